Source: an optimization exercise on an open RTL-to-GDS flow (aim: small area). Production flows keep margins and buffers that such runs may drop.
Only simulation tests tie the RTL to the original design; equivalence was not proved.
Order is by start time. A run may have started before the one above it ended, and the first run may already hold edits.
The series may have gaps, and a smaller design here may also do less where the tests do not look.

`design/flow/run.sh`:
```
#!/bin/bash
# synth_recipe.tcl (not shown) runs the flow's synth.tcl, then flattens the netlist and writes it again
# the make line also repeats each setting of config.mk as NAME=value (left out here)
make -C /OpenROAD-flow-scripts/flow DESIGN_CONFIG=/design/flow/config.mk WORK_HOME=/design/flow/orfs CLKGATE_MAP_FILE= SYNTH_SCRIPT=/design/flow/synth_recipe.tcl finish
```
`design/flow/config.mk`:
```
export PLATFORM = sky130hd
export DESIGN_NAME = core
export DESIGN_NICKNAME = core
export VERILOG_FILES = /design/flow/design.v
export SDC_FILE = /design/flow/constraint.sdc
export NUM_CORES = 4
export LEC_CHECK = 0
export CAP_MARGIN = 20
export CORE_MARGIN = 2
export CORE_UTILIZATION = 35
export PLACE_DENSITY = 0.55
export SLEW_MARGIN = 20
```
`design/flow/constraint.sdc`:
```
create_clock -name core_clock -period 25.0 [get_ports {clk}]
set_input_delay 5.0000 -clock core_clock [delete_from_list [all_inputs] [get_ports {clk}]]
set_output_delay 5.0000 -clock core_clock [all_outputs]
set_load 0.01 [all_outputs]
```
`design/flow/design.v`:
```
module mux2Data(
	input select,
	input [31:0] a,b,
	output [31:0] y);
	wire [31:0] a_internal, b_internal;
	assign y = (select) ? b : a;
endmodule
module mux2RegD(
	input select,
	input[4:0] a,b,
	output [4:0] y);
	assign y = (select) ? b : a;
endmodule
module mux2Logic(
	input select,
	input[3:0] a,b,
	output [3:0] y);
	assign y = (select) ? b : a;
endmodule
module mux4Logic(
	input [1:0] select,
	input [3:0] a,b,c,d,
	output [3:0] y);
	assign y = select[1] ? (select[0] ? d : c) : (select[0] ? b : a);
endmodule
module mux4Data(
	input [1:0] select,
	input [31:0] a,b,c,d,
	output [31:0] y);
	assign y = select[1] ? (select[0] ? d : c) : (select[0] ? b : a);
endmodule
module flipflop (
    input clk, reset, writeEn,
    input [31:0] regIn,
    output reg [31:0] regOut);
    always @ (posedge clk) begin
        if (reset == 1) regOut <= 0;
        else if (writeEn) regOut <= regIn;
    end
endmodule  
module ALU(
    input [31:0] regA,regB,
    input [3:0] aluoperation,
    output reg [31:0] regD,
    output reg zero,lt,gt,
    output reg is_comp);
    always@(*) begin 
        gt = 1'b0;
        lt = 1'b0;
        if(regA>regB) begin
            gt = 1'b1;
            lt = 1'b0; 
        end 
        else if(regA<regB) begin
            gt = 1'b0;
            lt = 1'b1;  
        end
        case (aluoperation)
            4'b0000 : regD = regA | regB;  
            4'b0001 : regD = regA & regB;  
            4'b0010 : regD = regA + regB;  
            4'b0100 : regD = regA ^ regB;  
            4'b0110 : regD = regA - regB;  
            4'b0111 : regD = {31'b0,lt};  
        default : regD = regA + regB;  
        endcase
        if (aluoperation == 4'b1000)
            is_comp = 1'b1;
        else
            is_comp = 1'b0;
        if (regD==32'd0) zero=1'b1;
        else zero=1'b0;
    end
endmodule
module alu_control (
    input [5:0] alu_function,
    input [1:0] alu_op,
    output reg [3:0] alu_control
    );
    always @(*) begin
        alu_control = 4'b0010;  
        if (alu_op == 2'b10) begin
            case (alu_function)
                6'b000000: alu_control = 4'b0000;  
                6'b000001: alu_control = 4'b0001;  
                6'b000010: alu_control = 4'b0010;  
                6'b000100: alu_control = 4'b0100;  
                6'b000110: alu_control = 4'b0110;  
                6'b000111: alu_control = 4'b0111;  
                6'b001000: alu_control = 4'b1000;  
                default: alu_control = 4'b0010;  
            endcase
        end
    end
endmodule  
module forwarding_unit(
    input RegW_en_mem, RegW_en_wb,
    input [4:0] mem_regD, wb_regD,
    input [4:0] reg_s, reg_t,
    output reg [1:0] selMuxRegA, selMuxRegB
);
always @(*) begin
        selMuxRegB = 2'b00;
        selMuxRegA = 2'b00;
        if (RegW_en_mem == 1 && mem_regD != 0) begin
            if ( mem_regD == reg_s ) begin
                selMuxRegA = 2'b10;
                selMuxRegB = 2'b00;
            end
            if ( mem_regD == reg_t ) begin
                selMuxRegB = 2'b10;
                selMuxRegA = 2'b00;
            end
        end
        else if (RegW_en_wb == 1 && wb_regD != 0) begin
            if (!(RegW_en_mem == 1 && mem_regD != 0)  && (mem_regD == reg_s )) begin
                if ( wb_regD == reg_s ) begin
                    selMuxRegA = 2'b01;
                    selMuxRegB = 2'b00;
                end
            end 
            if (!(RegW_en_mem == 1 && mem_regD != 0)  && (mem_regD == reg_t )) begin
                if ( wb_regD == reg_t ) begin
                    selMuxRegB = 2'b01;
                    selMuxRegA = 2'b00;
                end
            end
        end
    end
endmodule
module RegFile (
    input [4:0] regA, regB, regD,
    input [31:0] data_to_w,
    input clk, reset, RegWriteEn,
    output [31:0] regA_data, regB_data);
    reg [31:0] regfile [31:0];
    integer i;
    always @(posedge clk)begin
        if (reset) begin
            for (i=0; i<32; i=i+1)
                regfile[i] <= i*10;
        end
        else begin
	    if (RegWriteEn) 
	 	    regfile[regD] <= data_to_w;
            if (!(RegWriteEn && regD == 5'd0))
                regfile[0] <= 0;
        end
    end
    assign regA_data = regfile[regA];
    assign regB_data = regfile[regB];
endmodule
module control (
    input clk,reset,
    input [31:0] instruction,
    input block_pipe_data_cache,
    input block_pipe_instr_cache,
    output reg ALU_REG_DEST,
    output reg is_branch,
    output reg MEM_R_EN, MEM_W_EN,
    output reg MEM_TO_REG,
    output reg WB_EN,
    output reg [1:0] ALU_OP,
    output [4:0] regA,
    output reg [4:0] regB, regD,
    output reg EN_REG_FETCH, EN_REG_DECODE, EN_REG_ALU, EN_REG_MEM,
    output reg is_immediate,
    output [31:0] inject_nop,
    output reg injecting_nop
    );
    wire [5:0] FUNCTION_INT;
    assign FUNCTION_INT = instruction [31:26];
    assign regA = instruction [25:21];
    reg [1:0] ALU_OP_internal;
    always @ ( * ) begin 
        WB_EN = 0;
        ALU_REG_DEST = 0;
        is_branch = 0;
        MEM_R_EN = 0;
        MEM_W_EN = 0;
        MEM_TO_REG = 0;
        ALU_OP = 2'b00;
        regD = 5'b00000;
        regB = 5'b00000;
        is_immediate = 0;
        EN_REG_FETCH = 1;
        EN_REG_DECODE = 1;
        EN_REG_ALU = 1;
        EN_REG_MEM = 1;
        injecting_nop = 1'b0;
        case({FUNCTION_INT})
            6'b000000: begin
                WB_EN = 1;
                ALU_REG_DEST = 1;
                is_branch = 0;
                MEM_R_EN = 0;
                MEM_W_EN = 0;
                MEM_TO_REG = 0;
                ALU_OP = 2'b10;
                regD = instruction[15:11];
                regB = instruction[20:16];
                is_immediate  = 0;
            end
            6'b000001: begin
                WB_EN = 0;
                ALU_REG_DEST = 1;
                is_branch = 0;
                MEM_R_EN = 0;
                MEM_W_EN = 0;
                MEM_TO_REG = 0;
                ALU_OP = 2'b10;
                regD = instruction[15:11];
                regB = instruction[20:16];
                is_immediate  = 0;
            end
            6'b000010: begin
                WB_EN = 1;
                ALU_REG_DEST = 1;
                is_branch = 0;
                MEM_R_EN = 0;
                MEM_W_EN = 0;
                MEM_TO_REG = 0;
                ALU_OP = 2'b11;
                regD = instruction[20:16];
                regB = 6'b000000;
                is_immediate  = 1;
            end
            6'b000011: begin
                WB_EN = 1;
                ALU_REG_DEST = 0;
                is_branch = 0;
                MEM_R_EN = 1;
                MEM_W_EN = 0;
                MEM_TO_REG = 1;
                ALU_OP = 2'b00;
                regD = instruction[20:16];
                regB = 6'b000000;
                is_immediate  = 1;
            end
            6'b000100: begin
                WB_EN = 1;
                ALU_REG_DEST = 0;
                is_branch = 0;
                MEM_R_EN = 1;
                MEM_W_EN = 0;
                MEM_TO_REG = 1;
                ALU_OP = 2'b00;
                regD = instruction[20:16];
                regB = 6'b000000;
                is_immediate  = 1;
            end
            6'b000101: begin
                WB_EN = 0;
                ALU_REG_DEST = 1;
                is_branch = 0;
                MEM_R_EN = 0;
                MEM_W_EN = 1;
                MEM_TO_REG = 0;
                ALU_OP = 2'b00;
                regB = instruction[20:16];
                regD = 6'b000000;
                is_immediate  = 1;
            end
            6'b000110: begin
                WB_EN = 0;
                ALU_REG_DEST = 1;
                is_branch = 0;
                MEM_R_EN = 0;
                MEM_W_EN = 1;
                MEM_TO_REG = 0;
                ALU_OP = 2'b00;
                regB = instruction[20:16];
                regD = 6'b000000;
                is_immediate  = 1;
            end
            6'b000111: begin
                WB_EN = 1;
                ALU_REG_DEST = 0;
                is_branch = 0;
                MEM_R_EN = 0;
                MEM_W_EN = 0;
                MEM_TO_REG = 0;
                ALU_OP = 2'b00;
                regD = instruction[20:16];
                regB = 6'b000000;
                is_immediate  = 0;
            end
            6'b001000: begin
                WB_EN = 1;
                ALU_REG_DEST = 0;
                is_branch = 0;
                MEM_R_EN = 0;
                MEM_W_EN = 0;
                MEM_TO_REG = 0;
                ALU_OP = 2'b00;
                regD = instruction[20:16];
                regB = 6'b000000;
                is_immediate  = 0;
            end
            6'b001001: begin
                WB_EN = 1;
                ALU_REG_DEST = 1;
                is_branch = 1;
                MEM_R_EN = 0;
                MEM_W_EN = 0;
                MEM_TO_REG = 0;
                ALU_OP = 2'b01;
                regD = 6'b000000;
                regB = instruction[20:16];
                is_immediate  = 1;
            end
            6'b001010: begin
                WB_EN = 0;
                ALU_REG_DEST = 1;
                is_branch = 1;
                MEM_R_EN = 0;
                MEM_W_EN = 0;
                MEM_TO_REG = 0;
                ALU_OP = 2'b01;
                regD = 6'b000000;
                regB = instruction[20:16];
                is_immediate  = 0;
            end
            6'b001011: begin
                WB_EN = 0;
                ALU_REG_DEST = 1;
                is_branch = 1;
                MEM_R_EN = 0;
                MEM_W_EN = 0;
                MEM_TO_REG = 0;
                ALU_OP = 2'b01;
                regD = 6'b000000;
                regB = instruction[20:16];
                is_immediate  = 0;
            end
            6'b001100: begin
                WB_EN = 1;
                ALU_REG_DEST = 1;
                is_branch = 0;
                MEM_R_EN = 0;
                MEM_W_EN = 0;
                MEM_TO_REG = 0;
                ALU_OP = 2'b10;
                is_immediate  = 0;
            end
            6'b001101: begin
                WB_EN = 1;
                ALU_REG_DEST = 1;
                is_branch = 0;
                MEM_R_EN = 0;
                MEM_W_EN =0;
                MEM_TO_REG =0;
                ALU_OP = 2'b10;
                is_immediate  = 0;
            end
            6'b001110: begin
                WB_EN = 1;
                ALU_REG_DEST = 1;
                is_branch = 0;
                MEM_R_EN = 0;
                MEM_W_EN =0;
                MEM_TO_REG =0;
                ALU_OP = 2'b10;
                is_immediate  = 0;
            end
            default: begin
                WB_EN = 0;
                ALU_REG_DEST = 0;
                is_branch = 0;
                MEM_R_EN = 0;
                MEM_W_EN =0;
                MEM_TO_REG =0;
                ALU_OP = 2'b10;
                is_immediate  = 0;
            end
        endcase
        if (block_pipe_instr_cache == 1'b1) begin
            EN_REG_FETCH = 0;
            EN_REG_DECODE = 1;
            EN_REG_ALU = 1;
            EN_REG_MEM = 1;
            injecting_nop = 1'b1;
             WB_EN =0; 
        end
        else begin
            EN_REG_FETCH = 1;
            injecting_nop = 1'b0;
        end
        if (block_pipe_data_cache  == 1'b1) begin
            EN_REG_FETCH = 0;
            EN_REG_DECODE = 0;
            EN_REG_ALU = 0;
            EN_REG_MEM = 0;
            WB_EN =0; 
        end
        else if (block_pipe_data_cache  == 1'b0 && block_pipe_instr_cache == 1'b0) begin
            EN_REG_FETCH = 1;
            EN_REG_DECODE = 1;
            EN_REG_ALU = 1;
            EN_REG_MEM = 1;     
        end
    end 
    assign inject_nop = 32'b0;
endmodule  
module store_buffer (    
    input clk, reset,flush, 
    input mem_read,
    input mem_write, 
    input [31:0] address, 
    input [31:0] writedata,
    input cache_ready_to_catch,
    output reg [31:0] data_read,
    output reg hit_storeBuffer,
    output reg [63:0] data_to_cache,
    output reg sending_data_to_cache,
    output reg storeBuffer_full,
    output reg exists_address,
    input cache_hit);
    reg [63:0] storeBuffer [0:3];
    reg storeBuffer_valid [0:3];
    wire pos_0, pos_1,pos_2,pos_3;
    assign pos_0 = storeBuffer[0][63:32] & address & storeBuffer_valid[0];
    assign pos_1 = storeBuffer[1][63:32] & address & storeBuffer_valid[1];
    assign pos_2 = storeBuffer[2][63:32] & address & storeBuffer_valid[2];
    assign pos_3 = storeBuffer[3][63:32] & address & storeBuffer_valid[3];
    assign exists_address = pos_0 | pos_1 | pos_2 | pos_3;
    int valid;
    reg [31:0] t_data_read;
    reg t_hit_storeBuffer, t_sending_data_to_cache, t_storeBuffer_full;
    reg [63:0] t_data_to_cache;
    int t_valid;
    reg [63:0] t_storeBuffer [0:3];
    reg t_storeBuffer_valid [0:3];
    always @ (posedge clk) begin
        t_data_read = data_read;
        t_hit_storeBuffer = hit_storeBuffer;
        t_data_to_cache = data_to_cache;
        t_sending_data_to_cache = sending_data_to_cache;
        t_storeBuffer_full = storeBuffer_full;
        t_valid = valid;
        for (int q = 0; q < 4; q++) t_storeBuffer[q] = storeBuffer[q];
        for (int q = 0; q < 4; q++) t_storeBuffer_valid[q] = storeBuffer_valid[q];
        if (reset == 1'b1) begin
            for (int k = 0; k < 4; k++) begin         
                t_storeBuffer[k] = 64'b0;
                t_storeBuffer_valid[k] = 1'b0;
            end
            t_sending_data_to_cache = 0;
            t_hit_storeBuffer = 0;
            t_storeBuffer_full = 1'b0;
            t_data_read = 32'b0;
            t_data_to_cache = 64'b0;
            t_valid = 0;
        end
        else begin
        if (flush == 1'b1) begin
            for (int k = 0; k < 4; k++) begin         
                t_storeBuffer[k] = 64'b0;
                t_storeBuffer_valid[k] = 1'b0;
            end
            t_sending_data_to_cache = 0;
            t_hit_storeBuffer = 0;
            t_storeBuffer_full = 1'b0;
        end
        if (mem_read == 1'b1 && cache_ready_to_catch == 1'b0) begin
            t_hit_storeBuffer = 1'b0;
            t_valid = 1;
            for (int k = 0; k < 4; k++) if (t_valid == 1) begin
                if (t_storeBuffer_valid[k] == 1'b1 && t_storeBuffer[k][63:32] == address) begin
                    t_data_read = t_storeBuffer[k][31:0];
                    t_hit_storeBuffer = 1'b1;
                    t_valid = 0;
                end
            end
        end
        if (mem_write == 1'b1 && cache_ready_to_catch == 1'b0) begin
            t_hit_storeBuffer = 1'b0;
            t_valid = 1;
            for (int k = 0; k < 4; k++) if (t_valid == 1) begin
                if (t_storeBuffer_valid[k] == 1'b1 && t_storeBuffer[k][63:32] == address) begin
                    t_storeBuffer[k][31:0] = writedata;
                    t_hit_storeBuffer = 1'b1;
                    t_valid = 0;
                end
                if (t_storeBuffer_valid[k] == 1'b0 && cache_hit == 1'b1) begin
                    t_storeBuffer[k][31:0] = writedata;
                    t_storeBuffer[k][63:32] = address;
                    t_hit_storeBuffer = 1'b0;
                    t_storeBuffer_valid[k] = 1'b1;
                    t_valid = 0;
                end
            end
        end
        if (cache_ready_to_catch == 1'b1) begin
            if (t_storeBuffer_valid[0] == 1'b1) begin
                t_sending_data_to_cache= 1'b1;
                t_data_to_cache = t_storeBuffer[0];
                t_storeBuffer_valid[0] = 1'b0;
                t_valid = 1;
                for (int k = 1; k < 4; k++) if (t_valid == 1) begin
                    if (t_storeBuffer_valid[k] == 1'b1) begin
                        t_storeBuffer[k-1] = t_storeBuffer[k];
                        t_storeBuffer_valid[k-1] = 1'b1;
                        t_storeBuffer_valid[k] = 1'b0;
                    end
                    else begin
                        t_valid = 0;
                    end
                end
            end
            else begin
                t_sending_data_to_cache= 1'b0;
            end
        end
        if (t_storeBuffer_valid[3] == 1'b1) begin
            t_storeBuffer_full = 1'b1;
        end
        else begin
            t_storeBuffer_full = 1'b0;
        end
        end
        data_read <= t_data_read;
        hit_storeBuffer <= t_hit_storeBuffer;
        data_to_cache <= t_data_to_cache;
        sending_data_to_cache <= t_sending_data_to_cache;
        storeBuffer_full <= t_storeBuffer_full;
        valid <= t_valid;
        for (int q = 0; q < 4; q++) storeBuffer[q] <= t_storeBuffer[q];
        for (int q = 0; q < 4; q++) storeBuffer_valid[q] <= t_storeBuffer_valid[q];
    end
endmodule
module data_cache (    
    input clk, reset,flush, 
    input mem_read,
    input mem_write, 
    input [31:0] address, 
    input [31:0] writedata, 
    output reg [31:0] readdata,
    input [127:0] data_from_mem,
    input read_ready_from_mem,
    input written_data_ack,
    output reg reqD_mem,
    output reg reqD_stop,
    output reg [25:0] reqAddrD_mem,
    output reg reqD_cache_write,
    output reg [127:0] data_to_mem,
    output reg [25:0] reqAddrD_write_mem);
    reg [127:0] dataCache [0:3];
    reg [25:0] dataTag [0:3];
    reg dataValid [0:3];
    reg dataDirty [0:3];
    wire [3:0] addr_byte;
    wire [1:0] addr_index;
    wire [25:0] addr_tag;
    reg req_valid;
    reg pending_req;
    reg ready_next;
    wire [31:0] next_instruction;
    reg [31:0] readdata_intern;
    reg cache_hit;
    assign addr_byte = address[3:0];
    assign    addr_index = address[5:4];
    assign    addr_tag = address[31:6];
    int row;
    wire [31:0] data_read_store_buffer;
    wire [63:0] data_to_write_from_SB;
    wire hit_storeBuffer,storeBuffer_full,exists_address_in_SB;
    wire sending_data_to_cache,cache_ready_to_catch;
    int addr_byte_SB;
    int rowSB;
    assign addr_byte_SB = data_to_write_from_SB[35:32];
    assign rowSB = data_to_write_from_SB[37:36];
    reg cache_ready_to_catch_SB;
    assign cache_ready_to_catch = (!mem_read & !mem_write) | cache_ready_to_catch_SB;
    store_buffer store_buffer(
        .clk(clk),
        .reset(reset),
        .flush(flush),
        .mem_read(mem_read),
        .mem_write(mem_write),
        .address(address),
        .writedata(writedata),
        .cache_ready_to_catch(cache_ready_to_catch),
        .data_read(data_read_store_buffer),
        .hit_storeBuffer(hit_storeBuffer),
        .data_to_cache(data_to_write_from_SB),
        .sending_data_to_cache(sending_data_to_cache),
        .storeBuffer_full(storeBuffer_full),
        .exists_address(exists_address_in_SB),
        .cache_hit(cache_hit)
    );
    mux2Data dataread_StoreBuffer(
        .select(hit_storeBuffer),
        .a(readdata_intern),
        .b(data_read_store_buffer),
        .y(readdata)
    );
    int flushing_SB;
    reg [158:0] line_ext;
    always @ (negedge clk) begin
        if (reset == 1'b1) begin
            cache_hit = 1'b0;
            req_valid = 1'b1;
            pending_req = 1'b0;
            reqD_mem = 1'b0;
            reqD_cache_write = 1'b0;
            reqAddrD_write_mem =26'b0;
            reqD_stop = 1'b0;
            flushing_SB = 0;
            reqAddrD_mem = 26'b0;
            data_to_mem = 128'b0;
            readdata_intern = 32'b0;
            cache_ready_to_catch_SB = 1'b0;
            ready_next = 1'b0;
            for (int k = 0; k < 4; k++) begin         
                dataDirty[k] = 0;
                dataValid[k] = 0;
                dataCache[k] = 128'b0;
                dataTag[k] = 26'b0;
            end
        end
        else begin
        if (flush == 1'b1) begin
            cache_hit = 1'b0;
            req_valid = 1'b1;
            pending_req = 1'b0;
            reqD_mem = 1'b0;
            reqD_cache_write = 1'b0;
            reqAddrD_write_mem =26'b0;
            reqD_stop = 1'b0;
            flushing_SB = 0;
            for (int k = 0; k < 4; k++) begin         
                dataDirty[k] = 0;
                dataValid[k] = 0;
            end
        end
        row = addr_index;
        cache_hit=1'b0;
        if (sending_data_to_cache == 1'b1 && flushing_SB == 1) begin
            line_ext = {31'b0, dataCache [rowSB]};
            line_ext[addr_byte_SB*8 +: 31] = data_to_write_from_SB[30:0];
            dataCache [rowSB] = line_ext[127:0];
            cache_hit=1'b1;
            dataDirty[rowSB]=1;
        end
        if (storeBuffer_full == 1'b1 || sending_data_to_cache == 1'b1) begin
            cache_ready_to_catch_SB = 1'b1;
            ready_next = 1'b0;
            flushing_SB= 1;
            reqD_stop = 1'b1;
        end
        else begin
            cache_ready_to_catch_SB = 1'b0;
            ready_next = 1'b1;
            reqD_stop = 1'b0;
            flushing_SB= 0;
        end
        if (pending_req && flushing_SB == 0 && read_ready_from_mem == 1'b1) begin
            if (dataDirty[row] == 0) begin
                dataCache [row] = data_from_mem;
                dataTag [row] = addr_tag;
                pending_req = 1'b0;
                dataValid [row] = 1'b1;
                ready_next = 1'b1;
                reqD_mem = 1'b0;
            end
        end
        if (pending_req == 1'b1 && written_data_ack == 1'b1 && flushing_SB == 0) begin
            pending_req = 1'b0;
        end
        if (!pending_req && req_valid && mem_read && flushing_SB == 0) begin
            if (dataTag [row] == addr_tag) begin
                if (dataValid [row] == 1'b1) begin
                    line_ext = {31'b0, dataCache [row]};
                    readdata_intern = {1'b0, line_ext[addr_byte*8 +: 31]};
                    cache_hit=1'b1;
                end
            end
            else begin
                cache_hit = 1'b0;
            end
            if (cache_hit == 1'b0) begin
                if (dataDirty[row] == 1'b0) begin
                    pending_req = 1'b1;
                    reqAddrD_mem = address[31:2];
                    reqD_mem = 1'b1;
                    ready_next = 1'b0;
                end
                else begin
                    pending_req = 1'b1;
                    data_to_mem = dataCache [row];
                    reqAddrD_mem = address[31:2];
                    reqD_mem = 1'b1;
                    ready_next = 1'b0;
                    reqD_cache_write = 1'b1;
                    dataDirty[row] = 1'b0;
                end 
            end
        end
        else if (!pending_req && req_valid && mem_write && flushing_SB == 0) begin
            if (dataTag [row] == addr_tag) begin
                if (dataValid [row] == 1'b1) begin
                    cache_hit=1'b1;
                    dataDirty[row]=1;
                end
            end
            else begin
                cache_hit = 1'b0;
            end
            if (cache_hit == 1'b0) begin
                if (dataDirty[row] == 1'b0) begin
                    pending_req = 1'b1;
                    reqAddrD_mem = address[31:2];
                    reqD_mem = 1'b1;
                    ready_next = 1'b0;
                    reqD_cache_write = 1'b0;
                end
                else begin
                    pending_req = 1'b1;
                    data_to_mem = dataCache [row];
                    reqAddrD_write_mem = {dataTag[row],row,4'b0000};
                    reqAddrD_mem = address[31:2];
                    reqD_mem = 1'b1;
                    ready_next = 1'b0;
                    reqD_cache_write = 1'b1;
                    dataDirty[row] = 1'b0;
                end 
            end
        end
        end
    end
endmodule  
module instr_cache (    
    input clk, reset,flush, 
    input mem_read,
    input [31:0] address, 
    output reg [31:0] readdata,
    input [127:0] data_from_mem,
    input read_ready_from_mem,
    input written_data_ack,
    output reg reqI_mem,
    output reg [25:0] reqAddrI_mem,
    output reg cache_hit);
    reg [127:0] dataCache [0:3];
    reg [25:0] dataTag [0:3];
    reg dataValid [0:3];
    wire [3:0] addr_byte;
    wire [1:0] addr_index;
    wire [25:0] addr_tag;
    reg req_valid;
    reg pending_req;
    reg ready_next;
    wire [31:0] next_instruction;
    assign addr_byte = address[3:0];
    assign    addr_index = address[5:4];
    assign    addr_tag = address[31:6];
    integer row;
    reg [158:0] line_ext;
    always @ (negedge clk) begin
        if (reset == 1'b1) begin
            for (int k = 0; k < 4; k++) begin         
                cache_hit = 1'b0;
                req_valid = 1'b1;
                pending_req = 1'b0;
                dataValid[k] = 0;
                dataCache[k] = 128'b0;
                dataTag[k] = 26'b0;
                reqI_mem = 1'b0;
                reqAddrI_mem = 26'b0;
                ready_next = 1'b0;
                readdata = 32'b0;
            end
        end
        else begin
        if (flush == 1'b1) begin
            for (int k = 0; k < 4; k++) begin         
                cache_hit = 1'b0;
                req_valid = 1'b1;
                pending_req = 1'b0;
                dataValid[k] = 0;
                reqI_mem = 1'b0;
                readdata = 32'b0;
            end
        end
        row = addr_index;
        cache_hit=1'b0;
        if (pending_req && read_ready_from_mem == 1'b1) begin
            dataCache [row] = data_from_mem;
            dataTag [row] = addr_tag;
            pending_req = 1'b0;
            dataValid [row] = 1'b1;
            ready_next = 1'b1;
            reqI_mem = 1'b0;
        end
        if (pending_req == 1'b1 && written_data_ack == 1'b1) begin
            pending_req = 1'b0;
        end
        if (!pending_req && req_valid && mem_read) begin
            if (dataTag [row] == addr_tag) begin
                if (dataValid [row] == 1'b1) begin
                    line_ext = {31'b0, dataCache [row]};
                    readdata = {1'b0, line_ext[addr_byte*8 +: 31]};
                    cache_hit=1'b1;
                end
            end
            else begin
                cache_hit = 1'b0;
            end
            if (cache_hit == 1'b0) begin
                pending_req = 1'b1;
                reqAddrI_mem = address[31:4];
                reqI_mem = 1'b1;
                ready_next = 1'b0;
            end
        end
        end
    end
endmodule  
module memory_controller (    
    input clk, reset, 
    input reqI_cache,
    input reqD_cache,
    input reqD_cache_write,
    input [25:0] reqAddrD_mem,
    input [25:0] reqAddrD_write_mem,
    input [25:0] reqAddrI_mem,
    input [127:0] data_from_cache,
    output reg [127:0] data_to_cache,
    output reg read_ready_for_icache,
    output reg read_ready_for_dcache,
    output reg written_data_ack,
    output [25:0] mem_addr,
    input [127:0] mem_rdata,
    output [25:0] mem_waddr,
    output [127:0] mem_wdata,
    output mem_we);
    integer count_mem_received;
    integer count_mem_response;
    reg recived_mem_access;
    reg attending_mem_access;
    reg arbitror;
    reg [25:0] data_req_to_mem,where_to_write;
    reg [127:0] data_req_by_cache;
    reg write_to_mem;
    reg [127:0] data_to_write;
    assign mem_addr = data_req_to_mem;
    assign mem_waddr = where_to_write;
    assign mem_wdata = data_to_write;
    assign mem_we = write_to_mem;
    always @ (*) data_req_by_cache = mem_rdata;
    integer t_count_mem_received, t_count_mem_response;
    reg t_recived_mem_access, t_attending_mem_access, t_arbitror;
    reg [25:0] t_data_req_to_mem, t_where_to_write;
    reg [127:0] t_data_to_write, t_data_to_cache;
    reg t_write_to_mem, t_written_data_ack, t_read_ready_for_icache, t_read_ready_for_dcache;
    always @ (posedge clk) begin
        t_count_mem_received = count_mem_received;
        t_count_mem_response = count_mem_response;
        t_recived_mem_access = recived_mem_access;
        t_attending_mem_access = attending_mem_access;
        t_arbitror = arbitror;
        t_data_req_to_mem = data_req_to_mem;
        t_where_to_write = where_to_write;
        t_data_to_write = data_to_write;
        t_write_to_mem = write_to_mem;
        t_written_data_ack = written_data_ack;
        t_data_to_cache = data_to_cache;
        t_read_ready_for_icache = read_ready_for_icache;
        t_read_ready_for_dcache = read_ready_for_dcache;
        if (reset == 1'b1) begin
            t_recived_mem_access = 1'b0;
            t_attending_mem_access = 1'b0;
            t_count_mem_received = 0;
            t_count_mem_response = 0;
            t_arbitror = 1'b0;
            t_data_req_to_mem = 26'b0;
            t_where_to_write = 26'b0;
            t_data_to_write = 128'b0;
            t_data_to_cache = 128'b0;
            t_read_ready_for_icache = 1'b0;
            t_read_ready_for_dcache = 1'b0;
            t_write_to_mem = 1'b0;
            t_written_data_ack = 1'b0;
        end
        else begin
        t_write_to_mem=0;
        t_written_data_ack=0;
        if (( reqI_cache == 1'b1 || reqD_cache == 1'b1) && t_recived_mem_access != 1'b1 && t_attending_mem_access != 1'b1 && t_read_ready_for_icache == 1'b0 && t_read_ready_for_dcache == 1'b0 ) begin
            t_recived_mem_access = 1'b1;
            if (reqD_cache == 1'b1) begin
                t_arbitror = 1'b0;
            end
            else begin
                t_arbitror = 1'b1;
            end
        end
        if (t_count_mem_received == 4) begin
            t_attending_mem_access = 1'b1;
            t_count_mem_received = 0;
            if (t_arbitror == 1'b0) begin
                t_data_req_to_mem = reqAddrD_mem;
                if (reqD_cache_write == 1'b1) begin
                    t_data_to_write = data_from_cache;
                    t_where_to_write = reqAddrD_write_mem;
                    t_write_to_mem = 1'b1;
                    t_written_data_ack = 1'b1;
                end
            end
            else begin
                t_data_req_to_mem = reqAddrI_mem;
            end
            t_recived_mem_access = 1'b0;
        end
        if (t_count_mem_response == 4) begin
            t_data_to_cache = data_req_by_cache;
            t_count_mem_response = 0;
            if (t_arbitror == 1'b0) begin
                t_read_ready_for_dcache = 1'b1;
                t_read_ready_for_icache = 1'b0;
            end
            else begin
                t_read_ready_for_icache = 1'b1;
                t_read_ready_for_dcache = 1'b0;
            end
            t_attending_mem_access = 1'b0;
        end
        else begin
            t_read_ready_for_dcache = 1'b0;
            t_read_ready_for_icache = 1'b0;
        end
        if (t_recived_mem_access ==  1'b1) begin
            t_count_mem_received = t_count_mem_received + 1; 
        end
        if (t_attending_mem_access ==  1'b1) begin
            t_count_mem_response = t_count_mem_response + 1; 
        end
        end
        count_mem_received <= t_count_mem_received;
        count_mem_response <= t_count_mem_response;
        recived_mem_access <= t_recived_mem_access;
        attending_mem_access <= t_attending_mem_access;
        arbitror <= t_arbitror;
        data_req_to_mem <= t_data_req_to_mem;
        where_to_write <= t_where_to_write;
        data_to_write <= t_data_to_write;
        write_to_mem <= t_write_to_mem;
        written_data_ack <= t_written_data_ack;
        data_to_cache <= t_data_to_cache;
        read_ready_for_icache <= t_read_ready_for_icache;
        read_ready_for_dcache <= t_read_ready_for_dcache;
    end
endmodule  
module fetch_stage(
    input [31:0] PCbranch,
    input clk,reset,writePCEn,flush,
    input BRANCH, 
    input EN_REG,
    input [127:0] instr_from_mem,
    input read_ready_from_mem,
    input written_data_ack_from_mem,
    output reg [31:0] PCnext,
    output reg [31:0] instruction,
    output reg reqI_mem,
    output reg [25:0] reqAddrI_mem);
    wire [31:0] PC_internal_plus_4, PC_internal_plus_4_int,PC_address_to_PC,instruction_internal;
    wire [31:0] PC_INTERNAL;
    reg cache_hit;
    int count_ready_next_inst;
    mux2Data muxSelectPC(
        .select(BRANCH),
        .a(PC_internal_plus_4),
        .b(PCbranch),
        .y(PC_address_to_PC)
    );
    assign PC_internal_plus_4 = PC_INTERNAL +4;
    instr_cache instr_cache(
        .clk(clk),
        .reset(reset),
        .flush(flush), 
        .mem_read(EN_REG),
        .address(PC_INTERNAL), 
        .readdata(instruction_internal),
        .data_from_mem(instr_from_mem),
        .read_ready_from_mem(read_ready_from_mem),
        .written_data_ack(written_data_ack_from_mem),
        .reqI_mem(reqI_mem),
        .reqAddrI_mem(reqAddrI_mem),
        .cache_hit(cache_hit)
    );
    flipflop PC(
        .clk(clk),
        .reset(reset),
        .writeEn(EN_REG & !read_ready_from_mem & cache_hit ),
        .regIn(PC_address_to_PC),
        .regOut(PC_INTERNAL)
    );
    assign instruction = instruction_internal;
    always @ (posedge clk) begin
        if (flush || reset) begin
            PCnext <= 0;
        end
        else if (EN_REG && !read_ready_from_mem) begin
            PCnext <= PC_address_to_PC;
        end
    end
endmodule
module decode_stage(
    input clk,reset,flush,
    input [31:0] PCNEXT_init,
    input [31:0] instruction,
    input [4:0] registerD,
    input [31:0]registerD_data,
    input RegW_en,
    input EN_REG,
    input block_pipe_data_cache,
    input block_pipe_instr_cache,
    output reg [31:0] RegAdata,
    output reg [31:0] RegBdata,
    output reg [31:0] lower_half_instruction,
    output reg [31:0] PCNEXT,
    output reg WB_EN, MEM_R_EN, MEM_W_EN,
    output reg [4:0] regD_reg,
    output reg [4:0] regD_imme,
    output reg ALU_REG_DEST,
    output reg is_BRANCH,
    output reg [5:0] FUNCTION,
    output reg [4:0] regA, regB,
    output reg MEM_TO_REG,
    output reg [1:0] ALU_OP,
    output reg EN_REG_FETCH, EN_REG_DECODE, EN_REG_ALU, EN_REG_MEM,
    output reg is_immediate    );
    wire [31:0] instruction_internal,lower_half_instruction_internal;
    wire [31:0] PC_internal,PCnext_internal;
    wire [31:0] regAdata_internal,regBdata_internal;
    wire [4:0] regD_reg_internal, regD_imme_internal;
    wire ALU_REG_DEST_INT, IS_BRANCH_INT;
    wire MEM_R_EN_INT, MEM_W_EN_INT, MEM_TO_REG_INT, WB_EN_INT;
    wire [1:0] ALU_OP_INT;
    wire [5:0] FUNCTION_INT;
    wire [4:0] regA_int, regB_int, regD_init,regD_int;
    wire EN_REG_FETCH_INT, EN_REG_DECODE_INT, EN_REG_ALU_INT, EN_REG_MEM_INT;
    wire is_immediate_int;
    wire [31:0] inject_nop;
    wire injecting_nop;
    assign EN_REG_FETCH = EN_REG_FETCH_INT;
    assign EN_REG_DECODE = EN_REG_DECODE_INT;
    assign EN_REG_ALU = EN_REG_ALU_INT;
    assign EN_REG_MEM = EN_REG_MEM_INT;
    assign FUNCTION_INT = instruction [31:26];
    control control(
        .clk(clk),
        .reset(reset),
        .instruction(instruction),
        .ALU_REG_DEST(ALU_REG_DEST_INT),
        .is_branch(IS_BRANCH_INT),
        .MEM_R_EN(MEM_R_EN_INT),
        .MEM_W_EN(MEM_W_EN_INT),
        .MEM_TO_REG(MEM_TO_REG_INT),
        .WB_EN(WB_EN_INT),
        .regA(regA_int),
        .regB(regB_int),
        .regD(regD_int),
        .ALU_OP(ALU_OP_INT),
        .EN_REG_FETCH(EN_REG_FETCH_INT),
        .EN_REG_DECODE(EN_REG_DECODE_INT),
        .EN_REG_ALU(EN_REG_ALU_INT),
        .EN_REG_MEM(EN_REG_MEM_INT),
        .is_immediate(is_immediate_int),
        .block_pipe_instr_cache(block_pipe_instr_cache),
        .block_pipe_data_cache(block_pipe_data_cache),
        .inject_nop(inject_nop),
        .injecting_nop(injecting_nop)
    );
    RegFile registers(
        .clk(clk),
        .reset(reset),
        .regA(regA_int),
        .regB(regB_int),
        .regD(registerD),
        .data_to_w(registerD_data),
        .RegWriteEn(RegW_en),
        .regA_data(regAdata_internal),
        .regB_data(regBdata_internal)
    );
    mux2Data nop_injection(
        .a(instruction),
        .b(inject_nop),
        .y(instruction_internal),
        .select(injecting_nop)
    );
    assign lower_half_instruction_internal = { 16'b0, instruction_internal[15:0] };
    assign regD_reg_internal = instruction_internal[20:16];
    assign regD_imme_internal = instruction_internal[15:11];
    always @ (posedge clk) begin
        if (reset) begin
            RegAdata <= 0;
            RegBdata <= 0;
            lower_half_instruction  <= 0;
            PCNEXT <= 0;
            WB_EN <= 0;
            MEM_R_EN <= 0;
            MEM_W_EN <= 0;
            regD_reg  <= 0;
            regD_imme  <= 0;
            ALU_REG_DEST <= 0;
            is_BRANCH <= 0;
            MEM_R_EN <= 0;
            MEM_W_EN <= 0;
            MEM_TO_REG <= 0;
            WB_EN <= 0;
            FUNCTION <= 6'b000000;
            regA  <= 5'b00000;
            regB <= 5'b00000;
            ALU_OP <= 0;
            is_immediate <= 0;
        end
        else begin
            if (flush) begin
                RegAdata <= 0;
                RegBdata <= 0;
                lower_half_instruction  <= 0;
                PCNEXT <= 0;
                WB_EN <= 0;
                MEM_R_EN <= 0;
                MEM_W_EN <= 0;
                regD_reg  <= 0;
                regD_imme  <= 0;
                ALU_REG_DEST <= 0;
                is_BRANCH <= 0;
                MEM_R_EN <= 0;
                MEM_W_EN <= 0;
                MEM_TO_REG <= 0;
                WB_EN <= 0;
                FUNCTION <= 6'b000000;
                regA  <= 5'b00000;
                regB <= 5'b00000;
                ALU_OP <= 0;
                is_immediate <= 0;
            end
            else if (EN_REG) begin
                RegAdata <= regAdata_internal;
                RegBdata <= regBdata_internal;
                lower_half_instruction  <= lower_half_instruction_internal;
                PCNEXT<= PCNEXT_init;
                WB_EN <= WB_EN_INT;
                MEM_R_EN <= MEM_R_EN_INT;
                MEM_W_EN <= MEM_W_EN_INT;
                regD_reg <= regD_int;
                regD_imme <= regD_imme_internal;
                ALU_REG_DEST <= ALU_REG_DEST_INT;
                is_BRANCH <= IS_BRANCH_INT;
                MEM_R_EN <= MEM_R_EN_INT;
                MEM_TO_REG <= MEM_TO_REG_INT;
                FUNCTION <= FUNCTION_INT;
                regA  <= regA_int;
                regB <= regB_int;
                ALU_OP <= ALU_OP_INT;
                is_immediate <= is_immediate_int;
            end
        end
    end
endmodule
module alu_stage(
    input clk, reset, 
    input [4:0] mem_regD, wb_regD,
    input RegW_en_mem, RegW_en_wb,
    input [31:0] regAdata_init,regBdata_init,
    input [4:0] reg_s,reg_t,
    input [31:0] regFromWB, regFromMem,
    input [31:0] lower_half_instruction,
    input WB_EN_INIT, MEM_R_EN_INIT, MEM_W_EN_INIT,
    input [31:0] PCNEXT_init,
    input [1:0] ALU_OP,
    input REG_DEST,
    input [4:0] regD_reg,
    input [4:0] regD_imme,
    input is_BRANCH_init,
    input EN_REG,
    input MEM_TO_REG_INIT,
    input [5:0] FUNCTION,
    input is_immediate,
    output reg MEM_TO_REG,
    output reg [31:0] regDdata, regBdata,
    output reg zero,  
    output reg WB_EN, MEM_R_EN, MEM_W_EN,
    output reg [31:0] PCNEXT,
    output reg is_BRANCH,
    output reg [4:0] regD
    );
    wire [31:0] unused_data;
    wire [31:0] regDdata_internal;
    wire [31:0] regBdata_internal,regBdata_pre_internal;
    wire [31:0] regAdata_internal;
    wire [31:0] immediate;
    wire zero_internal;
    wire [4:0] regD_internal;
    wire [1:0] selMuxRegA, selMuxRegB;
    wire lt,gt;
    wire [3:0] alu_control_int;
    wire [31:0] PC_NEXT_INTERNAL;
    wire [5:0] FUNCTION_TO_ALU;
    assign immediate = lower_half_instruction;
    assign FUNCTION_TO_ALU = lower_half_instruction [5:0];
    assign PC_NEXT_INTERNAL = PCNEXT_init + (lower_half_instruction << 2);
    assign unused_data = 32'h0000;
    alu_control alu_controller(
        .alu_function(FUNCTION_TO_ALU),
        .alu_op(ALU_OP),
        .alu_control(alu_control_int)
    );
    forwarding_unit forward_logic(
        .RegW_en_mem(RegW_en_mem),
        .RegW_en_wb(RegW_en_wb),
        .mem_regD(mem_regD),
        .wb_regD(wb_regD),
        .reg_s(reg_s),
        .reg_t(reg_t),
        .selMuxRegA(selMuxRegA),
        .selMuxRegB(selMuxRegB)
    );
    mux2RegD muxRegD (
        .select(REG_DEST),
        .a(regD_imme),
        .b(regD_reg),
        .y(regD_internal)
    );
    mux4Data muxRegA (
        .select(selMuxRegA),
        .a(regAdata_init),
        .b(regFromWB),
        .c(regFromMem),
        .d(unused_data),
        .y(regAdata_internal)
    );
    mux2Data muxImmeRegB(
        .select(is_immediate),
        .a(regBdata_init),
        .b(immediate),
        .y(regBdata_pre_internal)
    );
    mux4Data muxRegB (
        .select(selMuxRegB),
        .a(regBdata_pre_internal),
        .b(regFromWB),
        .c(regFromMem),
        .d(unused_data),
        .y(regBdata_internal)
    );
    ALU alu(
        .regA(regAdata_internal),
        .regB(regBdata_internal),
        .aluoperation(alu_control_int),
        .regD(regDdata_internal),
        .zero(zero_internal),
        .lt(lt),
        .gt(gt)
    );
    always @ (posedge clk) begin
        if (reset) begin
            WB_EN <= 0;
            MEM_R_EN <= 0;
            MEM_W_EN <= 0;
            regDdata <= 0;
            zero <= 0;
            regBdata <= 0;
            PCNEXT <= 0;
            regD <= 0;
            is_BRANCH <= 0;
            MEM_TO_REG <= 0;
        end
        else if (EN_REG) begin
            WB_EN <= WB_EN_INIT;
            MEM_R_EN <= MEM_R_EN_INIT;
            MEM_W_EN <= MEM_W_EN_INIT;
            regDdata <= regDdata_internal;
            regBdata <= regBdata_internal;
            zero <= zero_internal;
            PCNEXT <= PC_NEXT_INTERNAL;
            regD <= regD_internal;
            is_BRANCH <= is_BRANCH_init;
            MEM_TO_REG <= MEM_TO_REG_INIT;
        end
    end
endmodule
module mem_stage(
    input clk, reset,zero, flush,
    input WB_EN_INIT, MEM_R_EN_INIT, MEM_W_EN_INIT,
    input [31:0] regBdata_write_data,regData_address,
    input [31:0] PCNEXT_INIT,
    input is_BRANCH,
    input EN_REG,
    input [4:0] regD_init,
    input MEM_TO_REG_INIT,
    output reg WB_EN,
    output reg MEM_TO_REG,
    output reg [31:0] read_data_mem,
    output reg [31:0] alu_result,
    output reg BRANCH,
    output reg [31:0] PCNEXT,
    output reg [4:0] regD,
    input [127:0] data_from_mem,
    input read_ready_from_mem,
    input written_data_ack_from_mem,
    output reg reqD_mem,
    output reg [25:0] reqAddrD_mem,
    output reg [127:0] data_to_mem,
    output reg reqD_cache_write,
    output reg [25:0] reqAddrD_write_mem,
    output reg reqD_stop    
);
    wire [31:0] read_data_mem_intern;
    assign BRANCH = is_BRANCH & zero;
    data_cache data_cache(
        .clk(clk), 
        .reset(reset),
        .flush(flush), 
        .mem_read(MEM_R_EN_INIT),
        .mem_write(MEM_W_EN_INIT), 
        .address(regData_address), 
        .writedata(regBdata_write_data), 
        .readdata(read_data_mem_intern),
        .data_from_mem ( data_from_mem),
        .read_ready_from_mem (read_ready_from_mem),
        .written_data_ack( written_data_ack_from_mem),
        .reqD_mem (reqD_mem),
        .reqD_stop(reqD_stop),
        .reqAddrD_mem ( reqAddrD_mem),
        .reqD_cache_write ( reqD_cache_write),
        .data_to_mem ( data_to_mem),
        .reqAddrD_write_mem(reqAddrD_write_mem)
    );
    always @ (posedge clk) begin
        if (reset) begin
            WB_EN <= 0;
            MEM_TO_REG <= 0;
            read_data_mem <= 0;
            alu_result <= 0;
            PCNEXT <= 32'b00000000000000000000000000000000;
            regD <= 0;
        end
        else if (EN_REG) begin
            WB_EN <= WB_EN_INIT;
            MEM_TO_REG <= MEM_R_EN_INIT;
            alu_result <= regData_address;
            read_data_mem <= read_data_mem_intern;
            PCNEXT <= PCNEXT_INIT;
            regD <= regD_init;
        end
    end
endmodule
module writeB_stage(
    input clk, reset, 
    input RegW_en_init,
    input [31:0] alu_result, memReadVal,
    input [4:0] RegD_init,
    input MemToReg,
    output [31:0] WriteData,
    output [4:0] RegD,
    output RegW_en);
    wire [31:0] WriteData_internal;
    mux2Data dataFromtoW(
        .select(MemToReg),
        .a(alu_result),
        .b(memReadVal),
        .y(WriteData_internal)
    );
    assign RegD = RegD_init;
    assign WriteData = WriteData_internal;
    assign RegW_en = RegW_en_init;
endmodule 
module core(
    input clk, reset, flush,
    output [25:0] mem_addr,
    input [127:0] mem_rdata,
    output [25:0] mem_waddr,
    output [127:0] mem_wdata,
    output mem_we
);
    wire [31:0] instruction_to_decode;
    wire [31:0] PCnext_to_decode;
    wire [31:0] RegAdata_to_alu, RegBdata_to_alu;
    wire [31:0] lower_half_instruction_to_alu;
    wire WB_EN_TO_ALU, MEM_R_EN_TO_ALU, MEM_W_EN_TO_ALU, ALU_REG_DEST_TO_ALU;
    wire [31:0] PC_TO_ALU;
    wire [4:0] regD_reg_ALU, regD_imme_ALU;
    wire is_BRANCH_TO_ALU;
    wire [1:0] ALU_OP_TO_ALU;
    wire [5:0] FUNCTION_TO_ALU;
    wire [4:0] reg_s, reg_t;
    wire MEM_TO_REG_TO_ALU;
    wire [31:0] regDdata_to_mem, regBdata_to_mem;
    wire zero_to_mem;
    wire WB_EN_TO_MEM, MEM_R_EN_TO_MEM, MEM_W_EN_TO_MEM;
    wire [31:0] PC_TO_MEM;
    wire is_BRANCH_TO_MEM;
    wire MEM_TO_REG_TO_MEM;
    wire WB_EN_TO_WB;
    wire MEM_TO_REG_TO_WB;
    wire [31:0] alu_result_to_wb;
    wire [31:0] read_data_mem_to_wb;
    wire [31:0] write_data_to_reg;
    wire [4:0] destination_reg;
    wire RegW_en_to_decode;
    wire BRANCH_TO_FETCH;
    wire [31:0] PCNEXT_TO_FETCH;
    wire [4:0] regD_to_wb;
    wire [4:0] regD_to_mem;
    wire is_immediate;
    wire EN_REG_FETCH, EN_REG_DECODE, EN_REG_ALU, EN_REG_MEM;
    wire reqI_cache, read_ready_for_icache, write,written_data_ack;
    wire [127:0] data_to_cache,data_to_mem;
    wire [25:0] reqAddrI_mem;
    wire reqD_cache, reqD_stop,reqD_cache_write;
    wire read_ready_for_dcache;
    wire [25:0] reqAddrD_mem,reqAddrD_write_mem;
    wire block_pipe_data_cache, block_pipe_instr_cache;
    assign block_pipe_data_cache = reqD_cache | reqD_stop;
    assign block_pipe_instr_cache = reqI_cache;
    fetch_stage fetch_state(
        .PCbranch(PCNEXT_TO_FETCH),
        .clk(clk),
        .reset(reset),
        .flush(flush),
        .writePCEn(EN_REG_FETCH),
        .BRANCH(BRANCH_TO_FETCH),
        .PCnext(PCnext_to_decode),
        .instruction(instruction_to_decode),
        .EN_REG ( EN_REG_FETCH),
        .read_ready_from_mem(read_ready_for_icache),
        .written_data_ack_from_mem(written_data_ack),
        .reqI_mem(reqI_cache),
        .reqAddrI_mem(reqAddrI_mem),
        .instr_from_mem(data_to_cache)
    );
    decode_stage decode_state(
        .clk(clk),
        .reset(reset),
        .flush(flush),
        .PCNEXT_init(PCnext_to_decode),
        .instruction(instruction_to_decode),
        .registerD(destination_reg),
        .registerD_data(write_data_to_reg),
        .RegW_en ( RegW_en_to_decode),
        .EN_REG ( EN_REG_DECODE),
        .RegAdata(RegAdata_to_alu),
        .RegBdata(RegBdata_to_alu),
        .lower_half_instruction(lower_half_instruction_to_alu),
        .PCNEXT(PC_TO_ALU),
        .WB_EN(WB_EN_TO_ALU), 
        .MEM_R_EN(MEM_R_EN_TO_ALU), 
        .MEM_W_EN(MEM_W_EN_TO_ALU),
        .regD_reg(regD_reg_ALU),
        .regD_imme(regD_imme_ALU),
        .ALU_OP(ALU_OP_TO_ALU),
        .ALU_REG_DEST(ALU_REG_DEST_TO_ALU),
        .is_BRANCH(is_BRANCH_TO_ALU),
        .FUNCTION(FUNCTION_TO_ALU),
        .regA(reg_s),
        .regB(reg_t),
        .MEM_TO_REG(MEM_TO_REG_TO_ALU),
        .EN_REG_FETCH(EN_REG_FETCH),
        .EN_REG_DECODE(EN_REG_DECODE),
        .EN_REG_ALU(EN_REG_ALU),
        .EN_REG_MEM(EN_REG_MEM),
        .is_immediate(is_immediate),
        .block_pipe_data_cache(block_pipe_data_cache),
        .block_pipe_instr_cache(block_pipe_instr_cache)
    );
    alu_stage alu_state(
        .clk(clk),
        .reset(reset),
        .mem_regD(regD_to_mem),
        .wb_regD(regD_to_wb),
        .RegW_en_mem(WB_EN_TO_MEM),
        .RegW_en_wb(RegW_en_to_decode),
        .regAdata_init(RegAdata_to_alu),
        .regBdata_init(RegBdata_to_alu),
        .reg_s(reg_s),
        .reg_t(reg_t),
        .regFromWB(write_data_to_reg),
        .regFromMem(alu_result_to_wb),
        .lower_half_instruction(lower_half_instruction_to_alu),
        .FUNCTION(FUNCTION_TO_ALU),
        .WB_EN_INIT(WB_EN_TO_ALU), 
        .MEM_R_EN_INIT(MEM_R_EN_TO_ALU),
        .MEM_W_EN_INIT(MEM_W_EN_TO_ALU),
        .MEM_TO_REG_INIT( MEM_TO_REG_TO_ALU),
        .is_immediate(is_immediate),
        .PCNEXT_init(PC_TO_ALU),
        .ALU_OP(ALU_OP_TO_ALU),
        .REG_DEST(ALU_REG_DEST_TO_ALU),
        .regD_reg(regD_reg_ALU),
        .regD_imme(regD_imme_ALU),
        .is_BRANCH_init(is_BRANCH_TO_ALU),
        .EN_REG ( EN_REG_ALU),
        .regDdata(regDdata_to_mem),
        .regBdata(regBdata_to_mem),
        .zero(zero_to_mem),
        .WB_EN(WB_EN_TO_MEM), 
        .MEM_R_EN(MEM_R_EN_TO_MEM),
        .MEM_W_EN(MEM_W_EN_TO_MEM),
        .MEM_TO_REG( MEM_TO_REG_TO_MEM),
        .PCNEXT(PC_TO_MEM),
        .regD ( regD_to_mem),
        .is_BRANCH(is_BRANCH_TO_MEM)
    );
    mem_stage mem_state(
        .clk(clk),
        .reset(reset),
        .flush(flush),
        .WB_EN_INIT(WB_EN_TO_MEM), 
        .MEM_R_EN_INIT(MEM_R_EN_TO_MEM),
        .MEM_W_EN_INIT(MEM_W_EN_TO_MEM),
        .regBdata_write_data(regBdata_to_mem),
        .regData_address(regDdata_to_mem),
        .PCNEXT_INIT(PC_TO_MEM),
        .zero(zero_to_mem),
        .is_BRANCH(is_BRANCH_TO_MEM),
        .WB_EN(WB_EN_TO_WB),
        .MEM_TO_REG_INIT( MEM_TO_REG_TO_MEM),
        .MEM_TO_REG( MEM_TO_REG_TO_WB),
        .read_data_mem( read_data_mem_to_wb),
        .alu_result (alu_result_to_wb),
        .regD_init (regD_to_mem),
        .regD (regD_to_wb),
        .BRANCH (BRANCH_TO_FETCH),
        .PCNEXT (PCNEXT_TO_FETCH),
        .EN_REG (EN_REG_MEM),
        .data_from_mem(data_to_cache),
        .read_ready_from_mem(read_ready_for_dcache),
        .written_data_ack_from_mem(written_data_ack),
        .reqD_mem(reqD_cache),
        .reqAddrD_mem(reqAddrD_mem),
        .data_to_mem(data_to_mem),
        .reqD_cache_write(reqD_cache_write),
        .reqAddrD_write_mem(reqAddrD_write_mem),
        .reqD_stop(reqD_stop)
    );
    writeB_stage writeB_state(
        .clk(clk),
        .reset(reset),
        .RegW_en_init(WB_EN_TO_WB),
        .alu_result(alu_result_to_wb),
        .memReadVal(read_data_mem_to_wb),
        .RegD_init(regD_to_wb),
        .MemToReg( MEM_TO_REG_TO_WB),
        .WriteData(write_data_to_reg),
        .RegD(destination_reg),
        .RegW_en(RegW_en_to_decode)
    );
    memory_controller memory_controller(
        .clk(clk), 
        .reset(reset), 
        .reqI_cache (reqI_cache),
        .reqD_cache (reqD_cache),
        .reqD_cache_write ( reqD_cache_write),
        .reqAddrD_mem ( reqAddrD_mem),
        .reqAddrI_mem ( reqAddrI_mem),
        .data_from_cache ( data_to_mem),
        .data_to_cache (data_to_cache),
        .read_ready_for_icache (read_ready_for_icache),
        .read_ready_for_dcache(read_ready_for_dcache),
        .written_data_ack (written_data_ack),
        .reqAddrD_write_mem(reqAddrD_write_mem),
        .mem_addr(mem_addr),
        .mem_rdata(mem_rdata),
        .mem_waddr(mem_waddr),
        .mem_wdata(mem_wdata),
        .mem_we(mem_we)
    );
endmodule
```
==> flow_summary_export.csv, run 1 <==
group,metric,value,unit
worst_setup_path,cp_max_fo,33,
grt,grt_pass1_wl,1250000,um
finish,layout-drive-gt1-share,0.112,
worst_setup_path,cp-endpoint,"mem_state.data_cache.readdata_intern[6]$_SDFFE_NP0P_",
worst_setup_path,r2r-start,"alu_state.regDdata[5]$_SDFFE_PP0N_",
grt,gr-total-overflow,0,
drt,drtIter0Drc,25610,
drt,drc,0,
floorplanning,start_util,0.351,
finish,finalNetCount,22782,
finish,top_register,"decode_state.registers.regfile",
clock_network,root_buffer,"clkbuf_16",
synthesis,yosys.cell_count.top_type,"nand2_1",
synthesis,ys_top_cells_by_area,"dfxtp_1 27%, edfxtp_1 16%, nand2_1 7.4%, mux4_2 7.1%, a21oi_1 5.8%",
clock_network,post-cts-setup-buffer-count,0,
placement,gp_congestion,1.01,
timing,drv_slew,0,
synthesis,ys_ff_latch,3664,
worst_setup_path,cp-start-kind,"input port",
synthesis,syn_inst,21917,
floorplanning,io_pins,312,
synthesis,synth-edff-count,1024,
finish,syn_to_final_growth,15.5,%
timing,max_slew_margin,0.151,
job,drv_cap,0,
drt,first_pass_iters,9,
floorplanning,dieArea,555000,um^2
placement,dp_cells,27844,
drt,routedWlPerCell,29.3,um
clock_network,cts_resized,0,
finish,instances_no_fill,30179,
finish,utilization,0.405,
placement,port_buffers,311,
synthesis,syn_area_per_cell,8.77,um^2
clock_network,numCtsBuffers,419,
worst_setup_path,worst_setup_path_end_kind,"register",
timing,setup-violations-final,0,
placement,post-dp-hpwl,559000,um
finish,largest_reg_flops,1024,
drt,wl_met2,372000,um
timing,worst_slew_pin_slew,1270,ps
worst_setup_path,worst_ep_arrival_time,10800,ps
worst_setup_path,rrSetupSlack,5600,ps
worst_setup_path,reg2reg_depth,14,
floorplanning,placementRows,272,
synthesis,ys_top_cells_by_count,"3805 x nand2_1, 2640 x dfxtp_1, 2606 x nor2_1, 2240 x a21oi_1, 1720 x clkbuf_1",
worst_setup_path,r2r_end,"mem_state.data_cache.readdata_intern[6]$_SDFFE_NP0P_",
drt,top_layer,"met5",
clock_network,clock_latency,1080,ps
grt,antenna_found_initial,55,
worst_setup_path,crit_start,"flush",
worst_setup_path,crit_required,13450,ps
drt,route.met3.wl,111000,um
synthesis,ys_seq_area_frac,0.435,
drt,drtAntennaViolNets,0,
clock_network,clock_sinks,3664,
synthesis,synth_cell_types,105,
finish,multi_input_area,100000,um^2
finish,fillers,54539,
timing,hold_viol,0,
timing,rsz0062_at_grt,"no",
timing,whs,390,ps
drt,wl_met1,346000,um
min_path,hold_path_class,"register to register",
clock_network,cts_htree_levels,5,
clock_network,clk_path_buf_depth,4,
clock_network,clkTransAtPathRegs,60,ps
synthesis,async_reset_ff_frac,0,
clock_network,cts_hold_buffers,0,
clock_network,cts_tree,"yes",
grt,grt_usage,0.301,
drt,vias,183470,
timing,fin_tns_setup,0,ps
drt,drt-total-wl,883000,um
worst_setup_path,timing.setup.critical_path_class,"input port to register",
floorplanning,core_area,548000,um^2
grt,grt_pass1_vias,172833,
timing,skew,129,ps
run_status,status,"timing/DRC/antenna clean",
synthesis,synth_top_area_cell,"dfxtp_1",
synthesis,ys.flop_type,"dfxtp_1",
grt,grt_max_degree,226,
floorplanning,die_x,745,um
finish,regArea,83700,um^2
synthesis,yosysTopAreaCellShare,0.275,
synthesis,ys_warn_count,32,
floorplanning,fp.dieH,745,um
synthesis,synth.cell_area,192000,um^2
drt,viasPerCell,6.08,
==> placed cells by master, fill, tap and decap left out, drive strengths merged, types with 309 or more instances in the layout <==
cell type      Yosys  layout
and2             362     362
mux4             605     605
edfxtp          1024    1024
a21oi           2240    2240
mux2             429     429
a211oi           504     504
nand2           3807    3807
o21ai            689     689
clkdlybuf4s50      0     309
mux2i            698     698
nor2            2608    2608
clkbuf          1721     535
dfxtp           2640    2640
buf              501     550
inv              218    1790
==> layout make-up <==
| cell class | count | area share |
|---|---|---|
| timing repair buffer | 862 | 0.0357 |
| inverter | 232 | 0.00398 |
| clock buffer | 532 | 0.0527 |
| multi-input combinational | 15829 | 0.452 |
| clock inverter | 1774 | 0.0378 |
| tap | 7261 | 0.0409 |
| sequential | 3664 | 0.377 |
| antenna | 25 | 0.000282 |
==> how the worst min path moves through the flow <==
stage	cells after the start	from	end	slack [ps]
CTS	2	alu_state.PCNEXT[9]$_SDFFE_PP0N_	mem_state.PCNEXT[9]$_SDFFE_PP0N_	390
finish	2	alu_state.PCNEXT[9]$_SDFFE_PP0N_	mem_state.PCNEXT[9]$_SDFFE_PP0N_	390
global route	2	alu_state.PCNEXT[9]$_SDFFE_PP0N_	mem_state.PCNEXT[9]$_SDFFE_PP0N_	410
global placement	1	mem_state.data_cache.req_valid$_SDFF_NP1_	mem_state.data_cache.req_valid$_SDFF_NP1_	420
floorplan	1	mem_state.data_cache.req_valid$_SDFF_NP1_	mem_state.data_cache.req_valid$_SDFF_NP1_	400
detailed placement	1	mem_state.data_cache.req_valid$_SDFF_NP1_	mem_state.data_cache.req_valid$_SDFF_NP1_	420
==> cell families after synthesis <==
group,count (synthesis),share of synthesized area
AND/OR/NAND/NOR,8289,0.186
flip-flops,3664,0.435
XOR/XNOR,205,0.00934
AO/OA/AOI/OAI,5450,0.180
buffers and inverters,2455,0.0500
other,1,0.0000195
multiplexers,1732,0.132
adder cells (fa/ha/maj),121,0.00798
==> per-stage QoR <==
| step | worst slack (ps) | cell area (um^2) |
|---|---|---|
| 2_1_floorplan | 3950 | 192000 |
| 3_3_place_gp | 1920 | 202000 |
| 3_5_place_dp | 1910 | 202000 |
| 4_1_cts | 2950 | 222000 |
| 5_1_grt | 2540 | 222000 |
| 6_report | 2660 | 222000 |
==> metal layers <==
layer	GRT usage	vias up
met3	0.0969	2328
met1	0.392	89745
met4	0.166	28
met2	0.442	11606
li1	-	79763
met5	0	-
==> worst max-delay path: stages <==
cell	delay, ps
buf_8	150
nand3b_4	530
nor4_4	990
nand2_4	540
a32oi_1	360
o32ai_1	140
a2111oi_2	470
nand4_1	290
nor2_2	390
and4_1	640
nand2_2	490
a2111oi_0	520
a22o_1	190
Power of run 1 is not shown: the default activity estimate is doubtful for this run.
==> inputs of run 2 (changes only) <==
--- a/design/flow/design.v
+++ b/design/flow/design.v
@@ -44,15 +44,10 @@
     output reg [31:0] regD,
-    output reg zero,lt,gt,
-    output reg is_comp);
-    always@(*) begin 
-        gt = 1'b0;
-        lt = 1'b0;
-        if(regA>regB) begin
-            gt = 1'b1;
-            lt = 1'b0; 
-        end 
-        else if(regA<regB) begin
-            gt = 1'b0;
-            lt = 1'b1;  
-        end
+    output zero,lt,gt,
+    output is_comp);
+    wire sub = aluoperation == 4'b0110 || aluoperation == 4'b0111;
+    wire [32:0] sum = {1'b0, regA} + {1'b0, regB ^ {32{sub}}} + {32'b0, sub};
+    assign lt = !sum[32];
+    assign gt = 1'b0;
+    assign is_comp = aluoperation == 4'b1000;
+    always @(*) begin
         case (aluoperation)
@@ -60,15 +55,8 @@
             4'b0001 : regD = regA & regB;  
-            4'b0010 : regD = regA + regB;  
             4'b0100 : regD = regA ^ regB;  
-            4'b0110 : regD = regA - regB;  
-            4'b0111 : regD = {31'b0,lt};  
-        default : regD = regA + regB;  
+            4'b0111 : regD = {31'b0, lt};  
+            default : regD = sum[31:0];    
         endcase
-        if (aluoperation == 4'b1000)
-            is_comp = 1'b1;
-        else
-            is_comp = 1'b0;
-        if (regD==32'd0) zero=1'b1;
-        else zero=1'b0;
     end
+    assign zero = regD == 32'd0;
 endmodule
@@ -135,18 +123,32 @@
     output [31:0] regA_data, regB_data);
-    reg [31:0] regfile [31:0];
+    reg [31:0] regfile [1:31];
+    reg [31:1] written;
+    reg [31:0] reg0;
     integer i;
-    always @(posedge clk)begin
-        if (reset) begin
-            for (i=0; i<32; i=i+1)
-                regfile[i] <= i*10;
-        end
-        else begin
-	    if (RegWriteEn) 
-	 	    regfile[regD] <= data_to_w;
-            if (!(RegWriteEn && regD == 5'd0))
-                regfile[0] <= 0;
+    always @(posedge clk) begin
+        if (reset)
+            written <= 31'b0;
+        else if (RegWriteEn && regD != 5'd0)
+            written[regD] <= 1'b1;
+    end
+    always @(posedge clk) begin
+        if (RegWriteEn && regD != 5'd0)
+            regfile[regD] <= data_to_w;
+    end
+    always @(posedge clk) begin
+        reg0 <= (!reset && RegWriteEn && regD == 5'd0) ? data_to_w : 32'b0;
+    end
+    reg [31:0] rawA, rawB;
+    always @(*) begin
+        rawA = (regA == 5'd0) ? reg0 : 32'b0;
+        rawB = (regB == 5'd0) ? reg0 : 32'b0;
+        for (i = 1; i < 32; i = i + 1) begin
+            rawA = rawA | ({32{regA == i}} & regfile[i]);
+            rawB = rawB | ({32{regB == i}} & regfile[i]);
         end
     end
-    assign regA_data = regfile[regA];
-    assign regB_data = regfile[regB];
+    wire wA = (regA == 5'd0) ? 1'b1 : written[regA];
+    wire wB = (regB == 5'd0) ? 1'b1 : written[regB];
+    assign regA_data = wA ? rawA : {23'b0, regA, 3'b0} + {25'b0, regA, 1'b0};
+    assign regB_data = wB ? rawB : {23'b0, regB, 3'b0} + {25'b0, regB, 1'b0};
 endmodule
@@ -413,119 +415,66 @@
     output reg hit_storeBuffer,
-    output reg [63:0] data_to_cache,
+    output [63:0] data_to_cache,
     output reg sending_data_to_cache,
     output reg storeBuffer_full,
-    output reg exists_address,
+    output exists_address,
     input cache_hit);
-    reg [63:0] storeBuffer [0:3];
-    reg storeBuffer_valid [0:3];
-    wire pos_0, pos_1,pos_2,pos_3;
-    assign pos_0 = storeBuffer[0][63:32] & address & storeBuffer_valid[0];
-    assign pos_1 = storeBuffer[1][63:32] & address & storeBuffer_valid[1];
-    assign pos_2 = storeBuffer[2][63:32] & address & storeBuffer_valid[2];
-    assign pos_3 = storeBuffer[3][63:32] & address & storeBuffer_valid[3];
-    assign exists_address = pos_0 | pos_1 | pos_2 | pos_3;
-    int valid;
-    reg [31:0] t_data_read;
-    reg t_hit_storeBuffer, t_sending_data_to_cache, t_storeBuffer_full;
-    reg [63:0] t_data_to_cache;
-    int t_valid;
-    reg [63:0] t_storeBuffer [0:3];
-    reg t_storeBuffer_valid [0:3];
-    always @ (posedge clk) begin
-        t_data_read = data_read;
-        t_hit_storeBuffer = hit_storeBuffer;
-        t_data_to_cache = data_to_cache;
-        t_sending_data_to_cache = sending_data_to_cache;
-        t_storeBuffer_full = storeBuffer_full;
-        t_valid = valid;
-        for (int q = 0; q < 4; q++) t_storeBuffer[q] = storeBuffer[q];
-        for (int q = 0; q < 4; q++) t_storeBuffer_valid[q] = storeBuffer_valid[q];
-        if (reset == 1'b1) begin
-            for (int k = 0; k < 4; k++) begin         
-                t_storeBuffer[k] = 64'b0;
-                t_storeBuffer_valid[k] = 1'b0;
-            end
-            t_sending_data_to_cache = 0;
-            t_hit_storeBuffer = 0;
-            t_storeBuffer_full = 1'b0;
-            t_data_read = 32'b0;
-            t_data_to_cache = 64'b0;
-            t_valid = 0;
-        end
-        else begin
-        if (flush == 1'b1) begin
-            for (int k = 0; k < 4; k++) begin         
-                t_storeBuffer[k] = 64'b0;
-                t_storeBuffer_valid[k] = 1'b0;
-            end
-            t_sending_data_to_cache = 0;
-            t_hit_storeBuffer = 0;
-            t_storeBuffer_full = 1'b0;
-        end
-        if (mem_read == 1'b1 && cache_ready_to_catch == 1'b0) begin
-            t_hit_storeBuffer = 1'b0;
-            t_valid = 1;
-            for (int k = 0; k < 4; k++) if (t_valid == 1) begin
-                if (t_storeBuffer_valid[k] == 1'b1 && t_storeBuffer[k][63:32] == address) begin
-                    t_data_read = t_storeBuffer[k][31:0];
-                    t_hit_storeBuffer = 1'b1;
-                    t_valid = 0;
-                end
-            end
-        end
-        if (mem_write == 1'b1 && cache_ready_to_catch == 1'b0) begin
-            t_hit_storeBuffer = 1'b0;
-            t_valid = 1;
-            for (int k = 0; k < 4; k++) if (t_valid == 1) begin
-                if (t_storeBuffer_valid[k] == 1'b1 && t_storeBuffer[k][63:32] == address) begin
-                    t_storeBuffer[k][31:0] = writedata;
-                    t_hit_storeBuffer = 1'b1;
-                    t_valid = 0;
-                end
-                if (t_storeBuffer_valid[k] == 1'b0 && cache_hit == 1'b1) begin
-                    t_storeBuffer[k][31:0] = writedata;
-                    t_storeBuffer[k][63:32] = address;
-                    t_hit_storeBuffer = 1'b0;
-                    t_storeBuffer_valid[k] = 1'b1;
-                    t_valid = 0;
-                end
-            end
+    reg [31:0] sbAddr [0:3];
+    reg [31:0] sbData [0:3];
+    reg [1:0] head;
+    reg [2:0] count;
+    assign exists_address = 1'b0;
+    wire [2:0] cnt = flush ? 3'd0 : count;
+    reg [3:0] vmask;
+    reg [3:0] match;
+    integer k;
+    always @(*) begin
+        for (k = 0; k < 4; k++) begin
+            vmask[k] = ((k - head) & 3) < cnt;
+            match[k] = vmask[k] && sbAddr[k] == address;
         end
-        if (cache_ready_to_catch == 1'b1) begin
-            if (t_storeBuffer_valid[0] == 1'b1) begin
-                t_sending_data_to_cache= 1'b1;
-                t_data_to_cache = t_storeBuffer[0];
-                t_storeBuffer_valid[0] = 1'b0;
-                t_valid = 1;
-                for (int k = 1; k < 4; k++) if (t_valid == 1) begin
-                    if (t_storeBuffer_valid[k] == 1'b1) begin
-                        t_storeBuffer[k-1] = t_storeBuffer[k];
-                        t_storeBuffer_valid[k-1] = 1'b1;
-                        t_storeBuffer_valid[k] = 1'b0;
-                    end
-                    else begin
-                        t_valid = 0;
-                    end
-                end
-            end
-            else begin
-                t_sending_data_to_cache= 1'b0;
-            end
+    end
+    wire any_match = |match;
+    wire [31:0] match_data = ({32{match[0]}} & sbData[0]) | ({32{match[1]}} & sbData[1])
+                           | ({32{match[2]}} & sbData[2]) | ({32{match[3]}} & sbData[3]);
+    wire do_read = mem_read && !cache_ready_to_catch;
+    wire do_write = mem_write && !cache_ready_to_catch;
+    wire insert = do_write && !any_match && cache_hit && cnt != 3'd4;
+    wire drain = cache_ready_to_catch && cnt != 3'd0;
+    wire [1:0] tail = head + cnt[1:0];
+    always @ (posedge clk) begin
+        for (k = 0; k < 4; k++) begin
+            if (!reset && do_write && (match[k] || (insert && tail == k)))
+                sbData[k] <= writedata;
+            if (!reset && insert && tail == k)
+                sbAddr[k] <= address;
         end
-        if (t_storeBuffer_valid[3] == 1'b1) begin
-            t_storeBuffer_full = 1'b1;
+    end
+    always @ (posedge clk) begin
+        if (reset == 1'b1) begin
+            head <= 2'd0;
+            count <= 3'd0;
+            sending_data_to_cache <= 1'b0;
+            hit_storeBuffer <= 1'b0;
+            storeBuffer_full <= 1'b0;
+            data_read <= 32'b0;
         end
         else begin
-            t_storeBuffer_full = 1'b0;
+            if (do_read && any_match)
+                data_read <= match_data;
+            if (do_read || do_write)
+                hit_storeBuffer <= any_match;
+            else if (flush)
+                hit_storeBuffer <= 1'b0;
+            if (cache_ready_to_catch)
+                sending_data_to_cache <= drain;
+            else if (flush)
+                sending_data_to_cache <= 1'b0;
+            if (drain)
+                head <= head + 2'd1;
+            count <= cnt + (insert ? 3'd1 : 3'd0) - (drain ? 3'd1 : 3'd0);
+            storeBuffer_full <= (cnt + (insert ? 3'd1 : 3'd0) - (drain ? 3'd1 : 3'd0)) == 3'd4;
         end
-        end
-        data_read <= t_data_read;
-        hit_storeBuffer <= t_hit_storeBuffer;
-        data_to_cache <= t_data_to_cache;
-        sending_data_to_cache <= t_sending_data_to_cache;
-        storeBuffer_full <= t_storeBuffer_full;
-        valid <= t_valid;
-        for (int q = 0; q < 4; q++) storeBuffer[q] <= t_storeBuffer[q];
-        for (int q = 0; q < 4; q++) storeBuffer_valid[q] <= t_storeBuffer_valid[q];
     end
+    wire [1:0] last = head - 2'd1;
+    assign data_to_cache = {sbAddr[last], sbData[last]};
 endmodule
@@ -537,3 +486,3 @@
     input [31:0] writedata, 
-    output reg [31:0] readdata,
+    output [31:0] readdata,
     input [127:0] data_from_mem,
@@ -541,35 +490,29 @@
     input written_data_ack,
-    output reg reqD_mem,
-    output reg reqD_stop,
-    output reg [25:0] reqAddrD_mem,
-    output reg reqD_cache_write,
+    output reqD_mem,
+    output reqD_stop,
+    output [25:0] reqAddrD_mem,
+    output reqD_cache_write,
     output reg [127:0] data_to_mem,
-    output reg [25:0] reqAddrD_write_mem);
+    output [25:0] reqAddrD_write_mem,
+    output reg reqD_q,
+    output reg reqD_stop_q);
     reg [127:0] dataCache [0:3];
     reg [25:0] dataTag [0:3];
-    reg dataValid [0:3];
-    reg dataDirty [0:3];
-    wire [3:0] addr_byte;
-    wire [1:0] addr_index;
-    wire [25:0] addr_tag;
-    reg req_valid;
+    reg [3:0] dataValid;
+    reg [3:0] dataDirty;
     reg pending_req;
-    reg ready_next;
-    wire [31:0] next_instruction;
-    reg [31:0] readdata_intern;
-    reg cache_hit;
-    assign addr_byte = address[3:0];
-    assign    addr_index = address[5:4];
-    assign    addr_tag = address[31:6];
-    int row;
+    reg reqD_cache_write_q;
+    reg [1:0] reqAddrD_write_row_q;
+    reg [25:0] reqAddrD_mem_q;
+    wire cache_hit;
+    wire [3:0] addr_byte = address[3:0];
+    wire [1:0] row = address[5:4];
+    wire [25:0] addr_tag = address[31:6];
     wire [31:0] data_read_store_buffer;
     wire [63:0] data_to_write_from_SB;
-    wire hit_storeBuffer,storeBuffer_full,exists_address_in_SB;
-    wire sending_data_to_cache,cache_ready_to_catch;
-    int addr_byte_SB;
-    int rowSB;
-    assign addr_byte_SB = data_to_write_from_SB[35:32];
-    assign rowSB = data_to_write_from_SB[37:36];
-    reg cache_ready_to_catch_SB;
-    assign cache_ready_to_catch = (!mem_read & !mem_write) | cache_ready_to_catch_SB;
+    wire hit_storeBuffer, storeBuffer_full, exists_address_in_SB;
+    wire sending_data_to_cache;
+    wire [3:0] addr_byte_SB = data_to_write_from_SB[35:32];
+    wire [1:0] rowSB = data_to_write_from_SB[37:36];
+    wire cache_ready_to_catch = (!mem_read & !mem_write) | reqD_stop;
     store_buffer store_buffer(
@@ -591,140 +534,93 @@
     );
-    mux2Data dataread_StoreBuffer(
-        .select(hit_storeBuffer),
-        .a(readdata_intern),
-        .b(data_read_store_buffer),
-        .y(readdata)
-    );
-    int flushing_SB;
-    reg [158:0] line_ext;
-    always @ (negedge clk) begin
-        if (reset == 1'b1) begin
-            cache_hit = 1'b0;
-            req_valid = 1'b1;
-            pending_req = 1'b0;
-            reqD_mem = 1'b0;
-            reqD_cache_write = 1'b0;
-            reqAddrD_write_mem =26'b0;
-            reqD_stop = 1'b0;
-            flushing_SB = 0;
-            reqAddrD_mem = 26'b0;
-            data_to_mem = 128'b0;
-            readdata_intern = 32'b0;
-            cache_ready_to_catch_SB = 1'b0;
-            ready_next = 1'b0;
-            for (int k = 0; k < 4; k++) begin         
-                dataDirty[k] = 0;
-                dataValid[k] = 0;
-                dataCache[k] = 128'b0;
-                dataTag[k] = 26'b0;
+    assign readdata = hit_storeBuffer ? data_read_store_buffer : readdata_intern;
+    wire [3:0] rowbit = 4'b1 << row;
+    wire [3:0] rowSBbit = 4'b1 << rowSB;
+    wire sbw = !reset && sending_data_to_cache && reqD_stop_q && !flush;
+    wire fs_new = storeBuffer_full || sending_data_to_cache;
+    wire p0 = pending_req && !flush;
+    wire [3:0] v0 = flush ? 4'b0 : dataValid;
+    wire [3:0] d0 = flush ? 4'b0 : dataDirty;
+    wire [3:0] d1 = sbw ? (d0 | rowSBbit) : d0;
+    wire fill = !reset && p0 && !fs_new && read_ready_from_mem && !d1[row];
+    wire p2 = p0 && !fill && !(written_data_ack && !fs_new);
+    wire look_r = !reset && !p2 && !fs_new && mem_read;
+    wire look_w = !reset && !p2 && !fs_new && !mem_read && mem_write;
+    wire [127:0] line_row = dataCache[row];
+    wire [25:0] tag_row = dataTag[row];
+    wire hit = fill || (v0[row] && tag_row == addr_tag);
+    wire miss = (look_r || look_w) && !hit;
+    wire dirty_miss = miss && d1[row];
+    wire [127:0] line_rd = fill ? data_from_mem : line_row;
+    wire [159:0] line_ext = {32'b0, line_rd};
+    reg [63:0] win;
+    always @(*) begin
+        case (addr_byte[3:2])
+            2'd0: win = line_ext[63:0];
+            2'd1: win = line_ext[95:32];
+            2'd2: win = line_ext[127:64];
+            default: win = line_ext[159:96];
+        endcase
+    end
+    reg [30:0] word_rd;
+    always @(*) begin
+        case (addr_byte[1:0])
+            2'd0: word_rd = win[30:0];
+            2'd1: word_rd = win[38:8];
+            2'd2: word_rd = win[46:16];
+            default: word_rd = win[54:24];
+        endcase
+    end
+    wire [31:0] readdata_intern = {1'b0, word_rd};
+    wire [158:0] sb_shift = {128'b0, data_to_write_from_SB[30:0]} << (addr_byte_SB*8);
+    reg [15:0] byte_en, bit7_en;
+    integer b;
+    always @(*) begin
+        for (b = 0; b < 16; b++) begin
+            byte_en[b] = (b >= addr_byte_SB) && (b <= addr_byte_SB + 3);
+            bit7_en[b] = (b >= addr_byte_SB) && (b < addr_byte_SB + 3);
+        end
+    end
+    wire [127:0] line_wr = fill ? data_from_mem : sb_shift[127:0];
+    integer r, j;
+    always @ (posedge clk) begin
+        for (r = 0; r < 4; r++) begin
+            for (j = 0; j < 128; j++) begin
+                if (!reset && ((fill && rowbit[r]) || (sbw && rowSBbit[r] && (j % 8 == 7 ? bit7_en[j/8] : byte_en[j/8]))))
+                    dataCache[r][j] <= line_wr[j];
             end
+            if (!reset && fill && rowbit[r])
+                dataTag[r] <= addr_tag;
         end
-        else begin
-        if (flush == 1'b1) begin
-            cache_hit = 1'b0;
-            req_valid = 1'b1;
-            pending_req = 1'b0;
-            reqD_mem = 1'b0;
-            reqD_cache_write = 1'b0;
-            reqAddrD_write_mem =26'b0;
-            reqD_stop = 1'b0;
-            flushing_SB = 0;
-            for (int k = 0; k < 4; k++) begin         
-                dataDirty[k] = 0;
-                dataValid[k] = 0;
-            end
-        end
-        row = addr_index;
-        cache_hit=1'b0;
-        if (sending_data_to_cache == 1'b1 && flushing_SB == 1) begin
-            line_ext = {31'b0, dataCache [rowSB]};
-            line_ext[addr_byte_SB*8 +: 31] = data_to_write_from_SB[30:0];
-            dataCache [rowSB] = line_ext[127:0];
-            cache_hit=1'b1;
-            dataDirty[rowSB]=1;
-        end
-        if (storeBuffer_full == 1'b1 || sending_data_to_cache == 1'b1) begin
-            cache_ready_to_catch_SB = 1'b1;
-            ready_next = 1'b0;
-            flushing_SB= 1;
-            reqD_stop = 1'b1;
+    end
+    assign cache_hit = sbw || ((look_r || look_w) && hit);
+    assign reqD_stop = !reset && fs_new;
+    assign reqD_mem = reset ? 1'b0 : miss ? 1'b1 : (flush || fill) ? 1'b0 : reqD_q;
+    assign reqAddrD_mem = reset ? 26'b0 : miss ? address[27:2] : reqAddrD_mem_q;
+    assign reqD_cache_write = reset ? 1'b0 : dirty_miss ? 1'b1 :
+                              (flush || (look_w && miss)) ? 1'b0 : reqD_cache_write_q;
+    wire [1:0] reqAddrD_write_row = reset ? 2'b0 : (look_w && dirty_miss) ? row :
+                                    flush ? 2'b0 : reqAddrD_write_row_q;
+    assign reqAddrD_write_mem = {20'b0, reqAddrD_write_row, 4'b0000};
+    always @ (posedge clk) begin
+        if (dirty_miss)
+            data_to_mem <= line_row;
+        reqD_q <= reqD_mem;
+        reqD_stop_q <= reqD_stop;
+        reqAddrD_mem_q <= reqAddrD_mem;
+        reqD_cache_write_q <= reqD_cache_write;
+        reqAddrD_write_row_q <= reqAddrD_write_row;
+        if (reset == 1'b1) begin
+            pending_req <= 1'b0;
+            dataDirty <= 4'b0;
+            dataValid <= 4'b0;
         end
         else begin
-            cache_ready_to_catch_SB = 1'b0;
-            ready_next = 1'b1;
-            reqD_stop = 1'b0;
-            flushing_SB= 0;
-        end
-        if (pending_req && flushing_SB == 0 && read_ready_from_mem == 1'b1) begin
-            if (dataDirty[row] == 0) begin
-                dataCache [row] = data_from_mem;
-                dataTag [row] = addr_tag;
-                pending_req = 1'b0;
-                dataValid [row] = 1'b1;
-                ready_next = 1'b1;
-                reqD_mem = 1'b0;
-            end
-        end
-        if (pending_req == 1'b1 && written_data_ack == 1'b1 && flushing_SB == 0) begin
-            pending_req = 1'b0;
-        end
-        if (!pending_req && req_valid && mem_read && flushing_SB == 0) begin
-            if (dataTag [row] == addr_tag) begin
-                if (dataValid [row] == 1'b1) begin
-                    line_ext = {31'b0, dataCache [row]};
-                    readdata_intern = {1'b0, line_ext[addr_byte*8 +: 31]};
-                    cache_hit=1'b1;
-                end
-            end
-            else begin
-                cache_hit = 1'b0;
-            end
-            if (cache_hit == 1'b0) begin
-                if (dataDirty[row] == 1'b0) begin
-                    pending_req = 1'b1;
-                    reqAddrD_mem = address[31:2];
-                    reqD_mem = 1'b1;
-                    ready_next = 1'b0;
-                end
-                else begin
-                    pending_req = 1'b1;
-                    data_to_mem = dataCache [row];
-                    reqAddrD_mem = address[31:2];
-                    reqD_mem = 1'b1;
-                    ready_next = 1'b0;
-                    reqD_cache_write = 1'b1;
-                    dataDirty[row] = 1'b0;
-                end 
-            end
-        end
-        else if (!pending_req && req_valid && mem_write && flushing_SB == 0) begin
-            if (dataTag [row] == addr_tag) begin
-                if (dataValid [row] == 1'b1) begin
-                    cache_hit=1'b1;
-                    dataDirty[row]=1;
-                end
-            end
-            else begin
-                cache_hit = 1'b0;
-            end
-            if (cache_hit == 1'b0) begin
-                if (dataDirty[row] == 1'b0) begin
-                    pending_req = 1'b1;
-                    reqAddrD_mem = address[31:2];
-                    reqD_mem = 1'b1;
-                    ready_next = 1'b0;
-                    reqD_cache_write = 1'b0;
-                end
-                else begin
-                    pending_req = 1'b1;
-                    data_to_mem = dataCache [row];
-                    reqAddrD_write_mem = {dataTag[row],row,4'b0000};
-                    reqAddrD_mem = address[31:2];
-                    reqD_mem = 1'b1;
-                    ready_next = 1'b0;
-                    reqD_cache_write = 1'b1;
-                    dataDirty[row] = 1'b0;
-                end 
-            end
-        end
+            pending_req <= p2 || miss;
+            dataValid <= fill ? (v0 | rowbit) : v0;
+            if (dirty_miss)
+                dataDirty <= d1 & ~rowbit;
+            else if (look_w && hit)
+                dataDirty <= d1 | rowbit;
+            else
+                dataDirty <= d1;
         end
@@ -736,3 +632,3 @@
     input [31:0] address, 
-    output reg [31:0] readdata,
+    output [31:0] readdata,
     input [127:0] data_from_mem,
@@ -740,80 +636,47 @@
     input written_data_ack,
-    output reg reqI_mem,
-    output reg [25:0] reqAddrI_mem,
-    output reg cache_hit);
-    reg [127:0] dataCache [0:3];
+    output reqI_mem,
+    output reg reqI_q,
+    output [25:0] reqAddrI_mem,
+    output cache_hit);
+    reg [123:0] dataCache [0:3];
     reg [25:0] dataTag [0:3];
-    reg dataValid [0:3];
-    wire [3:0] addr_byte;
-    wire [1:0] addr_index;
-    wire [25:0] addr_tag;
-    reg req_valid;
+    reg [3:0] dataValid;
     reg pending_req;
-    reg ready_next;
-    wire [31:0] next_instruction;
-    assign addr_byte = address[3:0];
-    assign    addr_index = address[5:4];
-    assign    addr_tag = address[31:6];
-    integer row;
-    reg [158:0] line_ext;
-    always @ (negedge clk) begin
+    reg [31:0] readdata_q;
+    wire [1:0] addr_word = address[3:2];
+    wire [1:0] row = address[5:4];
+    wire [25:0] addr_tag = address[31:6];
+    assign reqAddrI_mem = address[29:4];
+    wire [123:0] line_in = {data_from_mem[126:96], data_from_mem[94:64],
+                            data_from_mem[62:32], data_from_mem[30:0]};
+    wire fill = !reset && !flush && pending_req && read_ready_from_mem;
+    wire p1 = pending_req && !flush && !read_ready_from_mem && !written_data_ack;
+    wire [3:0] v1 = flush ? 4'b0 : dataValid;
+    wire look = !reset && !p1 && mem_read;
+    wire [123:0] line = dataCache[row];
+    wire [30:0] word = line[addr_word*31 +: 31];
+    wire hit = look && v1[row] && dataTag[row] == addr_tag;
+    wire miss = look && !hit;
+    assign cache_hit = hit;
+    assign readdata = reset ? 32'b0 : hit ? {1'b0, word} : flush ? 32'b0 : readdata_q;
+    assign reqI_mem = reset ? 1'b0 : miss ? 1'b1 : (flush || fill) ? 1'b0 : reqI_q;
+    always @ (posedge clk) begin
+        if (fill) begin
+            dataCache[row] <= line_in;
+            dataTag[row] <= addr_tag;
+        end
+    end
+    always @ (posedge clk) begin
+        readdata_q <= readdata;
+        reqI_q <= reqI_mem;
         if (reset == 1'b1) begin
-            for (int k = 0; k < 4; k++) begin         
-                cache_hit = 1'b0;
-                req_valid = 1'b1;
-                pending_req = 1'b0;
-                dataValid[k] = 0;
-                dataCache[k] = 128'b0;
-                dataTag[k] = 26'b0;
-                reqI_mem = 1'b0;
-                reqAddrI_mem = 26'b0;
-                ready_next = 1'b0;
-                readdata = 32'b0;
-            end
+            pending_req <= 1'b0;
+            dataValid <= 4'b0;
         end
         else begin
-        if (flush == 1'b1) begin
-            for (int k = 0; k < 4; k++) begin         
-                cache_hit = 1'b0;
-                req_valid = 1'b1;
-                pending_req = 1'b0;
-                dataValid[k] = 0;
-                reqI_mem = 1'b0;
-                readdata = 32'b0;
-            end
-        end
-        row = addr_index;
-        cache_hit=1'b0;
-        if (pending_req && read_ready_from_mem == 1'b1) begin
-            dataCache [row] = data_from_mem;
-            dataTag [row] = addr_tag;
-            pending_req = 1'b0;
-            dataValid [row] = 1'b1;
-            ready_next = 1'b1;
-            reqI_mem = 1'b0;
-        end
-        if (pending_req == 1'b1 && written_data_ack == 1'b1) begin
-            pending_req = 1'b0;
-        end
-        if (!pending_req && req_valid && mem_read) begin
-            if (dataTag [row] == addr_tag) begin
-                if (dataValid [row] == 1'b1) begin
-                    line_ext = {31'b0, dataCache [row]};
-                    readdata = {1'b0, line_ext[addr_byte*8 +: 31]};
-                    cache_hit=1'b1;
-                end
-            end
-            else begin
-                cache_hit = 1'b0;
-            end
-            if (cache_hit == 1'b0) begin
-                pending_req = 1'b1;
-                reqAddrI_mem = address[31:4];
-                reqI_mem = 1'b1;
-                ready_next = 1'b0;
-            end
-        end
+            dataValid <= fill ? (v1 | (4'b1 << row)) : v1;
+            pending_req <= miss || p1;
         end
     end
-endmodule  
+endmodule
 module memory_controller (    
@@ -836,117 +699,48 @@
     output mem_we);
-    integer count_mem_received;
-    integer count_mem_response;
-    reg recived_mem_access;
-    reg attending_mem_access;
+    reg [3:0] state;
     reg arbitror;
-    reg [25:0] data_req_to_mem,where_to_write;
-    reg [127:0] data_req_by_cache;
+    reg [25:0] data_req_to_mem;
+    reg [1:0] where_to_write;
     reg write_to_mem;
-    reg [127:0] data_to_write;
     assign mem_addr = data_req_to_mem;
-    assign mem_waddr = where_to_write;
-    assign mem_wdata = data_to_write;
+    assign mem_waddr = {20'b0, where_to_write, 4'b0000};
+    assign mem_wdata = data_from_cache;
     assign mem_we = write_to_mem;
-    always @ (*) data_req_by_cache = mem_rdata;
-    integer t_count_mem_received, t_count_mem_response;
-    reg t_recived_mem_access, t_attending_mem_access, t_arbitror;
-    reg [25:0] t_data_req_to_mem, t_where_to_write;
-    reg [127:0] t_data_to_write, t_data_to_cache;
-    reg t_write_to_mem, t_written_data_ack, t_read_ready_for_icache, t_read_ready_for_dcache;
+    wire accept = (reqI_cache || reqD_cache) && state == 4'd0 && !read_ready_for_icache && !read_ready_for_dcache;
+    wire issue = state == 4'd4;
+    wire respond = state == 4'd8;
+    wire do_write = issue && !arbitror && reqD_cache_write;
     always @ (posedge clk) begin
-        t_count_mem_received = count_mem_received;
-        t_count_mem_response = count_mem_response;
-        t_recived_mem_access = recived_mem_access;
-        t_attending_mem_access = attending_mem_access;
-        t_arbitror = arbitror;
-        t_data_req_to_mem = data_req_to_mem;
-        t_where_to_write = where_to_write;
-        t_data_to_write = data_to_write;
-        t_write_to_mem = write_to_mem;
-        t_written_data_ack = written_data_ack;
-        t_data_to_cache = data_to_cache;
-        t_read_ready_for_icache = read_ready_for_icache;
-        t_read_ready_for_dcache = read_ready_for_dcache;
         if (reset == 1'b1) begin
-            t_recived_mem_access = 1'b0;
-            t_attending_mem_access = 1'b0;
-            t_count_mem_received = 0;
-            t_count_mem_response = 0;
-            t_arbitror = 1'b0;
-            t_data_req_to_mem = 26'b0;
-            t_where_to_write = 26'b0;
-            t_data_to_write = 128'b0;
-            t_data_to_cache = 128'b0;
-            t_read_ready_for_icache = 1'b0;
-            t_read_ready_for_dcache = 1'b0;
-            t_write_to_mem = 1'b0;
-            t_written_data_ack = 1'b0;
+            state <= 4'd0;
+            arbitror <= 1'b0;
+            data_req_to_mem <= 26'b0;
+            write_to_mem <= 1'b0;
+            written_data_ack <= 1'b0;
+            read_ready_for_icache <= 1'b0;
+            read_ready_for_dcache <= 1'b0;
         end
         else begin
-        t_write_to_mem=0;
-        t_written_data_ack=0;
-        if (( reqI_cache == 1'b1 || reqD_cache == 1'b1) && t_recived_mem_access != 1'b1 && t_attending_mem_access != 1'b1 && t_read_ready_for_icache == 1'b0 && t_read_ready_for_dcache == 1'b0 ) begin
-            t_recived_mem_access = 1'b1;
-            if (reqD_cache == 1'b1) begin
-                t_arbitror = 1'b0;
-            end
-            else begin
-                t_arbitror = 1'b1;
-            end
-        end
-        if (t_count_mem_received == 4) begin
-            t_attending_mem_access = 1'b1;
-            t_count_mem_received = 0;
-            if (t_arbitror == 1'b0) begin
-                t_data_req_to_mem = reqAddrD_mem;
-                if (reqD_cache_write == 1'b1) begin
-                    t_data_to_write = data_from_cache;
-                    t_where_to_write = reqAddrD_write_mem;
-                    t_write_to_mem = 1'b1;
-                    t_written_data_ack = 1'b1;
-                end
-            end
-            else begin
-                t_data_req_to_mem = reqAddrI_mem;
-            end
-            t_recived_mem_access = 1'b0;
-        end
-        if (t_count_mem_response == 4) begin
-            t_data_to_cache = data_req_by_cache;
-            t_count_mem_response = 0;
-            if (t_arbitror == 1'b0) begin
-                t_read_ready_for_dcache = 1'b1;
-                t_read_ready_for_icache = 1'b0;
-            end
-            else begin
-                t_read_ready_for_icache = 1'b1;
-                t_read_ready_for_dcache = 1'b0;
-            end
-            t_attending_mem_access = 1'b0;
-        end
-        else begin
-            t_read_ready_for_dcache = 1'b0;
-            t_read_ready_for_icache = 1'b0;
-        end
-        if (t_recived_mem_access ==  1'b1) begin
-            t_count_mem_received = t_count_mem_received + 1; 
-        end
-        if (t_attending_mem_access ==  1'b1) begin
-            t_count_mem_response = t_count_mem_response + 1; 
+            if (accept) begin
+                state <= 4'd1;
+                arbitror <= !reqD_cache;
+            end
+            else if (respond)
+                state <= 4'd0;
+            else if (state != 4'd0)
+                state <= state + 4'd1;
+            if (issue)
+                data_req_to_mem <= arbitror ? reqAddrI_mem : reqAddrD_mem;
+            write_to_mem <= do_write;
+            written_data_ack <= do_write;
+            read_ready_for_icache <= respond && arbitror;
+            read_ready_for_dcache <= respond && !arbitror;
         end
+    end
+    always @ (posedge clk) begin
+        if (!reset && do_write) begin
+            where_to_write <= reqAddrD_write_mem[5:4];
         end
-        count_mem_received <= t_count_mem_received;
-        count_mem_response <= t_count_mem_response;
-        recived_mem_access <= t_recived_mem_access;
-        attending_mem_access <= t_attending_mem_access;
-        arbitror <= t_arbitror;
-        data_req_to_mem <= t_data_req_to_mem;
-        where_to_write <= t_where_to_write;
-        data_to_write <= t_data_to_write;
-        write_to_mem <= t_write_to_mem;
-        written_data_ack <= t_written_data_ack;
-        data_to_cache <= t_data_to_cache;
-        read_ready_for_icache <= t_read_ready_for_icache;
-        read_ready_for_dcache <= t_read_ready_for_dcache;
     end
+    always @ (*) data_to_cache = mem_rdata;
 endmodule  
@@ -957,2 +751,3 @@
     input EN_REG,
+    input mem_read_q,
     input [127:0] instr_from_mem,
@@ -962,7 +757,8 @@
     output reg [31:0] instruction,
-    output reg reqI_mem,
-    output reg [25:0] reqAddrI_mem);
+    output reqI_mem,
+    output reqI_q,
+    output [25:0] reqAddrI_mem);
     wire [31:0] PC_internal_plus_4, PC_internal_plus_4_int,PC_address_to_PC,instruction_internal;
     wire [31:0] PC_INTERNAL;
-    reg cache_hit;
+    wire cache_hit;
     int count_ready_next_inst;
@@ -979,3 +775,3 @@
         .flush(flush), 
-        .mem_read(EN_REG),
+        .mem_read(mem_read_q),
         .address(PC_INTERNAL), 
@@ -986,2 +782,3 @@
         .reqI_mem(reqI_mem),
+        .reqI_q(reqI_q),
         .reqAddrI_mem(reqAddrI_mem),
@@ -989,9 +786,8 @@
     );
-    flipflop PC(
-        .clk(clk),
-        .reset(reset),
-        .writeEn(EN_REG & !read_ready_from_mem & cache_hit ),
-        .regIn(PC_address_to_PC),
-        .regOut(PC_INTERNAL)
-    );
+    reg [31:2] PC_q;
+    always @ (posedge clk) begin
+        if (reset == 1) PC_q <= 0;
+        else if (EN_REG & !read_ready_from_mem & cache_hit) PC_q <= PC_address_to_PC[31:2];
+    end
+    assign PC_INTERNAL = {PC_q, 2'b00};
     assign instruction = instruction_internal;
@@ -1002,3 +798,3 @@
         else if (EN_REG && !read_ready_from_mem) begin
-            PCnext <= PC_address_to_PC;
+            PCnext <= {PC_address_to_PC[31:2], 2'b00};
         end
@@ -1203,3 +999,3 @@
     assign FUNCTION_TO_ALU = lower_half_instruction [5:0];
-    assign PC_NEXT_INTERNAL = PCNEXT_init + (lower_half_instruction << 2);
+    assign PC_NEXT_INTERNAL = {PCNEXT_init[31:2] + lower_half_instruction[29:0], 2'b00};
     assign unused_data = 32'h0000;
@@ -1303,8 +1099,10 @@
     input written_data_ack_from_mem,
-    output reg reqD_mem,
-    output reg [25:0] reqAddrD_mem,
-    output reg [127:0] data_to_mem,
-    output reg reqD_cache_write,
-    output reg [25:0] reqAddrD_write_mem,
-    output reg reqD_stop    
+    output reqD_mem,
+    output [25:0] reqAddrD_mem,
+    output [127:0] data_to_mem,
+    output reqD_cache_write,
+    output [25:0] reqAddrD_write_mem,
+    output reqD_stop,
+    output reqD_q,
+    output reqD_stop_q
 );
@@ -1326,2 +1124,4 @@
         .reqD_stop(reqD_stop),
+        .reqD_q(reqD_q),
+        .reqD_stop_q(reqD_stop_q),
         .reqAddrD_mem ( reqAddrD_mem),
@@ -1416,2 +1216,4 @@
     wire block_pipe_data_cache, block_pipe_instr_cache;
+    wire reqI_q, reqD_q, reqD_stop_q;
+    wire EN_FETCH_Q = !(reqI_q | reqD_q | reqD_stop_q);
     assign block_pipe_data_cache = reqD_cache | reqD_stop;
@@ -1428,2 +1230,4 @@
         .EN_REG ( EN_REG_FETCH),
+        .mem_read_q(EN_FETCH_Q),
+        .reqI_q(reqI_q),
         .read_ready_from_mem(read_ready_for_icache),
@@ -1536,3 +1340,5 @@
         .reqAddrD_write_mem(reqAddrD_write_mem),
-        .reqD_stop(reqD_stop)
+        .reqD_stop(reqD_stop),
+        .reqD_q(reqD_q),
+        .reqD_stop_q(reqD_stop_q)
     );
--- a/design/flow/config.mk
+++ b/design/flow/config.mk
@@ -9,4 +9,7 @@
 export CORE_MARGIN = 2
-export CORE_UTILIZATION = 35
-export PLACE_DENSITY = 0.55
+export CORE_UTILIZATION = 50
+export CTS_BUF_LIST = sky130_fd_sc_hd__clkbuf_16
+export CTS_CLUSTER_DIAMETER = 80
+export CTS_CLUSTER_SIZE = 20
+export PLACE_DENSITY = 0.6
 export SLEW_MARGIN = 20
==> run 2 against run 1 <==
  * Still clean
  * Final cell count is 52% lower
  * Critical path depth is 8 higher
  * Hold slack better by 45 ps
  * Synthesized area is 27% lower
==> flow_summary_export.csv, run 2 <==
group,metric,value,unit
run_status,status,"timing/DRC/antenna clean",
synthesis,ys.flop_type,"edfxtp_1",
drt,viasPerCell,7.10,
clock_network,clk_path_buf_depth,4,
finish,regArea,90200,um^2
worst_setup_path,timing.setup.critical_path_class,"input port to register",
synthesis,yosysTopAreaCellShare,0.557,
drt,routedWlPerCell,39.3,um
grt,grt_pass1_vias,96261,
min_path,whs_path_depth,2,
worst_setup_path,worst_ep_arrival_time,13090,ps
job,drv_cap,0,
synthesis,syn_area_per_cell,13.3,um^2
grt,antenna_found_initial,34,
grt,grt_pass1_wl,773000,um
finish,top_register,"decode_state.registers.regfile",
timing,hold_viol,0,
clock_network,root_buffer,"clkbuf_16",
clock_network,clock_sinks,3209,
finish,syn_to_final_growth,9.93,%
synthesis,synth.cell_area,140000,um^2
timing,fin_tns_setup,0,ps
synthesis,synth-edff-count,2594,
placement,post-dp-hpwl,357000,um
min_path,min_from,"decode_state.MEM_R_EN$_SDFFE_PP0N_",
worst_setup_path,reg2reg_depth,19,
synthesis,ys_ff_latch,3209,
timing,max_slew_margin,0.130,
worst_setup_path,worst_setup_path_end_kind,"register",
drt,first_pass_iters,10,
placement,gp_congestion,0.985,
min_path,hold_path_class,"register to register",
drt,drc,0,
finish,layout-drive-gt1-share,0.112,
timing,period_share,0.490,
floorplanning,placementRows,194,
synthesis,ys_top_cells_by_count,"2594 x edfxtp_1, 1043 x nand2_1, 663 x a22oi_1, 628 x nor2_1, 622 x clkbuf_1",
clock_network,clkTransAtPathRegs,90,ps
timing,drv_slew,0,
placement,port_buffers,287,
finish,largest_reg_flops,992,
clock_network,cts_hold_buffers,0,
drt,drt-total-wl,566000,um
grt,grt_usage,0.388,
floorplanning,core_area,279000,um^2
synthesis,synth_cell_types,93,
floorplanning,io_pins,312,
worst_setup_path,cp_max_fo,37,
clock_network,cts_resized,0,
finish,fillers,22730,
worst_setup_path,cp-start-kind,"input port",
worst_setup_path,rrSetupSlack,15970,ps
timing,setup-violations-final,0,
synthesis,syn_inst,10478,
worst_setup_path,r2r_end,"decode_state.RegBdata[6]$_SDFFE_PP0N_",
drt,drtIter0Drc,18583,
finish,finalNetCount,10834,
min_path,hold_end,"alu_state.MEM_R_EN$_SDFFE_PP0N_",
grt,grt_max_degree,140,
drt,drtAntennaViolNets,0,
synthesis,ys_seq_area_frac,0.645,
finish,multi_input_area,46700,um^2
floorplanning,die_x,533,um
worst_setup_path,crit_required,25850,ps
synthesis,yosys.cell_count.top_type,"edfxtp_1",
finish,final_cell_mix,"2594 x edfxtp_1, 1041 x nand2_1, 663 x a22oi_1, 601 x dfxtp_1, 572 x nor2_1",
floorplanning,fp.dieH,533,um
floorplanning,start_util,0.501,
synthesis,synth_top_area_cell,"edfxtp_1",
clock_network,cts_htree_levels,4,
synthesis,ys_warn_count,23,
clock_network,cts_tree,"yes",
timing,fmax,0.0817,GHz
timing,worst_slew_pin_slew,1300,ps
synthesis,async_reset_ff_frac,0,
finish,final_common_cell,"edfxtp_1",
drt,vias,102312,
timing,layout_min_cycle_time,12240,ps
floorplanning,dieArea,284000,um^2
clock_network,numCtsBuffers,195,
synthesis,ys_top_cells_by_area,"edfxtp_1 56%, dfxtp_1 8.8%, mux4_2 6.0%, a22oi_1 3.6%, nand2_1 2.8%",
timing,rsz0062_at_grt,"no",
grt,gr-total-overflow,0,
clock_network,post-cts-setup-buffer-count,0,
clock_network,clock_latency,970,ps
timing,skew,71.8,ps
==> run 2: changes by cell type in the layout (fill, tap and decap cells not counted), sizes merged, moves of 263 or more <==
cell    previous run  this run
dfxtp           2640       615
mux2             429        36
a211oi           504       108
edfxtp          1024      2594
a21oi           2240       548
and2             362        30
nor2            2608       628
nand2           3807      1044
clkbuf           535       204
mux2i            698       224
a22oi             92       663
o21ai            689       426
inv             1790       272
o221ai           271         4
==> run 2: worst max path at each step <==
| stage | start | to | depth (start not counted) |
|---|---|---|---|
| after floorplan | reset | fetch_state.instr_cache.dataValid[1]$_SDFF_PP0_ | 6 |
| after global placement | flush | decode_state.RegBdata[6]$_SDFFE_PP0N_ | 19 |
| after detailed placement | flush | decode_state.RegBdata[6]$_SDFFE_PP0N_ | 19 |
| after CTS | flush | decode_state.RegBdata[6]$_SDFFE_PP0N_ | 19 |
| after global routing | flush | decode_state.RegBdata[6]$_SDFFE_PP0N_ | 21 |
| final | flush | decode_state.RegBdata[6]$_SDFFE_PP0N_ | 21 |
==> run 2: per-stage QoR <==
| step | area [um^2] | instances | utilization | setup WS (ps) | hold WS [ps] |
|---|---|---|---|---|---|
| after floorplan | 140000 | 10501 | - | 7140 | 414 |
| after global placement | 148000 | 14054 | 0.530 | 12300 | 427 |
| after detailed placement | 148000 | 14063 | 0.530 | 12150 | 440 |
| after CTS | 154000 | 14392 | 0.551 | 13100 | 434 |
| after global routing | 154000 | 14397 | 0.551 | 12720 | 445 |
| final | 154000 | 14416 | 0.551 | 12760 | 436 |
==> run 2: final cells by class <==
type / instances / share of cell area
flip-flops and latches: 3209 / 0.587
multi-input cells: 6322 / 0.304
repair buffers: 635 / 0.0359
clock buffers: 203 / 0.0330
well taps: 3724 / 0.0303
clock inverters: 126 / 0.00501
inverters: 174 / 0.00428
diodes: 23 / 0.000374
==> run 2: per-layer routing <==
layer / GRT usage / up-vias / routed length [um] / part of all wire
met5: 0.00186 / - / 226 / 0.00040
met4: 0.174 / 24 / 32100 / 0.057
met3: 0.130 / 1743 / 79500 / 0.14
met2: 0.553 / 8168 / 237000 / 0.42
met1: 0.539 / 51530 / 217000 / 0.38
li1: - / 40847 / - / -
==> run 2: logic make-up after synthesis <==
family	Yosys count	synth area share
adders and majority gates	166	0.0151
AOI/OAI and AO/OA	2661	0.132
xor gates and xnor gates	317	0.0200
DFF	3209	0.645
muxes	633	0.0791
other	1	0.0000268
buffers and inverters	970	0.0275
and+or+nand+nor	2521	0.0815
==> run 2: critical path: stages <==
cell and delay, ps:
clkdlybuf4s50_1 460, buf_4 240, nor4b_1 100, nor3_1 380, o211ai_1 130, or4_1 490
or4b_1 520, or4_2 1060, mux2_2 460, inv_1 120, nand2_1 240, inv_1 210
ha_1 600, clkinv_1 680, nor3_2 810, buf_4 750, a22oi_1 220, nand3_1 130
or3_1 130, o21ai_2 60, a211oi_2 200
Power of run 2 is not shown: the default activity estimate is doubtful for this run.
==> inputs of run 3 (changes only) <==
==> design/flow/flow/run.sh (new file) <==
#!/bin/bash
# The standard layout (standard.sh, unchanged synthesis and steps),
# with two choices of how cells are picked:
#  - port buffers use the smallest buffer cell instead of a delay cell;
#  - clock tree synthesis inserts no dummy loads, with larger sink clusters
#    and 16x clock buffers.
# Every tool's output goes to the ORFS logs under orfs/logs; the make output
# as a whole is kept in flow_run.log.
set -o pipefail
export BUFFER_PORTS_ARGS="-buffer_cell sky130_fd_sc_hd__buf_1"
export CTS_ARGS="-sink_clustering_enable -repair_clock_nets -dont_use_dummy_load -buf_list sky130_fd_sc_hd__clkbuf_16 -sink_clustering_size 20 -sink_clustering_max_diameter 80"
bash standard.sh 2>&1 | tee flow_run.log
==> design/flow/standard.sh (new file) <==
#!/bin/bash
# synth_recipe.tcl (not shown) runs the flow's synth.tcl, then flattens the netlist and writes it again
# the make line also repeats each setting of config.mk as NAME=value (left out here)
make -C /OpenROAD-flow-scripts/flow DESIGN_CONFIG=/design/flow/config.mk WORK_HOME=/design/flow/orfs CLKGATE_MAP_FILE= SYNTH_SCRIPT=/design/flow/synth_recipe.tcl "${@:-finish}"
removed: design/flow/run.sh
==> run 3 against run 2 <==
  * Routed wire length shrank 2.1%
  * Critical path depth is 2 higher
  * Highest routed layer unchanged
  * Sequential share of layout area increased by 1.1 points
  * Final cell count shrank 1.1%
  * Global-route usage shrank 0.94 points
  * Die area unchanged
  * Critical endpoint unchanged
  * Register-to-register slack got worse by 700 ps
  * Maximum frequency is 0.41% lower
  * Critical path type unchanged
  * Clock skew up 2.7 ps
  * Still clean
  * Non-clock buffer count fell by 20
  * Sequential cell count unchanged
==> flow_summary_export.csv, run 3 <==
group,metric,value,unit
finish,syn_to_final_growth,7.90,%
synthesis,yosysTopAreaCellShare,0.557,
grt,antenna_found_initial,24,
placement,post-dp-hpwl,345000,um
min_path,min_from,"decode_state.MEM_W_EN$_SDFFE_PP0N_",
finish,layout-drive-gt1-share,0.108,
grt,grt_pass1_wl,757000,um
grt,met2_usage,0.531,
finish,finalNetCount,10815,
worst_setup_path,max_stage_delay,1180,ps
synthesis,ys.flop_type,"edfxtp_1",
timing,fin_tns_setup,0,ps
placement,gp_congestion,0.983,
synthesis,ys_ff_latch,3209,
synthesis,ys_warn_count,23,
grt,top_usage_layer,"met2",
timing,worst_slew_pin_slew,1210,ps
clock_network,clkTransAtPathRegs,80,ps
drt,drc,0,
min_path,hold_end,"alu_state.MEM_W_EN$_SDFFE_PP0N_",
clock_network,cts_tree,"yes",
min_path,hold_path_class,"register to register",
clock_network,post-cts-setup-buffer-count,0,
clock_network,numCtsBuffers,196,
worst_setup_path,cp_max_fo,37,
worst_setup_path,worst_ep_arrival_time,13160,ps
finish,largest_reg_flops,992,
synthesis,synth-edff-count,2594,
grt,grt_use_met3,0.131,
synthesis,syn_inst,10478,
floorplanning,placementRows,194,
min_path,whs_path_depth,2,
worst_setup_path,cp_common_cell,"buf_4",
grt,gr-total-overflow,0,
finish,final_cell_mix,"2594 x edfxtp_1, 1040 x nand2_1, 663 x a22oi_1, 601 x dfxtp_1, 572 x nor2_1",
drt,viasPerCell,7.17,
grt,grt_pass1_vias,94998,
job,drv_cap,0,
timing,drv_slew,0,
clock_network,cts_htree_levels,4,
synthesis,ys_seq_area_frac,0.645,
drt,routedWlPerCell,38.9,um
timing,rsz0062_at_grt,"no",
run_status,status,"timing/DRC/antenna clean",
worst_setup_path,cp-start-kind,"input port",
timing,period_share,0.492,
worst_setup_path,slowest_stage,"nor3_2",
worst_setup_path,timing.setup.critical_path_class,"input port to register",
worst_setup_path,crit_required,25870,ps
floorplanning,dieArea,284000,um^2
worst_setup_path,reg2reg_depth,21,
grt,met1_usage,0.529,
drt,drtIter0Drc,18539,
synthesis,ys_top_cells_by_count,"2594 x edfxtp_1, 1043 x nand2_1, 663 x a22oi_1, 628 x nor2_1, 622 x clkbuf_1",
synthesis,synth_top_area_cell,"edfxtp_1",
floorplanning,start_util,0.501,
drt,drt-total-wl,554000,um
timing,layout_min_cycle_time,12290,ps
clock_network,root_buffer,"clkbuf_16",
synthesis,syn_area_per_cell,13.3,um^2
worst_setup_path,crit_chain,"buf_1, buf_4, nor4b_1, nor3_1, o211ai_1, or4_1, or4b_1, or4_2, buf_4, mux2_2, inv_1, nand2_1, inv_1, ha_1, clkinv_1, nor3_2, buf_4, a22o_1, a221oi_1, nand3_1, or3_1, o21ai_2, a211oi_2",
clock_network,cts_resized,0,
clock_network,cts_hold_buffers,0,
worst_setup_path,r2r_end,"decode_state.RegBdata[6]$_SDFFE_PP0N_",
floorplanning,fp.dieH,533,um
timing,setup-violations-final,0,
grt,grt_usage,0.379,
grt,grt_max_degree,140,
clock_network,clock_sinks,3209,
worst_setup_path,rrSetupSlack,15270,ps
timing,fmax,0.0814,GHz
synthesis,ys_top_cells_by_area,"edfxtp_1 56%, dfxtp_1 8.8%, mux4_2 6.0%, a22oi_1 3.6%, nand2_1 2.8%",
drt,vias,102247,
placement,port_buffers,287,
finish,final_common_cell,"edfxtp_1",
worst_setup_path,worst_setup_path_end_kind,"register",
timing,max_slew_margin,0.169,
synthesis,synth_cell_types,93,
floorplanning,io_pins,312,
timing,skew,74.5,ps
synthesis,synth.cell_area,140000,um^2
synthesis,yosys.cell_count.top_type,"edfxtp_1",
floorplanning,die_x,533,um
synthesis,async_reset_ff_frac,0,
floorplanning,core_area,279000,um^2
finish,top_register,"decode_state.registers.regfile",
clock_network,clk_path_buf_depth,4,
clock_network,clock_latency,950,ps
timing,hold_viol,0,
drt,first_pass_iters,12,
drt,drtAntennaViolNets,0,
-- run 3: changes by cell type in the layout (fill, tap and decap cells not counted), moves of 7 or more --
cell             previous run  this run
o21ai_0                   368       359
clkinv_8                    8         0
clkdlybuf4s50_1           286         0
inv_6                       8         0
clkinv_2                    7         0
clkbuf_16                 203       196
buf_1                       0       286
buf_4                     338       317
inv_1                     248       166
-- run 3: cells by family (layout without fill, tap and decap cells) --
| group | after synthesis | count (layout) | synth area share |
|---|---|---|---|
| adders and majority gates | 166 | 166 | 0.0151 |
| other | 1 | 43 | 0.0000268 |
| muxes | 633 | 633 | 0.0791 |
| DFF | 3209 | 3209 | 0.645 |
| xor gates and xnor gates | 317 | 317 | 0.0200 |
| buffers and inverters | 970 | 985 | 0.0275 |
| AOI/OAI and AO/OA | 2661 | 2661 | 0.132 |
| and+or+nand+nor | 2521 | 2521 | 0.0815 |
-- run 3: metal layers --
metal / wire length [um] / share of wire / up-vias
met4: 32600 / 0.059 / 18
met3: 83300 / 0.15 / 1928
li1: - / - / 40662
met2: 229000 / 0.41 / 8451
met5: 158 / 0.00029 / -
met1: 209000 / 0.38 / 51188
-- run 3: worst max path at each step --
stage               cells after the start  startpoint                                               to  slack [ps]
floorplan                               6       reset  fetch_state.instr_cache.dataValid[1]$_SDFF_PP0_        7140
global placement                       23       flush            decode_state.RegBdata[6]$_SDFFE_PP0N_       12390
detailed placement                     23       flush            decode_state.RegBdata[6]$_SDFFE_PP0N_       12230
CTS                                    23       flush            decode_state.RegBdata[6]$_SDFFE_PP0N_       13160
global route                           23       flush            decode_state.RegBdata[6]$_SDFFE_PP0N_       12800
finish                                 23       flush            decode_state.RegBdata[6]$_SDFFE_PP0N_       12710
-- run 3: critical path: cells and delay by family --
kind | cells | cell delay, ps
AO/OA/AOI/OAI | 5 | 690
buffers and inverters | 7 | 2460
adder cells (fa/ha/maj) | 1 | 630
AND/OR/NAND/NOR | 9 | 3930
multiplexers | 1 | 370
-- run 3: area by class of cell --
class,instances,area (um^2)
clock buffer,196,4900
tap,3724,4660
inverter,174,658
antenna,19,47.5
sequential,3209,90200
timing repair buffer,615,3620
multi-input combinational,6322,46800
fill,23008,128000
-- run 3: metrics by stage --
step | hold WS [ps] | setup WS, ps | utilization | cells | cell area (um^2)
6_report | 427 | 12710 | 0.541 | 14259 | 151000
5_1_grt | 444 | 12800 | 0.541 | 14243 | 151000
4_1_cts | 422 | 13160 | 0.541 | 14237 | 151000
3_5_place_dp | 437 | 12230 | 0.523 | 14041 | 146000
3_3_place_gp | 430 | 12390 | 0.523 | 14037 | 146000
2_1_floorplan | 414 | 7140 | - | 10501 | 140000
Power of run 3 is not shown: the default activity estimate is doubtful for this run.
==> inputs of run 4 (changes only) <==
--- a/design/flow/design.v
+++ b/design/flow/design.v
@@ -40,2 +40,18 @@
 endmodule  
+module ripple_add #(parameter W = 32) (
+    input [W-1:0] a, b,
+    input cin,
+    output [W-1:0] s,
+    output cout);
+    wire [W-1:0] p = a ^ b;
+    wire [W-1:0] g = a & b;
+    wire [W:0] c;
+    assign c[0] = cin;
+    genvar i;
+    for (i = 0; i < W; i = i + 1) begin : rc
+        assign c[i+1] = g[i] | (p[i] & c[i]);
+    end
+    assign s = p ^ c[W-1:0];
+    assign cout = c[W];
+endmodule
 module ALU(
@@ -47,4 +63,6 @@
     wire sub = aluoperation == 4'b0110 || aluoperation == 4'b0111;
-    wire [32:0] sum = {1'b0, regA} + {1'b0, regB ^ {32{sub}}} + {32'b0, sub};
-    assign lt = !sum[32];
+    wire [31:0] sum;
+    wire carry;
+    ripple_add #(32) adder (.a(regA), .b(regB ^ {32{sub}}), .cin(sub), .s(sum), .cout(carry));
+    assign lt = !carry;
     assign gt = 1'b0;
@@ -57,3 +75,3 @@
             4'b0111 : regD = {31'b0, lt};  
-            default : regD = sum[31:0];    
+            default : regD = sum;          
         endcase
@@ -151,4 +169,16 @@
     wire wB = (regB == 5'd0) ? 1'b1 : written[regB];
-    assign regA_data = wA ? rawA : {23'b0, regA, 3'b0} + {25'b0, regA, 1'b0};
-    assign regB_data = wB ? rawB : {23'b0, regB, 3'b0} + {25'b0, regB, 1'b0};
+    function [8:0] times10 (input [4:0] r);
+        times10 = r * 9'd10;
+    endfunction
+    reg [8:0] initA, initB;
+    integer t;
+    always @(*) begin
+        initA = 9'd0; initB = 9'd0;
+        for (t = 0; t < 32; t = t + 1) begin
+            if (regA == t) initA = times10(t);
+            if (regB == t) initB = times10(t);
+        end
+    end
+    assign regA_data = wA ? rawA : {23'b0, initA};
+    assign regB_data = wB ? rawB : {23'b0, initB};
 endmodule
@@ -431,3 +461,8 @@
         for (k = 0; k < 4; k++) begin
-            vmask[k] = ((k - head) & 3) < cnt;
+            case (2'(k) - head)
+                2'd0: vmask[k] = cnt != 3'd0;
+                2'd1: vmask[k] = cnt[2] | cnt[1];
+                2'd2: vmask[k] = cnt[2] | (cnt[1] & cnt[0]);
+                default: vmask[k] = cnt[2];
+            endcase
             match[k] = vmask[k] && sbAddr[k] == address;
@@ -574,10 +609,5 @@
     wire [158:0] sb_shift = {128'b0, data_to_write_from_SB[30:0]} << (addr_byte_SB*8);
-    reg [15:0] byte_en, bit7_en;
-    integer b;
-    always @(*) begin
-        for (b = 0; b < 16; b++) begin
-            byte_en[b] = (b >= addr_byte_SB) && (b <= addr_byte_SB + 3);
-            bit7_en[b] = (b >= addr_byte_SB) && (b < addr_byte_SB + 3);
-        end
-    end
+    wire [18:0] off_hot = {3'b0, 16'b1 << addr_byte_SB};
+    wire [15:0] byte_en = off_hot[15:0] | (off_hot[15:0] << 1) | (off_hot[15:0] << 2) | (off_hot[15:0] << 3);
+    wire [15:0] bit7_en = off_hot[15:0] | (off_hot[15:0] << 1) | (off_hot[15:0] << 2);
     wire [127:0] line_wr = fill ? data_from_mem : sb_shift[127:0];
@@ -644,3 +674,3 @@
     reg pending_req;
-    reg [31:0] readdata_q;
+    reg [30:0] readdata_q;
     wire [1:0] addr_word = address[3:2];
@@ -660,3 +690,3 @@
     assign cache_hit = hit;
-    assign readdata = reset ? 32'b0 : hit ? {1'b0, word} : flush ? 32'b0 : readdata_q;
+    assign readdata = reset ? 32'b0 : hit ? {1'b0, word} : flush ? 32'b0 : {1'b0, readdata_q};
     assign reqI_mem = reset ? 1'b0 : miss ? 1'b1 : (flush || fill) ? 1'b0 : reqI_q;
@@ -669,3 +699,3 @@
     always @ (posedge clk) begin
-        readdata_q <= readdata;
+        readdata_q <= readdata[30:0];
         reqI_q <= reqI_mem;
@@ -740,5 +770,6 @@
     always @ (posedge clk) begin
-        if (!reset && do_write) begin
+        if (reset)
+            where_to_write <= 2'b0;
+        else if (do_write)
             where_to_write <= reqAddrD_write_mem[5:4];
-        end
     end
@@ -770,3 +801,6 @@
     );
-    assign PC_internal_plus_4 = PC_INTERNAL +4;
+    wire [31:2] PC_inc;
+    wire PC_inc_carry;
+    ripple_add #(30) pc_inc (.a(PC_INTERNAL[31:2]), .b(30'b0), .cin(1'b1), .s(PC_inc), .cout(PC_inc_carry));
+    assign PC_internal_plus_4 = {PC_inc, 2'b00};
     instr_cache instr_cache(
@@ -999,3 +1033,6 @@
     assign FUNCTION_TO_ALU = lower_half_instruction [5:0];
-    assign PC_NEXT_INTERNAL = {PCNEXT_init[31:2] + lower_half_instruction[29:0], 2'b00};
+    wire [31:2] PC_target;
+    wire PC_target_carry;
+    ripple_add #(30) pc_add (.a(PCNEXT_init[31:2]), .b(lower_half_instruction[29:0]), .cin(1'b0), .s(PC_target), .cout(PC_target_carry));
+    assign PC_NEXT_INTERNAL = {PC_target, 2'b00};
     assign unused_data = 32'h0000;
==> run 4 against run 3 <==
  * Setup slack worse by 4600 ps
  * Global-route usage is 0.23 points lower
  * Core utilization is 0.20 points higher
  * Routed wire length is 0.71% lower
  * Still clean
==> flow_summary_export.csv, run 4 <==
group,metric,value,unit
run_status,status,"timing/DRC/antenna clean",
clock_network,cts_htree_levels,4,
floorplanning,start_util,0.503,
drt,drtAntennaViolNets,0,
synthesis,ys_warn_count,23,
clock_network,post-cts-setup-buffer-count,0,
worst_setup_path,cp_common_cell,"fa_1",
synthesis,syn_area_per_cell,13.6,um^2
placement,preCtsSetupSlack,8350,ps
synthesis,ys_seq_area_frac,0.647,
worst_setup_path,crit_buf_inv,4,
synthesis,synth_fa_ha_area_frac,0.0197,
worst_setup_path,cp_max_fo,36,
finish,syn_to_final_growth,7.89,%
timing,rsz0062_at_grt,"no",
clock_network,clkTransAtPathRegs,80,ps
finish,final_cell_mix,"2592 x edfxtp_1, 1008 x nand2_1, 603 x dfxtp_1, 588 x a22oi_1, 542 x nor2_1",
clock_network,cts_resized,0,
finish,largest_reg_flops,992,
grt,grt_pass1_wl,750000,um
clock_network,clock_sinks,3208,
floorplanning,placementRows,193,
synthesis,synth_top_area_cell,"edfxtp_1",
drt,routedWlPerCell,39.2,um
worst_setup_path,slowest_stage,"or4_1",
timing,drv_slew,0,
timing,fmax,0.0593,GHz
worst_setup_path,timing.setup.critical_path_class,"register to register",
worst_setup_path,cp-start-kind,"register",
floorplanning,die_x,532,um
synthesis,synth_top_family_by_area,"compound AO/OA/AOI/OAI gates",
timing,period_share,0.674,
finish,layout-drive-gt1-share,0.106,
timing,max_slew_margin,0.102,
timing,fin_tns_setup,0,ps
worst_setup_path,worst_ep_arrival_time,17680,ps
synthesis,ys.flop_type,"edfxtp_1",
synthesis,ys_top_cells_by_count,"2592 x edfxtp_1, 1012 x nand2_1, 616 x dfxtp_1, 588 x a22oi_1, 573 x nor2_1",
placement,post-dp-hpwl,345000,um
drt,first_pass_iters,10,
grt,grt_usage,0.377,
clock_network,clk_path_buf_depth,4,
finish,top_register,"decode_state.registers.regfile",
drt,drc,0,
floorplanning,core_area,277000,um^2
synthesis,ys_top_cells_by_area,"edfxtp_1 56%, dfxtp_1 8.9%, mux4_2 5.3%, a22oi_1 3.2%, nand2_1 2.7%",
timing,setup_ws,8140,ps
synthesis,yosysTopAreaCellShare,0.559,
clock_network,cts_hold_buffers,0,
synthesis,synth_cell_types,110,
synthesis,synth.cell_area,139000,um^2
drt,drtIter0Drc,19943,
drt,viasPerCell,7.22,
floorplanning,fp.dieH,532,um
drt,drt-total-wl,550000,um
worst_setup_path,path_delay_family,"adder cells",
grt,grt_max_degree,125,
synthesis,synth-compound-area-share,0.130,
worst_setup_path,worst_setup_path_end_kind,"register",
min_path,hold_path_class,"register to register",
synthesis,synth_simple_gate_area_frac,0.0816,
synthesis,ys_ff_latch,3208,
clock_network,numCtsBuffers,194,
floorplanning,dieArea,283000,um^2
clock_network,root_buffer,"clkbuf_16",
synthesis,yosys.cell_count.top_type,"edfxtp_1",
timing,layout_min_cycle_time,16860,ps
grt,grt_pass1_vias,93814,
synthesis,synthXorXnorAreaFrac,0.0158,
floorplanning,io_pins,312,
synthesis,syn_inst,10244,
job,drv_cap,0,
finish,final_common_cell,"edfxtp_1",
worst_setup_path,crit_required,25830,ps
timing,worst_slew_pin_slew,1350,ps
grt,antenna_found_initial,54,
grt,gr-total-overflow,0,
placement,gp_congestion,0.991,
drt,vias,101373,
timing,hold_viol,0,
worst_setup_path,max_stage_delay,580,ps
finish,finalNetCount,10628,
synthesis,async_reset_ff_frac,0,
clock_network,cts_tree,"yes",
timing,skew,132,ps
timing,setup-violations-final,0,
synthesis,synth-edff-count,2592,
placement,port_buffers,287,
clock_network,clock_latency,1000,ps
synthesis,synthMuxAreaShare,0.0771,
-- run 4: tightest hold or removal path, cell delays in order (launching register included) --
cell and delay [ps]:
dfxtp_1 310, nand2_1 50, a21oi_1 50
-- run 4: final timing paths --
check | depth (start not counted) | slack, ps | end | from
min reg2reg | 2 | 410 | mem_state.PCNEXT[12]$_SDFFE_PP0N_ | alu_state.PCNEXT[12]$_SDFFE_PP0N_
max reg2reg | 51 | 8140 | alu_state.zero$_SDFFE_PP0N_ | alu_state.regD[0]$_SDFFE_PP0N_
min | 2 | 410 | mem_state.PCNEXT[12]$_SDFFE_PP0N_ | alu_state.PCNEXT[12]$_SDFFE_PP0N_
max | 51 | 8140 | alu_state.zero$_SDFFE_PP0N_ | alu_state.regD[0]$_SDFFE_PP0N_
-- run 4: cell families after synthesis --
kind of cell	after synthesis
other	1
DFF	3208
muxes	623
adders and majority gates	191
xor gates and xnor gates	251
buffers and inverters	947
and+or+nand+nor	2459
AOI/OAI and AO/OA	2564
-- run 4: per-layer routing --
metal	GRT usage	up-vias	wire [um]
met5	0.000843	-	282
met4	0.191	40	35200
met3	0.137	1895	85800
met2	0.522	8696	225000
met1	0.519	50763	204000
li1	-	39979	-
-- run 4: layout make-up --
type / count / area (um^2)
Fill cell: 22714 / 126000
Sequential cell: 3208 / 90200
Multi-Input combinational cell: 6112 / 46200
Clock buffer: 194 / 4850
Tap cell: 3705 / 4640
Timing Repair Buffer: 619 / 3680
Inverter: 171 / 644
Antenna cell: 32 / 80.1
-- run 4: per-stage QoR --
stage                      util  cells  cell area [um^2]  hold WS [ps]
after floorplan               -  10267            139000           418
after global placement    0.525  13810            145000           430
after detailed placement  0.525  13812            145000           439
after CTS                 0.543  14006            150000           420
after global routing      0.543  14017            150000           428
final                     0.543  14041            150000           408
Power of run 4 is not shown: the default activity estimate is doubtful for this run.
==> inputs of run 5 (changes only) <==
--- a/design/flow/config.mk
+++ b/design/flow/config.mk
@@ -9,3 +9,3 @@
 export CORE_MARGIN = 2
-export CORE_UTILIZATION = 50
+export CORE_UTILIZATION = 62
 export CTS_BUF_LIST = sky130_fd_sc_hd__clkbuf_16
@@ -13,3 +13,3 @@
 export CTS_CLUSTER_SIZE = 20
-export PLACE_DENSITY = 0.6
+export PLACE_DENSITY = 0.7
 export SLEW_MARGIN = 20
==> run 5 against run 4 <==
  * Global-route usage up 7.3 points
  * Final cell count fell by 5.4%
  * Synthesized area unchanged
  * Critical path type unchanged
  * Largest cell class unchanged
  * Critical endpoint unchanged
==> flow_summary_export.csv, run 5 <==
group,metric,value,unit
timing,worst_slew_pin_slew,1260,ps
clock_network,clock_sinks,3208,
clock_network,root_buffer,"clkbuf_16",
synthesis,synth.cell_area,139000,um^2
min_path,hold_end,"mem_state.PCNEXT[2]$_SDFFE_PP0N_",
min_path,hold_path_class,"register to register",
drt,routedWlPerCell,39.5,um
timing,hold_viol,0,
worst_setup_path,slowest_stage,"or2_2",
synthesis,ys_seq_area_frac,0.647,
drt,drtIter0Drc,21792,
floorplanning,io_pins,312,
finish,finalNetCount,10581,
placement,gp_congestion,1.03,
clock_network,cts_resized,0,
worst_setup_path,r2r_end,"alu_state.zero$_SDFFE_PP0N_",
finish,final_cell_mix,"2592 x edfxtp_1, 1007 x nand2_1, 595 x dfxtp_1, 588 x a22oi_1, 541 x nor2_1",
timing,layout_min_cycle_time,17310,ps
placement,post-dp-hpwl,321000,um
worst_setup_path,worst_setup_path_end_kind,"register",
synthesis,synth_top_area_cell,"edfxtp_1",
synthesis,syn_area_per_cell,13.6,um^2
run_status,status,"timing/DRC/antenna clean",
grt,grt_max_degree,151,
clock_network,clk_path_buf_depth,3,
grt,grt_pass1_wl,722000,um
floorplanning,core_area,223000,um^2
timing,rsz0062_at_grt,"no",
timing,drv_slew,0,
clock_network,clkTransAtPathRegs,90,ps
worst_setup_path,crit_start,"mem_state.regD[0]$_SDFFE_PP0N_",
synthesis,async_reset_ff_frac,0,
synthesis,synth_cell_types,110,
drt,drtAntennaViolNets,0,
clock_network,cts_tree,"yes",
clock_network,numCtsBuffers,186,
clock_network,clock_latency,920,ps
synthesis,yosys.cell_count.top_type,"edfxtp_1",
clock_network,cts_htree_levels,4,
finish,final_common_cell,"edfxtp_1",
drt,first_pass_iters,13,
worst_setup_path,r2r-start,"mem_state.regD[0]$_SDFFE_PP0N_",
drt,drt-total-wl,525000,um
grt,grt_pass1_vias,94863,
drt,vias,102543,
placement,port_buffers,287,
worst_setup_path,cp_max_fo,38,
worst_setup_path,crit_required,25830,ps
worst_setup_path,cp_common_cell,"fa_1",
clock_network,post-cts-setup-buffer-count,0,
timing,setup-violations-final,0,
job,drv_cap,0,
timing,fmax,0.0578,GHz
floorplanning,dieArea,228000,um^2
worst_setup_path,cp-start-kind,"register",
timing,max_slew_margin,0.135,
timing,skew,101,ps
worst_setup_path,worst_ep_arrival_time,18140,ps
finish,syn_to_final_growth,6.88,%
synthesis,ys_top_cells_by_area,"edfxtp_1 56%, dfxtp_1 8.9%, mux4_2 5.3%, a22oi_1 3.2%, nand2_1 2.7%",
synthesis,syn_inst,10244,
finish,top_register,"decode_state.registers.regfile",
drt,drc,0,
clock_network,cts_hold_buffers,0,
finish,utilization,0.668,
grt,gr-total-overflow,0,
synthesis,ys_ff_latch,3208,
synthesis,yosysTopAreaCellShare,0.559,
floorplanning,fp.dieH,478,um
finish,largest_reg_flops,992,
worst_setup_path,reg2reg_depth,50,
worst_setup_path,max_stage_delay,730,ps
min_path,whs_path_depth,2,
drt,viasPerCell,7.72,
worst_setup_path,rrSetupSlack,7690,ps
synthesis,ys.flop_type,"edfxtp_1",
grt,grt_usage,0.450,
worst_setup_path,timing.setup.critical_path_class,"register to register",
grt,antenna_found_initial,59,
floorplanning,placementRows,173,
min_path,min_from,"alu_state.PCNEXT[2]$_SDFFE_PP0N_",
finish,layout-drive-gt1-share,0.103,
timing,fin_tns_setup,0,ps
floorplanning,start_util,0.625,
synthesis,ys_warn_count,23,
floorplanning,die_x,478,um
synthesis,synth-edff-count,2592,
synthesis,ys_top_cells_by_count,"2592 x edfxtp_1, 1012 x nand2_1, 616 x dfxtp_1, 588 x a22oi_1, 573 x nor2_1",
timing,period_share,0.693,
run 5: changes by cell type in the layout (fill, tap and decap cells not counted), sizes merged:
| cell | delta |
|---|---|
| diode | +12 |
| buf | -40 |
| clkbuf | -7 |
run 5: worst max path at each step:
stage          slack [ps]                                         endpoint  depth (start not counted)
2_1_floorplan        8110  fetch_state.instr_cache.dataValid[2]$_SDFF_PP0_                          6
3_3_place_gp         8170                      alu_state.zero$_SDFFE_PP0N_                         51
3_5_place_dp         7960                      alu_state.zero$_SDFFE_PP0N_                         50
4_1_cts              7960                      alu_state.zero$_SDFFE_PP0N_                         50
5_1_grt              7100                      alu_state.zero$_SDFFE_PP0N_                         54
6_report             7690                      alu_state.zero$_SDFFE_PP0N_                         50
run 5: metrics by stage:
step	cells	hold WS, ps	instance area (um^2)	worst slack (ps)
finish	13276	430	149000	7690
global route	13240	451	149000	7100
CTS	13228	423	149000	7960
detailed placement	13042	432	144000	7960
global placement	13038	431	144000	8170
floorplan	10267	418	139000	8110
run 5: layout make-up:
| cell class | instances | area [um^2] |
|---|---|---|
| clock buffers | 186 | 4650 |
| diodes | 44 | 110 |
| inverters | 171 | 644 |
| well taps | 2975 | 3720 |
| repair buffers | 580 | 3390 |
| flip-flops and latches | 3208 | 90200 |
| multi-input cells | 6112 | 46200 |
| fillers | 15672 | 73900 |
run 5: cells by family (layout without fill, tap and decap cells):
logic type      count (synthesis)  in the layout  synth area share
simple gates                 2459           2459            0.0816
fa+ha+maj                     191            191            0.0197
xor+xnor                      251            251            0.0158
mux                           623            623            0.0771
compound gates               2564           2564             0.130
flops                        3208           3208             0.647
other cells                     1             68         0.0000269
buf+inv                       947            937            0.0286
run 5: worst max-delay path, delay by kind of cell, from the launching register on:
family,cells,cell delay (ps)
xor+xnor,1,180
buf+inv,5,930
flops,1,480
compound gates,5,1710
fa+ha+maj,32,12410
simple gates,7,1530
run 5: per-layer routing:
layer  global-route usage  routed length [um]
met1                0.604              177000
met5              0.00672                 354
met3                0.207               98900
met2                0.606              209000
met4                0.245               38700
Power of run 5 is not shown: the default activity estimate is doubtful for this run.
==> inputs of run 6 (changes only) <==
--- a/design/flow/design.v
+++ b/design/flow/design.v
@@ -685,4 +685,10 @@
     wire look = !reset && !p1 && mem_read;
-    wire [123:0] line = dataCache[row];
-    wire [30:0] word = line[addr_word*31 +: 31];
+    reg [30:0] word;
+    integer wr, ww;
+    always @(*) begin
+        word = 31'b0;
+        for (wr = 0; wr < 4; wr = wr + 1)
+            for (ww = 0; ww < 4; ww = ww + 1)
+                word = word | ({31{row == wr && addr_word == ww}} & dataCache[wr][ww*31 +: 31]);
+    end
     wire hit = look && v1[row] && dataTag[row] == addr_tag;
--- a/design/flow/config.mk
+++ b/design/flow/config.mk
@@ -9,3 +9,3 @@
 export CORE_MARGIN = 2
-export CORE_UTILIZATION = 62
+export CORE_UTILIZATION = 50
 export CTS_BUF_LIST = sky130_fd_sc_hd__clkbuf_16
@@ -13,3 +13,3 @@
 export CTS_CLUSTER_SIZE = 20
-export PLACE_DENSITY = 0.7
+export PLACE_DENSITY = 0.6
 export SLEW_MARGIN = 20
==> run 6 against run 5 <==
  * Synthesized cell count up 2.4%
  * Via count up 0.31%
  * Register-to-register slack better by 570 ps
  * Hold slack worse by 2.2 ps
  * First-iteration DRC count down 11%
  * Routed wire length up 7.7%
  * Core utilization down 13 points
  * Largest cell class unchanged
  * Synthesized area down 0.94%
  * Design area about the same
  * Highest routed layer unchanged
  * Count of clock-buffer cells in the layout up 9
  * Setup slack better by 570 ps
==> flow_summary_export.csv, run 6 <==
group,metric,value,unit
synthesis,yosys.cell_count.top_type,"edfxtp_1",
clock_network,cts_htree_levels,4,
floorplanning,start_util,0.503,
timing,whs,428,ps
worst_setup_path,crit_required,25850,ps
timing,max_slew_margin,0.0992,
synthesis,yosysTopAreaCellShare,0.564,
synthesis,synth_cell_types,98,
clock_network,clock_sinks,3208,
synthesis,syn_area_per_cell,13.1,um^2
drt,drc,0,
worst_setup_path,cp_max_fo,44,
grt,grt_max_degree,151,
timing,period_share,0.670,
timing,skew,116,ps
synthesis,async_reset_ff_frac,0,
job,drv_cap,0,
timing,hold_viol,0,
clock_network,cts_resized,0,
synthesis,ys.flop_type,"edfxtp_1",
finish,finalNetCount,10834,
clock_network,cts_hold_buffers,0,
drt,first_pass_iters,13,
floorplanning,die_x,529,um
finish,top_register,"decode_state.registers.regfile",
timing,fmax,0.0597,GHz
finish,final_cell_mix,"2592 x edfxtp_1, 1102 x nand2_1, 617 x a22oi_1, 601 x dfxtp_1, 527 x a21oi_1",
drt,drt-total-wl,565000,um
clock_network,cts_tree,"yes",
worst_setup_path,worst_ep_arrival_time,17590,ps
grt,antenna_found_initial,56,
min_path,hold_path_class,"register to register",
grt,grt_pass1_vias,95268,
synthesis,synth.cell_area,138000,um^2
synthesis,synth-edff-count,2592,
synthesis,ys_seq_area_frac,0.653,
synthesis,ys_warn_count,23,
placement,post-dp-hpwl,348000,um
floorplanning,dieArea,280000,um^2
synthesis,synth_top_area_cell,"edfxtp_1",
timing,fin_tns_setup,0,ps
drt,drtAntennaViolNets,0,
placement,port_buffers,287,
grt,gr-total-overflow,0,
worst_setup_path,cp-start-kind,"register",
worst_setup_path,worst_setup_path_end_kind,"register",
clock_network,root_buffer,"clkbuf_16",
worst_setup_path,max_stage_delay,550,ps
clock_network,clock_latency,960,ps
drt,route.met3.wl,98100,um
synthesis,ys_top_cells_by_area,"edfxtp_1 56%, dfxtp_1 8.9%, a22oi_1 3.4%, mux4_2 3.3%, nand2_1 3.0%",
drt,viasPerCell,7.23,
drt,wl_met1,209000,um
timing,rsz0062_at_grt,"no",
drt,top_layer,"met5",
run_status,status,"timing/DRC/antenna clean",
finish,largest_reg_flops,992,
timing,worst_slew_pin_slew,1340,ps
timing,layout_min_cycle_time,16740,ps
drt,wl_met2,225000,um
grt,grt_usage,0.393,
clock_network,clkTransAtPathRegs,90,ps
placement,gp_congestion,0.975,
synthesis,ys_top_cells_by_count,"2592 x edfxtp_1, 1108 x nand2_1, 647 x clkbuf_1, 617 x a22oi_1, 616 x dfxtp_1",
drt,routedWlPerCell,39.7,um
worst_setup_path,timing.setup.critical_path_class,"register to register",
timing,setup-violations-final,0,
floorplanning,core_area,274000,um^2
grt,grt_pass1_wl,768000,um
synthesis,ys_ff_latch,3208,
clock_network,numCtsBuffers,195,
synthesis,syn_inst,10494,
clock_network,post-cts-setup-buffer-count,0,
finish,layout-drive-gt1-share,0.0924,
drt,drtIter0Drc,19436,
floorplanning,io_pins,312,
timing,drv_slew,0,
worst_setup_path,slowest_stage,"or4_1",
worst_setup_path,cp_common_cell,"fa_1",
finish,final_common_cell,"edfxtp_1",
finish,syn_to_final_growth,7.82,%
floorplanning,fp.dieH,529,um
clock_network,clk_path_buf_depth,4,
floorplanning,placementRows,192,
drt,vias,102857,
==> run 6: cell count changes after synthesis, moves of 28 or more <==
cell / change
mux4_2: -125
a222oi_1: -47
a22o_1: +123
a211oi_1: -34
clkbuf_1: +102
nand4_1: +35
a22oi_1: +29
a221oi_1: +146
nor3_1: +48
nand2_1: +96
nor2_1: -44
a31oi_1: +28
o21ai_0: +53
nor2b_1: -41
==> run 6: routing by layer <==
metal / vias up / track usage
met1: 51380 / 0.536
met3: 1896 / 0.180
met5: - / 0.00121
met2: 8793 / 0.532
li1: 40760 / -
met4: 28 / 0.177
==> run 6: logic make-up (layout without fill, tap and decap cells) <==
family                   Yosys count  count (layout)  synth area share
flip-flops                      3208            3208             0.653
buffers and inverters            993             985            0.0287
other                              1              59         0.0000272
AO/OA/AOI/OAI                   2811            2811             0.144
multiplexers                     469             469            0.0530
AND/OR/NAND/NOR                 2568            2568            0.0846
adder cells (fa/ha/maj)          192             192            0.0200
XOR/XNOR                         252             252            0.0162
==> run 6: final timing paths <==
path | startpoint | to | slack [ps] | cells after the start
setup reg to reg | alu_state.regD[0]$_SDFFE_PP0N_ | alu_state.zero$_SDFFE_PP0N_ | 8260 | 49
hold reg to reg | alu_state.PCNEXT[15]$_SDFFE_PP0N_ | mem_state.PCNEXT[15]$_SDFFE_PP0N_ | 430 | 2
hold / removal | alu_state.PCNEXT[15]$_SDFFE_PP0N_ | mem_state.PCNEXT[15]$_SDFFE_PP0N_ | 430 | 2
setup / recovery | alu_state.regD[0]$_SDFFE_PP0N_ | alu_state.zero$_SDFFE_PP0N_ | 8260 | 49
==> run 6: area by class of cell <==
class,count,area [um^2]
Fill cell,22669,125000
Sequential cell,3208,90200
Multi-Input combinational cell,6316,44800
Tap cell,3686,4610
Clock buffer,195,4880
Inverter,170,638
Antenna cell,35,87.6
Timing Repair Buffer,620,3600
==> run 6: critical path: cells and delay by family (launching register included) <==
kind | cells | cell delay (ps)
fa+ha+maj | 31 | 11670
simple gates | 9 | 2370
compound gates | 6 | 1670
buf+inv | 3 | 510
flops | 1 | 390
==> run 6: stage by stage <==
step                 util  setup WS [ps]  cell area (um^2)  instances
floorplan               -           8230            138000      10517
global placement    0.524           8430            144000      13990
detailed placement  0.524           8380            144000      13998
CTS                 0.542           8330            149000      14193
global route        0.543           7640            149000      14210
finish              0.543           8260            149000      14230
Power of run 6 is not shown: the default activity estimate is doubtful for this run.
==> inputs of run 7 (changes only) <==
--- a/design/flow/flow/run.sh
+++ b/design/flow/flow/run.sh
@@ -10,3 +10,3 @@
 export BUFFER_PORTS_ARGS="-buffer_cell sky130_fd_sc_hd__buf_1"
-export CTS_ARGS="-sink_clustering_enable -repair_clock_nets -dont_use_dummy_load -buf_list sky130_fd_sc_hd__clkbuf_16 -sink_clustering_size 20 -sink_clustering_max_diameter 80"
+export CTS_ARGS="-sink_clustering_enable -repair_clock_nets -dont_use_dummy_load -buf_list sky130_fd_sc_hd__clkbuf_16 -sink_clustering_size 25 -sink_clustering_max_diameter 90"
 bash standard.sh 2>&1 | tee flow_run.log
==> run 7 against run 6 <==
  * Critical endpoint unchanged
  * Critical path type unchanged
  * Synthesized cell count stayed put
  * Maximum frequency up 0.26%
  * Count of clock-buffer cells in the layout down 36
  * Final cell count fell by 0.28%
  * Synthesized area did not move
  * Critical path depth stayed put
  * Sequential share of layout area is 0.37 points higher
  * Non-clock buffer count rose by 1
  * Still clean
==> flow_summary_export.csv, run 7 <==
group,metric,value,unit
placement,post-dp-hpwl,348000,um
floorplanning,start_util,0.503,
worst_setup_path,crit_required,25830,ps
clock_network,cts_hold_buffers,0,
grt,grt_pass1_vias,94857,
synthesis,yosys.cell_count.top_type,"edfxtp_1",
min_path,whs_path_depth,2,
grt,grt_pass1_wl,765000,um
drt,top_layer,"met5",
clock_network,cts_htree_levels,4,
finish,syn_to_final_growth,7.17,%
synthesis,synth.cell_area,138000,um^2
clock_network,clock_latency,930,ps
finish,top_register,"decode_state.registers.regfile",
worst_setup_path,max_stage_delay,550,ps
synthesis,synth_top_area_cell,"edfxtp_1",
floorplanning,fp.dieH,529,um
clock_network,root_buffer,"clkbuf_16",
finish,fillers,22773,
job,drv_cap,0,
clock_network,clock_sinks,3208,
grt,grt_max_degree,151,
worst_setup_path,rrSetupSlack,8300,ps
clock_network,cts_tree,"yes",
synthesis,ys_top_cells_by_count,"2592 x edfxtp_1, 1108 x nand2_1, 647 x clkbuf_1, 617 x a22oi_1, 616 x dfxtp_1",
worst_setup_path,slowest_stage,"or4_1",
placement,gp_congestion,0.975,
worst_setup_path,cp-start-kind,"register",
drt,routedWlPerCell,39.7,um
finish,final_cell_mix,"2592 x edfxtp_1, 1102 x nand2_1, 617 x a22oi_1, 601 x dfxtp_1, 527 x a21oi_1",
floorplanning,dieArea,280000,um^2
timing,rsz0062_at_grt,"no",
synthesis,yosysTopAreaCellShare,0.564,
finish,regArea,90200,um^2
synthesis,ys_top_cells_by_area,"edfxtp_1 56%, dfxtp_1 8.9%, a22oi_1 3.4%, mux4_2 3.3%, nand2_1 3.0%",
drt,wl_met2,225000,um
placement,postPlaceCellArea,144000,um^2
clock_network,clkTransAtPathRegs,100,ps
finish,layout-drive-gt1-share,0.0895,
synthesis,syn_area_per_cell,13.1,um^2
worst_setup_path,reg2reg_depth,49,
floorplanning,io_pins,312,
timing,max_slew_margin,0.104,
drt,drtIter0Drc,19392,
worst_setup_path,crit_start,"alu_state.regD[0]$_SDFFE_PP0N_",
worst_setup_path,timing.setup.critical_path_class,"register to register",
timing,layout_min_cycle_time,16700,ps
clock_network,numCtsBuffers,159,
run_status,status,"timing/DRC/antenna clean",
synthesis,ys.flop_type,"edfxtp_1",
timing,drv_slew,0,
synthesis,syn_inst,10494,
floorplanning,core_area,274000,um^2
synthesis,ys_seq_area_frac,0.653,
clock_network,cts_resized,0,
timing,period_share,0.668,
finish,final_common_cell,"edfxtp_1",
timing,skew,98.9,ps
min_path,hold_end,"mem_state.data_cache.dataValid[3]$_SDFF_PP0_",
synthesis,synth_cell_types,98,
synthesis,ys_ff_latch,3208,
floorplanning,placementRows,192,
floorplanning,die_x,529,um
timing,worst_slew_pin_slew,1330,ps
timing,fin_tns_setup,0,ps
drt,drtAntennaViolNets,0,
worst_setup_path,cp_max_fo,44,
min_path,min_from,"mem_state.data_cache.dataValid[3]$_SDFF_PP0_",
drt,wl_met1,209000,um
drt,route.met3.wl,96600,um
worst_setup_path,worst_setup_path_end_kind,"register",
finish,largest_reg_flops,992,
finish,finalInstanceArea,148000,um^2
synthesis,async_reset_ff_frac,0,
drt,drc,0,
timing,fmax,0.0599,GHz
clock_network,clk_path_buf_depth,4,
timing,hold_viol,0,
min_path,hold_path_class,"register to register",
drt,viasPerCell,7.24,
clock_network,post-cts-setup-buffer-count,0,
finish,multi_input_area,44800,um^2
synthesis,synth-edff-count,2592,
drt,drt-total-wl,564000,um
placement,port_buffers,287,
drt,first_pass_iters,21,
grt,antenna_found_initial,50,
timing,setup-violations-final,0,
grt,grt_usage,0.392,
drt,vias,102697,
worst_setup_path,r2r_end,"alu_state.zero$_SDFFE_PP0N_",
worst_setup_path,worst_ep_arrival_time,17530,ps
worst_setup_path,r2r-start,"alu_state.regD[0]$_SDFFE_PP0N_",
worst_setup_path,cp_common_cell,"fa_1",
grt,gr-total-overflow,0,
finish,finalNetCount,10799,
synthesis,ys_warn_count,23,
## run 7: cell counts after synthesis
Identical to the previous run, type by type.
## run 7: cells by family after synthesis
logic type	after synthesis	synth area share
xor+xnor	252	0.0162
flops	3208	0.653
compound gates	2811	0.144
mux	469	0.0530
other cells	1	0.0000272
buf+inv	993	0.0287
fa+ha+maj	192	0.0200
simple gates	2568	0.0846
## run 7: how the worst max path moves through the flow
stage,endpoint,slack (ps)
floorplan,fetch_state.instr_cache.dataValid[0]$_SDFF_PP0_,8230
global placement,alu_state.zero$_SDFFE_PP0N_,8430
detailed placement,alu_state.zero$_SDFFE_PP0N_,8380
CTS,alu_state.zero$_SDFFE_PP0N_,8380
global route,alu_state.zero$_SDFFE_PP0N_,7700
finish,alu_state.zero$_SDFFE_PP0N_,8300
## run 7: per-stage QoR
step,utilization,instances,hold slack (ps),worst slack (ps)
2_1_floorplan,-,10517,418,8230
3_3_place_gp,0.524,13990,427,8430
3_5_place_dp,0.524,13998,433,8380
4_1_cts,0.539,14157,448,8380
5_1_grt,0.539,14171,461,7700
6_report,0.539,14190,446,8300
## run 7: metal layers
metal,vias to the layer above,GRT usage
met5,-,0
met4,26,0.178
met3,1813,0.173
met2,8870,0.533
met1,51341,0.536
li1,40647,-
## run 7: final cells by class
cell class,count,share of cell area
Clock buffer,159,0.0269
Inverter,170,0.00432
Sequential cell,3208,0.610
Multi-Input combinational cell,6316,0.303
Timing Repair Buffer,621,0.0244
Antenna cell,30,0.000508
Tap cell,3686,0.0312
## run 7: critical path: cells and delay by family, from the launching register on
kind / cells / cell delay, ps
fa+ha+maj: 31 / 11680
simple gates: 9 / 2380
compound gates: 6 / 1670
buf+inv: 3 / 500
flops: 1 / 390
Power of run 7 is not shown: the default activity estimate is doubtful for this run.
==> inputs of run 8 (changes only) <==
--- a/design/flow/config.mk
+++ b/design/flow/config.mk
@@ -9,3 +9,3 @@
 export CORE_MARGIN = 2
-export CORE_UTILIZATION = 50
+export CORE_UTILIZATION = 62
 export CTS_BUF_LIST = sky130_fd_sc_hd__clkbuf_16
@@ -13,3 +13,3 @@
 export CTS_CLUSTER_SIZE = 20
-export PLACE_DENSITY = 0.6
+export PLACE_DENSITY = 0.7
 export SLEW_MARGIN = 20
==> run 8 against run 7 <==
  * Still clean
  * Routed wire length decreased by 4.1%
  * Non-clock buffer count decreased by 41
  * Via count increased by 1.1%
  * Largest cell class unchanged
==> flow_summary_export.csv, run 8 <==
group,metric,value,unit
run_status,status,"timing/DRC/antenna clean",
floorplanning,dieArea,226000,um^2
floorplanning,start_util,0.623,
finish,largest_reg_flops,992,
timing,fin_tns_setup,0,ps
grt,grt_pass1_vias,95340,
clock_network,cts_tree,"yes",
finish,layout-drive-gt1-share,0.0857,
synthesis,ys_warn_count,23,
clock_network,clock_sinks,3208,
timing,setup-violations-final,0,
placement,port_buffers,287,
clock_network,post-cts-setup-buffer-count,0,
finish,syn_to_final_growth,6.23,%
clock_network,root_buffer,"clkbuf_16",
worst_setup_path,cp-start-kind,"register",
finish,fillers,16240,
placement,post-dp-hpwl,332000,um
timing,skew,76.8,ps
synthesis,synth-edff-count,2592,
grt,grt_usage,0.468,
floorplanning,placementRows,173,
worst_setup_path,max_stage_delay,580,ps
timing,rsz0062_at_grt,"no",
finish,regArea,90200,um^2
floorplanning,die_x,476,um
grt,grt_max_degree,183,
clock_network,clk_path_buf_depth,3,
min_path,whs_path_depth,2,
clock_network,numCtsBuffers,156,
finish,final_common_cell,"edfxtp_1",
drt,drtAntennaViolNets,0,
synthesis,yosysTopAreaCellShare,0.564,
worst_setup_path,slowest_stage,"or4_1",
drt,drc,0,
synthesis,syn_area_per_cell,13.1,um^2
synthesis,ys_top_cells_by_count,"2592 x edfxtp_1, 1108 x nand2_1, 647 x clkbuf_1, 617 x a22oi_1, 616 x dfxtp_1",
synthesis,ys_ff_latch,3208,
drt,drt-total-wl,540000,um
timing,hold_viol,0,
worst_setup_path,timing.setup.critical_path_class,"register to register",
timing,max_slew_margin,0.140,
worst_setup_path,cp_max_fo,47,
synthesis,ys.flop_type,"edfxtp_1",
clock_network,clkTransAtPathRegs,100,ps
synthesis,yosys.cell_count.top_type,"edfxtp_1",
timing,layout_min_cycle_time,16760,ps
synthesis,synth_top_area_cell,"edfxtp_1",
clock_network,cts_resized,0,
clock_network,clock_latency,900,ps
finish,finalNetCount,10755,
timing,fmax,0.0596,GHz
worst_setup_path,worst_ep_arrival_time,17560,ps
timing,worst_slew_pin_slew,1280,ps
timing,period_share,0.671,
synthesis,synth.cell_area,138000,um^2
worst_setup_path,crit_required,25800,ps
worst_setup_path,reg2reg_depth,49,
synthesis,async_reset_ff_frac,0,
job,drv_cap,0,
clock_network,cts_hold_buffers,0,
clock_network,cts_htree_levels,4,
finish,multi_input_area,44700,um^2
drt,drtIter0Drc,22795,
min_path,hold_path_class,"register to register",
synthesis,ys_seq_area_frac,0.653,
floorplanning,io_pins,312,
timing,drv_slew,0,
drt,routedWlPerCell,40.2,um
placement,gp_congestion,1.04,
drt,first_pass_iters,14,
worst_setup_path,worst_setup_path_end_kind,"register",
floorplanning,fp.dieH,476,um
synthesis,synth_cell_types,98,
floorplanning,core_area,222000,um^2
synthesis,ys_top_cells_by_area,"edfxtp_1 56%, dfxtp_1 8.9%, a22oi_1 3.4%, mux4_2 3.3%, nand2_1 3.0%",
synthesis,syn_inst,10494,
grt,gr-total-overflow,0,
grt,grt_pass1_wl,735000,um
finish,final_cell_mix,"2592 x edfxtp_1, 1103 x nand2_1, 617 x a22oi_1, 603 x dfxtp_1, 527 x a21oi_1",
worst_setup_path,cp_common_cell,"fa_1",
drt,viasPerCell,7.73,
grt,antenna_found_initial,66,
drt,vias,103831,
finish,top_register,"decode_state.registers.regfile",
run 8: cell counts after synthesis:
No cell type changed its count.
run 8: logic make-up (layout without fill, tap and decap cells):
logic type,after synthesis,after routing,share of synthesized area
adder cells (fa/ha/maj),192,192,0.0200
flip-flops,3208,3208,0.653
AND/OR/NAND/NOR,2568,2568,0.0846
AO/OA/AOI/OAI,2811,2811,0.144
multiplexers,469,469,0.0530
buffers and inverters,993,906,0.0287
other,1,58,0.0000272
XOR/XNOR,252,252,0.0162
run 8: per-stage QoR:
stage                     std cells   util  hold slack [ps]  area [um^2]  setup WS, ps
final                         13439  0.661              441       147000          8240
after global routing          13411  0.661              461       147000          7610
after CTS                     13404  0.661              441       146000          8360
after detailed placement      13248  0.643              433       143000          8390
after global placement        13237  0.643              429       142000          8300
after floorplan               10517      -              418       138000          8230
run 8: critical path, delay by kind of cell, from the launching register on:
kind / cells / cell delay (ps)
compound gates: 6 / 1710
fa+ha+maj: 31 / 11710
buf+inv: 3 / 500
flops: 1 / 400
simple gates: 9 / 2350
run 8: final timing paths:
| kind | startpoint | to | slack (ps) |
|---|---|---|---|
| setup / recovery | alu_state.regD[4]$_SDFFE_PP0N_ | alu_state.zero$_SDFFE_PP0N_ | 8240 |
| hold / removal | alu_state.PCNEXT[15]$_SDFFE_PP0N_ | mem_state.PCNEXT[15]$_SDFFE_PP0N_ | 440 |
| setup reg to reg | alu_state.regD[4]$_SDFFE_PP0N_ | alu_state.zero$_SDFFE_PP0N_ | 8240 |
| hold reg to reg | alu_state.PCNEXT[15]$_SDFFE_PP0N_ | mem_state.PCNEXT[15]$_SDFFE_PP0N_ | 440 |
run 8: cell type report:
cell class	instances	share of cell area
Inverter	170	0.00435
Multi-Input combinational cell	6316	0.305
Clock buffer	156	0.0266
Sequential cell	3208	0.615
Antenna cell	34	0.000580
Tap cell	2975	0.0254
Timing Repair Buffer	580	0.0226
run 8: per-layer routing:
| metal | share of wire | up-vias | global-route usage |
|---|---|---|---|
| met5 | 0.0010 | - | 0.00448 |
| met4 | 0.070 | 66 | 0.240 |
| met2 | 0.39 | 10271 | 0.613 |
| met1 | 0.34 | 50551 | 0.629 |
| li1 | - | 40585 | - |
| met3 | 0.20 | 2358 | 0.246 |
Power of run 8 is not shown: the default activity estimate is doubtful for this run.

[re-timing with driven ports]
No port has a modelled driver above. Below, the same layouts with a new extraction and two added sets of constraints. Step 1, drivers: a clkbuf_16 drives clk and a buf_2 each remaining input, both assumed. Step 2 adds t to the input delays and takes it off the output delays; t is the mean of the earliest and latest rising clock arrival at the registers after step 1. Input paths then give back, and output paths get back, about the clock's delay inside the block. Three values: ideal, step 1, step 2; two values: the first two.
run | shift t [ns] | setup slack, ns | hold slack, ns | worst setup path after step 2 | worst register clock-pin slew, ns
run 2 | 1.051 | 12.760 / 12.855 / 11.803 | 0.436 / 0.436 / 0.436 | input to register | 0.09 / 0.09
run 3 | 1.012 | 12.710 / 12.782 / 11.770 | 0.427 / 0.427 / 0.427 | input to register | 0.10 / 0.10
run 4 | 1.014 | 8.142 / 8.142 / 8.142 | 0.408 / 0.408 / 0.408 | register to register | 0.10 / 0.10
run 5 | 0.964 | 7.686 / 7.686 / 7.686 | 0.430 / 0.430 / 0.430 | register to register | 0.09 / 0.09
run 6 | 1.010 | 8.258 / 8.258 / 8.258 | 0.428 / 0.428 / 0.428 | register to register | 0.09 / 0.09
run 7 | 0.978 | 8.302 / 8.302 / 8.302 | 0.446 / 0.446 / 0.446 | register to register | 0.11 / 0.11
run 8 | 0.959 | 8.235 / 8.235 / 8.235 | 0.441 / 0.441 / 0.441 | register to register | 0.11 / 0.11
After both steps every run listed still meets setup and hold. The setup slack of run 2, which loses most, moves by +0.095 ns with the drivers and by -0.957 ns with both steps.
